What follows belongs to an exercise in optimizing a design on an open flow for small area and a short achievable clock period; a production flow would make more cautious choices. Function was checked by simulation only, so behaviour that the tests miss may differ from the original. The runs stand in the order in which they began. Some may have run side by side, so a run need not build on the results above it, and the first need not be the original design. The series may have gaps, and a smaller design here may also do less where the tests do not look. Power figures rest on the tool's default switching activity, not on a simulated workload.

[flow/config.mk]
export PLATFORM = sky130hd
export DESIGN_NAME = fmul
export DESIGN_NICKNAME = fmul
export VERILOG_FILES = /design/flow/design.v
export SDC_FILE = /design/flow/constraint.sdc
export NUM_CORES = 4
export LEC_CHECK = 0
export CAP_MARGIN = 20
export CORE_MARGIN = 2
export CORE_UTILIZATION = 40
export SLEW_MARGIN = 20
[flow/constraint.sdc]
create_clock -name core_clock -period 11.0 [get_ports {clk}]
set_input_delay 2.2000 -clock core_clock [delete_from_list [all_inputs] [get_ports {clk}]]
set_output_delay 2.2000 -clock core_clock [all_outputs]
set_load 0.01 [all_outputs]
[flow/design.v]
module fmul
  (
   input             clk,
   input             reset,
   input             req,
   input [31:0]      x,
   input [31:0]      y,
   output reg [31:0] rslt,
   output reg [4:0]  flag
   );
   integer           i;
   reg [31:0]        xh;
   wire [2:0]    br0 = {xh[1:0],1'b0};
   wire [2:0]    br1 = xh[3:1];
   wire [2:0]    br2 = xh[5:3];
   wire [2:0]    br3 = xh[15:13];
   wire [2:0]    br4 = xh[17:15];
   wire [2:0]    br5 = xh[19:17];
   wire [35:0]   by0, by1, by2;
   wire [35:0]   by3, by4, by5;
   wire          ng0 = (br0[2:1]==2'b10)|(br0[2:0]==3'b110);
   wire          ng1 = (br1[2:1]==2'b10)|(br1[2:0]==3'b110);
   reg           ng2;
   wire          ng3 = (br3[2:1]==2'b10)|(br3[2:0]==3'b110);
   wire          ng4 = (br4[2:1]==2'b10)|(br4[2:0]==3'b110);
   reg           ng5;
   wire [23:0]   fracy;
   booth booth0(.i(1'b0), .y_signed(1'b0), .br(br0), .y({fracy,8'h00}), .by(by0));
   booth booth1(.i(1'b1), .y_signed(1'b0), .br(br1), .y({fracy,8'h00}), .by(by1));
   booth booth2(.i(1'b1), .y_signed(1'b0), .br(br2), .y({fracy,8'h00}), .by(by2));
   booth booth3(.i(1'b1), .y_signed(1'b0), .br(br3), .y({fracy,8'h00}), .by(by3));
   booth booth4(.i(1'b1), .y_signed(1'b0), .br(br4), .y({fracy,8'h00}), .by(by4));
   booth booth5(.i(1'b1), .y_signed(1'b0), .br(br5), .y({fracy,8'h00}), .by(by5));
   reg [50:18]   ms;
   reg [64:0]    m;
   wire [7:0]    expx = (x[30:23]==8'h00) ? 8'h01 : x[30:23];
   wire [7:0]    expy = (y[30:23]==8'h00) ? 8'h01 : y[30:23];
   reg [9:0]     expr;
   reg           subn;
   wire          sgnr = x[31]^y[31];
   wire [23:0]   fracx = {(x[30:23]!=8'h00),x[22:0]};
   assign        fracy = {(y[30:23]!=8'h00),y[22:0]};
   wire [25:0]   fracr;
   wire [30:0]   guard;
   wire          rnd;
   wire [5:0]    nrmsft;                                         
   wire [56:0]   nrmi,nrm0,nrm1,nrm2,nrm3,nrm4,nrm5;
   wire [5:0]    snci;
   wire [4:0]    snc5;
   wire [3:0]    snc4;
   wire [2:0]    snc3;
   wire [1:0]    snc2;
   wire          snc1;
   assign nrmsft[5] = snci[5] & (~(|nrmi[56:24])|(&nrmi[56:24]));
   assign nrmsft[4] = snc5[4] & (~(|nrm5[56:40])|(&nrm5[56:40]));
   assign nrmsft[3] = snc4[3] & (~(|nrm4[56:48])|(&nrm4[56:48]));
   assign nrmsft[2] = snc3[2] & (~(|nrm3[56:52])|(&nrm3[56:52]));
   assign nrmsft[1] = snc2[1] & (~(|nrm2[56:54])|(&nrm2[56:54]));
   assign nrmsft[0] = snc1    & (~(|nrm1[56:55])|(&nrm1[56:55]));
   assign snci[5:0] = (expr[8:6]!=3'h0)    ? 6'h3f : expr[5:0];
   assign snc5[4:0] = (snci[5]&~nrmsft[5]) ? 5'h1f : snci[4:0];
   assign snc4[3:0] = (snc5[4]&~nrmsft[4]) ? 4'hf  : snc5[3:0];
   assign snc3[2:0] = (snc4[3]&~nrmsft[3]) ? 3'h7  : snc4[2:0];
   assign snc2[1:0] = (snc3[2]&~nrmsft[2]) ? 2'h3  : snc3[1:0];
   assign snc1      = (snc2[1]&~nrmsft[1]) ? 1'h1  : snc2[0];
   assign {fracr[25:0],guard[30:0]} = (subn) ? {1'b0,{26{1'b0}},m[55:28],(|m[27:0])}
                                             : {1'b0,m[55:2],|m[1:0]};
   assign nrmi = {fracr,guard};
   assign nrm5 = (~nrmsft[5]) ? nrmi : {nrmi[24:0], 32'h0000};
   assign nrm4 = (~nrmsft[4]) ? nrm5 : {nrm5[40:0], 16'h0000};
   assign nrm3 = (~nrmsft[3]) ? nrm4 : {nrm4[48:0], 8'h00};
   assign nrm2 = (~nrmsft[2]) ? nrm3 : {nrm3[52:0], 4'h0};
   assign nrm1 = (~nrmsft[1]) ? nrm2 : {nrm2[54:0], 2'b00};
   assign nrm0 = (~nrmsft[0]) ? nrm1 : {nrm1[55:0], 1'b0};
   wire [1:0] ssn = {nrm0[30],(|nrm0[29:0])};
   wire [2:0] grsn = {nrm0[32:31],(|ssn)};
   assign rnd = (grsn[1:0]==2'b11)|(grsn[2:1]==2'b11);
   wire [9:0]  expn = expr-nrmsft+(nrm0[56]^nrm0[55]);  
   always @ (posedge clk) begin
      if(req) begin
         subn <= 1'b0;
         expr <= expx + expy - 127 + 1;
         i<=5;
         xh<={8'h00,(x[30:23]!=8'h00),x[22:0]};
      end else if(i>=2) begin  
         ng2 <= (br2[2:1]==2'b10)|(br2[2:0]==3'b110);
         ng5 <= (br5[2:1]==2'b10)|(br5[2:0]==3'b110);
         case(i)
           5: begin
              ms[50:26] <= {3'b000,by0[35:14]}+{1'b0,by1[35:12]}+{1'b0,by2[33:10]};
              ms[25:18] <= 8'h00;
              m[64:8] <= {7'h00,by3[35:0],               by0[13:0]}+
                         {5'h00,by4[35:0],1'b0,ng3,      by1[11:0],1'b0,ng0}+
                         {3'h0 ,by5[35:0],1'b0,ng4,2'b00,by2[ 9:0],1'b0,ng1,2'b00};
              m[7:0]  <= 8'h00;
           end
           4,3: begin
              ms[50:26] <= {3'b000,ms[50],~ms[50],ms[49:30]}+{1'b0,by1[35:12]}+{1'b0,by2[33:10]};
              ms[25:18] <= ms[29:22];
              m[64:8] <= {3'b000, m[64], ~m[64], m[63:12]}+
                         {5'h00,by4[35:0],1'b0,ng5,      by1[11:0],1'b0,ng2}+
                         {3'h0 ,by5[33:0],1'b0,ng4,2'b00,by2[ 9:0],1'b0,ng1,2'b00};
              m[7:0]  <= m[11:4];
           end
           2: begin
              m[64:0] <= m[64:0]+
                         {1'b0,by4[35:0],1'b0,ng5,26'h0}+
                         {       ms[50], ~ms[50], ms[49:18],1'b0,ng2,12'h0000};
              if((expr==0)|expr[9])begin
                 expr <= expr+26;
                 subn <= 1'b1;
              end
           end
         endcase
         i<=i-1;
         xh<={4'h0,xh[31:4]};
      end
   end
   always @(*) begin
      rslt[31] = sgnr;
      flag = 0;
      if((x[30:23]==8'hff)&(x[22:0]!=0))begin
         rslt = x|32'h00400000;
         flag[4]=~x[22]|((y[30:23]==8'hff)&~y[22]&(y[21:0]!=0));
      end else if((y[30:23]==8'hff)&(y[22:0]!=0))begin
         rslt = y|32'h00400000;
         flag[4]=~y[22]|((x[30:23]==8'hff)&~x[22]&(x[21:0]!=0));
      end else if(x[30:23]==8'hff)begin
         if(y[30:0]==0)begin
            rslt = 32'hffc00000;
            flag[4] = 1'b1;
         end else begin
            rslt[31:0] = {x[31]^y[31],x[30:0]};
         end
      end else if(y[30:23]==8'hff)begin
         if(x[30:0]==0)begin
            rslt = 32'hffc00000;
            flag[4] = 1'b1;
         end else begin
            rslt[31:0] = {x[31]^y[31],y[30:0]};
         end
      end else if({fracr,guard}==0)begin
         rslt[30:0] = 31'h00000000;
      end else if(expn[9])begin
         rslt[30:0] = 31'h00000000;
         flag[0] = 1'b1;
         flag[1] = 1'b1;
      end else if((expn[8:0]>=9'h0ff)&(~expn[9]))begin
         rslt[30:0] = 31'h7f800000;
         flag[0] = 1'b1;
         flag[2] = 1'b1;
      end else begin
         rslt[30:0] = {expn[7:0],nrm0[54:32]}+rnd;
         flag[0]=|grsn[1:0];
         flag[1]=((rslt[30:23]==8'h00)|((expn[7:0]==8'h00)&~ssn[1]))&(flag[0]);
         flag[2]=(rslt[30:23]==8'hff);
      end
   end
endmodule
module booth
  (
   input             i,
   input             y_signed,
   input [2:0]       br,
   input [31:0]      y,
   output reg [35:0] by
   );
   wire              S = ((br==3'b000)|(br==3'b111)) ? 1'b0 : (y[31]&y_signed)^br[2] ;
   always @(*) begin
      case(br)
        3'b000: by[32:0] =  {33{1'b0}};
        3'b001: by[32:0] =  {y[31]&y_signed,y[31:0]};
        3'b010: by[32:0] =  {y[31]&y_signed,y[31:0]};
        3'b011: by[32:0] =  {y[31:0],1'b0};
        3'b100: by[32:0] = ~{y[31:0],1'b0};
        3'b101: by[32:0] = ~{y[31]&y_signed,y[31:0]};
        3'b110: by[32:0] = ~{y[31]&y_signed,y[31:0]};
        3'b111: by[32:0] =  {33{1'b0}};
      endcase
      if(i) by[35:33] = {2'b01,~S};
      else  by[35:33] = {~S,S,S};
   end
endmodule
[flow/run.sh]
#!/bin/bash
# synth_recipe.tcl (not shown) runs the flow's synth.tcl, then flattens the netlist and writes it again
# the make line also repeats each setting of config.mk as NAME=value (left out here)
make -C /OpenROAD-flow-scripts/flow DESIGN_CONFIG=/design/flow/config.mk WORK_HOME=/design/flow/orfs CLKGATE_MAP_FILE= SYNTH_SCRIPT=/design/flow/synth_recipe.tcl finish
==> impl_results.md, run 1 <==
- Detailed Routing Iterations Pass 1: 6
- Core Region: 75800 um2
- Most area-hungry cell type in the Yosys netlist: sky130_fd_sc_hd__edfxtp_1
- Ranking of synthesized cells by area: sky130_fd_sc_hd__edfxtp_1 (13%), sky130_fd_sc_hd__ha_1 (11%), sky130_fd_sc_hd__fa_1 (9.9%)
- Endpoint class of the critical path: primary output
- Rows: roughly 100
- I/O Pins: 104
- Reg2Reg Setup Slack: around 2.2 ns
- Root cell of the clock tree: sky130_fd_sc_hd__clkbuf_16
- Number of instances in the synthesized netlist: ~3900
- Uppermost routed layer: met5
- Area of the mapped netlist: 30500 um2
- Clock tree skew after final layout: about 0.025 ns
- Met3 wire length: between 7000 and 8000 um
- Count of vias placed by the detailed router: 29500
- Overall routing resource usage: between 20% and 30%
- Pin count of the biggest net entering global routing: 66
- Data required, critical path: 8.80 ns
- Total negative slack for setup checks: 0 ns
- # H-tree levels: 4
- Die Ht: ~280 um
- Clock buffer count from CTS: 17
- Flip-flop cell with the highest count after synthesis: sky130_fd_sc_hd__edfxtp_1
- GP Congestion: 0.978
- Number of synthesized flops with an enable pin: about 130
- Average size of a mapped cell: just under 8 um2
- Maximum capacitance violations: 0
- Share of the yosys chip area belonging to registers: roughly 15%
- Net count after synthesis: between 4000 and 5000
- Data arrival time at the worst-slack endpoint: between 8 and 9 ns
- WL met1: between 40000 and 50000 um
- Layout-stage area growth over the synthesis result: 11.0%
- Initial DRC count: 2946
- Worst flop-to-flop path endpoint: m[61]$_DFFE_PP_
- Post-DRT Antenna Nets: 0
- Worst reg2reg path depth: 23
- Result of the run: timing/DRC/antenna clean
- Effective utilization at floorplan: between 40% and 50%
- Type of the worst setup path: reg2out
- Highest net fanout along the worst path: 28
- Share of synthesized registers carrying an async set or reset: 0%
- PortBufs: ~100
- Period utilisation layout: between 90% and 100%
- Horizontal extent of the die: around 280 um
- WL final: 110000 um
- Number of library cell types mapped by synthesis: 100
- Antenna diode instance count: 0
- Nature of the critical path startpoint: flop
- Detailed-route wire length per cell: about 23 um
- Pin slew with the least headroom to its limit: ~1.2 ns
- Max Clk Rate: between 90 and 100 MHz
- Final nets: between 4000 and 5000
- Slowest stage cell, crit path: sky130_fd_sc_hd__clkdlybuf4s50_1
- Worst-case hold slack: ~0.47 ns
- Cell mode on critical path: sky130_fd_sc_hd__buf_4
- Worst min path class: reg2reg
- Share of the synthesized area in the top cell type: 13.2%
- Most frequent cells in the layout: sky130_fd_sc_hd__inv_1 (349), sky130_fd_sc_hd__nor2_1 (316), sky130_fd_sc_hd__nand2_1 (280)
- Dpl hpwl: between 80000 and 90000 um
- CP Capture Point: rslt[22]
- Number of storage elements in the synthesis netlist: approximately 170
- Fraction of layout cells with a size suffix above 1: a little under 9%
- Number of antenna violations at the first check in global routing: 4
- Count of endpoints failing setup in the final report: 0
- Num Clock Sinks: 167
- Setup repair after global routing missed its margin: true
- Global route overflow: 0
- CTS tree: yes
- Final cell utilization of the core: 44.7%
- Overall die area: around 79000 um2
- Final Critical Period: roughly 11 ns
- Max-slew headroom: roughly a fifth
- Non-filler instance count after layout: 4900
- Global-route wire length before repair: about 170000 um
- Met2 WL: 48800 um
- Yosys warns: 2
- Max-slew violation count: 0
- Most common cell after layout, fill and taps aside: sky130_fd_sc_hd__inv_1
- FF-to-FF Start: xh[1]$_DFFE_PP_
- Avg Vias per Cell: 6.03
- Delay of the slowest cell on the worst path: between 0.6 and 0.7 ns
- Number of global-route vias before repair: between 20000 and 30000
- Launch point of the worst path: m[48]$_DFFE_PP_
- Maximum buffer depth of the clock tree: 2
- DP Cell Count: ~4900
- Clk latency of the worst-skew pair: around 0.50 ns
- DRC viols: 0
- CTS clock-pin slew for the worst setup and hold paths: 0.08 ns
- Final Hold Vio Count: 0
-- critical path, delay by kind of cell (launching register included) --
kind / cells / cell delay, ns
AND/OR/NAND/NOR: 8 / 2.66
flip-flops: 1 / 0.45
adder cells (fa/ha/maj): 2 / 0.42
AO/OA/AOI/OAI: 10 / 2.21
buffers and inverters: 8 / 1.59
multiplexers: 2 / 0.62
-- per-layer routing --
layer / track usage (%) / up-vias
met1: 39.1 / 14200
met2: 43.4 / 1187
li1: - / 14000
met5: 0 / -
met4: 9.58 / 4
met3: 3.91 / 198
-- Yosys cell counts, types with 32 or more instances --
cell and count:
sky130_fd_sc_hd__a211oi_1 50, sky130_fd_sc_hd__a21o_1 90, sky130_fd_sc_hd__a21oi_1 238, sky130_fd_sc_hd__a22oi_1 77, sky130_fd_sc_hd__and2_1 35, sky130_fd_sc_hd__buf_1 40
sky130_fd_sc_hd__clkbuf_1 177, sky130_fd_sc_hd__dfxtp_1 33, sky130_fd_sc_hd__edfxtp_1 134, sky130_fd_sc_hd__fa_1 151, sky130_fd_sc_hd__ha_1 272, sky130_fd_sc_hd__inv_1 349
sky130_fd_sc_hd__mux2_2 48, sky130_fd_sc_hd__mux2i_1 105, sky130_fd_sc_hd__nand2_1 281, sky130_fd_sc_hd__nand2b_1 53, sky130_fd_sc_hd__nand3_1 72, sky130_fd_sc_hd__nor2_1 319
sky130_fd_sc_hd__nor2b_1 32, sky130_fd_sc_hd__nor3_1 77, sky130_fd_sc_hd__nor4_1 47, sky130_fd_sc_hd__o21ai_0 234, sky130_fd_sc_hd__o221ai_1 55, sky130_fd_sc_hd__o22ai_1 51
sky130_fd_sc_hd__o31ai_1 35, sky130_fd_sc_hd__or3_1 45, sky130_fd_sc_hd__xnor2_1 230, sky130_fd_sc_hd__xor2_1 109
-- registers in the layout (all words and copies together) (netlist names) --
register,flops
expr,10
i,32
m,65
ms,33
ng2,1
ng5,1
subn,1
xh,24
-- metrics by stage --
stage / instance area [um2] / worst slack, ns
after global placement: 33000 / 0.275
after CTS: 33700 / 0.0327
final: 33900 / 0.309
after detailed placement: 33000 / 0.276
after global routing: 33900 / -0.0204
after floorplan: 30500 / 0.451
-- worst min path at each step --
stage | to | slack (ns) | start | depth (start not counted)
2_1_floorplan | i[19]$_SDFFE_PP0N_ | 0.44 | i[19]$_SDFFE_PP0N_ | 2
3_3_place_gp | i[19]$_SDFFE_PP0N_ | 0.45 | i[19]$_SDFFE_PP0N_ | 2
3_5_place_dp | i[19]$_SDFFE_PP0N_ | 0.46 | i[19]$_SDFFE_PP0N_ | 2
4_1_cts | i[19]$_SDFFE_PP0N_ | 0.47 | i[19]$_SDFFE_PP0N_ | 2
5_1_grt | i[19]$_SDFFE_PP0N_ | 0.49 | i[19]$_SDFFE_PP0N_ | 2
6_report | i[19]$_SDFFE_PP0N_ | 0.47 | i[19]$_SDFFE_PP0N_ | 2
-- timing repair --
action,in CTS,in global routing
setup buffers,13,5
hold buffers,0,0
resized for setup,9,34
endpoints found under the setup margin,17,26
pin swaps,2,11
-- cells by family after synthesis --
logic type,after synthesis,share of synthesized area [%]
other cells,1,0.0123
buf+inv,586,7.33
xor+xnor,339,9.72
fa+ha+maj,423,21.0
mux,156,5.37
flops,167,15.3
compound gates,1103,24.2
simple gates,1081,17.0
-- final cells by class --
| class | instances | area, um2 |
|---|---|---|
| fill | 7581 | 41900 |
| multi-input combinational | 3103 | 23800 |
| sequential | 167 | 4690 |
| tap | 978 | 1220 |
| inverter | 356 | 1340 |
| clock buffer | 18 | 429 |
| timing repair buffer | 264 | 2260 |
| clock inverter | 14 | 153 |
Power of run 1 is left out: the tool's default activity adds up to more than one toggle a clock period on the data nets, which glitch-free logic cannot reach.
==> run 2: changes to the inputs <==
==> flow/design.v (replaced) <==
module fmul
  (
   input         clk,
   input         reset,
   input         req,
   input [31:0]  x,
   input [31:0]  y,
   output [31:0] rslt,
   output [4:0]  flag
   );
   reg [3:0]     st;             
   always @(posedge clk)
     st <= req ? 4'b0001 : {st[2:0], 1'b0};
   wire          xz = (x[30:23] == 8'h00);
   wire          yz = (y[30:23] == 8'h00);
   wire [23:0]   fx = {~xz, x[22:0]};
   wire [23:0]   fy = {~yz, y[22:0]};
   wire [8:0]    grp = req   ? {fx[7:0], 1'b0} :
                       st[0] ? fx[15:7] : fx[23:15];
   reg [3:0]     bneg, bone, btwo;
   reg           xt;             
   integer       k;
   always @(posedge clk) begin
      for (k = 0; k < 4; k = k + 1) begin
         bneg[k] <= grp[2*k+2] & ~(grp[2*k+1] & grp[2*k]);
         bone[k] <= grp[2*k+1] ^ grp[2*k];
         btwo[k] <= (grp[2*k+2] & ~grp[2*k+1] & ~grp[2*k]) | (~grp[2*k+2] & grp[2*k+1] & grp[2*k]);
      end
      xt <= st[1] & fx[23];
   end
   reg [23:0]    yr;             
   reg [24:0]    hr;             
   reg [2:0]     hc;             
   reg [23:0]    lr;             
   wire [24:0]   y2 = {yr, 1'b0};
   wire [24:0]   y1 = {1'b0, yr};
   wire [24:0]   pp0 = ((y1 & {25{bone[0]}}) | (y2 & {25{btwo[0]}})) ^ {25{bneg[0]}};
   wire [24:0]   pp1 = ((y1 & {25{bone[1]}}) | (y2 & {25{btwo[1]}})) ^ {25{bneg[1]}};
   wire [24:0]   pp2 = ((y1 & {25{bone[2]}}) | (y2 & {25{btwo[2]}})) ^ {25{bneg[2]}};
   wire [24:0]   pp3 = ((y1 & {25{bone[3]}}) | (y2 & {25{btwo[3]}})) ^ {25{bneg[3]}};
   wire [32:0]   r0 = {7'b1010101, ~bneg[0], pp0};
   wire [32:0]   r1 = {5'h00, ~bneg[1], pp1, 1'b0, bneg[0]};
   wire [32:0]   r2 = {3'h0, ~bneg[2], pp2, 1'b0, bneg[1], 2'b00};
   wire [32:0]   r3 = {1'b0, ~bneg[3], pp3, 1'b0, bneg[2], 4'h0};
   wire [32:0]   rh = {7'h00, ~hr[24], hr[24], hr[23:0]};
   wire [32:0]   rx = {1'b0, yr & {24{xt}}, 1'b0, bneg[3], 6'h00};
   function [65:0] csa(input [32:0] a, input [32:0] b, input [32:0] c);
      csa = {a ^ b ^ c, ((a & b) | (a & c) | (b & c)) << 1};
   endfunction
   wire [32:0]   s1, c1, s2, c2, s3, c3, s4, c4;
   assign {s1, c1} = csa(r0, r1, r2);
   assign {s2, c2} = csa(r3, rh, rx);
   assign {s3, c3} = csa(s1, c1, s2);
   assign {s4, c4} = csa(s3, c3, c2);
   wire [8:0]    b0 = {1'b0, s4[7:0]}   + {1'b0, c4[7:0]}   + {8'h00, hc[0] & ~st[0]};
   wire [8:0]    b1 = {1'b0, s4[15:8]}  + {1'b0, c4[15:8]}  + {8'h00, hc[1] & ~st[0]};
   wire [8:0]    b2 = {1'b0, s4[23:16]} + {1'b0, c4[23:16]} + {8'h00, hc[2] & ~st[0]};
   wire [8:0]    b3 = s4[32:24] + c4[32:24];
   always @(posedge clk) begin
      lr <= {b0[7:0], lr[23:8]};
      hr <= req ? 25'h0 : {b3, b2[7:0], b1[7:0]};
      hc <= {b2[8], b1[8], b0[8]};
   end
   function [4:0] lzc24(input [23:0] v);
      integer i;
      begin
         lzc24 = 5'd24;
         for (i = 0; i < 24; i = i + 1)
           if (v[i]) lzc24 = 5'd23 - i;
      end
   endfunction
   reg [9:0]     er;             
   reg [6:0]     qr;             
   reg           cok, nrmok;
   wire [7:0]    ex = xz ? 8'h01 : x[30:23];
   wire [7:0]    ey = yz ? 8'h01 : y[30:23];
   wire [9:0]    e0 = {2'b00, ex} + {2'b00, ey} - 10'd126;
   wire [5:0]    lz = {1'b0, lzc24(fx)} + {1'b0, lzc24(fy)};
   wire [9:0]    l1 = {4'h0, qr[5:0]} + 10'd1;
   wire [9:0]    e_l1 = er - l1;                 
   wire          e_ge = ~e_l1[9];                
   wire [9:0]    t0 = e_ge ? l1 : er;            
   wire [8:0]    h0 = {1'b0, hr[7:0]} + {8'h00, hc[0]};
   wire [8:0]    h1 = {1'b0, hr[15:8]} + {8'h00, hc[1]} + {8'h00, h0[8]};
   wire [7:0]    h2 = hr[23:16] + {7'h00, hc[2]} + {7'h00, h1[8]};
   wire [49:0]   v0 = {h2, h1[7:0], h0[7:0], lr, 2'b00};
   wire [49:0]   v1 = qr[5] ? {32'h0, v0[49:32]} : v0;
   wire          k1 = qr[5] & (|v0[31:0]);
   wire [41:0]   v2 = qr[4] ? {8'h00, v1[49:16]} : v1[41:0];
   wire          k2 = qr[4] & (|v1[15:0]);
   wire [33:0]   v3 = qr[3] ? v2[41:8] : v2[33:0];
   wire          k3 = qr[3] & (|v2[7:0]);
   wire [29:0]   v4 = qr[2] ? v3[33:4] : v3[29:0];
   wire          k4 = qr[2] & (|v3[3:0]);
   wire [27:0]   v5 = qr[1] ? v4[29:2] : v4[27:0];
   wire          k5 = qr[1] & (|v4[1:0]);
   wire [26:0]   w  = qr[0] ? v5[27:1] : v5[26:0];
   wire          k6 = qr[0] & v5[0];
   wire          stk0 = k1 | k2 | k3 | k4 | k5 | k6;
   wire          c = ~w[26];
   wire          sh = c & cok;
   wire [25:0]   nw = sh ? w[25:0] : w[26:1];
   wire          stk = stk0 | (~sh & w[0]);
   wire [22:0]   man = nw[24:2];
   wire          gb = nw[1];
   wire          rb = nw[0];
   wire          rnd = gb & (rb | stk | man[0]);
   wire          inx = gb | rb | stk;
   wire [9:0]    expn = c ? er - 10'd1 : er;     
   wire [7:0]    e8 = nrmok ? expn[7:0] : 8'h00;
   wire          ovf = nrmok & (expn[8:0] >= 9'h0ff);
   wire          xnan = (x[30:23] == 8'hff) & (x[22:0] != 0);
   wire          ynan = (y[30:23] == 8'hff) & (y[22:0] != 0);
   wire          xinf = (x[30:23] == 8'hff) & (x[22:0] == 0);
   wire          yinf = (y[30:23] == 8'hff) & (y[22:0] == 0);
   wire          xsn = xnan & ~x[22];
   wire          ysn = ynan & ~y[22];
   wire          xzero = (x[30:0] == 0);
   wire          yzero = (y[30:0] == 0);
   wire          flush = e0[9] & (e0 <= 10'd997);      
   reg           o_sgn, o_inc, o_f4, o_f2, o_f0, o_ufa, o_ufb, o_nm;
   reg [30:0]    o_v;
   always @(*) begin
      o_sgn = x[31] ^ y[31]; o_v = 31'h0; o_inc = 1'b0; o_f4 = 1'b0; o_f2 = 1'b0; o_f0 = 1'b0;
      o_ufa = 1'b0; o_ufb = 1'b0; o_nm = 1'b0;
      if (xnan) begin
         o_sgn = x[31]; o_v = x[30:0] | 31'h00400000;
         o_f4 = xsn | ysn;
      end else if (ynan) begin
         o_sgn = y[31]; o_v = y[30:0] | 31'h00400000;
         o_f4 = ysn;
      end else if ((xinf & yzero) | (yinf & xzero)) begin
         o_sgn = 1'b1; o_v = 31'h7fc00000; o_f4 = 1'b1;
      end else if (xinf | yinf) begin
         o_v = 31'h7f800000;
      end else if (xzero | yzero) begin
      end else if (flush) begin
         o_f0 = 1'b1; o_ufa = 1'b1; o_ufb = 1'b1;
      end else if (ovf) begin
         o_v = 31'h7f800000; o_f2 = 1'b1; o_f0 = 1'b1;
      end else begin
         o_v = {e8, man}; o_inc = rnd; o_f0 = inx; o_nm = 1'b1;
         o_ufa = inx & (e8 == 8'h00);
         o_ufb = inx & (e8 == 8'h00) & ~rb;
      end
   end
   always @(posedge clk) begin
      if (req)
        yr <= fy;
      else if (st[3])
        yr <= o_v[23:0];
      if (req)
        er <= e0;
      else if (st[1])
        er <= er - {4'h0, qr[5:0]};
      else if (st[3])
        er <= {o_f4, o_inc, o_sgn, o_v[30:24]};
      if (st[0])
        qr <= {1'b0, lz};
      else if (st[1])
        qr <= 7'd24 - t0[6:0];
      else if (st[3])
        qr <= {2'b00, o_nm, o_ufb, o_ufa, o_f2, o_f0};
      if (st[1]) begin
         cok <= e_ge & (e_l1 != 10'd0);
         nrmok <= e_ge;
      end
   end
   wire [30:0]   rv = {er[6:0], yr};
   wire          r_inc = er[8];
   wire          c23 = r_inc & (&rv[22:0]);
   assign rslt = {er[7], rv + {30'h0, r_inc}};
   assign flag = {er[9], 1'b0, qr[1] | (qr[4] & c23 & (rv[30:23] == 8'hfe)),
                  qr[3] | (qr[2] & ~c23), qr[0]};
endmodule
--- a/flow/config.mk
+++ b/flow/config.mk
@@ -7,5 +7,7 @@
 export LEC_CHECK = 0
+export ABC_CLOCK_PERIOD_IN_PS = 4000
 export CAP_MARGIN = 20
 export CORE_MARGIN = 2
-export CORE_UTILIZATION = 40
+export CORE_UTILIZATION = 55
+export SETUP_SLACK_MARGIN = 5
 export SLEW_MARGIN = 20
==> impl_results.md, run 2 <==
- Worst path cell trace: ha_1 > nand3_1 > or2_2 > nor3_2 > nand2_1 > nor2_1 > xor2_1 > clkdlybuf4s50_1
- Share of the yosys chip area belonging to registers: 16.5%
- Crit-path leading delay family: simple AND/OR/NAND/NOR gates
- Detailed Routing Iterations Pass 1: 6
- Horizontal extent of the die: ~170 um
- Post-DRT Antenna Nets: 0
- Area of the mapped netlist: about 16000 um2
- Average size of a mapped cell: around 8.3 um2
- Most used standard cell by instance count after synthesis: sky130_fd_sc_hd__inv_1
- Crit path buffers/inverters: 1
- Die Ht: between 150 and 200 um
- Number of library cell types mapped by synthesis: 86
- Max Clk Rate: around 170 MHz
- # H-tree levels: 3
- Dpl hpwl: 39900 um
- Result of the run: timing/DRC/antenna clean
- Register ranked first by flip-flop count: hr
- Nature of the critical path startpoint: flop
- I/O Pins: 104
- Ranking of synthesized cells by area: sky130_fd_sc_hd__fa_1 (13%), sky130_fd_sc_hd__xnor2_1 (9.3%), sky130_fd_sc_hd__dfxtp_1 (8.6%)
- Clk latency of the worst-skew pair: roughly 0.39 ns
- Highest net fanout along the worst path: 14
- Data required, critical path: 8.80 ns
- Type of the worst setup path: reg2out
- WL final: 51600 um
- Most area-hungry cell type in the Yosys netlist: sky130_fd_sc_hd__fa_1
- Count of endpoints failing setup in the final report: 0
- Count of vias placed by the detailed router: ~15000
- Most frequent cells in the layout: sky130_fd_sc_hd__inv_1 (191), sky130_fd_sc_hd__xnor2_1 (169), sky130_fd_sc_hd__nand2_1 (125)
- Net count after synthesis: between 2000 and 2500
- Max-slew headroom: between 30% and 40%
- Area fraction in compound gates after synthesis: between 20% and 30%
- Area occupied by registers: between 2000 and 3000 um2
- Data arrival time at the worst-slack endpoint: approximately 3.7 ns
- Yosys warns: 1
- Antenna diode instance count: 0
- Number of synthesized flops with an enable pin: 42
- Rows: slightly above 60
- CTS clock-pin slew for the worst setup and hold paths: around 0.08 ns
- Endpoint class of the critical path: primary output
- GP Congestion: ~0.96
- Global-route wire length before repair: slightly above 80000 um
- Multiplexer share of the synthesized area: between 8 and 9%
- Setup repair after global routing missed its margin: true
- Top cells by instance count after synthesis: sky130_fd_sc_hd__inv_1 (191), sky130_fd_sc_hd__xnor2_1 (170), sky130_fd_sc_hd__nand2_1 (127)
- Slowest stage cell, crit path: sky130_fd_sc_hd__edfxtp_1
- Fraction of layout cells with a size suffix above 1: roughly 6.9%
- Post-cts hold buffer count: 0
- Maximum buffer depth of the clock tree: 2
- Overall die area: just over 30000 um2
- Delay of the slowest cell on the worst path: approximately 0.70 ns
- Root cell of the clock tree: sky130_fd_sc_hd__clkbuf_16
- Clock buffer count from CTS: 9
- Number of storage elements in the synthesis netlist: 111
- Final Critical Period: just under 6 ns
- Most common cell after layout, fill and taps aside: sky130_fd_sc_hd__inv_1
- Number of antenna violations at the first check in global routing: 1
- Simple-gate area share of the yosys netlist: between 10% and 20%
- DRC viols: 0
- Flip-flop cell with the highest count after synthesis: sky130_fd_sc_hd__dfxtp_1
- Pin slew with the least headroom to its limit: 0.924 ns
- Fraction of the mapped netlist area in adder cells: 20.5%
- Pin count of the biggest net entering global routing: 69
- Main combinational cell family by area after synthesis: compound AO/OA/AOI/OAI gates
- Initial DRC count: between 1500 and 2000
- Number of instances in the synthesized netlist: roughly 1900
- Share of synthesized registers carrying an async set or reset: 0%
- Total negative slack for setup checks: 0 ns
- Period utilisation layout: a little over half
- Combined area of the multi-input logic cells: about 12000 um2
- Worst min path class: reg2reg
- Core Region: 28700 um2
- Max-slew violation count: 0
- Final Hold Vio Count: 0
- Final nets: ~2200
- Xor-xnor portion of the synthesized cell area: between 10 and 15%
- Global route overflow: 0
- Overall routing resource usage: 34.2%
- Filler instances: 2567
- Effective utilization at floorplan: a little under three fifths
- Share of the synthesized area in the top cell type: roughly 13%
- Clock tree skew after final layout: 0.0143 ns
- Number of global-route vias before repair: about 14000
- Registers with the most flip-flops: hr (25), lr (24), yr (24)
- Avg Vias per Cell: 6.35
- Layout-stage area growth over the synthesis result: 9.32%
- Detailed-route wire length per cell: about 22 um
- PortBufs: ~100
- Maximum capacitance violations: 0
- Num Clock Sinks: around 110
- CTS tree: yes
- Largest register FFs: 25
## run 2: changes by cell type in the layout (fill, tap and decap cells not counted), sizes merged, moves of 47 or more
cell / previous run / this run
ha: 272 / 96
xnor2: 230 / 170
edfxtp: 134 / 42
nand2: 281 / 127
fa: 151 / 104
o221ai: 55 / 6
o21ai: 240 / 87
buf: 164 / 27
nor2: 321 / 117
xor2: 109 / 28
a21o: 91 / 29
a21oi: 240 / 94
inv: 364 / 197
## run 2: cell type report
type,count,share of cell area (%)
clock buffer,10,1.31
clock inverter,6,0.300
inverter,195,4.18
multi-input combinational,1481,69.5
sequential,111,15.1
tap,384,2.74
timing repair buffer,127,6.88
## run 2: cell families after synthesis
logic type                 count (synthesis)
and+or+nand+nor                          486
AOI/OAI and AO/OA                        477
buffers and inverters                    331
adders and majority gates                200
xor gates and xnor gates                 198
muxes                                    119
DFF                                      111
other                                      1
## run 2: what timing repair did
item / 4_1_cts / 5_1_grt
endpoints found under the hold margin: 0 / 0
setup buffers: 4 / 2
pin swaps: 1 / 2
endpoints found under the setup margin: 42 / 37
gates resized for setup: 10 / 13
## run 2: metrics by stage
step / hold slack, ns / area (um2) / utilization (%) / setup slack [ns] / std cells
floorplan: 0.348 / 16000 / - / 5.58 / 1923
global placement: 0.362 / 17100 / 59.5 / 4.14 / 2292
detailed placement: 0.368 / 17100 / 59.5 / 4.04 / 2292
CTS: 0.381 / 17400 / 60.7 / 5.03 / 2312
global route: 0.394 / 17500 / 61.0 / 4.99 / 2314
finish: 0.381 / 17500 / 61.0 / 5.15 / 2314
## run 2: worst paths after layout
check	to	slack (ns)	cells after the start	start
setup reg to reg	yr[1]$_DFFE_PP_	5.42	20	hr[0]$_SDFF_PP0_
hold reg to reg	lr[1]$_DFF_P_	0.38	0	lr[9]$_DFF_P_
setup / recovery	rslt[30]	5.15	8	yr[1]$_DFFE_PP_
hold / removal	lr[1]$_DFF_P_	0.38	0	lr[9]$_DFF_P_
## run 2: routing by layer
layer	global-route usage, %	wire length (um)
met3	6.66	4420
met4	11.9	1730
met5	1.60	75
met1	47.1	22000
met2	53.6	23400
Power of run 2 is not shown: the default activity estimate is doubtful for this run.
==> run 3: changes to the inputs <==
--- a/flow/design.v
+++ b/flow/design.v
@@ -54,5 +54,8 @@
    assign {s4, c4} = csa(s3, c3, c2);
-   wire [8:0]    b0 = {1'b0, s4[7:0]}   + {1'b0, c4[7:0]}   + {8'h00, hc[0] & ~st[0]};
-   wire [8:0]    b1 = {1'b0, s4[15:8]}  + {1'b0, c4[15:8]}  + {8'h00, hc[1] & ~st[0]};
-   wire [8:0]    b2 = {1'b0, s4[23:16]} + {1'b0, c4[23:16]} + {8'h00, hc[2] & ~st[0]};
+   wire [9:0]    a0 = {1'b0, s4[7:0], 1'b1}   + {1'b0, c4[7:0], hc[0] & ~st[0]};
+   wire [9:0]    a1 = {1'b0, s4[15:8], 1'b1}  + {1'b0, c4[15:8], hc[1] & ~st[0]};
+   wire [9:0]    a2 = {1'b0, s4[23:16], 1'b1} + {1'b0, c4[23:16], hc[2] & ~st[0]};
+   wire [8:0]    b0 = a0[9:1];
+   wire [8:0]    b1 = a1[9:1];
+   wire [8:0]    b2 = a2[9:1];
    wire [8:0]    b3 = s4[32:24] + c4[32:24];
@@ -73,15 +76,13 @@
    reg [6:0]     qr;             
-   reg           cok, nrmok;
-   wire [7:0]    ex = xz ? 8'h01 : x[30:23];
-   wire [7:0]    ey = yz ? 8'h01 : y[30:23];
-   wire [9:0]    e0 = {2'b00, ex} + {2'b00, ey} - 10'd126;
-   wire [5:0]    lz = {1'b0, lzc24(fx)} + {1'b0, lzc24(fy)};
-   wire [9:0]    l1 = {4'h0, qr[5:0]} + 10'd1;
-   wire [9:0]    e_l1 = er - l1;                 
-   wire          e_ge = ~e_l1[9];                
-   wire [9:0]    t0 = e_ge ? l1 : er;            
-   wire [8:0]    h0 = {1'b0, hr[7:0]} + {8'h00, hc[0]};
-   wire [8:0]    h1 = {1'b0, hr[15:8]} + {8'h00, hc[1]} + {8'h00, h0[8]};
-   wire [7:0]    h2 = hr[23:16] + {7'h00, hc[2]} + {7'h00, h1[8]};
-   wire [49:0]   v0 = {h2, h1[7:0], h0[7:0], lr, 2'b00};
+   reg           cok, nrmok, flush;
+   wire [7:0]    ex = {x[30:24], x[23] | xz};
+   wire [7:0]    ey = {y[30:24], y[23] | yz};
+   wire [8:0]    sxy = {1'b0, ex} + {1'b0, ey};
+   wire [4:0]    lz = lzc24(xz ? fx : fy);
+   wire [9:0]    sm = {1'b0, er[8:0]} - {5'h00, qr[4:0]};    
+   wire [9:0]    e_l1 = sm - 10'd127;                       
+   wire          e_ge = ~e_l1[9];                           
+   wire [5:0]    shv = e_ge ? 6'd23 - {1'b0, qr[4:0]} : 6'd22 - er[5:0];   
+   wire [23:0]   hf = hr[23:0] + {7'h00, hc[2], 7'h00, hc[1], 7'h00, hc[0]};
+   wire [49:0]   v0 = {hf, lr, 2'b00};
    wire [49:0]   v1 = qr[5] ? {32'h0, v0[49:32]} : v0;
@@ -119,3 +120,2 @@
    wire          yzero = (y[30:0] == 0);
-   wire          flush = e0[9] & (e0 <= 10'd997);      
    reg           o_sgn, o_inc, o_f4, o_f2, o_f0, o_ufa, o_ufb, o_nm;
@@ -152,5 +152,5 @@
       if (req)
-        er <= e0;
+        er <= {1'b0, sxy};
       else if (st[1])
-        er <= er - {4'h0, qr[5:0]};
+        er <= sm - 10'd126;
       else if (st[3])
@@ -158,5 +158,5 @@
       if (st[0])
-        qr <= {1'b0, lz};
+        qr <= {2'b00, lz};
       else if (st[1])
-        qr <= 7'd24 - t0[6:0];
+        qr <= {1'b0, shv};
       else if (st[3])
@@ -166,2 +166,3 @@
          nrmok <= e_ge;
+         flush <= (er[8:0] <= 9'd99);           
       end
==> flow/flow/run.sh (new file) <==
#!/bin/bash
export SETUP_SLACK_MARGIN=${SETUP_SLACK_MARGIN_OVERRIDE:-7}
bash standard.sh > standard_flow.log 2>&1
==> flow/standard.sh (new file) <==
#!/bin/bash
# synth_recipe.tcl (not shown) runs the flow's synth.tcl, then flattens the netlist and writes it again
# the make line also repeats each setting of config.mk as NAME=value (left out here)
make -C /OpenROAD-flow-scripts/flow DESIGN_CONFIG=/design/flow/config.mk WORK_HOME=/design/flow/orfs CLKGATE_MAP_FILE= SYNTH_SCRIPT=/design/flow/synth_recipe.tcl "${@:-finish}"
--- a/flow/config.mk
+++ b/flow/config.mk
@@ -11,3 +11,2 @@
 export CORE_UTILIZATION = 55
-export SETUP_SLACK_MARGIN = 5
 export SLEW_MARGIN = 20
removed: flow/run.sh
==> impl_results.md, run 3 <==
- Result of the run: timing/DRC/antenna clean
- Global route overflow: 0
- Most common cell after layout, fill and taps aside: sky130_fd_sc_hd__inv_1
- DRC viols: 0
- Highest net fanout along the worst path: 3
- Pin count of the biggest net entering global routing: 73
- Register ranked first by flip-flop count: hr
- Max Clk Rate: ~210 MHz
- Post-cts hold buffer count: 0
- Share of the synthesized area in the top cell type: 11.7%
- Worst path cell trace: and2_4 > nand4_1 > nor2_4 > and3_4 > and3_4 > nand3_2 > xnor2_2 > buf_2
- PortBufs: 101
- Ranking of synthesized cells by area: sky130_fd_sc_hd__fa_1 (12%), sky130_fd_sc_hd__xnor2_1 (8.6%), sky130_fd_sc_hd__dfxtp_1 (8.5%)
- Number of instances in the synthesized netlist: ~2100
- Overall routing resource usage: between 30% and 40%
- CTS tree: yes
- Final Hold Vio Count: 0
- Period utilisation layout: a little over two fifths
- Delay of the slowest cell on the worst path: around 0.50 ns
- Average size of a mapped cell: about 8.1 um2
- Number of synthesized flops with an enable pin: between 40 and 50
- Initial DRC count: ~2100
- Dpl hpwl: about 45000 um
- GP Congestion: about 1
- Layout-stage area growth over the synthesis result: 28.6%
- Yosys warns: 1
- Max-slew violation count: 0
- Detailed Routing Iterations Pass 1: 6
- Global-route wire length before repair: 96400 um
- Overall die area: 32000 um2
- Share of synthesized registers carrying an async set or reset: 0%
- Number of antenna violations at the first check in global routing: 0
- Most used standard cell by instance count after synthesis: sky130_fd_sc_hd__inv_1
- Type of the worst setup path: reg2out
- Endpoint class of the critical path: primary output
- Fraction of layout cells with a size suffix above 1: about 28%
- Count of vias placed by the detailed router: approximately 18000
- Slowest stage cell, crit path: sky130_fd_sc_hd__edfxtp_1
- Crit path buffers/inverters: 1
- Root cell of the clock tree: sky130_fd_sc_hd__clkbuf_16
- Number of storage elements in the synthesis netlist: between 100 and 150
- Total negative slack for setup checks: 0 ns
- Top cells by instance count after synthesis: sky130_fd_sc_hd__inv_1 (174), sky130_fd_sc_hd__xnor2_1 (165), sky130_fd_sc_hd__nor2_1 (157)
- Registers with the most flip-flops: hr (25), lr (24), yr (24)
- Net count after synthesis: around 2300
- Die Ht: roughly 180 um
- Most frequent cells in the layout: sky130_fd_sc_hd__inv_1 (164), sky130_fd_sc_hd__xnor2_1 (145), sky130_fd_sc_hd__nor2_1 (140)
- Clock tree skew after final layout: between 0.01 and 0.015 ns
- Final cell utilization of the core: between 70% and 80%
- # H-tree levels: 3
- Area of the mapped netlist: between 15000 and 20000 um2
- Share of the yosys chip area belonging to registers: approximately 16%
- Maximum buffer depth of the clock tree: 2
- Final nets: roughly 2500
- Horizontal extent of the die: 179 um
- Detailed-route wire length per cell: 25.0 um
- Post-DRT Antenna Nets: 0
- Flip-flop cell with the highest count after synthesis: sky130_fd_sc_hd__dfxtp_1
- Antenna diode instance count: 0
- WL final: roughly 66000 um
- Data required, critical path: approximately 9 ns
- Avg Vias per Cell: approximately 6.8
- Cell mode on critical path: sky130_fd_sc_hd__and3_4
- Final Critical Period: around 4.7 ns
- Nature of the critical path startpoint: flop
- Data arrival time at the worst-slack endpoint: between 2 and 2.5 ns
- Pin slew with the least headroom to its limit: ~0.90 ns
- Clock buffer count from CTS: 9
- Effective utilization at floorplan: between 50% and 60%
- Number of library cell types mapped by synthesis: between 100 and 150
- Core Region: 30300 um2
- Worst min path class: reg2reg
- Largest register FFs: 25
- Filler instances: 2249
- Crit-path leading delay family: simple AND/OR/NAND/NOR gates
- Setup repair after global routing missed its margin: true
- Num Clock Sinks: about 110
- I/O Pins: 104
- Number of global-route vias before repair: 16500
- CTS clock-pin slew for the worst setup and hold paths: about 0.09 ns
- Maximum capacitance violations: 0
- Rows: 64
- Most area-hungry cell type in the Yosys netlist: sky130_fd_sc_hd__fa_1
- Count of endpoints failing setup in the final report: 0
- Clk latency of the worst-skew pair: ~0.38 ns
- Max-slew headroom: about 40%
-- run 3: cell types whose count changed in the layout (fill, tap and decap cells not counted), moves of 30 or more --
cell and delta:
sky130_fd_sc_hd__a22oi_2 +45, sky130_fd_sc_hd__buf_6 +69, sky130_fd_sc_hd__a22oi_1 -42, sky130_fd_sc_hd__clkdlybuf4s50_1 -92, sky130_fd_sc_hd__buf_2 +35, sky130_fd_sc_hd__dlygate4sd2_1 +30
sky130_fd_sc_hd__a21oi_1 -35, sky130_fd_sc_hd__buf_4 +114
-- run 3: per-layer routing --
metal  share of wire, %  track usage [%]  wire length [um]
met5                  0                0                 0
met4                6.6             21.1              4380
met3                8.9             5.70              5930
met2                 45             61.7             30100
met1                 39             52.6             26100
-- run 3: path summary, 6_finish.rpt --
path	from	to	slack, ns	cells after the start
setup / recovery	yr[3]$_DFFE_PP_	rslt[28]	6.34	8
hold / removal	lr[11]$_DFF_P_	lr[3]$_DFF_P_	0.37	0
setup reg to reg	yr[2]$_DFFE_PP_	hr[7]$_SDFF_PP0_	6.55	20
hold reg to reg	lr[11]$_DFF_P_	lr[3]$_DFF_P_	0.37	0
-- run 3: kinds of logic after synthesis --
| family | after synthesis | share of synthesized area [%] |
|---|---|---|
| flip-flops | 112 | 15.8 |
| adder cells (fa/ha/maj) | 176 | 17.5 |
| AND/OR/NAND/NOR | 603 | 18.3 |
| multiplexers | 94 | 6.14 |
| XOR/XNOR | 192 | 10.0 |
| buffers and inverters | 337 | 7.99 |
| other | 1 | 0.0223 |
| AO/OA/AOI/OAI | 561 | 24.3 |
-- run 3: metrics by stage --
| stage | hold WS, ns | instances | worst slack, ns | instance area (um2) |
|---|---|---|---|---|
| floorplan | 0.344 | 2076 | 6.28 | 17300 |
| global placement | 0.357 | 2441 | 5.67 | 18000 |
| detailed placement | 0.359 | 2441 | 5.60 | 18000 |
| CTS | 0.366 | 2597 | 6.46 | 20500 |
| global route | 0.374 | 2653 | 6.25 | 21600 |
| finish | 0.366 | 2653 | 6.34 | 21600 |
-- run 3: repair_timing --
item                                   4_1_cts  5_1_grt
setup endpoints to repair                  100       88
pin swaps                                  130      141
resized for setup                          513      177
buffers inserted                           134       56
endpoints found under the hold margin        0        0
gates cloned                                 6        0
-- run 3: cell type report --
class	instances	area, um2	area share (%)
Clock inverter	6	72.6	0.336
Sequential cell	112	2680	12.4
Clock buffer	10	250	1.16
Inverter	180	697	3.22
Tap cell	396	495	2.29
Timing Repair Buffer	321	2870	13.3
Multi-Input combinational cell	1628	14600	67.3
-- run 3: worst reg2reg max path: cells and delay by family (launching register included) --
family,cells,cell delay (ns)
AO/OA/AOI/OAI,6,1.00
buffers and inverters,5,0.47
XOR/XNOR,2,0.25
flip-flops,1,0.51
adder cells (fa/ha/maj),4,1.76
AND/OR/NAND/NOR,3,0.30
Power of run 3 is not shown: the default activity estimate is doubtful for this run.
==> run 4: changes to the inputs <==
==> flow/run.sh (new file) <==
#!/bin/bash
# synth_recipe.tcl (not shown) runs the flow's synth.tcl, then flattens the netlist and writes it again
# the make line also repeats each setting of config.mk as NAME=value (left out here)
make -C /OpenROAD-flow-scripts/flow DESIGN_CONFIG=/design/flow/config.mk WORK_HOME=/design/flow/orfs CLKGATE_MAP_FILE= SYNTH_SCRIPT=/design/flow/synth_recipe.tcl finish
--- a/flow/config.mk
+++ b/flow/config.mk
@@ -11,2 +11,3 @@
 export CORE_UTILIZATION = 55
+export SETUP_SLACK_MARGIN = 5
 export SLEW_MARGIN = 20
removed: flow/flow/run.sh
removed: flow/standard.sh
==> impl_results.md, run 4 <==
- Crit path buffers/inverters: 1
- Most frequent cells in the layout: sky130_fd_sc_hd__inv_1 (174), sky130_fd_sc_hd__xnor2_1 (165), sky130_fd_sc_hd__nor2_1 (156)
- Detailed Routing Iterations Pass 1: 8
- Reg2Reg Setup Slack: ~5.5 ns
- Number of antenna violations at the first check in global routing: 0
- Maximum buffer depth of the clock tree: 2
- Ranking of synthesized cells by area: sky130_fd_sc_hd__fa_1 (12%), sky130_fd_sc_hd__xnor2_1 (8.6%), sky130_fd_sc_hd__dfxtp_1 (8.5%)
- Net count after synthesis: 2319
- CTS clock-pin slew for the worst setup and hold paths: 0.08 ns
- Yosys warns: 1
- Number of instances in the synthesized netlist: slightly above 2000
- Data arrival time at the worst-slack endpoint: about 3.6 ns
- Flip-flop cell with the highest count after synthesis: sky130_fd_sc_hd__dfxtp_1
- Global-route wire length before repair: ~88000 um
- Max-slew headroom: roughly 17%
- Worst setup slack after layout: around 5.2 ns
- Initial DRC count: 1986
- Most common cell after layout, fill and taps aside: sky130_fd_sc_hd__inv_1
- Worst hold path startpoint: lr[11]$_DFF_P_
- Max-slew violation count: 0
- Effective utilization at floorplan: 55.4%
- Share of the synthesized area in the top cell type: a little under an eighth
- Total negative slack for setup checks: 0 ns
- Core Region: 30300 um2
- WP depth: 8
- Number of global-route vias before repair: ~15000
- Worst reg2reg path depth: 12
- Detailed-route wire length per cell: ~24 um
- Average size of a mapped cell: between 8 and 9 um2
- # H-tree levels: 3
- Rows: 64
- Pin slew with the least headroom to its limit: roughly 1.2 ns
- Final nets: 2300
- Most area-hungry cell type in the Yosys netlist: sky130_fd_sc_hd__fa_1
- Crit-path leading delay family: simple AND/OR/NAND/NOR gates
- Final Hold Vio Count: 0
- Die Ht: 179 um
- Registers with the most flip-flops: hr (25), lr (24), yr (24)
- Num Clock Sinks: between 100 and 150
- Slowest stage cell, crit path: sky130_fd_sc_hd__edfxtp_1
- Endpoint class of the critical path: primary output
- Data required, critical path: slightly below 9 ns
- CP Capture Point: rslt[29]
- Nature of the critical path startpoint: flop
- I/O Pins: 104
- Worst-case hold slack: about 0.37 ns
- Root cell of the clock tree: sky130_fd_sc_hd__clkbuf_16
- Number of synthesized flops with an enable pin: 41
- Clock tree skew after final layout: ~0.013 ns
- Final Critical Period: between 5 and 6 ns
- Most used standard cell by instance count after synthesis: sky130_fd_sc_hd__inv_1
- Period utilisation layout: between 50% and 60%
- Worst min path class: reg2reg
- Highest net fanout along the worst path: 13
- Worst path cell trace: and2_1 > nand4_1 > nor2_1 > and3_1 > and3_1 > nand3_1 > xnor2_1 > clkdlybuf4s50_1
- PortBufs: approximately 100
- Type of the worst setup path: reg2out
- Clock buffer count from CTS: 9
- Pin count of the biggest net entering global routing: 73
- Maximum capacitance violations: 0
- Avg Vias per Cell: roughly 6.6
- Count of vias placed by the detailed router: 16300
- Clk latency of the worst-skew pair: roughly 0.39 ns
- Cell mode on critical path: sky130_fd_sc_hd__and3_1
- Result of the run: timing/DRC/antenna clean
- Layout-stage area growth over the synthesis result: 7.92%
- Overall routing resource usage: approximately 36%
- Share of synthesized registers carrying an async set or reset: 0%
- CTS tree: yes
- Post-DRT Antenna Nets: 0
- Setup repair after global routing missed its margin: false
- Number of storage elements in the synthesis netlist: between 100 and 150
- Overall die area: around 32000 um2
- Horizontal extent of the die: between 150 and 200 um
- WL final: about 60000 um
- Area of the mapped netlist: about 17000 um2
- Largest register FFs: 25
- Launch point of the worst path: yr[3]$_DFFE_PP_
- Dpl hpwl: around 45000 um
- Number of library cell types mapped by synthesis: 105
- Share of the yosys chip area belonging to registers: about 16%
- Fraction of layout cells with a size suffix above 1: under 10%
- Top cells by instance count after synthesis: sky130_fd_sc_hd__inv_1 (174), sky130_fd_sc_hd__xnor2_1 (165), sky130_fd_sc_hd__nor2_1 (157)
- GP Congestion: roughly 0.98
- Register ranked first by flip-flop count: hr
- Post-cts hold buffer count: 0
- FF-to-FF Start: hr[0]$_SDFF_PP0_
- Placement-stage worst setup slack: between 5 and 6 ns
- Global route overflow: 0
- Count of endpoints failing setup in the final report: 0
- Number of setup buffers added after CTS: 0
- Final cell utilization of the core: approximately three fifths
- Worst flop-to-flop path endpoint: qr[3]$_DFFE_PP_
- Delay of the slowest cell on the worst path: roughly 0.7 ns
- Antenna diode instance count: 0
- Filler instances: 2715
- Max Clk Rate: ~170 MHz
- DRC viols: 0
-- run 4: layout make-up --
cell class / count / area, um2 / area share, %
multi-input combinational: 1627 / 12800 / 70.7
sequential: 112 / 2650 / 14.6
timing repair buffer: 127 / 1200 / 6.62
inverter: 180 / 676 / 3.72
tap: 396 / 495 / 2.73
clock buffer: 9 / 225 / 1.24
clock inverter: 7 / 73.8 / 0.407
-- run 4: stage by stage --
step | instance area, um2 | instances
CTS | 18100 | 2458
floorplan | 16800 | 2076
detailed placement | 17800 | 2442
global placement | 17800 | 2442
finish | 18200 | 2458
global route | 18200 | 2458
-- run 4: kinds of logic (layout without fill, tap and decap cells) --
group                    after synthesis  count (layout)  synth area share (%)
XOR/XNOR                             192             192                  10.0
buffers and inverters                337             323                  7.99
AND/OR/NAND/NOR                      603             603                  18.3
adder cells (fa/ha/maj)              176             176                  17.5
flip-flops                           112             112                  15.8
other                                  1               1                0.0223
AO/OA/AOI/OAI                        561             561                  24.3
multiplexers                          94              94                  6.14
-- run 4: worst reg2reg max path, stage by stage (launching register included) --
cell and delay, ns:
sky130_fd_sc_hd__dfxtp_1 0.34, sky130_fd_sc_hd__ha_1 0.26, sky130_fd_sc_hd__ha_1 0.27, sky130_fd_sc_hd__nand4_2 0.23
sky130_fd_sc_hd__o21a_1 0.55, sky130_fd_sc_hd__o211ai_1 0.35, sky130_fd_sc_hd__a2111oi_0 0.89, sky130_fd_sc_hd__a221oi_1 0.17
sky130_fd_sc_hd__a2111oi_0 0.67, sky130_fd_sc_hd__o211ai_1 0.24, sky130_fd_sc_hd__a2111oi_0 0.82, sky130_fd_sc_hd__nor3_1 0.18
sky130_fd_sc_hd__a31o_2 0.28
-- run 4: timing repair --
| action | in CTS | in global routing |
|---|---|---|
| endpoints found under the setup margin | 1 | 2 |
| cloned | 0 | 0 |
| gates resized for setup | 1 | 1 |
-- run 4: worst min path at each step --
stage / endpoint / depth (start not counted) / slack, ns
after floorplan: lr[2]$_DFF_P_ / 0 / 0.34
after global placement: lr[2]$_DFF_P_ / 0 / 0.36
after detailed placement: lr[3]$_DFF_P_ / 0 / 0.36
after CTS: lr[3]$_DFF_P_ / 0 / 0.36
after global routing: lr[3]$_DFF_P_ / 0 / 0.37
final: lr[3]$_DFF_P_ / 0 / 0.37
-- run 4: layer usage --
layer	GRT usage [%]	vias to the layer above	part of all wire, %	wire length [um]
met5	0	-	0	0
met4	16.0	0	4.7	2720
met3	4.96	143	8.5	4980
met2	55.8	910	45	26200
met1	50.7	7825	42	24400
li1	-	7466	-	-
Power of run 4 is not shown: the default activity estimate is doubtful for this run.
==> run 5: changes to the inputs <==
--- a/flow/design.v
+++ b/flow/design.v
@@ -19,3 +19,3 @@
                        st[0] ? fx[15:7] : fx[23:15];
-   reg [3:0]     bneg, bone, btwo;
+   reg [3:0]     bneg, bone, btwo, bneh, bonh, btwh;
    reg           xt;             
@@ -27,4 +27,7 @@
          btwo[k] <= (grp[2*k+2] & ~grp[2*k+1] & ~grp[2*k]) | (~grp[2*k+2] & grp[2*k+1] & grp[2*k]);
+         bneh[k] <= grp[2*k+2] & ~(grp[2*k+1] & grp[2*k]);
+         bonh[k] <= grp[2*k+1] ^ grp[2*k];
+         btwh[k] <= (grp[2*k+2] & ~grp[2*k+1] & ~grp[2*k]) | (~grp[2*k+2] & grp[2*k+1] & grp[2*k]);
       end
-      xt <= st[1] & fx[23];
+      xt <= fx[23];
    end
@@ -32,3 +35,2 @@
    reg [24:0]    hr;             
-   reg [2:0]     hc;             
    reg [23:0]    lr;             
@@ -36,6 +38,10 @@
    wire [24:0]   y1 = {1'b0, yr};
-   wire [24:0]   pp0 = ((y1 & {25{bone[0]}}) | (y2 & {25{btwo[0]}})) ^ {25{bneg[0]}};
-   wire [24:0]   pp1 = ((y1 & {25{bone[1]}}) | (y2 & {25{btwo[1]}})) ^ {25{bneg[1]}};
-   wire [24:0]   pp2 = ((y1 & {25{bone[2]}}) | (y2 & {25{btwo[2]}})) ^ {25{bneg[2]}};
-   wire [24:0]   pp3 = ((y1 & {25{bone[3]}}) | (y2 & {25{btwo[3]}})) ^ {25{bneg[3]}};
+   wire [24:0]   pp0 = {((y1[24:12] & {13{bonh[0]}}) | (y2[24:12] & {13{btwh[0]}})) ^ {13{bneh[0]}},
+                         ((y1[11:0] & {12{bone[0]}}) | (y2[11:0] & {12{btwo[0]}})) ^ {12{bneg[0]}}};
+   wire [24:0]   pp1 = {((y1[24:12] & {13{bonh[1]}}) | (y2[24:12] & {13{btwh[1]}})) ^ {13{bneh[1]}},
+                         ((y1[11:0] & {12{bone[1]}}) | (y2[11:0] & {12{btwo[1]}})) ^ {12{bneg[1]}}};
+   wire [24:0]   pp2 = {((y1[24:12] & {13{bonh[2]}}) | (y2[24:12] & {13{btwh[2]}})) ^ {13{bneh[2]}},
+                         ((y1[11:0] & {12{bone[2]}}) | (y2[11:0] & {12{btwo[2]}})) ^ {12{bneg[2]}}};
+   wire [24:0]   pp3 = {((y1[24:12] & {13{bonh[3]}}) | (y2[24:12] & {13{btwh[3]}})) ^ {13{bneh[3]}},
+                         ((y1[11:0] & {12{bone[3]}}) | (y2[11:0] & {12{btwo[3]}})) ^ {12{bneg[3]}}};
    wire [32:0]   r0 = {7'b1010101, ~bneg[0], pp0};
@@ -45,3 +51,3 @@
    wire [32:0]   rh = {7'h00, ~hr[24], hr[24], hr[23:0]};
-   wire [32:0]   rx = {1'b0, yr & {24{xt}}, 1'b0, bneg[3], 6'h00};
+   wire [32:0]   rx = {1'b0, yr & {24{xt & st[2]}}, 1'b0, bneg[3], 6'h00};
    function [65:0] csa(input [32:0] a, input [32:0] b, input [32:0] c);
@@ -54,13 +60,6 @@
    assign {s4, c4} = csa(s3, c3, c2);
-   wire [9:0]    a0 = {1'b0, s4[7:0], 1'b1}   + {1'b0, c4[7:0], hc[0] & ~st[0]};
-   wire [9:0]    a1 = {1'b0, s4[15:8], 1'b1}  + {1'b0, c4[15:8], hc[1] & ~st[0]};
-   wire [9:0]    a2 = {1'b0, s4[23:16], 1'b1} + {1'b0, c4[23:16], hc[2] & ~st[0]};
-   wire [8:0]    b0 = a0[9:1];
-   wire [8:0]    b1 = a1[9:1];
-   wire [8:0]    b2 = a2[9:1];
-   wire [8:0]    b3 = s4[32:24] + c4[32:24];
+   wire [32:0]   tot = s4 + c4;
    always @(posedge clk) begin
-      lr <= {b0[7:0], lr[23:8]};
-      hr <= req ? 25'h0 : {b3, b2[7:0], b1[7:0]};
-      hc <= {b2[8], b1[8], b0[8]};
+      lr <= {tot[7:0], lr[23:8]};
+      hr <= req ? 25'h0 : tot[32:8];
    end
@@ -77,12 +76,10 @@
    reg           cok, nrmok, flush;
-   wire [7:0]    ex = {x[30:24], x[23] | xz};
-   wire [7:0]    ey = {y[30:24], y[23] | yz};
-   wire [8:0]    sxy = {1'b0, ex} + {1'b0, ey};
+   wire [8:0]    sxy = {1'b0, x[30:23]} + {1'b0, y[30:23]};
+   wire [9:0]    sxz = {1'b0, er[8:0]} + {9'h000, ~xt} + {9'h000, ~yr[23]};
    wire [4:0]    lz = lzc24(xz ? fx : fy);
-   wire [9:0]    sm = {1'b0, er[8:0]} - {5'h00, qr[4:0]};    
+   wire [9:0]    sm = sxz - {5'h00, qr[4:0]};                
    wire [9:0]    e_l1 = sm - 10'd127;                       
    wire          e_ge = ~e_l1[9];                           
-   wire [5:0]    shv = e_ge ? 6'd23 - {1'b0, qr[4:0]} : 6'd22 - er[5:0];   
-   wire [23:0]   hf = hr[23:0] + {7'h00, hc[2], 7'h00, hc[1], 7'h00, hc[0]};
-   wire [49:0]   v0 = {hf, lr, 2'b00};
+   wire [5:0]    shv = e_ge ? 6'd23 - {1'b0, qr[4:0]} : 6'd22 - sxz[5:0];   
+   wire [49:0]   v0 = {hr[23:0], lr, 2'b00};
    wire [49:0]   v1 = qr[5] ? {32'h0, v0[49:32]} : v0;
@@ -120,26 +117,30 @@
    wire          yzero = (y[30:0] == 0);
-   reg           o_sgn, o_inc, o_f4, o_f2, o_f0, o_ufa, o_ufb, o_nm;
-   reg [30:0]    o_v;
+   wire [30:0]   nv = {e8, man};
+   wire          all1 = &man;
+   wire [30:0]   nr = nv + {30'h0, rnd};
+   wire          c23 = rnd & all1;                       
+   wire          uf = inx & (e8 == 8'h00) & (~c23 | ~rb);   
+   wire          of = c23 & (e8 == 8'hfe);
+   reg [31:0]    o_r;
+   reg [4:0]     o_f;
    always @(*) begin
-      o_sgn = x[31] ^ y[31]; o_v = 31'h0; o_inc = 1'b0; o_f4 = 1'b0; o_f2 = 1'b0; o_f0 = 1'b0;
-      o_ufa = 1'b0; o_ufb = 1'b0; o_nm = 1'b0;
+      o_r = {x[31] ^ y[31], 31'h0}; o_f = 5'h00;
       if (xnan) begin
-         o_sgn = x[31]; o_v = x[30:0] | 31'h00400000;
-         o_f4 = xsn | ysn;
+         o_r = x | 32'h00400000;
+         o_f[4] = xsn | ysn;
       end else if (ynan) begin
-         o_sgn = y[31]; o_v = y[30:0] | 31'h00400000;
-         o_f4 = ysn;
+         o_r = y | 32'h00400000;
+         o_f[4] = ysn;
       end else if ((xinf & yzero) | (yinf & xzero)) begin
-         o_sgn = 1'b1; o_v = 31'h7fc00000; o_f4 = 1'b1;
+         o_r = 32'hffc00000; o_f[4] = 1'b1;
       end else if (xinf | yinf) begin
-         o_v = 31'h7f800000;
+         o_r[30:0] = 31'h7f800000;
       end else if (xzero | yzero) begin
       end else if (flush) begin
-         o_f0 = 1'b1; o_ufa = 1'b1; o_ufb = 1'b1;
+         o_f[1:0] = 2'b11;
       end else if (ovf) begin
-         o_v = 31'h7f800000; o_f2 = 1'b1; o_f0 = 1'b1;
+         o_r[30:0] = 31'h7f800000; o_f[2] = 1'b1; o_f[0] = 1'b1;
       end else begin
-         o_v = {e8, man}; o_inc = rnd; o_f0 = inx; o_nm = 1'b1;
-         o_ufa = inx & (e8 == 8'h00);
-         o_ufb = inx & (e8 == 8'h00) & ~rb;
+         o_r[30:0] = nr;
+         o_f[2:0] = {of, uf, inx};
       end
@@ -150,3 +151,3 @@
       else if (st[3])
-        yr <= o_v[23:0];
+        yr <= o_r[23:0];
       if (req)
@@ -156,3 +157,3 @@
       else if (st[3])
-        er <= {o_f4, o_inc, o_sgn, o_v[30:24]};
+        er <= {2'b00, o_r[31:24]};
       if (st[0])
@@ -162,3 +163,3 @@
       else if (st[3])
-        qr <= {2'b00, o_nm, o_ufb, o_ufa, o_f2, o_f0};
+        qr <= {2'b00, o_f};
       if (st[1]) begin
@@ -166,11 +167,7 @@
          nrmok <= e_ge;
-         flush <= (er[8:0] <= 9'd99);           
+         flush <= (sxz[8:0] <= 9'd99);          
       end
    end
-   wire [30:0]   rv = {er[6:0], yr};
-   wire          r_inc = er[8];
-   wire          c23 = r_inc & (&rv[22:0]);
-   assign rslt = {er[7], rv + {30'h0, r_inc}};
-   assign flag = {er[9], 1'b0, qr[1] | (qr[4] & c23 & (rv[30:23] == 8'hfe)),
-                  qr[3] | (qr[2] & ~c23), qr[0]};
+   assign rslt = {er[7:0], yr};
+   assign flag = qr[4:0];
 endmodule
--- a/flow/config.mk
+++ b/flow/config.mk
@@ -7,6 +7,6 @@
 export LEC_CHECK = 0
-export ABC_CLOCK_PERIOD_IN_PS = 4000
+export ABC_AREA = 1
 export CAP_MARGIN = 20
 export CORE_MARGIN = 2
-export CORE_UTILIZATION = 55
+export CORE_UTILIZATION = 65
 export SETUP_SLACK_MARGIN = 5
==> impl_results.md, run 5 <==
- Overall routing resource usage: 41.2%
- Most frequent cells in the layout: sky130_fd_sc_hd__nand2_1 (648), sky130_fd_sc_hd__inv_1 (330), sky130_fd_sc_hd__nand3_1 (218)
- Count of endpoints failing setup in the final report: 0
- Net count after synthesis: around 2700
- Most used standard cell by instance count after synthesis: sky130_fd_sc_hd__nand2_1
- Registers with the most flip-flops: hr (25), lr (24), yr (24)
- Die Ht: roughly 160 um
- Register ranked first by flip-flop count: hr
- Ranking of synthesized cells by area: sky130_fd_sc_hd__nand2_1 (15%), sky130_fd_sc_hd__fa_1 (12%), sky130_fd_sc_hd__dfxtp_1 (8.3%)
- Top cells by instance count after synthesis: sky130_fd_sc_hd__nand2_1 (648), sky130_fd_sc_hd__inv_1 (336), sky130_fd_sc_hd__nand3_1 (218)
- Most area-hungry cell type in the Yosys netlist: sky130_fd_sc_hd__nand2_1
- Share of the yosys chip area belonging to registers: about 16%
- Core Region: roughly 24000 um2
- Non-Filler Cell Area, Final: 17700 um2
- Max-slew violation count: 0
- Final Critical Period: between 5 and 6 ns
- Fraction of layout cells with a size suffix above 1: 6.32%
- Worst min path class: reg2reg
- Post-cts hold buffer count: 0
- Layout-stage area growth over the synthesis result: 8.74%
- Maximum capacitance violations: 0
- Max-slew headroom: ~28%
- Worst hold path startpoint: lr[8]$_DFF_P_
- Largest register FFs: 25
- Rows: 57
- Avg Vias per Cell: between 6 and 7
- Number of synthesized flops with an enable pin: 41
- Placement-stage worst setup slack: a little over 5 ns
- Share of synthesized registers carrying an async set or reset: 0%
- Pin count of the biggest net entering global routing: 60
- Root cell of the clock tree: sky130_fd_sc_hd__clkbuf_16
- Count of vias placed by the detailed router: 17700
- Setup repair after global routing missed its margin: false
- PortBufs: roughly 100
- GP Congestion: roughly 1
- Nature of the critical path startpoint: flop
- Data arrival time at the worst-slack endpoint: between 6 and 7 ns
- Endpoint class of the critical path: flop
- Crit path buffers/inverters: 5
- Total negative slack for setup checks: 0 ns
- Global-route wire length before repair: 85600 um
- Worst setup slack after layout: between 5 and 6 ns
- Slowest stage cell, crit path: sky130_fd_sc_hd__dfxtp_1
- Highest net fanout along the worst path: 7
- Share of the synthesized area in the top cell type: ~15%
- Crit-path leading delay family: compound AO/OA/AOI/OAI gates
- Clock buffer count from CTS: 9
- Flip-flop cell with the highest count after synthesis: sky130_fd_sc_hd__dfxtp_1
- Global route overflow: 0
- Detailed Routing Iterations Pass 1: 6
- Horizontal extent of the die: 162 um
- Number of storage elements in the synthesis netlist: approximately 110
- Clock tree skew after final layout: around 0.015 ns
- Dpl hpwl: between 40000 and 50000 um
- Cell depth of the worst hold path: 0
- Cell mode on critical path: sky130_fd_sc_hd__nand2_1
- # H-tree levels: 3
- Data required, critical path: between 10 and 15 ns
- Type of the worst setup path: reg2reg
- Yosys warns: 1
- WP depth: 26
- FF-to-FF Start: btwh[1]$_DFF_P_
- CTS tree: yes
- Post-DRT Antenna Nets: 0
- CTS clock-pin slew for the worst setup and hold paths: approximately 0.070 ns
- Cell area reported after detailed placement: 17100 um2
- Effective utilization at floorplan: roughly 67%
- I/O Pins: 104
- Antenna diode instance count: 0
- Period utilisation layout: 52.7%
- Number of antenna violations at the first check in global routing: 0
- Average size of a mapped cell: between 6 and 7 um2
- Final nets: ~2700
- DRC viols: 0
- Worst reg2reg path depth: 26
- Initial DRC count: approximately 2700
- Delay of the slowest cell on the worst path: around 0.51 ns
- Maximum buffer depth of the clock tree: 2
- Area of the mapped netlist: about 16000 um2
- Number of library cell types mapped by synthesis: 58
- Clk latency of the worst-skew pair: between 0.3 and 0.4 ns
- Most common cell after layout, fill and taps aside: sky130_fd_sc_hd__nand2_1
- Overall die area: about 26000 um2
- Result of the run: timing/DRC/antenna clean
- Pin slew with the least headroom to its limit: 1.08 ns
- Number of instances in the synthesized netlist: around 2500
- Final Hold Vio Count: 0
- Number of global-route vias before repair: 16600
- Detailed-route wire length per cell: 20.0 um
- Num Clock Sinks: between 100 and 150
- Launch point of the worst path: btwh[1]$_DFF_P_
- WL final: 56600 um
- DP Cell Count: 2796
- Non-filler instance count after layout: 2838
- Max Clk Rate: 173 MHz
run 5: cell types whose count changed in the layout (fill, tap and decap cells not counted), moves of 25 or more:
cell and change:
sky130_fd_sc_hd__o22ai_1 +90, sky130_fd_sc_hd__nor2b_1 -25, sky130_fd_sc_hd__xnor2_1 -153, sky130_fd_sc_hd__xor2_1 +102, sky130_fd_sc_hd__nor3_1 -30, sky130_fd_sc_hd__nand2_1 +511
sky130_fd_sc_hd__nor2_1 -29, sky130_fd_sc_hd__mux2i_1 -61, sky130_fd_sc_hd__o21ai_0 +53, sky130_fd_sc_hd__a22oi_1 -119, sky130_fd_sc_hd__inv_1 +156, sky130_fd_sc_hd__a21o_1 -26
sky130_fd_sc_hd__nand3_1 +173
run 5: final timing paths:
check | end | slack [ns]
worst max-delay path | hr[22]$_SDFF_PP0_ | 5.20
worst min-delay path | lr[0]$_DFF_P_ | 0.38
worst max register to register | hr[22]$_SDFF_PP0_ | 5.20
worst min register to register | lr[0]$_DFF_P_ | 0.38
run 5: kinds of logic after synthesis:
family	after synthesis	share of synthesized area (%)
and+or+nand+nor	1138	30.6
adders and majority gates	170	17.6
DFF	108	15.8
xor gates and xnor gates	141	7.60
AOI/OAI and AO/OA	434	15.6
buffers and inverters	474	12.4
muxes	5	0.308
run 5: what timing repair did:
action / in CTS / in global routing
setup endpoints to repair: 0 / 7
setup buffers: 0 / 19
gates resized for setup: 0 / 13
run 5: metal layers:
metal | track usage, % | wire, um | vias to the layer above
met3 | 7.35 | 6140 | 278
met4 | 22.8 | 3950 | 0
met1 | 50.2 | 20700 | 8096
met5 | 0 | 0 | -
li1 | - | - | 8144
met2 | 69.1 | 25800 | 1214
run 5: cell type report:
cell class / count / area (um2)
clock buffers: 10 / 229
well taps: 324 / 405
flip-flops and latches: 108 / 2570
fillers: 1957 / 6730
clock inverters: 6 / 57.6
repair inverters: 6 / 30.0
repair buffers: 139 / 1330
inverters: 357 / 1380
multi-input cells: 1888 / 11700
run 5: per-stage QoR:
step | hold WS, ns | util, %
2_1_floorplan | 0.347 | -
3_3_place_gp | 0.356 | 70.2
3_5_place_dp | 0.361 | 70.2
4_1_cts | 0.371 | 71.4
5_1_grt | 0.378 | 72.4
6_report | 0.377 | 72.4
Power of run 5 is not shown: the default activity estimate is doubtful for this run.
==> run 6: changes to the inputs <==
==> flow/flow/run.sh (new file) <==
#!/bin/bash
export SETUP_SLACK_MARGIN=${SETUP_SLACK_MARGIN_OVERRIDE:-6}
bash standard.sh > standard_flow.log 2>&1
==> flow/standard.sh (new file) <==
#!/bin/bash
# synth_recipe.tcl (not shown) runs the flow's synth.tcl, then flattens the netlist and writes it again
# the make line also repeats each setting of config.mk as NAME=value (left out here)
make -C /OpenROAD-flow-scripts/flow DESIGN_CONFIG=/design/flow/config.mk WORK_HOME=/design/flow/orfs CLKGATE_MAP_FILE= SYNTH_SCRIPT=/design/flow/synth_recipe.tcl "${@:-finish}"
--- a/flow/config.mk
+++ b/flow/config.mk
@@ -10,4 +10,3 @@
 export CORE_MARGIN = 2
-export CORE_UTILIZATION = 65
-export SETUP_SLACK_MARGIN = 5
+export CORE_UTILIZATION = 50
 export SLEW_MARGIN = 20
removed: flow/run.sh
==> impl_results.md, run 6 <==
- Data required, critical path: about 11 ns
- Number of library cell types mapped by synthesis: 58
- I/O Pins: about 100
- Ranking of synthesized cells by area: sky130_fd_sc_hd__nand2_1 (15%), sky130_fd_sc_hd__fa_1 (12%), sky130_fd_sc_hd__dfxtp_1 (8.3%)
- Slowest stage cell, crit path: sky130_fd_sc_hd__fa_1
- Initial DRC count: ~1600
- Maximum buffer depth of the clock tree: 2
- Net count after synthesis: ~2700
- Number of instances in the synthesized netlist: 2470
- WL final: about 58000 um
- Flip-flop cell with the highest count after synthesis: sky130_fd_sc_hd__dfxtp_1
- Root cell of the clock tree: sky130_fd_sc_hd__clkbuf_16
- Detailed-route wire length per cell: between 15 and 20 um
- CTS tree: yes
- Final cell utilization of the core: 57.9%
- Effective utilization at floorplan: between 50% and 60%
- FF-to-FF Start: yr[4]$_DFFE_PP_
- Number of storage elements in the synthesis netlist: 108
- Filler instances: between 3000 and 4000
- Met2 WL: around 27000 um
- Most common cell after layout, fill and taps aside: sky130_fd_sc_hd__nand2_1
- Endpoint class of the critical path: flop
- CP Capture Point: hr[24]$_SDFF_PP0_
- Met3 wire length: between 4000 and 5000 um
- Final nets: between 2000 and 3000
- GP Congestion: 0.988
- Type of the worst setup path: reg2reg
- Avg Vias per Cell: approximately 5.7
- Top cells by instance count after synthesis: sky130_fd_sc_hd__nand2_1 (648), sky130_fd_sc_hd__inv_1 (336), sky130_fd_sc_hd__nand3_1 (218)
- Detailed Routing Iterations Pass 1: 6
- Launch point of the worst path: yr[4]$_DFFE_PP_
- Final Hold Vio Count: 0
- Most used standard cell by instance count after synthesis: sky130_fd_sc_hd__nand2_1
- Uppermost routed layer: met4
- Max-slew violation count: 0
- PortBufs: 102
- Area of the mapped netlist: around 16000 um2
- Most area-hungry cell type in the Yosys netlist: sky130_fd_sc_hd__nand2_1
- Overall routing resource usage: between 30 and 40%
- Register ranked first by flip-flop count: hr
- Total negative slack for setup checks: 0 ns
- Average size of a mapped cell: between 6 and 7 um2
- Share of the yosys chip area belonging to registers: between 15 and 20%
- Number of antenna violations at the first check in global routing: 0
- Global-route wire length before repair: a little under 90000 um
- Share of the synthesized area in the top cell type: about 15%
- Global route overflow: 0
- Count of endpoints failing setup in the final report: 0
- Dpl hpwl: roughly 46000 um
- Result of the run: timing/DRC/antenna clean
- Data arrival time at the worst-slack endpoint: ~5.2 ns
- Registers with the most flip-flops: hr (25), lr (24), yr (24)
- Post-cts hold buffer count: 0
- Worst min path class: reg2reg
- # H-tree levels: 3
- Fraction of layout cells with a size suffix above 1: 9.66%
- DRC viols: 0
- Delay of the slowest cell on the worst path: 0.52 ns
- Pin count of the biggest net entering global routing: 49
- Worst reg2reg path depth: 26
- Reg2Reg Setup Slack: between 6 and 7 ns
- WL met1: 23400 um
- Period utilisation layout: between 40% and 50%
- Clock buffer count from CTS: 9
- Share of synthesized registers carrying an async set or reset: 0%
- Layout-stage area growth over the synthesis result: 13.5%
- Num Clock Sinks: 108
- Maximum capacitance violations: 0
- Count of vias placed by the detailed router: about 17000
- Number of synthesized flops with an enable pin: 41
- Die Ht: about 180 um
- Overall die area: about 34000 um2
- Final Critical Period: ~5.0 ns
- Nature of the critical path startpoint: flop
- Pin slew with the least headroom to its limit: 0.937 ns
- Antenna diode instance count: 0
- Number of global-route vias before repair: approximately 16000
- Max-slew headroom: between 30 and 40%
- Core Region: ~32000 um2
- Worst setup slack after layout: ~6 ns
- Clock tree skew after final layout: about 0.017 ns
- Placement-stage worst setup slack: between 5 and 6 ns
- Yosys warns: 1
- Worst flop-to-flop path endpoint: hr[24]$_SDFF_PP0_
- Most frequent cells in the layout: sky130_fd_sc_hd__nand2_1 (638), sky130_fd_sc_hd__inv_1 (322), sky130_fd_sc_hd__nand3_1 (218)
- Post-DRT Antenna Nets: 0
- Max Clk Rate: between 200 and 250 MHz
- Highest net fanout along the worst path: 5
- Largest register FFs: 25
- Worst-case hold slack: 0.375 ns
- CTS clock-pin slew for the worst setup and hold paths: ~0.090 ns
- Horizontal extent of the die: 184 um
- Clk latency of the worst-skew pair: 0.38 ns
- Rows: 65
- Setup repair after global routing missed its margin: false
-- run 6: cells by family (layout without fill, tap and decap cells) --
kind of cell | after synthesis | in the layout | share of synthesized area [%]
xor+xnor | 141 | 141 | 7.60
buf+inv | 474 | 539 | 12.4
flops | 108 | 108 | 15.8
mux | 5 | 5 | 0.308
compound gates | 434 | 434 | 15.6
simple gates | 1138 | 1138 | 30.6
fa+ha+maj | 170 | 170 | 17.6
-- run 6: how the worst min path moves through the flow --
stage | start | end | cells past startpoint
4_1_cts | lr[18]$_DFF_P_ | lr[10]$_DFF_P_ | 0
3_5_place_dp | lr[18]$_DFF_P_ | lr[10]$_DFF_P_ | 0
2_1_floorplan | lr[8]$_DFF_P_ | lr[0]$_DFF_P_ | 0
3_3_place_gp | lr[12]$_DFF_P_ | lr[4]$_DFF_P_ | 0
6_report | lr[18]$_DFF_P_ | lr[10]$_DFF_P_ | 0
5_1_grt | lr[18]$_DFF_P_ | lr[10]$_DFF_P_ | 0
-- run 6: cell type report --
class / instances / area, um2 / area share (%)
clock buffer: 9 / 225 / 1.22
clock inverter: 7 / 66.3 / 0.360
inverter: 357 / 1390 / 7.54
multi-input combinational: 1888 / 12000 / 65.0
sequential: 108 / 2580 / 14.0
tap: 435 / 544 / 2.95
timing repair buffer: 163 / 1620 / 8.81
timing repair inverter: 3 / 20.0 / 0.109
-- run 6: repair_timing --
item | CTS | global route
endpoints found under the setup margin | 50 | 37
cloned | 4 | 2
buffers inserted | 15 | 22
pin swaps | 4 | 21
resized for setup | 55 | 69
-- run 6: worst max-delay path: cells and delay by family (launching register included) --
family	cells	cell delay, ns
xor+xnor	1	0.19
compound gates	9	1.35
fa+ha+maj	4	1.73
buf+inv	5	0.49
simple gates	7	0.57
flops	1	0.51
-- run 6: through the flow --
stage	instances	area, um2
finish	2970	18400
global route	2970	18400
CTS	2946	17900
detailed placement	2911	17300
global placement	2911	17300
floorplan	2470	16200
-- run 6: per-layer routing --
layer	GRT usage (%)	vias to the layer above
li1	-	8186
met1	41.2	7962
met2	56.3	745
met3	6.05	146
met4	18.5	0
met5	0	-
Power of run 6 is not shown: the default activity estimate is doubtful for this run.
==> run 7: changes to the inputs <==
--- a/flow/design.v
+++ b/flow/design.v
@@ -60,3 +60,17 @@
    assign {s4, c4} = csa(s3, c3, c2);
-   wire [32:0]   tot = s4 + c4;
+   wire [32:0]   ap = s4 ^ c4;
+   wire [32:0]   ag = s4 & c4;
+   reg [32:0]    pg, pp_;
+   integer       l, m, j;
+   always @(*) begin
+      pg = ag; pp_ = ap;
+      for (l = 0; l < 6; l = l + 1)
+        for (m = 0; m < 33; m = m + 1)
+          if ((m >> l) & 1) begin
+             j = ((m >> l) << l) - 1;
+             pg[m] = pg[m] | (pp_[m] & pg[j]);
+             pp_[m] = pp_[m] & pp_[j];
+          end
+   end
+   wire [32:0]   tot = ap ^ {pg[31:0], 1'b0};
    always @(posedge clk) begin
==> impl_results.md, run 7 <==
- Result of the run: timing/DRC/antenna clean
- Clock tree skew after final layout: ~0.014 ns
- Most frequent cells in the layout: sky130_fd_sc_hd__nand2_1 (563), sky130_fd_sc_hd__inv_1 (328), sky130_fd_sc_hd__nand3_1 (220)
- Setup repair after global routing missed its margin: true
- Fraction of layout cells with a size suffix above 1: 10.9%
- Die Ht: ~180 um
- GP Congestion: between 0.9 and 1
- Detailed Routing Iterations Pass 1: 7
- CTS tree: yes
- Slowest stage cell, crit path: sky130_fd_sc_hd__fa_1
- Share of the synthesized area in the top cell type: a little over an eighth
- Delay of the slowest cell on the worst path: approximately 0.56 ns
- Type of the worst setup path: reg2reg
- Number of instances in the synthesized netlist: approximately 2400
- Rows: 65
- DRC viols: 0
- WL final: approximately 59000 um
- Nature of the critical path startpoint: flop
- Registers with the most flip-flops: hr (25), lr (24), yr (24)
- Clk latency of the worst-skew pair: 0.39 ns
- Cell mode on critical path: sky130_fd_sc_hd__nand2_1
- Register ranked first by flip-flop count: hr
- Period utilisation layout: a little under half
- Maximum capacitance violations: 0
- Clock buffer count from CTS: 9
- Worst min path class: reg2reg
- Flip-flop cell with the highest count after synthesis: sky130_fd_sc_hd__dfxtp_1
- Horizontal extent of the die: 182 um
- Number of antenna violations at the first check in global routing: 0
- Most used standard cell by instance count after synthesis: sky130_fd_sc_hd__nand2_1
- Most area-hungry cell type in the Yosys netlist: sky130_fd_sc_hd__nand2_1
- Yosys warns: 1
- Final nets: approximately 2800
- Max-slew headroom: roughly 52%
- Count of endpoints failing setup in the final report: 0
- Final Critical Period: about 5 ns
- Endpoint class of the critical path: flop
- Largest register FFs: 25
- Dpl hpwl: between 40000 and 50000 um
- Number of synthesized flops with an enable pin: 41
- PortBufs: roughly 100
- Highest net fanout along the worst path: 6
- Crit path buffers/inverters: 4
- Antenna diode instance count: 0
- Share of the yosys chip area belonging to registers: 16.2%
- Top cells by instance count after synthesis: sky130_fd_sc_hd__nand2_1 (573), sky130_fd_sc_hd__inv_1 (351), sky130_fd_sc_hd__nand3_1 (222)
- Max-slew violation count: 0
- Most common cell after layout, fill and taps aside: sky130_fd_sc_hd__nand2_1
- Net count after synthesis: 2655
- Overall routing resource usage: a little over a third
- Crit-path leading delay family: adder cells
- Root cell of the clock tree: sky130_fd_sc_hd__clkbuf_16
- Layout-stage area growth over the synthesis result: 16.1%
- Maximum buffer depth of the clock tree: 2
- Initial DRC count: 1475
- Total negative slack for setup checks: 0 ns
- Share of synthesized registers carrying an async set or reset: 0%
- Overall die area: roughly 33000 um2
- Number of global-route vias before repair: approximately 16000
- Num Clock Sinks: approximately 110
- Number of library cell types mapped by synthesis: 60
- Number of storage elements in the synthesis netlist: 108
- Pin slew with the least headroom to its limit: 0.712 ns
- Ranking of synthesized cells by area: sky130_fd_sc_hd__nand2_1 (14%), sky130_fd_sc_hd__fa_1 (13%), sky130_fd_sc_hd__dfxtp_1 (8.4%)
- Global route overflow: 0
- Data arrival time at the worst-slack endpoint: 5.28 ns
- Avg Vias per Cell: just under 6
- Area of the mapped netlist: ~16000 um2
- Detailed-route wire length per cell: just over 20 um
- CTS clock-pin slew for the worst setup and hold paths: ~0.08 ns
- Global-route wire length before repair: roughly 91000 um
- Data required, critical path: 11.28 ns
- # H-tree levels: 3
- Final Hold Vio Count: 0
- Core Region: 31500 um2
- Post-DRT Antenna Nets: 0
- Max Clk Rate: ~200 MHz
- Pin count of the biggest net entering global routing: 62
- Post-cts hold buffer count: 0
- Average size of a mapped cell: about 6.6 um2
- Count of vias placed by the detailed router: approximately 17000
- Effective utilization at floorplan: a little over 50%
- I/O Pins: 104
## run 7: final timing paths
path                                       from                end  slack [ns]  depth (start not counted)
worst max-delay path            yr[0]$_DFFE_PP_  hr[24]$_SDFF_PP0_        6.00                         27
worst min-delay path              lr[8]$_DFF_P_      lr[0]$_DFF_P_        0.37                          0
worst max register to register  yr[0]$_DFFE_PP_  hr[24]$_SDFF_PP0_        6.00                         27
worst min register to register    lr[8]$_DFF_P_      lr[0]$_DFF_P_        0.37                          0
## run 7: routing by layer
metal  global-route usage (%)  share of wire (%)  up-vias
met3                     5.11                7.4      133
met1                     47.9                 43     8061
met2                     58.1                 46      796
li1                         -                  -     8064
met4                     13.1                3.7        0
met5                        0                  0        -
## run 7: final cells by class
| type | count | area, um2 |
|---|---|---|
| well taps | 402 | 503 |
| multi-input cells | 1827 | 11700 |
| repair buffers | 196 | 1920 |
| repair inverters | 5 | 37.5 |
| fillers | 3121 | 13000 |
| clock buffers | 10 | 229 |
| clock inverters | 6 | 57.6 |
| inverters | 367 | 1450 |
| flip-flops and latches | 108 | 2610 |
## run 7: cells by family (layout without fill, tap and decap cells)
logic type | Yosys count | in the layout | share of synthesized area (%)
and+or+nand+nor | 1121 | 1121 | 30.6
muxes | 3 | 3 | 0.189
AOI/OAI and AO/OA | 389 | 389 | 14.5
DFF | 108 | 108 | 16.2
xor gates and xnor gates | 142 | 142 | 7.81
buffers and inverters | 481 | 584 | 12.5
adders and majority gates | 172 | 172 | 18.2
## run 7: metrics by stage
step | setup slack, ns | cells | util (%) | hold WS (ns) | cell area (um2)
final | 6.00 | 2921 | 58.7 | 0.372 | 18500
after detailed placement | 4.89 | 2828 | 54.0 | 0.360 | 17000
after global routing | 5.79 | 2921 | 58.7 | 0.381 | 18500
after floorplan | 6.04 | 2416 | - | 0.346 | 15900
after CTS | 5.95 | 2883 | 56.8 | 0.371 | 17900
after global placement | 4.88 | 2828 | 54.0 | 0.362 | 17000
## run 7: repair_timing
action,4_1_cts,5_1_grt
resized for setup,68,87
pin swaps,7,36
cloned,8,2
endpoints found under the setup margin,35,36
buffers inserted,31,36
Power of run 7 is not shown: the default activity estimate is doubtful for this run.
==> run 8: changes to the inputs <==
==> flow/flow/run.sh (replaced) <==
#!/bin/bash
export SETUP_SLACK_MARGIN=${SETUP_SLACK_MARGIN_OVERRIDE:-6.5}
bash standard.sh > standard_flow.log 2>&1
==> impl_results.md, run 8 <==
- Clk latency of the worst-skew pair: 0.40 ns
- Max-slew headroom: between 50% and 60%
- Dpl hpwl: 45300 um
- WL final: 61200 um
- Overall die area: roughly 33000 um2
- GP Congestion: roughly 1
- CTS clock-pin slew for the worst setup and hold paths: 0.09 ns
- Share of the synthesized area in the top cell type: 13.5%
- Most common cell after layout, fill and taps aside: sky130_fd_sc_hd__nand2_1
- FF-to-FF Start: bone[1]$_DFF_P_
- Count of vias placed by the detailed router: between 15000 and 20000
- Average size of a mapped cell: ~6.6 um2
- Die Ht: 182 um
- Result of the run: timing/DRC/antenna clean
- Number of antenna violations at the first check in global routing: 0
- Simple-gate area share of the yosys netlist: 30.6%
- DRC viols: 0
- Global-route wire length before repair: between 90000 and 100000 um
- Most area-hungry cell type in the Yosys netlist: sky130_fd_sc_hd__nand2_1
- Horizontal extent of the die: 182 um
- Final nets: approximately 2800
- Initial DRC count: between 1500 and 2000
- Cell area reported after detailed placement: 17100 um2
- Multiplexer share of the synthesized area: less than 1%
- Worst hold path startpoint: lr[8]$_DFF_P_
- Detailed Routing Iterations Pass 1: 6
- Maximum buffer depth of the clock tree: 2
- Yosys warns: 1
- Cell depth of the worst hold path: 0
- Endpoint class of the critical path: flop
- Rows: 65
- Pin count of the biggest net entering global routing: 62
- Xor-xnor portion of the synthesized cell area: 7.81%
- Final Critical Period: around 5 ns
- Avg Vias per Cell: about 6
- Slowest stage cell, crit path: sky130_fd_sc_hd__fa_1
- Count of endpoints failing setup in the final report: 0
- Area fraction in compound gates after synthesis: 14.5%
- Largest register FFs: 25
- Delay of the slowest cell on the worst path: 0.65 ns
- Overall routing resource usage: roughly 36%
- Max Clk Rate: between 150 and 200 MHz
- Data arrival time at the worst-slack endpoint: about 5.3 ns
- Most used standard cell by instance count after synthesis: sky130_fd_sc_hd__nand2_1
- Net count after synthesis: roughly 2700
- # H-tree levels: 3
- Register ranked first by flip-flop count: hr
- PortBufs: roughly 100
- Final Hold Vio Count: 0
- Share of synthesized registers carrying an async set or reset: 0%
- Clock buffer count from CTS: 9
- Top cells by instance count after synthesis: sky130_fd_sc_hd__nand2_1 (573), sky130_fd_sc_hd__inv_1 (351), sky130_fd_sc_hd__nand3_1 (222)
- Total negative slack for setup checks: 0 ns
- Max-slew violation count: 0
- Non-Filler Cell Area, Final: 19500 um2
- Worst setup slack after layout: around 6 ns
- Worst reg2reg path depth: 25
- Main combinational cell family by area after synthesis: simple AND/OR/NAND/NOR gates
- Fraction of the mapped netlist area in adder cells: a little under a fifth
- Post-DRT Antenna Nets: 0
- Global route overflow: 0
- Type of the worst setup path: reg2reg
- Maximum capacitance violations: 0
- Number of library cell types mapped by synthesis: 60
- Ranking of synthesized cells by area: sky130_fd_sc_hd__nand2_1 (14%), sky130_fd_sc_hd__fa_1 (13%), sky130_fd_sc_hd__dfxtp_1 (8.4%)
- Registers with the most flip-flops: hr (25), lr (24), yr (24)
- I/O Pins: 104
- Flip-flop cell with the highest count after synthesis: sky130_fd_sc_hd__dfxtp_1
- Pin slew with the least headroom to its limit: 0.742 ns
- Root cell of the clock tree: sky130_fd_sc_hd__clkbuf_16
- Worst min path class: reg2reg
- CTS tree: yes
- Placement-stage worst setup slack: between 5 and 6 ns
- Core Region: approximately 31000 um2
- Layout-stage area growth over the synthesis result: 22.5%
- Detailed-route wire length per cell: roughly 21 um
- Effective utilization at floorplan: between 50% and 60%
- Share of the yosys chip area belonging to registers: approximately 16%
- Data required, critical path: 11.28 ns
- Antenna diode instance count: 0
- Fraction of layout cells with a size suffix above 1: between 15 and 20%
- Area of the mapped netlist: between 15000 and 20000 um2
- Period utilisation layout: between 40% and 50%
- Worst flop-to-flop path endpoint: hr[23]$_SDFF_PP0_
- Nature of the critical path startpoint: flop
- Number of storage elements in the synthesis netlist: approximately 110
- Reg2Reg Setup Slack: about 6.0 ns
- Setup repair after global routing missed its margin: true
- End point of the most critical hold path: lr[0]$_DFF_P_
- Number of global-route vias before repair: about 17000
- Highest net fanout along the worst path: 7
- Number of synthesized flops with an enable pin: 41
- Clock tree skew after final layout: about 0.019 ns
- Num Clock Sinks: about 110
- Most frequent cells in the layout: sky130_fd_sc_hd__nand2_1 (560), sky130_fd_sc_hd__inv_1 (312), sky130_fd_sc_hd__nand3_1 (211)
- Number of instances in the synthesized netlist: ~2400
## run 8: worst max-delay path by stage
stage / start / to / slack, ns / cells past startpoint
after floorplan: yr[5]$_DFFE_PP_ / hr[8]$_SDFF_PP0_ / 6.49 / 23
after global placement: y[7] / flag[0]$_DFFE_PP_ / 5.26 / 11
after detailed placement: bone[0]$_DFF_P_ / hr[24]$_SDFF_PP0_ / 5.27 / 26
after CTS: yr[4]$_DFFE_PP_ / hr[24]$_SDFF_PP0_ / 6.06 / 26
after global routing: bone[1]$_DFF_P_ / hr[24]$_SDFF_PP0_ / 5.80 / 26
final: bone[1]$_DFF_P_ / hr[23]$_SDFF_PP0_ / 5.99 / 25
## run 8: cell families after synthesis
family	after synthesis
fa+ha+maj	172
simple gates	1121
compound gates	389
buf+inv	481
xor+xnor	142
flops	108
mux	3
## run 8: timing repair
action	CTS	global route
gates cloned	12	2
endpoints found under the setup margin	63	59
hold buffers	0	0
pin swaps	35	73
buffers inserted	79	43
gates resized for setup	132	150
## run 8: layout make-up
cell class	count	area (um2)
multi-input cells	1829	12100
fillers	2949	12000
flip-flops and latches	108	2610
repair buffers	253	2480
inverters	367	1440
well taps	402	503
clock buffers	9	225
clock inverters	7	91.3
repair inverters	5	37.5
## run 8: critical path, delay by kind of cell, from the launching register on
family / cells / cell delay (ns)
adders and majority gates: 4 / 1.90
AOI/OAI and AO/OA: 10 / 1.38
and+or+nand+nor: 7 / 0.59
buffers and inverters: 3 / 0.49
DFF: 1 / 0.41
xor gates and xnor gates: 1 / 0.11
## run 8: metal layers
layer  global-route usage [%]  share of wire [%]
met5                        0              0.075
met4                     16.2                5.4
met3                     7.16                8.6
met2                     58.3                 45
met1                     46.7                 41
## run 8: stage by stage
step                      util (%)  cells  hold slack [ns]
after detailed placement      54.2   2828            0.365
after CTS                     59.2   2935            0.377
after global routing          61.9   2980            0.385
after global placement        54.2   2828            0.361
final                         61.9   2980            0.377
after floorplan                  -   2416            0.346
Power of run 8 is not shown: the default activity estimate is doubtful for this run.
==> run 9: changes to the inputs <==
--- a/flow/design.v
+++ b/flow/design.v
@@ -17,5 +17,6 @@
    wire [23:0]   fy = {~yz, y[22:0]};
-   wire [8:0]    grp = req   ? {fx[7:0], 1'b0} :
-                       st[0] ? fx[15:7] : fx[23:15];
-   reg [3:0]     bneg, bone, btwo, bneh, bonh, btwh;
+   wire          g1 = st[0] & ~req;
+   wire          g2 = st[1] & ~req;
+   wire [8:0]    grp = g1 ? fx[15:7] : g2 ? fx[23:15] : {fx[7:0], 1'b0};
+   reg [3:0]     bneg, bone, btwo;
    reg           xt;             
@@ -27,5 +28,2 @@
          btwo[k] <= (grp[2*k+2] & ~grp[2*k+1] & ~grp[2*k]) | (~grp[2*k+2] & grp[2*k+1] & grp[2*k]);
-         bneh[k] <= grp[2*k+2] & ~(grp[2*k+1] & grp[2*k]);
-         bonh[k] <= grp[2*k+1] ^ grp[2*k];
-         btwh[k] <= (grp[2*k+2] & ~grp[2*k+1] & ~grp[2*k]) | (~grp[2*k+2] & grp[2*k+1] & grp[2*k]);
       end
@@ -38,10 +36,6 @@
    wire [24:0]   y1 = {1'b0, yr};
-   wire [24:0]   pp0 = {((y1[24:12] & {13{bonh[0]}}) | (y2[24:12] & {13{btwh[0]}})) ^ {13{bneh[0]}},
-                         ((y1[11:0] & {12{bone[0]}}) | (y2[11:0] & {12{btwo[0]}})) ^ {12{bneg[0]}}};
-   wire [24:0]   pp1 = {((y1[24:12] & {13{bonh[1]}}) | (y2[24:12] & {13{btwh[1]}})) ^ {13{bneh[1]}},
-                         ((y1[11:0] & {12{bone[1]}}) | (y2[11:0] & {12{btwo[1]}})) ^ {12{bneg[1]}}};
-   wire [24:0]   pp2 = {((y1[24:12] & {13{bonh[2]}}) | (y2[24:12] & {13{btwh[2]}})) ^ {13{bneh[2]}},
-                         ((y1[11:0] & {12{bone[2]}}) | (y2[11:0] & {12{btwo[2]}})) ^ {12{bneg[2]}}};
-   wire [24:0]   pp3 = {((y1[24:12] & {13{bonh[3]}}) | (y2[24:12] & {13{btwh[3]}})) ^ {13{bneh[3]}},
-                         ((y1[11:0] & {12{bone[3]}}) | (y2[11:0] & {12{btwo[3]}})) ^ {12{bneg[3]}}};
+   wire [24:0]   pp0 = ((y1 & {25{bone[0]}}) | (y2 & {25{btwo[0]}})) ^ {25{bneg[0]}};
+   wire [24:0]   pp1 = ((y1 & {25{bone[1]}}) | (y2 & {25{btwo[1]}})) ^ {25{bneg[1]}};
+   wire [24:0]   pp2 = ((y1 & {25{bone[2]}}) | (y2 & {25{btwo[2]}})) ^ {25{bneg[2]}};
+   wire [24:0]   pp3 = ((y1 & {25{bone[3]}}) | (y2 & {25{btwo[3]}})) ^ {25{bneg[3]}};
    wire [32:0]   r0 = {7'b1010101, ~bneg[0], pp0};
@@ -50,3 +44,4 @@
    wire [32:0]   r3 = {1'b0, ~bneg[3], pp3, 1'b0, bneg[2], 4'h0};
-   wire [32:0]   rh = {7'h00, ~hr[24], hr[24], hr[23:0]};
+   wire [24:0]   hg = hr & {25{~st[0]}};      
+   wire [32:0]   rh = {7'h00, ~hg[24], hg[24], hg[23:0]};
    wire [32:0]   rx = {1'b0, yr & {24{xt & st[2]}}, 1'b0, bneg[3], 6'h00};
@@ -77,3 +72,3 @@
       lr <= {tot[7:0], lr[23:8]};
-      hr <= req ? 25'h0 : tot[32:8];
+      hr <= tot[32:8];
    end
@@ -92,3 +87,5 @@
    wire [9:0]    sxz = {1'b0, er[8:0]} + {9'h000, ~xt} + {9'h000, ~yr[23]};
-   wire [4:0]    lz = lzc24(xz ? fx : fy);
+   wire [4:0]    lzx = lzc24({1'b0, x[22:0]});
+   wire [4:0]    lzy = lzc24({1'b0, y[22:0]});
+   wire [4:0]    lz = xz ? lzx : yz ? lzy : 5'd0;
    wire [9:0]    sm = sxz - {5'h00, qr[4:0]};                
==> flow/flow/run.sh (replaced) <==
#!/bin/bash
export SETUP_SLACK_MARGIN=${SETUP_SLACK_MARGIN_OVERRIDE:-6}
bash standard.sh > standard_flow.log 2>&1
==> impl_results.md, run 9 <==
- Flip-flop cell with the highest count after synthesis: sky130_fd_sc_hd__dfxtp_1
- Type of the worst setup path: reg2reg
- Number of instances in the synthesized netlist: ~2500
- Max-slew violation count: 0
- CTS tree: yes
- Ranking of synthesized cells by area: sky130_fd_sc_hd__nand2_1 (15%), sky130_fd_sc_hd__fa_1 (12%), sky130_fd_sc_hd__nand3_1 (11%)
- Final nets: roughly 2800
- Number of global-route vias before repair: 16300
- Most frequent cells in the layout: sky130_fd_sc_hd__nand2_1 (649), sky130_fd_sc_hd__nand3_1 (345), sky130_fd_sc_hd__inv_1 (319)
- Final Hold Vio Count: 0
- Nature of the critical path startpoint: flop
- Endpoint class of the critical path: flop
- DP Cell Count: 2887
- Count of vias placed by the detailed router: between 15000 and 20000
- Fraction of layout cells with a size suffix above 1: approximately 7.6%
- # H-tree levels: 3
- Register ranked first by flip-flop count: hr
- Clock buffer count from CTS: 9
- Detailed Routing Iterations Pass 1: 6
- PortBufs: about 100
- Avg Vias per Cell: about 5.8
- I/O Pins: ~100
- Data arrival time at the worst-slack endpoint: between 5 and 6 ns
- Final Critical Period: ~5 ns
- Initial DRC count: between 1500 and 2000
- Net count after synthesis: ~2700
- Pin slew with the least headroom to its limit: approximately 1.1 ns
- DRC viols: 0
- Detailed-route wire length per cell: roughly 20 um
- Number of antenna violations at the first check in global routing: 5
- Worst min path class: reg2reg
- Non-filler instance count after layout: 2937
- Top cells by instance count after synthesis: sky130_fd_sc_hd__nand2_1 (652), sky130_fd_sc_hd__nand3_1 (345), sky130_fd_sc_hd__inv_1 (330)
- Post-DRT Antenna Nets: 0
- Share of the synthesized area in the top cell type: ~15%
- Most area-hungry cell type in the Yosys netlist: sky130_fd_sc_hd__nand2_1
- Maximum capacitance violations: 0
- Share of the yosys chip area belonging to registers: 15.9%
- Max-slew headroom: 28.9%
- Data required, critical path: around 11 ns
- Horizontal extent of the die: around 180 um
- Overall die area: 33800 um2
- Result of the run: timing/DRC/antenna clean
- Number of synthesized flops with an enable pin: 41
- Count of endpoints failing setup in the final report: 0
- Overall routing resource usage: between 30% and 40%
- Root cell of the clock tree: sky130_fd_sc_hd__clkbuf_16
- Number of library cell types mapped by synthesis: between 50 and 60
- WL final: 57600 um
- Clock tree skew after final layout: 0.0202 ns
- Global route overflow: 0
- Core Region: about 32000 um2
- Setup repair after global routing missed its margin: true
- Die Ht: 184 um
- Most common cell after layout, fill and taps aside: sky130_fd_sc_hd__nand2_1
- Registers with the most flip-flops: hr (25), lr (24), yr (24)
- Total negative slack for setup checks: 0 ns
- Delay of the slowest cell on the worst path: 0.55 ns
- Clk latency of the worst-skew pair: roughly 0.38 ns
- Yosys warns: 1
- Largest register FFs: 25
- Num Clock Sinks: around 110
- Rows: 65
- Dpl hpwl: between 40000 and 50000 um
- Worst path cell trace: clkinvlp_2 > o22ai_1 > xor2_1 > fa_1 > inv_1 > fa_1 > inv_1 > fa_1 > inv_1 > ha_1 > a21oi_1 > inv_1 > a21oi_1 > o21ai_2 > nand2_2 > nand2_4 > fa_1 > xor2_1
- Effective utilization at floorplan: between 50% and 60%
- Global-route wire length before repair: between 80000 and 90000 um
- Slowest stage cell, crit path: sky130_fd_sc_hd__clkinvlp_2
- Number of storage elements in the synthesis netlist: around 110
- Layout-stage area growth over the synthesis result: 11.9%
- Most used standard cell by instance count after synthesis: sky130_fd_sc_hd__nand2_1
- GP Congestion: between 0.9 and 1
- Highest net fanout along the worst path: 11
- Period utilisation layout: between 40% and 50%
- Max Clk Rate: 204 MHz
- Average size of a mapped cell: roughly 6.5 um2
- Area of the mapped netlist: about 16000 um2
- Maximum buffer depth of the clock tree: 2
- CTS clock-pin slew for the worst setup and hold paths: around 0.08 ns
- Pin count of the biggest net entering global routing: 70
- Share of synthesized registers carrying an async set or reset: 0%
run 9: critical path, delay by kind of cell, from the launching register on:
family | cells | cell delay [ns]
AOI/OAI and AO/OA | 4 | 0.84
xor gates and xnor gates | 2 | 0.26
adders and majority gates | 5 | 2.29
buffers and inverters | 5 | 0.77
DFF | 1 | 0.42
and+or+nand+nor | 2 | 0.20
run 9: kinds of logic after synthesis:
logic type / count (synthesis) / share of synthesized area [%]
buffers and inverters: 463 / 12.1
and+or+nand+nor: 1296 / 35.5
DFF: 108 / 15.9
AOI/OAI and AO/OA: 279 / 10.2
xor gates and xnor gates: 155 / 8.38
muxes: 1 / 0.0618
adders and majority gates: 172 / 17.9
run 9: worst paths after layout:
kind | to | from | cells past startpoint | slack [ns]
setup / recovery | hr[9]$_DFF_P_ | btwo[3]$_DFF_P_ | 18 | 6.11
hold / removal | lr[2]$_DFF_P_ | lr[10]$_DFF_P_ | 0 | 0.37
setup reg to reg | hr[9]$_DFF_P_ | btwo[3]$_DFF_P_ | 18 | 6.11
hold reg to reg | lr[2]$_DFF_P_ | lr[10]$_DFF_P_ | 0 | 0.37
run 9: metrics by stage:
step | util [%] | instance area, um2 | hold slack [ns] | worst slack (ns)
floorplan | - | 16200 | 0.351 | 6.01
global placement | 54.4 | 17300 | 0.363 | 5.13
detailed placement | 54.4 | 17300 | 0.358 | 5.04
CTS | 55.9 | 17700 | 0.369 | 6.01
global route | 57.1 | 18100 | 0.383 | 5.94
finish | 57.1 | 18100 | 0.369 | 6.11
run 9: metal layers:
layer | track usage (%) | share of wire, % | routed length [um]
met1 | 45.4 | 43 | 24700
met2 | 55.0 | 45 | 26000
met3 | 7.03 | 7.9 | 4550
met4 | 13.2 | 3.9 | 2260
met5 | 0 | 0.099 | 57
run 9: cell type report:
type | instances | area, um2
Fill cell | 3210 | 13600
Tap cell | 402 | 503
Multi-Input combinational cell | 1903 | 11900
Inverter | 350 | 1350
Sequential cell | 108 | 2590
Clock inverter | 5 | 42.5
Timing Repair Buffer | 153 | 1480
Antenna cell | 1 | 2.50
Timing Repair inverter | 4 | 22.5
Clock buffer | 11 | 254
run 9: what timing repair did:
| item | CTS | global route |
|---|---|---|
| pin swaps | 2 | 18 |
| resized for setup | 28 | 51 |
| setup endpoints to repair | 20 | 35 |
| hold buffers | 0 | 0 |
| gates cloned | 4 | 0 |
| setup buffers | 12 | 17 |
Power of run 9 is not shown: the default activity estimate is doubtful for this run.
==> run 10: changes to the inputs <==
--- a/flow/design.v
+++ b/flow/design.v
@@ -33,2 +33,3 @@
    reg [24:0]    hr;             
+   reg [2:0]     hc;             
    reg [23:0]    lr;             
@@ -55,17 +56,8 @@
    assign {s4, c4} = csa(s3, c3, c2);
-   wire [32:0]   ap = s4 ^ c4;
-   wire [32:0]   ag = s4 & c4;
-   reg [32:0]    pg, pp_;
-   integer       l, m, j;
-   always @(*) begin
-      pg = ag; pp_ = ap;
-      for (l = 0; l < 6; l = l + 1)
-        for (m = 0; m < 33; m = m + 1)
-          if ((m >> l) & 1) begin
-             j = ((m >> l) << l) - 1;
-             pg[m] = pg[m] | (pp_[m] & pg[j]);
-             pp_[m] = pp_[m] & pp_[j];
-          end
-   end
-   wire [32:0]   tot = ap ^ {pg[31:0], 1'b0};
+   wire [2:0]    hci = hc & {3{~st[0]}};
+   wire [9:0]    a0 = {1'b0, s4[7:0], 1'b1}   + {1'b0, c4[7:0], hci[0]};
+   wire [9:0]    a1 = {1'b0, s4[15:8], 1'b1}  + {1'b0, c4[15:8], hci[1]};
+   wire [9:0]    a2 = {1'b0, s4[23:16], 1'b1} + {1'b0, c4[23:16], hci[2]};
+   wire [8:0]    a3 = s4[32:24] + c4[32:24];
+   wire [32:0]   tot = {a3, a2[8:1], a1[8:1], a0[8:1]};
    always @(posedge clk) begin
@@ -73,2 +65,3 @@
       hr <= tot[32:8];
+      hc <= {a2[9], a1[9], a0[9]};
    end
@@ -94,3 +87,4 @@
    wire [5:0]    shv = e_ge ? 6'd23 - {1'b0, qr[4:0]} : 6'd22 - sxz[5:0];   
-   wire [49:0]   v0 = {hr[23:0], lr, 2'b00};
+   wire [23:0]   hf = hr[23:0] + {7'h00, hc[2], 7'h00, hc[1], 7'h00, hc[0]};
+   wire [49:0]   v0 = {hf, lr, 2'b00};
    wire [49:0]   v1 = qr[5] ? {32'h0, v0[49:32]} : v0;
==> flow/flow/run.sh (replaced) <==
#!/bin/bash
export SETUP_SLACK_MARGIN=${SETUP_SLACK_MARGIN_OVERRIDE:-6.5}
bash standard.sh > standard_flow.log 2>&1
==> impl_results.md, run 10 <==
- Result of the run: timing/DRC/antenna clean
- Maximum capacitance violations: 0
- Overall routing resource usage: 35.4%
- Data required, critical path: approximately 11 ns
- Detailed Routing Iterations Pass 1: 6
- Clk pwr share: 5.5%
- Placement-stage worst setup slack: about 5.3 ns
- Pin count of the biggest net entering global routing: 46
- Endpoint class of the critical path: flop
- Number of storage elements in the synthesis netlist: between 100 and 150
- DRC viols: 0
- Max-slew headroom: between 40% and 50%
- GP Congestion: ~0.98
- Dpl hpwl: about 50000 um
- Type of the worst setup path: in2reg
- Final nets: a little over 3000
- WL final: ~66000 um
- Yosys warns: 1
- Root cell of the clock tree: sky130_fd_sc_hd__clkbuf_16
- PortBufs: 102
- # H-tree levels: 3
- Flip-flop cell with the highest count after synthesis: sky130_fd_sc_hd__dfxtp_1
- Area occupied by registers: about 2700 um2
- Clock tree skew after final layout: between 0.015 and 0.02 ns
- Avg Vias per Cell: about 5.8
- Overall die area: around 36000 um2
- Share of the yosys chip area belonging to registers: 15.2%
- Largest register FFs: 25
- Nature of the critical path startpoint: primary input
- Count of vias placed by the detailed router: 19300
- Max Clk Rate: 225 MHz
- Number of library cell types mapped by synthesis: 56
- Number of global-route vias before repair: roughly 18000
- Highest ir drop seen on vdd: about 350 uV
- Layout-stage area growth over the synthesis result: 17.7%
- Leakage Power: approximately 0.01 uW
- Period utilisation layout: 40.5%
- Core Region: 34400 um2
- Filler instances: around 3300
- Num Clock Sinks: about 110
- Total negative slack for setup checks: 0 ns
- Number of antenna violations at the first check in global routing: 1
- Die Ht: 190 um
- Sw frac: ~56%
- Most frequent cells in the layout: sky130_fd_sc_hd__nand2_1 (655), sky130_fd_sc_hd__nand3_1 (409), sky130_fd_sc_hd__inv_1 (340)
- Comb power frac: slightly above 80%
- Effective utilization at floorplan: between 50% and 60%
- Count of endpoints failing setup in the final report: 0
- Clk latency of the worst-skew pair: ~0.4 ns
- Ranking of synthesized cells by area: sky130_fd_sc_hd__nand2_1 (15%), sky130_fd_sc_hd__nand3_1 (12%), sky130_fd_sc_hd__fa_1 (11%)
- CTS clock-pin slew for the worst setup and hold paths: 0.09 ns
- Rows: 68
- Share of synthesized registers carrying an async set or reset: 0%
- Data arrival time at the worst-slack endpoint: ~4.6 ns
- Detailed-route wire length per cell: approximately 20 um
- Power Density: between 300 and 400 nW/um2
- Registers with the most flip-flops: hr (25), lr (24), yr (24)
- Number of synthesized flops with an enable pin: 41
- Register share of total power: around 14%
- Most area-hungry cell type in the Yosys netlist: sky130_fd_sc_hd__nand2_1
- Most common cell after layout, fill and taps aside: sky130_fd_sc_hd__nand2_1
- Clock buffer count from CTS: 9
- Fraction of layout cells with a size suffix above 1: 13.6%
- Number of instances in the synthesized netlist: approximately 2700
- Highest net fanout along the worst path: 10
- Net count after synthesis: just under 3000
- Area of the mapped netlist: 17400 um2
- Final Hold Vio Count: 0
- Share of the synthesized area in the top cell type: roughly 15%
- Combined area of the multi-input logic cells: roughly 13000 um2
- Post-DRT Antenna Nets: 0
- Maximum buffer depth of the clock tree: 2
- Horizontal extent of the die: 190 um
- Global route overflow: 0
- Average size of a mapped cell: between 6 and 7 um2
- Max-slew violation count: 0
- Setup repair after global routing missed its margin: true
- CTS tree: yes
- Worst setup slack after layout: around 6.5 ns
- Worst min path class: reg2reg
- I/O Pins: 104
- Cell-internal power: 2840 uW
- Switching pwr: between 3000 and 4000 uW
- Pin slew with the least headroom to its limit: 0.850 ns
- Most used standard cell by instance count after synthesis: sky130_fd_sc_hd__nand2_1
- Global-route wire length before repair: slightly below 100000 um
- Initial DRC count: around 2300
- Top cells by instance count after synthesis: sky130_fd_sc_hd__nand2_1 (677), sky130_fd_sc_hd__nand3_1 (430), sky130_fd_sc_hd__inv_1 (358)
- Post-cts hold buffer count: 0
- Final Critical Period: 4.45 ns
- Register ranked first by flip-flop count: hr
==> run 10: cell count changes after synthesis, moves of 9 or more <==
cell                      change
sky130_fd_sc_hd__inv_1       +28
sky130_fd_sc_hd__nand2_1     +25
sky130_fd_sc_hd__buf_1       +20
sky130_fd_sc_hd__nand3_1     +85
sky130_fd_sc_hd__nand4_1      -9
sky130_fd_sc_hd__a21oi_1     +21
sky130_fd_sc_hd__nor2_1      +46
sky130_fd_sc_hd__or2_2       +13
sky130_fd_sc_hd__xor2_1      +18
==> run 10: metal layers <==
metal	vias to the layer above	track usage, %	part of all wire, %
met2	976	58.7	47
met5	-	0	0
met1	9066	46.2	41
met4	0	13.8	3.6
met3	147	5.82	8.7
li1	9100	-	-
==> run 10: worst paths after layout <==
check              startpoint                end  slack, ns  cells past startpoint
max                     y[11]  flag[4]$_DFFE_PP_       6.55                     14
min             lr[8]$_DFF_P_      lr[0]$_DFF_P_       0.38                      0
max reg2reg  yr[11]$_DFFE_PP_      hc[2]$_DFF_P_       6.67                     20
min reg2reg     lr[8]$_DFF_P_      lr[0]$_DFF_P_       0.38                      0
==> run 10: timing repair <==
action	CTS	global route
setup endpoints to repair	49	50
setup buffers	15	63
gates resized for setup	71	169
gates cloned	9	7
pin swaps	6	41
==> run 10: kinds of logic after synthesis <==
family,count (synthesis),synth area share (%)
buf+inv,501,11.4
compound gates,313,10.7
xor+xnor,165,8.32
fa+ha+maj,177,17.0
simple gates,1463,37.4
mux,1,0.0577
flops,111,15.2
==> run 10: critical path: stages <==
cell	delay, ns
sky130_fd_sc_hd__clkdlybuf4s50_1	0.48
sky130_fd_sc_hd__nor2_2	0.18
sky130_fd_sc_hd__nand2_1	0.11
sky130_fd_sc_hd__nor2_2	0.16
sky130_fd_sc_hd__nand2_1	0.11
sky130_fd_sc_hd__nor2_4	0.14
sky130_fd_sc_hd__inv_1	0.10
sky130_fd_sc_hd__nand2_4	0.11
sky130_fd_sc_hd__clkinvlp_4	0.11
sky130_fd_sc_hd__buf_4	0.19
sky130_fd_sc_hd__a221oi_2	0.24
sky130_fd_sc_hd__nor2_1	0.08
sky130_fd_sc_hd__nor2_2	0.25
sky130_fd_sc_hd__o211ai_1	0.13
==> run 10: power groups by stage <==
stage	combinational, uW	clock, uW	sequential (uW)
after floorplan	3750	0	757
after global placement	4770	0	868
after detailed placement	4870	0	868
after CTS	4950	359	866
after global routing	5880	374	890
final	5200	355	884
==> run 10: layout make-up <==
class | count | share of cell area, %
Timing Repair inverter | 12 | 0.435
Inverter | 384 | 7.44
Timing Repair Buffer | 201 | 9.22
Antenna cell | 1 | 0.0122
Clock buffer | 9 | 1.10
Sequential cell | 111 | 13.0
Tap cell | 455 | 2.79
Multi-Input combinational cell | 2123 | 65.6
Clock inverter | 7 | 0.380
==> run 10: metrics by stage <==
step	hold WS, ns	utilization [%]	cell area, um2	total power [uW]	std cells
floorplan	0.345	-	17400	4510	2731
global placement	0.357	54.0	18600	5640	3191
detailed placement	0.364	54.0	18600	5740	3191
CTS	0.371	56.1	19300	6180	3231
global route	0.387	59.4	20400	7150	3302
finish	0.375	59.4	20400	6440	3303
==> run 11: changes to the inputs <==
--- a/flow/design.v
+++ b/flow/design.v
@@ -33,3 +33,2 @@
    reg [24:0]    hr;             
-   reg [2:0]     hc;             
    reg [23:0]    lr;             
@@ -56,8 +55,17 @@
    assign {s4, c4} = csa(s3, c3, c2);
-   wire [2:0]    hci = hc & {3{~st[0]}};
-   wire [9:0]    a0 = {1'b0, s4[7:0], 1'b1}   + {1'b0, c4[7:0], hci[0]};
-   wire [9:0]    a1 = {1'b0, s4[15:8], 1'b1}  + {1'b0, c4[15:8], hci[1]};
-   wire [9:0]    a2 = {1'b0, s4[23:16], 1'b1} + {1'b0, c4[23:16], hci[2]};
-   wire [8:0]    a3 = s4[32:24] + c4[32:24];
-   wire [32:0]   tot = {a3, a2[8:1], a1[8:1], a0[8:1]};
+   wire [32:0]   ap = s4 ^ c4;
+   wire [32:0]   ag = s4 & c4;
+   reg [32:0]    pg, pp_;
+   integer       l, m, j;
+   always @(*) begin
+      pg = ag; pp_ = ap;
+      for (l = 0; l < 6; l = l + 1)
+        for (m = 0; m < 33; m = m + 1)
+          if ((m >> l) & 1) begin
+             j = ((m >> l) << l) - 1;
+             pg[m] = pg[m] | (pp_[m] & pg[j]);
+             pp_[m] = pp_[m] & pp_[j];
+          end
+   end
+   wire [32:0]   tot = ap ^ {pg[31:0], 1'b0};
    always @(posedge clk) begin
@@ -65,3 +73,2 @@
       hr <= tot[32:8];
-      hc <= {a2[9], a1[9], a0[9]};
    end
@@ -87,4 +94,3 @@
    wire [5:0]    shv = e_ge ? 6'd23 - {1'b0, qr[4:0]} : 6'd22 - sxz[5:0];   
-   wire [23:0]   hf = hr[23:0] + {7'h00, hc[2], 7'h00, hc[1], 7'h00, hc[0]};
-   wire [49:0]   v0 = {hf, lr, 2'b00};
+   wire [49:0]   v0 = {hr[23:0], lr, 2'b00};
    wire [49:0]   v1 = qr[5] ? {32'h0, v0[49:32]} : v0;
@@ -99,9 +105,7 @@
    wire          k5 = qr[1] & (|v4[1:0]);
-   wire [26:0]   w  = qr[0] ? v5[27:1] : v5[26:0];
-   wire          k6 = qr[0] & v5[0];
-   wire          stk0 = k1 | k2 | k3 | k4 | k5 | k6;
-   wire          c = ~w[26];
+   wire          c = ~(qr[0] ? v5[27] : v5[26]);
    wire          sh = c & cok;
-   wire [25:0]   nw = sh ? w[25:0] : w[26:1];
-   wire          stk = stk0 | (~sh & w[0]);
+   wire [2:0]    t = {qr[0] & ~sh, qr[0] ^ ~sh, ~qr[0] & sh};    
+   wire [25:0]   nw = ({26{t[0]}} & v5[25:0]) | ({26{t[1]}} & v5[26:1]) | ({26{t[2]}} & v5[27:2]);
+   wire          stk = k1 | k2 | k3 | k4 | k5 | (~t[0] & v5[0]) | (t[2] & v5[1]);
    wire [22:0]   man = nw[24:2];
==> impl_results.md, run 11 <==
- Result of the run: timing/DRC/antenna clean
- Delay of the slowest cell on the worst path: approximately 0.5 ns
- PortBufs: 102
- Share of the yosys chip area belonging to registers: ~17%
- Data required, critical path: ~11 ns
- Layout-stage area growth over the synthesis result: 22.6%
- Endpoint class of the critical path: flop
- Overall die area: roughly 32000 um2
- Count of endpoints failing setup in the final report: 0
- Antenna diode instance count: 0
- Number of instances in the synthesized netlist: about 2300
- Pin slew with the least headroom to its limit: 1.03 ns
- Overall routing resource usage: a little over a third
- Max-slew violation count: 0
- Worst path cell trace: clkinvlp_4 > buf_6 > buf_4 > o22ai_2 > xor2_1 > fa_1 > fa_1 > inv_1 > fa_1 > inv_1 > ha_4 > nand4_1 > nor4_4 > buf_4 > a21oi_4 > nor2_4 > nor2_4 > buf_4 > o21ai_2 > xor2_1
- Slowest stage cell, crit path: sky130_fd_sc_hd__fa_1
- Root cell of the clock tree: sky130_fd_sc_hd__clkbuf_16
- Number of storage elements in the synthesis netlist: between 100 and 150
- Highest net fanout along the worst path: 4
- Detailed Routing Iterations Pass 1: 7
- Initial DRC count: between 1500 and 2000
- Num Clock Sinks: about 110
- Registers with the most flip-flops: hr (25), lr (24), yr (24)
- Most common cell after layout, fill and taps aside: sky130_fd_sc_hd__nand2_1
- Detailed-route wire length per cell: 21.1 um
- Yosys warns: 1
- Global route overflow: 0
- Top cells by instance count after synthesis: sky130_fd_sc_hd__nand2_1 (426), sky130_fd_sc_hd__nand3_1 (375), sky130_fd_sc_hd__inv_1 (331)
- # H-tree levels: 3
- Number of global-route vias before repair: around 16000
- Post-DRT Antenna Nets: 0
- Global-route wire length before repair: roughly 88000 um
- GP Congestion: 0.976
- Number of library cell types mapped by synthesis: 60
- Maximum capacitance violations: 0
- Average size of a mapped cell: roughly 7 um2
- Largest register FFs: 25
- Max-slew headroom: 31.2%
- CTS tree: yes
- Worst min path class: reg2reg
- Type of the worst setup path: reg2reg
- Final nets: around 2600
- Max Clk Rate: 219 MHz
- Number of antenna violations at the first check in global routing: 1
- Share of synthesized registers carrying an async set or reset: 0%
- Share of the synthesized area in the top cell type: about an eighth
- Clock tree skew after final layout: 0.0226 ns
- Filler instances: about 2800
- CTS clock-pin slew for the worst setup and hold paths: roughly 0.09 ns
- Setup repair after global routing missed its margin: true
- Dpl hpwl: between 40000 and 50000 um
- Horizontal extent of the die: ~180 um
- Maximum buffer depth of the clock tree: 2
- Net count after synthesis: roughly 2500
- Final Hold Vio Count: 0
- Data arrival time at the worst-slack endpoint: ~4.9 ns
- Pin count of the biggest net entering global routing: 72
- Period utilisation layout: roughly two fifths
- Avg Vias per Cell: 5.94
- Most used standard cell by instance count after synthesis: sky130_fd_sc_hd__nand2_1
- Clk latency of the worst-skew pair: 0.39 ns
- Flip-flop cell with the highest count after synthesis: sky130_fd_sc_hd__dfxtp_1
- Total negative slack for setup checks: 0 ns
- Clock buffer count from CTS: 9
- DRC viols: 0
- Register ranked first by flip-flop count: hr
- Ranking of synthesized cells by area: sky130_fd_sc_hd__fa_1 (13%), sky130_fd_sc_hd__nand3_1 (12%), sky130_fd_sc_hd__nand2_1 (10%)
- Effective utilization at floorplan: about half
- Area of the mapped netlist: approximately 15000 um2
- Number of synthesized flops with an enable pin: between 40 and 50
- Nature of the critical path startpoint: flop
- Die Ht: 180 um
- Rows: 64
- Most area-hungry cell type in the Yosys netlist: sky130_fd_sc_hd__fa_1
- Core Region: around 31000 um2
- Most frequent cells in the layout: sky130_fd_sc_hd__nand2_1 (420), sky130_fd_sc_hd__nand3_1 (374), sky130_fd_sc_hd__inv_1 (307)
- I/O Pins: approximately 100
- Final Critical Period: about 4.6 ns
- Fraction of layout cells with a size suffix above 1: around 14%
- WL final: between 50000 and 60000 um
- Count of vias placed by the detailed router: between 15000 and 20000
## run 11: cell families (layout without fill, tap and decap cells)
group | Yosys count | count (layout) | share of synthesized area, %
adder cells (fa/ha/maj) | 174 | 174 | 18.9
XOR/XNOR | 169 | 169 | 9.66
flip-flops | 108 | 108 | 16.6
AND/OR/NAND/NOR | 1068 | 1069 | 31.3
buffers and inverters | 452 | 579 | 12.0
AO/OA/AOI/OAI | 304 | 304 | 11.4
multiplexers | 1 | 1 | 0.0646
## run 11: cell type report
class	count	area, um2	area share (%)
clock inverter	7	88.8	0.468
sequential	108	2590	13.7
tap	396	495	2.61
clock buffer	9	225	1.19
timing repair inverter	6	46.3	0.244
multi-input combinational	1717	12000	62.9
timing repair buffer	209	2160	11.4
inverter	348	1430	7.53
## run 11: repair_timing
| item | 4_1_cts | 5_1_grt |
|---|---|---|
| pin swaps | 52 | 55 |
| hold buffers | 0 | 0 |
| cloned | 9 | 2 |
| gates resized for setup | 144 | 120 |
| setup endpoints to repair | 63 | 58 |
| setup buffers | 53 | 31 |
## run 11: metrics by stage
stage	hold slack [ns]	instances	setup slack [ns]	instance area [um2]	utilization, %
finish	0.372	2800	6.43	19000	62.2
global route	0.388	2800	6.29	19000	62.2
CTS	0.372	2767	6.48	18100	59.5
detailed placement	0.360	2689	4.92	16600	54.4
global placement	0.357	2689	4.92	16600	54.4
floorplan	0.344	2276	6.52	15500	-
## run 11: final timing paths
check	cells after the start	slack, ns	start	end
setup / recovery	20	6.43	btwo[2]$_DFF_P_	hr[24]$_DFF_P_
hold / removal	0	0.37	lr[10]$_DFF_P_	lr[2]$_DFF_P_
setup reg to reg	20	6.43	btwo[2]$_DFF_P_	hr[24]$_DFF_P_
hold reg to reg	0	0.37	lr[10]$_DFF_P_	lr[2]$_DFF_P_
## run 11: metal layers
| metal | vias to the layer above | track usage [%] | share of wire [%] |
|---|---|---|---|
| met5 | - | 0 | 0.029 |
| met4 | 2 | 10.7 | 3.2 |
| met3 | 148 | 6.04 | 9.3 |
| met2 | 845 | 55.8 | 46 |
| met1 | 7896 | 48.3 | 42 |
| li1 | 7736 | - | - |
## run 11: critical path: cells and delay by family, from the launching register on
kind                     cells  cell delay (ns)
buffers and inverters        7             0.99
XOR/XNOR                     2             0.38
flip-flops                   1             0.39
AND/OR/NAND/NOR              4             0.63
AO/OA/AOI/OAI                3             0.35
adder cells (fa/ha/maj)      4             1.75
Power of run 11 is not shown: the default activity estimate is doubtful for this run.
==> run 12: changes to the inputs <==
==> flow/flow/run.sh (replaced) <==
#!/bin/bash
export SETUP_SLACK_MARGIN=${SETUP_SLACK_MARGIN_OVERRIDE:-6}
bash standard.sh > standard_flow.log 2>&1
==> impl_results.md, run 12 <==
- Result of the run: timing/DRC/antenna clean
- Overall routing resource usage: 33.6%
- Global-route wire length before repair: roughly 85000 um
- Period utilisation layout: approximately 45%
- Max Clk Rate: between 200 and 250 MHz
- Maximum buffer depth of the clock tree: 2
- Most frequent cells in the layout: sky130_fd_sc_hd__nand2_1 (424), sky130_fd_sc_hd__nand3_1 (374), sky130_fd_sc_hd__inv_1 (316)
- Delay of the slowest cell on the worst path: approximately 0.58 ns
- Endpoint class of the critical path: flop
- Slowest stage cell, crit path: sky130_fd_sc_hd__nor4_2
- Largest register FFs: 25
- Total negative slack for setup checks: 0 ns
- WL final: between 50000 and 60000 um
- Setup repair after global routing missed its margin: true
- Post-cts hold buffer count: 0
- FF-to-FF Start: btwo[3]$_DFF_P_
- Final Critical Period: between 4 and 5 ns
- End point of the most critical hold path: lr[0]$_DFF_P_
- GP Congestion: around 0.94
- Maximum capacitance violations: 0
- Average size of a mapped cell: approximately 7 um2
- Reg2Reg Setup Slack: approximately 6.1 ns
- DP Cell Count: between 2000 and 3000
- Core Region: roughly 31000 um2
- Nature of the critical path startpoint: flop
- Worst reg2reg path depth: 18
- Area of the mapped netlist: roughly 15000 um2
- Data arrival time at the worst-slack endpoint: around 5.2 ns
- Clock tree skew after final layout: ~0.013 ns
- Worst flop-to-flop path endpoint: hr[21]$_DFF_P_
- Dpl hpwl: ~43000 um
- Most used standard cell by instance count after synthesis: sky130_fd_sc_hd__nand2_1
- Highest net fanout along the worst path: 11
- Fraction of layout cells with a size suffix above 1: 7.10%
- Rows: between 60 and 70
- Fraction of the mapped netlist area in adder cells: between 10% and 20%
- Pin count of the biggest net entering global routing: between 70 and 80
- Most area-hungry cell type in the Yosys netlist: sky130_fd_sc_hd__fa_1
- Data required, critical path: around 11 ns
- Worst min path class: reg2reg
- PortBufs: ~100
- I/O Pins: between 100 and 150
- CTS tree: yes
- Final Hold Vio Count: 0
- Share of the yosys chip area belonging to registers: ~17%
- CTS clock-pin slew for the worst setup and hold paths: 0.09 ns
- Register ranked first by flip-flop count: hr
- Number of storage elements in the synthesis netlist: between 100 and 150
- Cell depth of the worst hold path: 0
- Number of global-route vias before repair: around 15000
- Layout-stage area growth over the synthesis result: 12.3%
- Registers with the most flip-flops: hr (25), lr (24), yr (24)
- Avg Vias per Cell: 5.87
- Number of instances in the synthesized netlist: 2276
- Worst hold path startpoint: lr[8]$_DFF_P_
- Type of the worst setup path: reg2reg
- Filler instances: 3114
- Global route overflow: 0
- Ranking of synthesized cells by area: sky130_fd_sc_hd__fa_1 (13%), sky130_fd_sc_hd__nand3_1 (12%), sky130_fd_sc_hd__nand2_1 (10%)
- Clk latency of the worst-skew pair: 0.38 ns
- Net count after synthesis: approximately 2500
- Share of the synthesized area in the top cell type: approximately 13%
- Yosys warns: 1
- Count of endpoints failing setup in the final report: 0
- Max-slew violation count: 0
- Non-filler instance count after layout: 2735
- Detailed Routing Iterations Pass 1: 6
- Area fraction in compound gates after synthesis: a little under an eighth
- Xor-xnor portion of the synthesized cell area: under 10%
- Initial DRC count: 1894
- Multiplexer share of the synthesized area: less than 1%
- Main combinational cell family by area after synthesis: simple AND/OR/NAND/NOR gates
- Overall die area: 32400 um2
- Number of library cell types mapped by synthesis: 60
- Most common cell after layout, fill and taps aside: sky130_fd_sc_hd__nand2_1
- Worst path cell trace: clkinvlp_4 > o22ai_1 > xor2_1 > fa_1 > inv_1 > fa_1 > inv_1 > fa_1 > inv_1 > ha_1 > nand4_1 > nor4_2 > a21oi_4 > nor2_2 > nor2_1 > nor2_1 > nor2_1 > xnor2_1
- Die Ht: ~180 um
- Simple-gate area share of the yosys netlist: between 30% and 40%
- Num Clock Sinks: between 100 and 150
- Crit-path leading delay family: adder cells
- Post-DRT Antenna Nets: 0
- Final nets: 2574
- Count of vias placed by the detailed router: around 16000
- # H-tree levels: 3
- Clock buffer count from CTS: 9
- Number of antenna violations at the first check in global routing: 3
- Flip-flop cell with the highest count after synthesis: sky130_fd_sc_hd__dfxtp_1
- Share of synthesized registers carrying an async set or reset: 0%
- DRC viols: 0
- Max-slew headroom: ~33%
- Effective utilization at floorplan: 50.8%
- Number of synthesized flops with an enable pin: 41
- Crit path buffers/inverters: 4
- Horizontal extent of the die: ~180 um
- Root cell of the clock tree: sky130_fd_sc_hd__clkbuf_16
- Top cells by instance count after synthesis: sky130_fd_sc_hd__nand2_1 (426), sky130_fd_sc_hd__nand3_1 (375), sky130_fd_sc_hd__inv_1 (331)
- Detailed-route wire length per cell: about 20 um
- Pin slew with the least headroom to its limit: between 1 and 1.5 ns
-- run 12: cell counts after synthesis --
Identical to the previous run, type by type.
-- run 12: final cells by class --
cell class	count	area (um2)	share of cell area, %
clock buffers	10	250	1.44
clock inverters	6	58.8	0.338
inverters	348	1380	7.91
repair inverters	8	57.6	0.331
flip-flops and latches	108	2590	14.9
diodes	1	2.50	0.0144
well taps	396	495	2.85
repair buffers	142	1410	8.10
multi-input cells	1716	11100	64.1
-- run 12: cell families (layout without fill, tap and decap cells) --
group | count (synthesis) | count (layout)
muxes | 1 | 1
and+or+nand+nor | 1068 | 1068
DFF | 108 | 108
adders and majority gates | 174 | 174
AOI/OAI and AO/OA | 304 | 304
xor gates and xnor gates | 169 | 169
buffers and inverters | 452 | 514
other | 0 | 1
-- run 12: worst max path at each step --
stage / cells after the start / start / endpoint / slack (ns)
after CTS: 22 / xt$_DFF_P_ / hr[21]$_DFF_P_ / 6.00
after global placement: 9 / x[4] / er[7]$_DFFE_PP_ / 4.94
after floorplan: 22 / bneg[3]$_DFF_P_ / hr[24]$_DFF_P_ / 6.39
after detailed placement: 9 / x[4] / er[7]$_DFFE_PP_ / 4.91
after global routing: 18 / btwo[3]$_DFF_P_ / hr[21]$_DFF_P_ / 5.87
final: 18 / btwo[3]$_DFF_P_ / hr[21]$_DFF_P_ / 6.07
-- run 12: routing by layer --
layer  share of wire (%)  global-route usage, %  vias up
met5               0.057                      0        -
met4                 3.3                   11.5        4
met3                 8.9                   7.05      110
met2                  45                   53.7      730
met1                  43                   45.0     7593
li1                    -                      -     7610
-- run 12: timing repair --
item,4_1_cts,5_1_grt
resized for setup,31,48
setup endpoints to repair,44,44
cloned,6,3
buffers inserted,11,12
pin swaps,0,3
-- run 12: metrics by stage --
step	hold slack [ns]	instance area (um2)	utilization, %	setup WS, ns
after floorplan	0.344	15500	-	6.39
after global placement	0.357	16600	54.3	4.94
after detailed placement	0.360	16600	54.3	4.91
after CTS	0.372	17100	56.0	6.00
after global routing	0.376	17400	57.0	5.87
final	0.373	17400	57.0	6.07
Power of run 12 is not shown: the default activity estimate is doubtful for this run.
==> run 13: changes to the inputs <==
==> flow/flow/run.sh (replaced) <==
#!/bin/bash
export SETUP_SLACK_MARGIN=${SETUP_SLACK_MARGIN_OVERRIDE:-6}
export BUFFER_PORTS_ARGS="-buffer_cell sky130_fd_sc_hd__buf_1"
bash standard.sh > standard_flow.log 2>&1
==> impl_results.md, run 13 <==
- End point of the most critical hold path: lr[6]$_DFF_P_
- Result of the run: timing/DRC/antenna clean
- Maximum capacitance violations: 0
- Num Clock Sinks: around 110
- Max-slew headroom: 33.8%
- Reg2Reg Setup Slack: ~6.3 ns
- PortBufs: ~100
- Die Ht: about 180 um
- Share of the synthesized area in the top cell type: about 13%
- GP Congestion: roughly 1
- Maximum buffer depth of the clock tree: 2
- Endpoint class of the critical path: flop
- Detailed Routing Iterations Pass 1: 6
- I/O Pins: roughly 100
- Number of storage elements in the synthesis netlist: approximately 110
- Initial DRC count: ~1800
- Final Hold Vio Count: 0
- Area of the mapped netlist: approximately 15000 um2
- Worst flop-to-flop path endpoint: hr[21]$_DFF_P_
- Slowest stage cell, crit path: sky130_fd_sc_hd__fa_1
- Area occupied by registers: approximately 2600 um2
- Count of vias placed by the detailed router: ~16000
- Final Critical Period: ~4.7 ns
- Clock buffer count from CTS: 9
- Uppermost routed layer: met5
- Max-slew violation count: 0
- Number of global-route vias before repair: around 15000
- Most used standard cell by instance count after synthesis: sky130_fd_sc_hd__nand2_1
- Root cell of the clock tree: sky130_fd_sc_hd__clkbuf_16
- CTS clock-pin slew for the worst setup and hold paths: roughly 0.090 ns
- Overall routing resource usage: between 30% and 40%
- Core Region: about 31000 um2
- Pin slew with the least headroom to its limit: between 0.9 and 1 ns
- Delay of the slowest cell on the worst path: 0.54 ns
- Filler instances: ~3100
- Number of antenna violations at the first check in global routing: 3
- Count of endpoints failing setup in the final report: 0
- Data required, critical path: roughly 11 ns
- Met3 wire length: 4470 um
- Registers with the most flip-flops: hr (25), lr (24), yr (24)
- Post-cts hold buffer count: 0
- Most area-hungry cell type in the Yosys netlist: sky130_fd_sc_hd__fa_1
- Global-route wire length before repair: 84900 um
- Number of instances in the synthesized netlist: approximately 2300
- Max Clk Rate: 212 MHz
- Share of synthesized registers carrying an async set or reset: 0%
- Layout-stage area growth over the synthesis result: 7.80%
- Most frequent cells in the layout: sky130_fd_sc_hd__nand2_1 (425), sky130_fd_sc_hd__nand3_1 (375), sky130_fd_sc_hd__inv_1 (319)
- Share of the yosys chip area belonging to registers: 16.6%
- FF-to-FF Start: btwo[3]$_DFF_P_
- Effective utilization at floorplan: about half
- Combined area of the multi-input logic cells: 11100 um2
- Final nets: about 2600
- WL met1: approximately 24000 um
- Clock tree skew after final layout: 0.0109 ns
- Ranking of synthesized cells by area: sky130_fd_sc_hd__fa_1 (13%), sky130_fd_sc_hd__nand3_1 (12%), sky130_fd_sc_hd__nand2_1 (10%)
- Worst hold path startpoint: lr[14]$_DFF_P_
- WL final: about 55000 um
- Crit path buffers/inverters: 4
- Rows: 64
- Cell area reported after detailed placement: between 15000 and 20000 um2
- Global route overflow: 0
- Most common cell after layout, fill and taps aside: sky130_fd_sc_hd__nand2_1
- Overall die area: roughly 32000 um2
- Top cells by instance count after synthesis: sky130_fd_sc_hd__nand2_1 (426), sky130_fd_sc_hd__nand3_1 (375), sky130_fd_sc_hd__inv_1 (331)
- Data arrival time at the worst-slack endpoint: approximately 5.0 ns
- Number of synthesized flops with an enable pin: 41
- CTS tree: yes
- Worst reg2reg path depth: 18
- Type of the worst setup path: reg2reg
- Average size of a mapped cell: ~7 um2
- Nature of the critical path startpoint: flop
- Flip-flop cell with the highest count after synthesis: sky130_fd_sc_hd__dfxtp_1
- Post-DRT Antenna Nets: 0
- Horizontal extent of the die: between 150 and 200 um
- Register ranked first by flip-flop count: hr
- Met2 WL: about 24000 um
- Period utilisation layout: a little over two fifths
- Avg Vias per Cell: slightly below 6
- Dpl hpwl: approximately 43000 um
- Crit-path leading delay family: adder cells
- Worst path cell trace: clkinvlp_4 > o22ai_1 > xor2_1 > fa_1 > inv_1 > fa_1 > inv_1 > fa_1 > inv_1 > ha_1 > nand4_1 > nor4_4 > a21oi_4 > nor2_2 > nor2_1 > nor2_1 > nor2_1 > xnor2_1
- Non-Filler Cell Area, Final: approximately 17000 um2
- DRC viols: 0
- Clk latency of the worst-skew pair: between 0.3 and 0.4 ns
- Total negative slack for setup checks: 0 ns
- # H-tree levels: 3
- Setup repair after global routing missed its margin: true
- Highest net fanout along the worst path: 11
- Net count after synthesis: approximately 2500
- Yosys warns: 1
- Pin count of the biggest net entering global routing: 72
- Detailed-route wire length per cell: slightly above 20 um
- Fraction of layout cells with a size suffix above 1: 6.39%
- Worst min path class: reg2reg
- Number of library cell types mapped by synthesis: 60
- Cell depth of the worst hold path: 0
- Largest register FFs: 25
-- run 13: what timing repair did --
action	in CTS	in global routing
endpoints found under the setup margin	35	35
resized for setup	22	45
cloned	5	2
pin swaps	0	1
buffers inserted	8	9
-- run 13: logic make-up after synthesis --
group,Yosys count,share of synthesized area (%)
compound gates,304,11.4
xor+xnor,169,9.66
fa+ha+maj,174,18.9
buf+inv,452,12.0
flops,108,16.6
mux,1,0.0646
simple gates,1068,31.3
-- run 13: area by class of cell --
cell class	count	area share, %
Clock inverter	7	0.585
Timing Repair inverter	6	0.270
Inverter	348	8.22
Tap cell	396	2.97
Timing Repair Buffer	138	4.48
Multi-Input combinational cell	1716	66.6
Antenna cell	2	0.0300
Clock buffer	9	1.35
Sequential cell	108	15.5
-- run 13: worst max-delay path by stage --
| stage | from | endpoint | slack (ns) | cells after the start |
|---|---|---|---|---|
| 4_1_cts | bneg[2]$_DFF_P_ | hr[21]$_DFF_P_ | 6.00 | 20 |
| 5_1_grt | flag[4]$_DFFE_PP_ | er[2]$_DFFE_PP_ | 5.98 | 27 |
| 2_1_floorplan | bneg[3]$_DFF_P_ | hr[24]$_DFF_P_ | 6.39 | 22 |
| 3_3_place_gp | x[6] | er[7]$_DFFE_PP_ | 5.31 | 9 |
| 3_5_place_dp | x[0] | er[7]$_DFFE_PP_ | 5.32 | 11 |
| 6_report | btwo[3]$_DFF_P_ | hr[21]$_DFF_P_ | 6.29 | 18 |
-- run 13: metal layers --
layer / global-route usage, % / up-vias
li1: - / 7606
met5: 0 / -
met4: 12.1 / 4
met1: 47.2 / 7601
met2: 52.2 / 702
met3: 5.04 / 121
-- run 13: metrics by stage --
stage / cells / hold slack, ns / utilization (%) / worst slack, ns
2_1_floorplan: 2276 / 0.344 / - / 6.39
3_3_place_gp: 2688 / 0.359 / 52.3 / 5.31
3_5_place_dp: 2688 / 0.357 / 52.3 / 5.32
4_1_cts: 2717 / 0.369 / 53.8 / 6.00
5_1_grt: 2728 / 0.374 / 54.7 / 5.98
6_report: 2730 / 0.370 / 54.7 / 6.29
Power of run 13 is not shown: the default activity estimate is doubtful for this run.
==> run 14: changes to the inputs <==
==> flow/flow/run.sh (replaced) <==
#!/bin/bash
export SETUP_SLACK_MARGIN=${SETUP_SLACK_MARGIN_OVERRIDE:-6}
export BUFFER_PORTS_ARGS="-buffer_cell sky130_fd_sc_hd__buf_2"
bash standard.sh > standard_flow.log 2>&1
==> impl_results.md, run 14 <==
- Period utilisation layout: between 40% and 50%
- # H-tree levels: 3
- Final Critical Period: a little under 5 ns
- Slowest stage cell, crit path: sky130_fd_sc_hd__fa_1
- Worst path cell trace: clkinvlp_4 > o22ai_1 > xor2_1 > fa_1 > inv_1 > fa_1 > fa_1 > ha_1 > a21o_1 > a31oi_2 > o21bai_2 > a21oi_2 > o31ai_1 > buf_4 > a21oi_2 > nor2_1 > nor2_1 > nor2_1 > nor2_1 > xnor2_1
- Total negative slack for setup checks: 0 ns
- Worst reg2reg path depth: 20
- Final nets: around 2600
- CTS clock-pin slew for the worst setup and hold paths: 0.09 ns
- Data required, critical path: about 11 ns
- Endpoint class of the critical path: flop
- Antenna diode instance count: 0
- Share of the synthesized area in the top cell type: approximately 13%
- Worst min path class: reg2reg
- Number of instances in the synthesized netlist: ~2300
- Flip-flop cell with the highest count after synthesis: sky130_fd_sc_hd__dfxtp_1
- Horizontal extent of the die: 180 um
- Largest register FFs: 25
- Nature of the critical path startpoint: flop
- Rows: 64
- Result of the run: timing/DRC/antenna clean
- Reg2Reg Setup Slack: 6.16 ns
- Ranking of synthesized cells by area: sky130_fd_sc_hd__fa_1 (13%), sky130_fd_sc_hd__nand3_1 (12%), sky130_fd_sc_hd__nand2_1 (10%)
- Global route overflow: 0
- Number of library cell types mapped by synthesis: 60
- PortBufs: just over 100
- Max Clk Rate: 207 MHz
- Placement-stage worst setup slack: 5.30 ns
- CTS tree: yes
- Clock buffer count from CTS: 9
- Maximum buffer depth of the clock tree: 2
- Count of vias placed by the detailed router: 16000
- Overall routing resource usage: between 30% and 40%
- Register ranked first by flip-flop count: hr
- Number of synthesized flops with an enable pin: roughly 40
- Dpl hpwl: between 40000 and 50000 um
- Die Ht: ~180 um
- GP Congestion: just under 1
- Detailed-route wire length per cell: approximately 20 um
- Overall die area: approximately 32000 um2
- Layout-stage area growth over the synthesis result: 8.70%
- Clk latency of the worst-skew pair: between 0.3 and 0.4 ns
- Top cells by instance count after synthesis: sky130_fd_sc_hd__nand2_1 (426), sky130_fd_sc_hd__nand3_1 (375), sky130_fd_sc_hd__inv_1 (331)
- Filler instances: 3087
- Max-slew headroom: roughly 30%
- Initial DRC count: 1719
- I/O Pins: around 100
- Launch point of the worst path: bone[0]$_DFF_P_
- Num Clock Sinks: 108
- Maximum capacitance violations: 0
- Number of storage elements in the synthesis netlist: 108
- CP Capture Point: hr[21]$_DFF_P_
- Delay of the slowest cell on the worst path: 0.55 ns
- Detailed Routing Iterations Pass 1: 8
- Final Hold Vio Count: 0
- Registers with the most flip-flops: hr (25), lr (24), yr (24)
- Avg Vias per Cell: slightly below 6
- Clock tree skew after final layout: approximately 0.018 ns
- Worst flop-to-flop path endpoint: hr[21]$_DFF_P_
- Net count after synthesis: 2517
- Max-slew violation count: 0
- Most used standard cell by instance count after synthesis: sky130_fd_sc_hd__nand2_1
- Average size of a mapped cell: slightly below 7 um2
- Cell mode on critical path: sky130_fd_sc_hd__nor2_1
- Pin slew with the least headroom to its limit: 1.03 ns
- Number of global-route vias before repair: between 10000 and 15000
- Data arrival time at the worst-slack endpoint: about 5 ns
- Setup repair after global routing missed its margin: true
- Count of endpoints failing setup in the final report: 0
- Non-Filler Cell Area, Final: between 15000 and 20000 um2
- Root cell of the clock tree: sky130_fd_sc_hd__clkbuf_16
- Yosys warns: 1
- Worst setup slack after layout: roughly 6.2 ns
- Effective utilization at floorplan: between 50% and 60%
- Pin count of the biggest net entering global routing: roughly 70
- Most frequent cells in the layout: sky130_fd_sc_hd__nand2_1 (425), sky130_fd_sc_hd__nand3_1 (375), sky130_fd_sc_hd__inv_1 (318)
- Most area-hungry cell type in the Yosys netlist: sky130_fd_sc_hd__fa_1
- Post-cts hold buffer count: 0
- Global-route wire length before repair: about 84000 um
- DRC viols: 0
- Most common cell after layout, fill and taps aside: sky130_fd_sc_hd__nand2_1
- Share of the yosys chip area belonging to registers: roughly 17%
- Cell area reported after detailed placement: approximately 16000 um2
- Share of synthesized registers carrying an async set or reset: 0%
- Area of the mapped netlist: around 15000 um2
- Core Region: ~31000 um2
- Number of antenna violations at the first check in global routing: 4
- Type of the worst setup path: reg2reg
- FF-to-FF Start: bone[0]$_DFF_P_
- Fraction of layout cells with a size suffix above 1: 11.0%
- WL final: 55600 um
- Post-DRT Antenna Nets: 0
- Highest net fanout along the worst path: 5
[run 14: worst max-delay path, delay by kind of cell, from the launching register on]
| kind | cells | cell delay (ns) |
|---|---|---|
| AOI/OAI and AO/OA | 7 | 1.28 |
| buffers and inverters | 3 | 0.43 |
| and+or+nand+nor | 4 | 0.39 |
| adders and majority gates | 4 | 1.90 |
| DFF | 1 | 0.45 |
| xor gates and xnor gates | 2 | 0.26 |
[run 14: logic make-up (layout without fill, tap and decap cells)]
| group | after synthesis | in the layout | share of synthesized area [%] |
|---|---|---|---|
| and+or+nand+nor | 1068 | 1068 | 31.3 |
| buffers and inverters | 452 | 512 | 12.0 |
| AOI/OAI and AO/OA | 304 | 304 | 11.4 |
| adders and majority gates | 174 | 174 | 18.9 |
| xor gates and xnor gates | 169 | 169 | 9.66 |
| DFF | 108 | 108 | 16.6 |
| muxes | 1 | 1 | 0.0646 |
[run 14: worst min path at each step]
stage          slack (ns)            end  cells after the start      startpoint
5_1_grt              0.37  lr[6]$_DFF_P_                      0  lr[14]$_DFF_P_
3_5_place_dp         0.36  lr[6]$_DFF_P_                      0  lr[14]$_DFF_P_
3_3_place_gp         0.36  lr[2]$_DFF_P_                      0  lr[10]$_DFF_P_
2_1_floorplan        0.34  lr[0]$_DFF_P_                      0   lr[8]$_DFF_P_
4_1_cts              0.37  lr[6]$_DFF_P_                      0  lr[14]$_DFF_P_
6_report             0.37  lr[2]$_DFF_P_                      0  lr[10]$_DFF_P_
[run 14: what timing repair did]
action	4_1_cts	5_1_grt
gates resized for setup	22	42
setup buffers	9	12
cloned	5	2
pin swaps	0	1
endpoints found under the setup margin	37	34
[run 14: area by class of cell]
class                   instances  area [um2]  area share, %
flip-flops and latches        108        2580           15.4
repair inverters                6        45.0          0.268
repair buffers                142         907           5.39
clock buffers                   9         225           1.34
multi-input cells            1716       11100           66.0
well taps                     396         495           2.94
clock inverters                 7        95.1          0.565
inverters                     348        1370           8.12
[run 14: layer usage]
metal | share of wire (%) | vias to the layer above | global-route usage (%) | routed length, um
met3 | 9.1 | 102 | 5.90 | 5070
met5 | 0.095 | - | 0 | 53
met2 | 45 | 765 | 53.1 | 25100
li1 | - | 7613 | - | -
met4 | 2.9 | 8 | 10.4 | 1600
met1 | 43 | 7527 | 46.2 | 23800
[run 14: metrics by stage]
step / util (%) / instances / hold WS [ns]
after floorplan: - / 2276 / 0.344
after global placement: 52.7 / 2688 / 0.357
after detailed placement: 52.7 / 2688 / 0.359
after CTS: 54.3 / 2718 / 0.371
after global routing: 55.2 / 2732 / 0.375
final: 55.2 / 2732 / 0.372
Power of run 14 is not shown: the default activity estimate is doubtful for this run.
==> run 15: changes to the inputs <==
==> flow/flow/run.sh (replaced) <==
#!/bin/bash
export SETUP_SLACK_MARGIN=${SETUP_SLACK_MARGIN_OVERRIDE:-6.5}
export BUFFER_PORTS_ARGS="-buffer_cell sky130_fd_sc_hd__buf_1"
bash standard.sh > standard_flow.log 2>&1
==> impl_results.md, run 15 <==
- Share of synthesized registers carrying an async set or reset: 0%
- Post-DRT Antenna Nets: 0
- Number of antenna violations at the first check in global routing: 3
- Period utilisation layout: roughly 41%
- Number of global-route vias before repair: around 15000
- Data required, critical path: around 11 ns
- Most common cell after layout, fill and taps aside: sky130_fd_sc_hd__nand2_1
- Final nets: approximately 2600
- Result of the run: timing/DRC/antenna clean
- Pin slew with the least headroom to its limit: between 0.9 and 1 ns
- Net count after synthesis: about 2500
- Dpl hpwl: 42800 um
- Most area-hungry cell type in the Yosys netlist: sky130_fd_sc_hd__fa_1
- Most used standard cell by instance count after synthesis: sky130_fd_sc_hd__nand2_1
- # H-tree levels: 3
- Max-slew violation count: 0
- Final cell utilization of the core: roughly three fifths
- Largest register FFs: 25
- Area of the mapped netlist: ~15000 um2
- GP Congestion: around 1
- Effective utilization at floorplan: 50.8%
- Core Region: between 30000 and 40000 um2
- Highest net fanout along the worst path: 7
- Rows: 64
- Share of the synthesized area in the top cell type: between 10% and 20%
- Worst min path class: reg2reg
- Data arrival time at the worst-slack endpoint: ~4.8 ns
- Maximum capacitance violations: 0
- Share of the yosys chip area belonging to registers: between 15 and 20%
- Overall die area: 32400 um2
- Final Hold Vio Count: 0
- Count of vias placed by the detailed router: between 15000 and 20000
- Detailed-route wire length per cell: ~21 um
- Fraction of layout cells with a size suffix above 1: between 10% and 20%
- Detailed Routing Iterations Pass 1: 7
- Clock buffer count from CTS: 9
- Total negative slack for setup checks: 0 ns
- Number of instances in the synthesized netlist: approximately 2300
- Initial DRC count: between 1500 and 2000
- Placement-stage worst setup slack: around 5.2 ns
- Horizontal extent of the die: approximately 180 um
- Post-cts hold buffer count: 0
- Top cells by instance count after synthesis: sky130_fd_sc_hd__nand2_1 (426), sky130_fd_sc_hd__nand3_1 (375), sky130_fd_sc_hd__inv_1 (331)
- Global route overflow: 0
- Register ranked first by flip-flop count: hr
- Max Clk Rate: ~220 MHz
- Number of synthesized flops with an enable pin: a little over 40
- Ranking of synthesized cells by area: sky130_fd_sc_hd__fa_1 (13%), sky130_fd_sc_hd__nand3_1 (12%), sky130_fd_sc_hd__nand2_1 (10%)
- Endpoint class of the critical path: flop
- Final Critical Period: 4.52 ns
- Crit-path leading delay family: adder cells
- Layout-stage area growth over the synthesis result: 18.9%
- Filler instances: between 2000 and 3000
- Global-route wire length before repair: about 90000 um
- WL final: 59000 um
- Flip-flop cell with the highest count after synthesis: sky130_fd_sc_hd__dfxtp_1
- Clock tree skew after final layout: 0.0155 ns
- PortBufs: about 100
- I/O Pins: between 100 and 150
- Most frequent cells in the layout: sky130_fd_sc_hd__nand2_1 (418), sky130_fd_sc_hd__nand3_1 (370), sky130_fd_sc_hd__inv_1 (301)
- Pin count of the biggest net entering global routing: around 70
- Registers with the most flip-flops: hr (25), lr (24), yr (24)
- Avg Vias per Cell: a little under 6
- Type of the worst setup path: reg2reg
- Clk latency of the worst-skew pair: between 0.3 and 0.4 ns
- Average size of a mapped cell: ~7 um2
- Number of storage elements in the synthesis netlist: around 110
- DP Cell Count: 2686
- CTS tree: yes
- Slowest stage cell, crit path: sky130_fd_sc_hd__fa_1
- Worst path cell trace: clkinvlp_4 > buf_6 > o22ai_2 > xor2_1 > fa_1 > inv_2 > fa_1 > inv_2 > fa_1 > inv_2 > ha_4 > a21oi_2 > inv_1 > a21oi_2 > nor2_1 > nor2_2 > o221ai_4 > a21oi_4 > buf_6 > nor2_4 > a21oi_2 > xor2_1
- Yosys warns: 1
- Nature of the critical path startpoint: flop
- Non-filler instance count after layout: ~2800
- Count of endpoints failing setup in the final report: 0
- Overall routing resource usage: 35.1%
- CTS clock-pin slew for the worst setup and hold paths: ~0.080 ns
- Crit path buffers/inverters: 7
- Delay of the slowest cell on the worst path: 0.54 ns
- Die Ht: ~180 um
- Num Clock Sinks: around 110
- Maximum buffer depth of the clock tree: 2
- Number of library cell types mapped by synthesis: 60
- Worst setup slack after layout: around 6.5 ns
- Max-slew headroom: 33.2%
- Root cell of the clock tree: sky130_fd_sc_hd__clkbuf_16
- Setup repair after global routing missed its margin: true
- DRC viols: 0
[run 15: cell counts after synthesis]
Identical to the previous run, type by type.
[run 15: cell families (layout without fill, tap and decap cells)]
family	after synthesis	after routing	synth area share, %
adder cells (fa/ha/maj)	174	174	18.9
multiplexers	1	1	0.0646
AO/OA/AOI/OAI	304	304	11.4
buffers and inverters	452	588	12.0
AND/OR/NAND/NOR	1068	1068	31.3
other	0	1	0
XOR/XNOR	169	169	9.66
flip-flops	108	108	16.6
[run 15: final timing paths]
kind,start,to,slack (ns),cells past startpoint
worst max-delay path,yr[11]$_DFFE_PP_,hr[18]$_DFF_P_,6.48,22
worst max register to register,yr[11]$_DFFE_PP_,hr[18]$_DFF_P_,6.48,22
worst min-delay path,lr[14]$_DFF_P_,lr[6]$_DFF_P_,0.38,0
worst min register to register,lr[14]$_DFF_P_,lr[6]$_DFF_P_,0.38,0
[run 15: through the flow]
| step | cell area [um2] | hold WS, ns |
|---|---|---|
| final | 18400 | 0.378 |
| after detailed placement | 15900 | 0.362 |
| after floorplan | 15500 | 0.344 |
| after global placement | 15900 | 0.357 |
| after CTS | 17300 | 0.374 |
| after global routing | 18400 | 0.385 |
[run 15: repair_timing]
item / CTS / global route
setup buffers: 47 / 47
hold endpoints to repair: 0 / 0
cloned: 10 / 2
endpoints found under the setup margin: 63 / 55
pin swaps: 33 / 63
resized for setup: 117 / 144
[run 15: layout make-up]
class	count	area (um2)	area share (%)
inverters	348	1410	7.67
diodes	1	2.50	0.0136
clock buffers	9	225	1.22
repair inverters	7	52.6	0.285
multi-input cells	1716	11900	64.8
well taps	396	495	2.69
clock inverters	7	68.8	0.374
flip-flops and latches	108	2610	14.2
repair buffers	217	1610	8.73
[run 15: per-layer routing]
| metal | track usage, % | up-vias | wire (um) |
|---|---|---|---|
| met5 | 0 | - | 11 |
| met4 | 10.8 | 2 | 2080 |
| met3 | 6.42 | 135 | 5330 |
| met2 | 55.4 | 805 | 26500 |
| met1 | 48.7 | 7990 | 25200 |
| li1 | - | 7761 | - |
[run 15: worst reg2reg max path, cell delays in order, from the launching register on]
cell and delay [ns]:
sky130_fd_sc_hd__edfxtp_1 0.47, sky130_fd_sc_hd__clkinvlp_4 0.27, sky130_fd_sc_hd__buf_6 0.19, sky130_fd_sc_hd__o22ai_2 0.09, sky130_fd_sc_hd__xor2_1 0.10, sky130_fd_sc_hd__fa_1 0.51
sky130_fd_sc_hd__inv_2 0.04, sky130_fd_sc_hd__fa_1 0.54, sky130_fd_sc_hd__inv_2 0.04, sky130_fd_sc_hd__fa_1 0.50, sky130_fd_sc_hd__inv_2 0.05, sky130_fd_sc_hd__ha_4 0.22
sky130_fd_sc_hd__a21oi_2 0.11, sky130_fd_sc_hd__inv_1 0.08, sky130_fd_sc_hd__a21oi_2 0.12, sky130_fd_sc_hd__nor2_1 0.05, sky130_fd_sc_hd__nor2_2 0.18, sky130_fd_sc_hd__o221ai_4 0.18
sky130_fd_sc_hd__a21oi_4 0.20, sky130_fd_sc_hd__buf_6 0.13, sky130_fd_sc_hd__nor2_4 0.04, sky130_fd_sc_hd__a21oi_2 0.16, sky130_fd_sc_hd__xor2_1 0.17
Power of run 15 is not shown: the default activity estimate is doubtful for this run.
==> run 16: changes to the inputs <==
==> flow/flow/run.sh (replaced) <==
#!/bin/bash
export SETUP_SLACK_MARGIN=${SETUP_SLACK_MARGIN_OVERRIDE:-6}
export BUFFER_PORTS_ARGS="-buffer_cell sky130_fd_sc_hd__buf_1"
bash standard.sh > standard_flow.log 2>&1
--- a/flow/config.mk
+++ b/flow/config.mk
@@ -10,3 +10,3 @@
 export CORE_MARGIN = 2
-export CORE_UTILIZATION = 50
+export CORE_UTILIZATION = 60
 export SLEW_MARGIN = 20
==> impl_results.md, run 16 <==
- Result of the run: timing/DRC/antenna clean
- Post-cts hold buffer count: 0
- Num Clock Sinks: between 100 and 150
- CTS tree: yes
- Cell area reported after detailed placement: approximately 16000 um2
- Type of the worst setup path: in2reg
- Pin count of the biggest net entering global routing: 72
- Net count after synthesis: between 2000 and 3000
- Flip-flop cell with the highest count after synthesis: sky130_fd_sc_hd__dfxtp_1
- Worst reg2reg path depth: 26
- Nature of the critical path startpoint: primary input
- Endpoint class of the critical path: flop
- Most used standard cell by instance count after synthesis: sky130_fd_sc_hd__nand2_1
- Cell depth of the worst hold path: 0
- Global route overflow: 0
- Area of the mapped netlist: approximately 15000 um2
- Overall routing resource usage: 39.3%
- Setup repair after global routing missed its margin: true
- Root cell of the clock tree: sky130_fd_sc_hd__clkbuf_16
- Ranking of synthesized cells by area: sky130_fd_sc_hd__fa_1 (13%), sky130_fd_sc_hd__nand3_1 (12%), sky130_fd_sc_hd__nand2_1 (10%)
- Die Ht: between 150 and 200 um
- Pin slew with the least headroom to its limit: roughly 1 ns
- Most area-hungry cell type in the Yosys netlist: sky130_fd_sc_hd__fa_1
- Post-DRT Antenna Nets: 0
- Most frequent cells in the layout: sky130_fd_sc_hd__nand2_1 (425), sky130_fd_sc_hd__nand3_1 (375), sky130_fd_sc_hd__inv_1 (316)
- Dpl hpwl: 40800 um
- Number of antenna violations at the first check in global routing: 3
- PortBufs: slightly above 100
- Avg Vias per Cell: between 6 and 7
- Effective utilization at floorplan: around three fifths
- Layout-stage area growth over the synthesis result: 7.60%
- Registers with the most flip-flops: hr (25), lr (24), yr (24)
- I/O Pins: approximately 100
- Register ranked first by flip-flop count: hr
- Fraction of layout cells with a size suffix above 1: slightly above 7%
- Top cells by instance count after synthesis: sky130_fd_sc_hd__nand2_1 (426), sky130_fd_sc_hd__nand3_1 (375), sky130_fd_sc_hd__inv_1 (331)
- Non-Filler Cell Area, Final: approximately 17000 um2
- Clock buffer count from CTS: 9
- Share of the synthesized area in the top cell type: 12.9%
- DRC viols: 0
- Data arrival time at the worst-slack endpoint: ~5 ns
- Period utilisation layout: 43.4%
- Detailed-route wire length per cell: a little over 20 um
- Number of storage elements in the synthesis netlist: 108
- Max Clk Rate: about 210 MHz
- Yosys warns: 1
- Number of library cell types mapped by synthesis: 60
- Clock tree skew after final layout: 0.0217 ns
- Overall die area: 27100 um2
- Max-slew headroom: between 30% and 40%
- Maximum buffer depth of the clock tree: 2
- Horizontal extent of the die: about 160 um
- Rows: 58
- WL final: 54200 um
- Final nets: around 2600
- Count of vias placed by the detailed router: 16400
- Initial DRC count: approximately 2100
- Number of synthesized flops with an enable pin: 41
- GP Congestion: just over 1
- Worst min path class: reg2reg
- Most common cell after layout, fill and taps aside: sky130_fd_sc_hd__nand2_1
- Total negative slack for setup checks: 0 ns
- Number of instances in the synthesized netlist: ~2300
- Average size of a mapped cell: between 6 and 7 um2
- CTS clock-pin slew for the worst setup and hold paths: 0.10 ns
- Count of endpoints failing setup in the final report: 0
- Share of the yosys chip area belonging to registers: 16.6%
- Clk latency of the worst-skew pair: between 0.3 and 0.4 ns
- Core Region: approximately 25000 um2
- Number of global-route vias before repair: between 15000 and 20000
- Highest net fanout along the worst path: 19
- Max-slew violation count: 0
- Final Hold Vio Count: 0
- Largest register FFs: 25
- Global-route wire length before repair: ~80000 um
- Data required, critical path: ~11 ns
- Maximum capacitance violations: 0
- Detailed Routing Iterations Pass 1: 7
- Final Critical Period: ~4.8 ns
- # H-tree levels: 3
- Share of synthesized registers carrying an async set or reset: 0%
==> run 16: cell counts after synthesis <==
No cell type changed its count.
==> run 16: cell type report <==
cell class,instances,area [um2]
Multi-Input combinational cell,1716,11100
Fill cell,2387,8590
Sequential cell,108,2590
Inverter,348,1380
Timing Repair Buffer,142,749
Tap cell,330,413
Clock buffer,9,225
Clock inverter,7,91.3
Timing Repair inverter,9,67.6
Antenna cell,3,7.51
==> run 16: worst paths after layout <==
| path | startpoint | endpoint | slack, ns |
|---|---|---|---|
| setup / recovery | y[7] | flag[4]$_DFFE_PP_ | 6.23 |
| hold / removal | lr[8]$_DFF_P_ | lr[0]$_DFF_P_ | 0.36 |
| setup reg to reg | flag[3]$_DFFE_PP_ | er[0]$_DFFE_PP_ | 6.25 |
| hold reg to reg | lr[8]$_DFF_P_ | lr[0]$_DFF_P_ | 0.36 |
==> run 16: per-stage QoR <==
stage,util (%),std cells,hold WS [ns],setup WS [ns]
6_report,66.0,2672,0.363,6.23
5_1_grt,66.0,2672,0.369,5.98
4_1_cts,64.7,2655,0.365,6.01
3_5_place_dp,62.7,2620,0.362,5.60
3_3_place_gp,62.7,2620,0.356,5.68
2_1_floorplan,-,2276,0.344,6.39
==> run 16: cells by family after synthesis <==
logic type / Yosys count / share of synthesized area (%)
AND/OR/NAND/NOR: 1068 / 31.3
buffers and inverters: 452 / 12.0
AO/OA/AOI/OAI: 304 / 11.4
adder cells (fa/ha/maj): 174 / 18.9
XOR/XNOR: 169 / 9.66
flip-flops: 108 / 16.6
multiplexers: 1 / 0.0646
==> run 16: repair_timing <==
item | CTS | global route
pin swaps | 0 | 1
setup endpoints to repair | 28 | 45
cloned | 8 | 2
gates resized for setup | 20 | 54
buffers inserted | 11 | 12
==> run 16: routing by layer <==
layer / vias up / track usage (%) / wire length, um
met5: - / 0 / 0
met4: 0 / 17.1 / 2420
met3: 167 / 8.69 / 6110
met2: 1003 / 60.6 / 23700
met1: 7632 / 53.1 / 22000
li1: 7606 / - / -
==> run 16: worst max-delay path: stages <==
cell	delay, ns
sky130_fd_sc_hd__buf_1	0.12
sky130_fd_sc_hd__nor4_1	0.65
sky130_fd_sc_hd__nand3_1	0.29
sky130_fd_sc_hd__nand2_1	0.35
sky130_fd_sc_hd__clkinvlp_4	0.43
sky130_fd_sc_hd__a221oi_1	0.42
sky130_fd_sc_hd__nor2_1	0.07
sky130_fd_sc_hd__nor2_1	0.23
sky130_fd_sc_hd__o211ai_1	0.14
Power of run 16 is not shown: the default activity estimate is doubtful for this run.
==> run 17: changes to the inputs <==
==> flow/flow/run.sh (replaced) <==
#!/bin/bash
export SETUP_SLACK_MARGIN=${SETUP_SLACK_MARGIN_OVERRIDE:-5.75}
export BUFFER_PORTS_ARGS="-buffer_cell sky130_fd_sc_hd__buf_1"
bash standard.sh > standard_flow.log 2>&1
--- a/flow/config.mk
+++ b/flow/config.mk
@@ -10,3 +10,3 @@
 export CORE_MARGIN = 2
-export CORE_UTILIZATION = 60
+export CORE_UTILIZATION = 50
 export SLEW_MARGIN = 20
==> impl_results.md, run 17 <==
- Result of the run: timing/DRC/antenna clean
- Horizontal extent of the die: 180 um
- GP Congestion: slightly below 1
- Max Clk Rate: approximately 200 MHz
- Global route overflow: 0
- Delay of the slowest cell on the worst path: 0.55 ns
- Type of the worst setup path: reg2reg
- Data arrival time at the worst-slack endpoint: 5.22 ns
- Share of synthesized registers carrying an async set or reset: 0%
- Overall routing resource usage: between 30% and 40%
- Avg Vias per Cell: between 5 and 6
- Registers with the most flip-flops: hr (25), lr (24), yr (24)
- PortBufs: approximately 100
- Setup repair after global routing missed its margin: false
- Area of the mapped netlist: 15500 um2
- Detailed-route wire length per cell: ~20 um
- Layout-stage area growth over the synthesis result: 6.66%
- Number of instances in the synthesized netlist: roughly 2300
- Cell mode on critical path: sky130_fd_sc_hd__nor2_1
- Crit path buffers/inverters: 5
- I/O Pins: 104
- Number of antenna violations at the first check in global routing: 3
- Worst setup slack after layout: approximately 6 ns
- Dpl hpwl: around 43000 um
- Clk latency of the worst-skew pair: approximately 0.37 ns
- Core Region: a little over 30000 um2
- Max-slew headroom: between 30% and 40%
- Nature of the critical path startpoint: flop
- Fraction of layout cells with a size suffix above 1: just under 6%
- Most common cell after layout, fill and taps aside: sky130_fd_sc_hd__nand2_1
- Clock tree skew after final layout: roughly 0.014 ns
- Post-DRT Antenna Nets: 0
- Number of storage elements in the synthesis netlist: 108
- CTS clock-pin slew for the worst setup and hold paths: ~0.090 ns
- Share of the synthesized area in the top cell type: roughly an eighth
- Top cells by instance count after synthesis: sky130_fd_sc_hd__nand2_1 (426), sky130_fd_sc_hd__nand3_1 (375), sky130_fd_sc_hd__inv_1 (331)
- Cell area reported after detailed placement: 15900 um2
- Post-cts hold buffer count: 0
- Clock buffer count from CTS: 9
- Average size of a mapped cell: between 6 and 7 um2
- Count of vias placed by the detailed router: between 15000 and 20000
- End point of the most critical hold path: lr[6]$_DFF_P_
- Most used standard cell by instance count after synthesis: sky130_fd_sc_hd__nand2_1
- Rows: 64
- Num Clock Sinks: between 100 and 150
- Final Hold Vio Count: 0
- Effective utilization at floorplan: about half
- Slowest stage cell, crit path: sky130_fd_sc_hd__fa_1
- Initial DRC count: ~1800
- Yosys warns: 1
- Largest register FFs: 25
- Worst reg2reg path depth: 22
- # H-tree levels: 3
- Worst hold path startpoint: lr[14]$_DFF_P_
- Pin count of the biggest net entering global routing: 72
- Period utilisation layout: between 40 and 50%
- Worst path cell trace: nand2_1 > clkinvlp_4 > nand2_1 > fa_1 > inv_1 > fa_1 > inv_1 > fa_1 > inv_1 > ha_1 > a21oi_1 > inv_1 > a21oi_1 > nor2_1 > nor2_1 > o221ai_1 > a21oi_2 > nor2_1 > nor2_1 > nor2_1 > nor2_1 > xnor2_1
- Final nets: about 2600
- Cell depth of the worst hold path: 0
- Number of library cell types mapped by synthesis: 60
- Die Ht: 180 um
- Count of endpoints failing setup in the final report: 0
- DRC viols: 0
- Non-Filler Cell Area, Final: 16500 um2
- Number of global-route vias before repair: approximately 15000
- Ranking of synthesized cells by area: sky130_fd_sc_hd__fa_1 (13%), sky130_fd_sc_hd__nand3_1 (12%), sky130_fd_sc_hd__nand2_1 (10%)
- Worst flop-to-flop path endpoint: hr[21]$_DFF_P_
- Maximum buffer depth of the clock tree: 2
- Flip-flop cell with the highest count after synthesis: sky130_fd_sc_hd__dfxtp_1
- Final Critical Period: just under 5 ns
- Filler instances: between 3000 and 4000
- WL final: approximately 55000 um
- Overall die area: roughly 32000 um2
- CTS tree: yes
- Number of synthesized flops with an enable pin: 41
- Net count after synthesis: about 2500
- Share of the yosys chip area belonging to registers: approximately 17%
- Global-route wire length before repair: between 80000 and 90000 um
- Endpoint class of the critical path: flop
- Worst-case hold slack: 0.370 ns
- Root cell of the clock tree: sky130_fd_sc_hd__clkbuf_16
- Pin slew with the least headroom to its limit: around 1 ns
- Most area-hungry cell type in the Yosys netlist: sky130_fd_sc_hd__fa_1
- Highest net fanout along the worst path: 17
- Maximum capacitance violations: 0
- Placement-stage worst setup slack: 5.32 ns
- Total negative slack for setup checks: 0 ns
- FF-to-FF Start: xt$_DFF_P_
- Detailed Routing Iterations Pass 1: 6
- Reg2Reg Setup Slack: about 6.1 ns
- Max-slew violation count: 0
- Worst min path class: reg2reg
- Most frequent cells in the layout: sky130_fd_sc_hd__nand2_1 (426), sky130_fd_sc_hd__nand3_1 (375), sky130_fd_sc_hd__inv_1 (322)
- Data required, critical path: roughly 11 ns
- Crit-path leading delay family: adder cells
- Register ranked first by flip-flop count: hr
## run 17: cell count changes in the layout (fill, tap and decap cells not counted), sizes merged
cell,change
diode,-1
clkinvlp,-9
clkbuf,-1
bufinv,+1
buf,-8
clkinv,+5
## run 17: what timing repair did
item | 4_1_cts | 5_1_grt
endpoints found under the setup margin | 13 | 32
gates cloned | 2 | 4
setup buffers | 4 | 9
hold endpoints to repair | 0 | 0
resized for setup | 6 | 32
## run 17: final cells by class
type | count | area, um2 | area share [%]
Timing Repair Buffer | 133 | 647 | 3.92
Clock buffer | 9 | 225 | 1.36
Antenna cell | 2 | 5.00 | 0.0303
Sequential cell | 108 | 2580 | 15.6
Clock inverter | 7 | 97.6 | 0.591
Tap cell | 396 | 495 | 3.00
Inverter | 348 | 1350 | 8.15
Multi-Input combinational cell | 1716 | 11100 | 67.1
Timing Repair inverter | 6 | 45.0 | 0.273
## run 17: cell families (layout without fill, tap and decap cells)
| kind of cell | Yosys count | after routing | synth area share [%] |
|---|---|---|---|
| AOI/OAI and AO/OA | 304 | 304 | 11.4 |
| DFF | 108 | 108 | 16.6 |
| buffers and inverters | 452 | 503 | 12.0 |
| other | 0 | 2 | 0 |
| and+or+nand+nor | 1068 | 1068 | 31.3 |
| xor gates and xnor gates | 169 | 169 | 9.66 |
| adders and majority gates | 174 | 174 | 18.9 |
| muxes | 1 | 1 | 0.0646 |
## run 17: per-stage QoR
stage                     utilization, %  std cells
after floorplan                        -       2276
after global placement              52.3       2688
after detailed placement            52.3       2688
after CTS                           53.5       2710
after global routing                54.1       2723
final                               54.1       2725
## run 17: metal layers
metal / up-vias / global-route usage [%] / share of wire (%)
li1: 7583 / - / -
met1: 7500 / 46.8 / 44
met2: 729 / 52.1 / 44
met3: 108 / 4.34 / 7.8
met4: 4 / 11.0 / 3.5
met5: - / 0 / 0.047
## run 17: worst max path at each step
stage | from | end | slack, ns | depth (start not counted)
4_1_cts | bneg[2]$_DFF_P_ | hr[21]$_DFF_P_ | 5.76 | 20
2_1_floorplan | bneg[3]$_DFF_P_ | hr[24]$_DFF_P_ | 6.39 | 22
6_report | xt$_DFF_P_ | hr[21]$_DFF_P_ | 6.08 | 22
3_3_place_gp | x[6] | er[7]$_DFFE_PP_ | 5.31 | 9
5_1_grt | bneg[0]$_DFF_P_ | hr[24]$_DFF_P_ | 5.78 | 19
3_5_place_dp | x[0] | er[7]$_DFFE_PP_ | 5.32 | 11
Power of run 17 is not shown: the default activity estimate is doubtful for this run.
==> run 18: changes to the inputs <==
==> flow/flow/run.sh (replaced) <==
#!/bin/bash
export SETUP_SLACK_MARGIN=${SETUP_SLACK_MARGIN_OVERRIDE:-6.25}
export BUFFER_PORTS_ARGS="-buffer_cell sky130_fd_sc_hd__buf_1"
bash standard.sh > standard_flow.log 2>&1
==> impl_results.md, run 18 <==
- Average size of a mapped cell: roughly 7 um2
- Register ranked first by flip-flop count: hr
- Post-cts hold buffer count: 0
- Clk latency of the worst-skew pair: around 0.38 ns
- Worst flop-to-flop path endpoint: hr[9]$_DFF_P_
- Net count after synthesis: around 2500
- Area of the mapped netlist: 15500 um2
- Overall routing resource usage: ~34%
- Detailed-route wire length per cell: approximately 20 um
- Worst min path class: reg2reg
- Pin slew with the least headroom to its limit: 1.02 ns
- DRC viols: 0
- Max-slew headroom: about a third
- Core Region: approximately 31000 um2
- Share of the synthesized area in the top cell type: approximately 13%
- Reg2Reg Setup Slack: about 6.4 ns
- Number of antenna violations at the first check in global routing: 3
- Number of library cell types mapped by synthesis: 60
- Die Ht: about 180 um
- Count of vias placed by the detailed router: 16200
- Registers with the most flip-flops: hr (25), lr (24), yr (24)
- CP Capture Point: hr[9]$_DFF_P_
- Num Clock Sinks: ~110
- Initial DRC count: 1936
- Flip-flop cell with the highest count after synthesis: sky130_fd_sc_hd__dfxtp_1
- Yosys warns: 1
- Global-route wire length before repair: between 80000 and 90000 um
- Most used standard cell by instance count after synthesis: sky130_fd_sc_hd__nand2_1
- Count of endpoints failing setup in the final report: 0
- Rows: 64
- # H-tree levels: 3
- WL final: 56700 um
- Effective utilization at floorplan: between 50% and 60%
- Share of the yosys chip area belonging to registers: 16.6%
- Max Clk Rate: about 220 MHz
- Highest net fanout along the worst path: 12
- Number of global-route vias before repair: ~15000
- Global route overflow: 0
- Largest register FFs: 25
- Overall die area: 32400 um2
- I/O Pins: 104
- Share of synthesized registers carrying an async set or reset: 0%
- Most common cell after layout, fill and taps aside: sky130_fd_sc_hd__nand2_1
- Final Hold Vio Count: 0
- Result of the run: timing/DRC/antenna clean
- Number of storage elements in the synthesis netlist: 108
- Nature of the critical path startpoint: flop
- Setup repair after global routing missed its margin: false
- Post-DRT Antenna Nets: 0
- Final Critical Period: around 4.6 ns
- Final nets: ~2600
- Maximum buffer depth of the clock tree: 2
- Pin count of the biggest net entering global routing: 72
- Number of instances in the synthesized netlist: between 2000 and 2500
- Maximum capacitance violations: 0
- Ranking of synthesized cells by area: sky130_fd_sc_hd__fa_1 (13%), sky130_fd_sc_hd__nand3_1 (12%), sky130_fd_sc_hd__nand2_1 (10%)
- FF-to-FF Start: bneg[0]$_DFF_P_
- Total negative slack for setup checks: 0 ns
- PortBufs: between 100 and 150
- Worst reg2reg path depth: 17
- CTS clock-pin slew for the worst setup and hold paths: ~0.09 ns
- Detailed Routing Iterations Pass 1: 6
- Layout-stage area growth over the synthesis result: 10.9%
- Clock tree skew after final layout: approximately 0.013 ns
- Endpoint class of the critical path: flop
- Top cells by instance count after synthesis: sky130_fd_sc_hd__nand2_1 (426), sky130_fd_sc_hd__nand3_1 (375), sky130_fd_sc_hd__inv_1 (331)
- Type of the worst setup path: reg2reg
- Most area-hungry cell type in the Yosys netlist: sky130_fd_sc_hd__fa_1
- Max-slew violation count: 0
- Cell depth of the worst hold path: 0
- CTS tree: yes
- Fraction of layout cells with a size suffix above 1: roughly 8.7%
- Data arrival time at the worst-slack endpoint: 4.86 ns
- Period utilisation layout: a little over two fifths
- Launch point of the worst path: bneg[0]$_DFF_P_
- Root cell of the clock tree: sky130_fd_sc_hd__clkbuf_16
- Dpl hpwl: ~43000 um
- Most frequent cells in the layout: sky130_fd_sc_hd__nand2_1 (424), sky130_fd_sc_hd__nand3_1 (374), sky130_fd_sc_hd__inv_1 (313)
- Data required, critical path: ~11 ns
- Avg Vias per Cell: 5.89
- Clock buffer count from CTS: 9
- Horizontal extent of the die: between 150 and 200 um
- Number of synthesized flops with an enable pin: between 40 and 50
- GP Congestion: about 0.99
run 18: cell counts after synthesis:
No cell type changed its count.
run 18: what timing repair did:
| item | 4_1_cts | 5_1_grt |
|---|---|---|
| pin swaps | 1 | 23 |
| setup buffers | 14 | 25 |
| cloned | 8 | 1 |
| resized for setup | 52 | 67 |
| endpoints found under the hold margin | 0 | 0 |
| endpoints found under the setup margin | 59 | 48 |
run 18: layout make-up:
cell class	instances	area (um2)
inverters	348	1400
multi-input cells	1716	11300
diodes	2	5.00
well taps	396	495
fillers	3106	13300
repair buffers	162	1000
repair inverters	6	45.0
clock inverters	7	97.6
clock buffers	9	225
flip-flops and latches	108	2600
run 18: routing by layer:
| layer | global-route usage [%] | part of all wire [%] | wire length, um |
|---|---|---|---|
| met2 | 53.0 | 44 | 25200 |
| met5 | 0 | 0.046 | 26 |
| met1 | 48.4 | 44 | 24800 |
| met4 | 11.4 | 3.3 | 1860 |
| met3 | 5.00 | 8.5 | 4800 |
run 18: critical path, stage by stage, from the launching register on:
cell                         delay (ns)
sky130_fd_sc_hd__dfxtp_2           0.39
sky130_fd_sc_hd__buf_12            0.18
sky130_fd_sc_hd__clkinvlp_4        0.17
sky130_fd_sc_hd__xor2_1            0.21
sky130_fd_sc_hd__fa_1              0.56
sky130_fd_sc_hd__inv_1             0.06
sky130_fd_sc_hd__fa_1              0.56
sky130_fd_sc_hd__fa_1              0.46
sky130_fd_sc_hd__ha_4              0.32
sky130_fd_sc_hd__a21o_1            0.16
sky130_fd_sc_hd__a31oi_4           0.05
sky130_fd_sc_hd__o21bai_2          0.17
sky130_fd_sc_hd__a21oi_2           0.10
sky130_fd_sc_hd__o31ai_1           0.21
sky130_fd_sc_hd__buf_4             0.23
sky130_fd_sc_hd__inv_1             0.08
sky130_fd_sc_hd__fa_1              0.44
sky130_fd_sc_hd__xnor2_1           0.14
run 18: metrics by stage:
step / hold WS [ns] / instance area [um2] / std cells / setup slack (ns) / util [%]
2_1_floorplan: 0.344 / 15500 / 2276 / 6.39 / -
3_3_place_gp: 0.359 / 15900 / 2688 / 5.31 / 52.3
3_5_place_dp: 0.357 / 15900 / 2688 / 5.32 / 52.3
4_1_cts: 0.369 / 16600 / 2726 / 6.23 / 54.5
5_1_grt: 0.374 / 17200 / 2752 / 6.19 / 56.3
6_report: 0.370 / 17200 / 2754 / 6.40 / 56.3
run 18: worst min path at each step:
stage / end / slack [ns] / from
2_1_floorplan: lr[0]$_DFF_P_ / 0.34 / lr[8]$_DFF_P_
3_3_place_gp: lr[6]$_DFF_P_ / 0.36 / lr[14]$_DFF_P_
3_5_place_dp: lr[6]$_DFF_P_ / 0.36 / lr[14]$_DFF_P_
4_1_cts: lr[6]$_DFF_P_ / 0.37 / lr[14]$_DFF_P_
5_1_grt: lr[6]$_DFF_P_ / 0.37 / lr[14]$_DFF_P_
6_report: lr[6]$_DFF_P_ / 0.37 / lr[14]$_DFF_P_
run 18: logic make-up (layout without fill, tap and decap cells):
| family | Yosys count | count (layout) | synth area share [%] |
|---|---|---|---|
| mux | 1 | 1 | 0.0646 |
| xor+xnor | 169 | 169 | 9.66 |
| simple gates | 1068 | 1068 | 31.3 |
| fa+ha+maj | 174 | 174 | 18.9 |
| compound gates | 304 | 304 | 11.4 |
| flops | 108 | 108 | 16.6 |
| buf+inv | 452 | 532 | 12.0 |
| other cells | 0 | 2 | 0 |
Power of run 18 is not shown: the default activity estimate is doubtful for this run.
==> run 19: changes to the inputs <==
--- a/flow/design.v
+++ b/flow/design.v
@@ -126,30 +126,26 @@
    wire          yzero = (y[30:0] == 0);
-   wire [30:0]   nv = {e8, man};
-   wire          all1 = &man;
-   wire [30:0]   nr = nv + {30'h0, rnd};
-   wire          c23 = rnd & all1;                       
-   wire          uf = inx & (e8 == 8'h00) & (~c23 | ~rb);   
-   wire          of = c23 & (e8 == 8'hfe);
-   reg [31:0]    o_r;
-   reg [4:0]     o_f;
+   reg           o_sgn, o_inc, o_f4, o_f2, o_f0, o_ufa, o_ufb, o_nm;
+   reg [30:0]    o_v;
    always @(*) begin
-      o_r = {x[31] ^ y[31], 31'h0}; o_f = 5'h00;
+      o_sgn = x[31] ^ y[31]; o_v = 31'h0; o_inc = 1'b0; o_f4 = 1'b0; o_f2 = 1'b0; o_f0 = 1'b0;
+      o_ufa = 1'b0; o_ufb = 1'b0; o_nm = 1'b0;
       if (xnan) begin
-         o_r = x | 32'h00400000;
-         o_f[4] = xsn | ysn;
+         o_sgn = x[31]; o_v = x[30:0] | 31'h00400000;
+         o_f4 = xsn | ysn;
       end else if (ynan) begin
-         o_r = y | 32'h00400000;
-         o_f[4] = ysn;
+         o_sgn = y[31]; o_v = y[30:0] | 31'h00400000;
+         o_f4 = ysn;
       end else if ((xinf & yzero) | (yinf & xzero)) begin
-         o_r = 32'hffc00000; o_f[4] = 1'b1;
+         o_sgn = 1'b1; o_v = 31'h7fc00000; o_f4 = 1'b1;
       end else if (xinf | yinf) begin
-         o_r[30:0] = 31'h7f800000;
+         o_v = 31'h7f800000;
       end else if (xzero | yzero) begin
       end else if (flush) begin
-         o_f[1:0] = 2'b11;
+         o_f0 = 1'b1; o_ufa = 1'b1; o_ufb = 1'b1;
       end else if (ovf) begin
-         o_r[30:0] = 31'h7f800000; o_f[2] = 1'b1; o_f[0] = 1'b1;
+         o_v = 31'h7f800000; o_f2 = 1'b1; o_f0 = 1'b1;
       end else begin
-         o_r[30:0] = nr;
-         o_f[2:0] = {of, uf, inx};
+         o_v = {e8, man}; o_inc = rnd; o_f0 = inx; o_nm = 1'b1;
+         o_ufa = inx & (e8 == 8'h00);
+         o_ufb = inx & (e8 == 8'h00) & ~rb;
       end
@@ -160,3 +156,3 @@
       else if (st[3])
-        yr <= o_r[23:0];
+        yr <= o_v[23:0];
       if (req)
@@ -166,3 +162,3 @@
       else if (st[3])
-        er <= {2'b00, o_r[31:24]};
+        er <= {o_f4, o_inc, o_sgn, o_v[30:24]};
       if (st[0])
@@ -172,3 +168,3 @@
       else if (st[3])
-        qr <= {2'b00, o_f};
+        qr <= {2'b00, o_nm, o_ufb, o_ufa, o_f2, o_f0};
       if (st[1]) begin
@@ -179,4 +175,7 @@
    end
-   assign rslt = {er[7:0], yr};
-   assign flag = qr[4:0];
+   wire [30:0]   rv = {er[6:0], yr};
+   wire          c23 = er[8] & (&rv[22:0]);            
+   assign rslt = {er[7], rv + {30'h0, er[8]}};
+   assign flag = {er[9], 1'b0, qr[1] | (qr[4] & c23 & (rv[30:23] == 8'hfe)),
+                  qr[3] | (qr[2] & ~c23), qr[0]};
 endmodule
==> flow/flow/run.sh (replaced) <==
#!/bin/bash
export SETUP_SLACK_MARGIN=${SETUP_SLACK_MARGIN_OVERRIDE:-6}
export BUFFER_PORTS_ARGS="-buffer_cell sky130_fd_sc_hd__buf_1"
bash standard.sh > standard_flow.log 2>&1
==> impl_results.md, run 19 <==
- Final Hold Vio Count: 0
- # H-tree levels: 3
- Data arrival time at the worst-slack endpoint: between 3 and 4 ns
- Count of vias placed by the detailed router: 15600
- Core Region: 29700 um2
- Yosys warns: 1
- Pin slew with the least headroom to its limit: about 0.93 ns
- Result of the run: timing/DRC/antenna clean
- Placement-stage worst setup slack: approximately 5.2 ns
- Pin count of the biggest net entering global routing: 50
- Maximum capacitance violations: 0
- Number of synthesized flops with an enable pin: a little over 40
- Worst min path class: reg2reg
- Initial DRC count: approximately 1500
- Worst setup slack after layout: between 5 and 6 ns
- Number of storage elements in the synthesis netlist: between 100 and 150
- Period utilisation layout: 49.4%
- GP Congestion: 0.935
- Overall routing resource usage: between 30% and 40%
- Most common cell after layout, fill and taps aside: sky130_fd_sc_hd__nand2_1
- Final nets: 2579
- Number of library cell types mapped by synthesis: 59
- Max-slew headroom: between 30% and 40%
- Ranking of synthesized cells by area: sky130_fd_sc_hd__fa_1 (13%), sky130_fd_sc_hd__nand2_1 (12%), sky130_fd_sc_hd__xor2_1 (9.3%)
- WL final: approximately 54000 um
- Horizontal extent of the die: between 150 and 200 um
- Fraction of layout cells with a size suffix above 1: 10.3%
- Most used standard cell by instance count after synthesis: sky130_fd_sc_hd__nand2_1
- Setup repair after global routing missed its margin: true
- Clock buffer count from CTS: 9
- CTS tree: yes
- Average size of a mapped cell: between 6 and 7 um2
- Share of the yosys chip area belonging to registers: between 10% and 20%
- Nature of the critical path startpoint: flop
- Largest register FFs: 25
- Maximum buffer depth of the clock tree: 2
- Effective utilization at floorplan: 50.9%
- I/O Pins: 104
- Antenna diode instance count: 0
- Net count after synthesis: around 2500
- Total negative slack for setup checks: 0 ns
- Most area-hungry cell type in the Yosys netlist: sky130_fd_sc_hd__fa_1
- Count of endpoints failing setup in the final report: 0
- PortBufs: ~100
- Endpoint class of the critical path: primary output
- Register ranked first by flip-flop count: hr
- Type of the worst setup path: reg2out
- Highest net fanout along the worst path: 3
- Post-DRT Antenna Nets: 0
- Root cell of the clock tree: sky130_fd_sc_hd__clkbuf_16
- Share of synthesized registers carrying an async set or reset: 0%
- Layout-stage area growth over the synthesis result: 13.4%
- Overall die area: between 30000 and 40000 um2
- Worst-case hold slack: 0.368 ns
- Max-slew violation count: 0
- DRC viols: 0
- Non-filler instance count after layout: approximately 2700
- Num Clock Sinks: 109
- Final Critical Period: approximately 5.4 ns
- CTS clock-pin slew for the worst setup and hold paths: ~0.080 ns
- Number of antenna violations at the first check in global routing: 0
- Detailed-route wire length per cell: between 15 and 20 um
- Data required, critical path: 8.80 ns
- Number of instances in the synthesized netlist: roughly 2200
- Avg Vias per Cell: around 5.7
- Most frequent cells in the layout: sky130_fd_sc_hd__nand2_1 (482), sky130_fd_sc_hd__inv_1 (303), sky130_fd_sc_hd__nor2_1 (226)
- Max Clk Rate: about 180 MHz
- Global-route wire length before repair: 81800 um
- Die Ht: ~180 um
- Rows: 63
- Flip-flop cell with the highest count after synthesis: sky130_fd_sc_hd__dfxtp_1
- Number of global-route vias before repair: approximately 14000
- DP Cell Count: roughly 2600
- Clk latency of the worst-skew pair: 0.39 ns
- Top cells by instance count after synthesis: sky130_fd_sc_hd__nand2_1 (489), sky130_fd_sc_hd__inv_1 (309), sky130_fd_sc_hd__nor2_1 (233)
- Area of the mapped netlist: about 15000 um2
- Post-cts hold buffer count: 0
- Detailed Routing Iterations Pass 1: 5
- Registers with the most flip-flops: hr (25), lr (24), yr (24)
- Dpl hpwl: 42000 um
- Clock tree skew after final layout: 0.0131 ns
- Global route overflow: 0
- Share of the synthesized area in the top cell type: a little over an eighth
[run 19: area by class of cell]
cell class	instances	area (um2)
Tap cell	390	488
Clock inverter	6	50.0
Timing Repair inverter	2	12.5
Multi-Input combinational cell	1663	11100
Clock buffer	10	239
Timing Repair Buffer	206	1290
Sequential cell	109	2590
Fill cell	2970	12600
Inverter	343	1370
[run 19: final timing paths]
check                         to       startpoint  cells past startpoint  slack [ns]
setup / recovery        rslt[27]  yr[0]$_DFFE_PP_                     15        5.56
hold / removal     lr[5]$_DFF_P_   lr[13]$_DFF_P_                      0        0.37
setup reg to reg  hr[12]$_DFF_P_  yr[0]$_DFFE_PP_                     25        6.01
hold reg to reg    lr[5]$_DFF_P_   lr[13]$_DFF_P_                      0        0.37
[run 19: critical path, stage by stage (launching register included)]
cell and delay (ns):
sky130_fd_sc_hd__edfxtp_1 0.53, sky130_fd_sc_hd__ha_4 0.20, sky130_fd_sc_hd__nand3_4 0.07, sky130_fd_sc_hd__nor2_4 0.12, sky130_fd_sc_hd__nand2_2 0.09, sky130_fd_sc_hd__nor3_4 0.22
sky130_fd_sc_hd__nand3_2 0.16, sky130_fd_sc_hd__nor2_4 0.14, sky130_fd_sc_hd__nand4_1 0.21, sky130_fd_sc_hd__nor3_4 0.26, sky130_fd_sc_hd__nand3_2 0.18, sky130_fd_sc_hd__nor2_4 0.14
sky130_fd_sc_hd__nand3_2 0.10, sky130_fd_sc_hd__buf_4 0.16, sky130_fd_sc_hd__xor2_1 0.13, sky130_fd_sc_hd__buf_2 0.14
[run 19: timing repair]
action,CTS,global route
pin swaps,23,34
cloned,0,3
setup endpoints to repair,37,63
gates resized for setup,58,56
hold endpoints to repair,0,0
buffers inserted,39,46
[run 19: metal layers]
layer  share of wire [%]  GRT usage [%]  routed length [um]
met3                 8.0           6.67                4350
met5                0.11           1.60                  57
met4                 4.1           14.1                2190
met2                  46           54.0               24700
met1                  42           44.9               22800
[run 19: cells by family (layout without fill, tap and decap cells)]
logic type / Yosys count / after routing / synth area share, %
AND/OR/NAND/NOR: 908 / 908 / 25.2
buffers and inverters: 435 / 567 / 11.3
AO/OA/AOI/OAI: 378 / 378 / 14.9
adder cells (fa/ha/maj): 178 / 178 / 19.7
XOR/XNOR: 175 / 175 / 10.2
flip-flops: 109 / 109 / 17.1
multiplexers: 23 / 23 / 1.52
other: 1 / 1 / 0.0248
[run 19: metrics by stage]
stage	util (%)	cell area, um2
after floorplan	-	15200
after global placement	52.9	15700
after detailed placement	52.9	15700
after CTS	55.8	16600
after global routing	57.8	17200
final	57.8	17200
Power of run 19 is not shown: the default activity estimate is doubtful for this run.
==> run 20: changes to the inputs <==
--- a/flow/design.v
+++ b/flow/design.v
@@ -20,3 +20,3 @@
    wire [8:0]    grp = g1 ? fx[15:7] : g2 ? fx[23:15] : {fx[7:0], 1'b0};
-   reg [3:0]     bneg, bone, btwo;
+   reg [3:0]     bneg, bone, btwo, nneg, none, ntwo;
    reg           xt;             
@@ -28,2 +28,5 @@
          btwo[k] <= (grp[2*k+2] & ~grp[2*k+1] & ~grp[2*k]) | (~grp[2*k+2] & grp[2*k+1] & grp[2*k]);
+         nneg[k] <= ~(grp[2*k+2] & ~(grp[2*k+1] & grp[2*k]));
+         none[k] <= ~(grp[2*k+1] ^ grp[2*k]);
+         ntwo[k] <= ~((grp[2*k+2] & ~grp[2*k+1] & ~grp[2*k]) | (~grp[2*k+2] & grp[2*k+1] & grp[2*k]));
       end
@@ -36,6 +39,10 @@
    wire [24:0]   y1 = {1'b0, yr};
-   wire [24:0]   pp0 = ((y1 & {25{bone[0]}}) | (y2 & {25{btwo[0]}})) ^ {25{bneg[0]}};
-   wire [24:0]   pp1 = ((y1 & {25{bone[1]}}) | (y2 & {25{btwo[1]}})) ^ {25{bneg[1]}};
-   wire [24:0]   pp2 = ((y1 & {25{bone[2]}}) | (y2 & {25{btwo[2]}})) ^ {25{bneg[2]}};
-   wire [24:0]   pp3 = ((y1 & {25{bone[3]}}) | (y2 & {25{btwo[3]}})) ^ {25{bneg[3]}};
+   wire [24:0]   pp0 = {~((~y1[24:12] | {13{none[0]}}) & (~y2[24:12] | {13{ntwo[0]}})) ^ ~{13{nneg[0]}},
+                         ((y1[11:0] & {12{bone[0]}}) | (y2[11:0] & {12{btwo[0]}})) ^ {12{bneg[0]}}};
+   wire [24:0]   pp1 = {~((~y1[24:12] | {13{none[1]}}) & (~y2[24:12] | {13{ntwo[1]}})) ^ ~{13{nneg[1]}},
+                         ((y1[11:0] & {12{bone[1]}}) | (y2[11:0] & {12{btwo[1]}})) ^ {12{bneg[1]}}};
+   wire [24:0]   pp2 = {~((~y1[24:12] | {13{none[2]}}) & (~y2[24:12] | {13{ntwo[2]}})) ^ ~{13{nneg[2]}},
+                         ((y1[11:0] & {12{bone[2]}}) | (y2[11:0] & {12{btwo[2]}})) ^ {12{bneg[2]}}};
+   wire [24:0]   pp3 = {~((~y1[24:12] | {13{none[3]}}) & (~y2[24:12] | {13{ntwo[3]}})) ^ ~{13{nneg[3]}},
+                         ((y1[11:0] & {12{bone[3]}}) | (y2[11:0] & {12{btwo[3]}})) ^ {12{bneg[3]}}};
    wire [32:0]   r0 = {7'b1010101, ~bneg[0], pp0};
@@ -126,26 +133,30 @@
    wire          yzero = (y[30:0] == 0);
-   reg           o_sgn, o_inc, o_f4, o_f2, o_f0, o_ufa, o_ufb, o_nm;
-   reg [30:0]    o_v;
+   wire [30:0]   nv = {e8, man};
+   wire          all1 = &man;
+   wire [30:0]   nr = nv + {30'h0, rnd};
+   wire          c23 = rnd & all1;                       
+   wire          uf = inx & (e8 == 8'h00) & (~c23 | ~rb);   
+   wire          of = c23 & (e8 == 8'hfe);
+   reg [31:0]    o_r;
+   reg [4:0]     o_f;
    always @(*) begin
-      o_sgn = x[31] ^ y[31]; o_v = 31'h0; o_inc = 1'b0; o_f4 = 1'b0; o_f2 = 1'b0; o_f0 = 1'b0;
-      o_ufa = 1'b0; o_ufb = 1'b0; o_nm = 1'b0;
+      o_r = {x[31] ^ y[31], 31'h0}; o_f = 5'h00;
       if (xnan) begin
-         o_sgn = x[31]; o_v = x[30:0] | 31'h00400000;
-         o_f4 = xsn | ysn;
+         o_r = x | 32'h00400000;
+         o_f[4] = xsn | ysn;
       end else if (ynan) begin
-         o_sgn = y[31]; o_v = y[30:0] | 31'h00400000;
-         o_f4 = ysn;
+         o_r = y | 32'h00400000;
+         o_f[4] = ysn;
       end else if ((xinf & yzero) | (yinf & xzero)) begin
-         o_sgn = 1'b1; o_v = 31'h7fc00000; o_f4 = 1'b1;
+         o_r = 32'hffc00000; o_f[4] = 1'b1;
       end else if (xinf | yinf) begin
-         o_v = 31'h7f800000;
+         o_r[30:0] = 31'h7f800000;
       end else if (xzero | yzero) begin
       end else if (flush) begin
-         o_f0 = 1'b1; o_ufa = 1'b1; o_ufb = 1'b1;
+         o_f[1:0] = 2'b11;
       end else if (ovf) begin
-         o_v = 31'h7f800000; o_f2 = 1'b1; o_f0 = 1'b1;
+         o_r[30:0] = 31'h7f800000; o_f[2] = 1'b1; o_f[0] = 1'b1;
       end else begin
-         o_v = {e8, man}; o_inc = rnd; o_f0 = inx; o_nm = 1'b1;
-         o_ufa = inx & (e8 == 8'h00);
-         o_ufb = inx & (e8 == 8'h00) & ~rb;
+         o_r[30:0] = nr;
+         o_f[2:0] = {of, uf, inx};
       end
@@ -156,3 +167,3 @@
       else if (st[3])
-        yr <= o_v[23:0];
+        yr <= o_r[23:0];
       if (req)
@@ -162,3 +173,3 @@
       else if (st[3])
-        er <= {o_f4, o_inc, o_sgn, o_v[30:24]};
+        er <= {2'b00, o_r[31:24]};
       if (st[0])
@@ -168,3 +179,3 @@
       else if (st[3])
-        qr <= {2'b00, o_nm, o_ufb, o_ufa, o_f2, o_f0};
+        qr <= {2'b00, o_f};
       if (st[1]) begin
@@ -175,7 +186,4 @@
    end
-   wire [30:0]   rv = {er[6:0], yr};
-   wire          c23 = er[8] & (&rv[22:0]);            
-   assign rslt = {er[7], rv + {30'h0, er[8]}};
-   assign flag = {er[9], 1'b0, qr[1] | (qr[4] & c23 & (rv[30:23] == 8'hfe)),
-                  qr[3] | (qr[2] & ~c23), qr[0]};
+   assign rslt = {er[7:0], yr};
+   assign flag = qr[4:0];
 endmodule
==> flow/flow/run.sh (replaced) <==
#!/bin/bash
export SETUP_SLACK_MARGIN=${SETUP_SLACK_MARGIN_OVERRIDE:-6.25}
export BUFFER_PORTS_ARGS="-buffer_cell sky130_fd_sc_hd__buf_1"
bash standard.sh > standard_flow.log 2>&1
==> impl_results.md, run 20 <==
- Result of the run: timing/DRC/antenna clean
- Horizontal extent of the die: 184 um
- WL final: ~57000 um
- PortBufs: slightly above 100
- Share of synthesized registers carrying an async set or reset: 0%
- Global-route wire length before repair: between 80000 and 90000 um
- Worst reg2reg path depth: 20
- Global route overflow: 0
- Worst path cell trace: clkinvlp_4 > buf_6 > o22ai_4 > xor2_2 > fa_1 > fa_1 > inv_1 > fa_1 > inv_1 > ha_4 > a21oi_1 > a21boi_2 > o21bai_2 > a21oi_2 > o21ai_2 > nand2_2 > nand2_4 > inv_6 > fa_2 > inv_1
- GP Congestion: about 0.96
- FF-to-FF Start: bone[1]$_DFF_P_
- Final cell utilization of the core: between 50% and 60%
- Registers with the most flip-flops: hr (25), lr (24), yr (24)
- Met2 GRT Util: between 50% and 60%
- Data required, critical path: approximately 11 ns
- Max-slew violation count: 0
- Register ranked first by flip-flop count: hr
- Highest net fanout along the worst path: 4
- Maximum capacitance violations: 0
- Detailed-route wire length per cell: around 20 um
- Max-slew headroom: a little under half
- Overall die area: ~34000 um2
- Root cell of the clock tree: sky130_fd_sc_hd__clkbuf_16
- Clock buffer count from CTS: 17
- Largest register FFs: 25
- DRC viols: 0
- Effective utilization at floorplan: roughly half
- Count of endpoints failing setup in the final report: 0
- Dpl hpwl: roughly 45000 um
- I/O Pins: roughly 100
- Initial DRC count: approximately 1700
- Final Critical Period: between 4 and 5 ns
- Number of global-route vias before repair: around 16000
- # H-tree levels: 4
- Total negative slack for setup checks: 0 ns
- Met1 usage in global routing: 45.0%
- Worst flop-to-flop path endpoint: hr[8]$_DFF_P_
- Share of the synthesized area in the top cell type: between 10 and 15%
- M3 GR Usage: just over 7%
- Busiest layer in global routing: met2
- Antenna diode instance count: 0
- Most used standard cell by instance count after synthesis: sky130_fd_sc_hd__nand2_1
- Count of vias placed by the detailed router: around 17000
- Data arrival time at the worst-slack endpoint: 5.05 ns
- Number of antenna violations at the first check in global routing: 2
- Fraction of layout cells with a size suffix above 1: between 10% and 20%
- Layout-stage area growth over the synthesis result: 13.1%
- Nature of the critical path startpoint: flop
- Number of storage elements in the synthesis netlist: 120
- Launch point of the worst path: bone[1]$_DFF_P_
- Number of instances in the synthesized netlist: 2371
- CTS tree: yes
- Final nets: 2715
- Endpoint class of the critical path: flop
- Average size of a mapped cell: 6.80 um2
- Max Clk Rate: roughly 210 MHz
- Net count after synthesis: approximately 2600
- Area of the mapped netlist: approximately 16000 um2
- Yosys warns: 1
- Die Ht: between 150 and 200 um
- Detailed Routing Iterations Pass 1: 7
- Pin count of the biggest net entering global routing: between 70 and 80
- Worst min path class: reg2reg
- Most area-hungry cell type in the Yosys netlist: sky130_fd_sc_hd__fa_1
- Ranking of synthesized cells by area: sky130_fd_sc_hd__fa_1 (13%), sky130_fd_sc_hd__nand3_1 (11%), sky130_fd_sc_hd__nand2_1 (11%)
- Final Hold Vio Count: 0
- Clock tree skew after final layout: 0.0110 ns
- Delay of the slowest cell on the worst path: approximately 0.56 ns
- Number of library cell types mapped by synthesis: 53
- Reg2Reg Setup Slack: 6.29 ns
- Type of the worst setup path: reg2reg
- Most common cell after layout, fill and taps aside: sky130_fd_sc_hd__nand2_1
- Pin slew with the least headroom to its limit: approximately 0.8 ns
- Num Clock Sinks: between 100 and 150
- Maximum buffer depth of the clock tree: 2
- Number of synthesized flops with an enable pin: 41
- Slowest stage cell, crit path: sky130_fd_sc_hd__fa_2
- Rows: 65
- Clk latency of the worst-skew pair: ~0.44 ns
- Most frequent cells in the layout: sky130_fd_sc_hd__nand2_1 (438), sky130_fd_sc_hd__nand3_1 (360), sky130_fd_sc_hd__inv_1 (338)
- CTS clock-pin slew for the worst setup and hold paths: around 0.060 ns
- Post-DRT Antenna Nets: 0
- Setup repair after global routing missed its margin: true
- Period utilisation layout: around 43%
- Avg Vias per Cell: 5.79
- Overall routing resource usage: between 30% and 40%
- Core Region: 31600 um2
- Flip-flop cell with the highest count after synthesis: sky130_fd_sc_hd__dfxtp_1
- Share of the yosys chip area belonging to registers: between 10% and 20%
- CP Capture Point: hr[8]$_DFF_P_
- Top cells by instance count after synthesis: sky130_fd_sc_hd__nand2_1 (451), sky130_fd_sc_hd__inv_1 (369), sky130_fd_sc_hd__nand3_1 (361)
[run 20: changes by cell type after synthesis, moves of 16 or more]
cell and change:
sky130_fd_sc_hd__o21ai_0 -57, sky130_fd_sc_hd__mux2i_1 -23, sky130_fd_sc_hd__nor2_1 -64, sky130_fd_sc_hd__nand3_1 +270, sky130_fd_sc_hd__inv_1 +60, sky130_fd_sc_hd__nand3_2 +35
sky130_fd_sc_hd__xor2_1 -17, sky130_fd_sc_hd__o21ai_1 +29, sky130_fd_sc_hd__o221ai_1 -16, sky130_fd_sc_hd__nand2_1 -38, sky130_fd_sc_hd__o22ai_1 -24
[run 20: cell type report]
class / count / area, um2
fill: 3127 / 13400
multi-input combinational: 1756 / 11600
sequential: 120 / 2840
inverter: 390 / 1580
timing repair buffer: 187 / 1100
clock buffer: 21 / 514
tap: 402 / 503
clock inverter: 11 / 121
timing repair inverter: 1 / 5.00
[run 20: worst max-delay path, delay by kind of cell (launching register included)]
kind	cells	cell delay, ns
DFF	1	0.35
and+or+nand+nor	2	0.23
AOI/OAI and AO/OA	6	0.89
adders and majority gates	5	2.35
buffers and inverters	6	0.61
xor gates and xnor gates	1	0.18
[run 20: stage by stage]
step	setup slack, ns	instances	hold slack, ns	area [um2]
final	6.29	2888	0.365	18200
after global routing	6.19	2888	0.371	18200
after CTS	6.18	2852	0.365	17600
after detailed placement	5.05	2782	0.358	16500
after global placement	5.08	2782	0.357	16500
after floorplan	6.26	2371	0.351	16100
[run 20: worst min-delay path by stage]
stage	cells past startpoint	startpoint	to	slack (ns)
after floorplan	0	lr[8]$_DFF_P_	lr[0]$_DFF_P_	0.35
after global placement	0	lr[14]$_DFF_P_	lr[6]$_DFF_P_	0.36
after detailed placement	0	lr[14]$_DFF_P_	lr[6]$_DFF_P_	0.36
after CTS	0	lr[8]$_DFF_P_	lr[0]$_DFF_P_	0.36
after global routing	0	lr[14]$_DFF_P_	lr[6]$_DFF_P_	0.37
final	0	lr[8]$_DFF_P_	lr[0]$_DFF_P_	0.36
[run 20: kinds of logic (layout without fill, tap and decap cells)]
kind of cell | count (synthesis) | in the layout | synth area share (%)
simple gates | 1115 | 1115 | 31.8
compound gates | 303 | 303 | 10.9
flops | 120 | 120 | 17.4
xor+xnor | 163 | 163 | 8.86
fa+ha+maj | 175 | 175 | 18.3
buf+inv | 495 | 610 | 12.7
[run 20: per-layer routing]
metal	routed length, um	up-vias
met4	2080	2
met3	5020	137
met5	13	-
met2	26000	744
met1	24100	7881
li1	-	7957
[run 20: timing repair]
item,in CTS,in global routing
pin swaps,14,23
setup endpoints to repair,55,52
hold buffers,0,0
cloned,1,0
gates resized for setup,55,87
buffers inserted,37,36
hold endpoints to repair,0,0
Power of run 20 is not shown: the default activity estimate is doubtful for this run.
==> run 21: changes to the inputs <==
--- a/flow/design.v
+++ b/flow/design.v
@@ -20,3 +20,3 @@
    wire [8:0]    grp = g1 ? fx[15:7] : g2 ? fx[23:15] : {fx[7:0], 1'b0};
-   reg [3:0]     bneg, bone, btwo, nneg, none, ntwo;
+   reg [3:0]     bneg, bone, btwo;
    reg           xt;             
@@ -28,5 +28,2 @@
          btwo[k] <= (grp[2*k+2] & ~grp[2*k+1] & ~grp[2*k]) | (~grp[2*k+2] & grp[2*k+1] & grp[2*k]);
-         nneg[k] <= ~(grp[2*k+2] & ~(grp[2*k+1] & grp[2*k]));
-         none[k] <= ~(grp[2*k+1] ^ grp[2*k]);
-         ntwo[k] <= ~((grp[2*k+2] & ~grp[2*k+1] & ~grp[2*k]) | (~grp[2*k+2] & grp[2*k+1] & grp[2*k]));
       end
@@ -39,10 +36,6 @@
    wire [24:0]   y1 = {1'b0, yr};
-   wire [24:0]   pp0 = {~((~y1[24:12] | {13{none[0]}}) & (~y2[24:12] | {13{ntwo[0]}})) ^ ~{13{nneg[0]}},
-                         ((y1[11:0] & {12{bone[0]}}) | (y2[11:0] & {12{btwo[0]}})) ^ {12{bneg[0]}}};
-   wire [24:0]   pp1 = {~((~y1[24:12] | {13{none[1]}}) & (~y2[24:12] | {13{ntwo[1]}})) ^ ~{13{nneg[1]}},
-                         ((y1[11:0] & {12{bone[1]}}) | (y2[11:0] & {12{btwo[1]}})) ^ {12{bneg[1]}}};
-   wire [24:0]   pp2 = {~((~y1[24:12] | {13{none[2]}}) & (~y2[24:12] | {13{ntwo[2]}})) ^ ~{13{nneg[2]}},
-                         ((y1[11:0] & {12{bone[2]}}) | (y2[11:0] & {12{btwo[2]}})) ^ {12{bneg[2]}}};
-   wire [24:0]   pp3 = {~((~y1[24:12] | {13{none[3]}}) & (~y2[24:12] | {13{ntwo[3]}})) ^ ~{13{nneg[3]}},
-                         ((y1[11:0] & {12{bone[3]}}) | (y2[11:0] & {12{btwo[3]}})) ^ {12{bneg[3]}}};
+   wire [24:0]   pp0 = ((y1 & {25{bone[0]}}) | (y2 & {25{btwo[0]}})) ^ {25{bneg[0]}};
+   wire [24:0]   pp1 = ((y1 & {25{bone[1]}}) | (y2 & {25{btwo[1]}})) ^ {25{bneg[1]}};
+   wire [24:0]   pp2 = ((y1 & {25{bone[2]}}) | (y2 & {25{btwo[2]}})) ^ {25{bneg[2]}};
+   wire [24:0]   pp3 = ((y1 & {25{bone[3]}}) | (y2 & {25{btwo[3]}})) ^ {25{bneg[3]}};
    wire [32:0]   r0 = {7'b1010101, ~bneg[0], pp0};
--- a/flow/config.mk
+++ b/flow/config.mk
@@ -10,3 +10,3 @@
 export CORE_MARGIN = 2
-export CORE_UTILIZATION = 50
+export CORE_UTILIZATION = 45
 export SLEW_MARGIN = 20
==> impl_results.md, run 21 <==
- Result of the run: timing/DRC/antenna clean
- Number of global-route vias before repair: ~15000
- Clock buffer count from CTS: 9
- Most frequent cells in the layout: sky130_fd_sc_hd__nand2_1 (424), sky130_fd_sc_hd__nand3_1 (375), sky130_fd_sc_hd__inv_1 (313)
- Number of instances in the synthesized netlist: between 2000 and 2500
- Effective utilization at floorplan: between 40 and 50%
- Placement-stage worst setup slack: 5.09 ns
- Detailed-route wire length per cell: 20.1 um
- Most common cell after layout, fill and taps aside: sky130_fd_sc_hd__nand2_1
- Most area-hungry cell type in the Yosys netlist: sky130_fd_sc_hd__fa_1
- Largest register FFs: 25
- Root cell of the clock tree: sky130_fd_sc_hd__clkbuf_16
- Initial DRC count: between 2000 and 2500
- Highest net fanout along the worst path: 27
- Total negative slack for setup checks: 0 ns
- Number of storage elements in the synthesis netlist: 108
- DP Cell Count: between 2000 and 3000
- Max Clk Rate: 216 MHz
- Number of synthesized flops with an enable pin: 41
- Global-route wire length before repair: 86600 um
- Uppermost routed layer: met5
- Max-slew headroom: between 30% and 40%
- Most used standard cell by instance count after synthesis: sky130_fd_sc_hd__nand2_1
- Core Region: 33700 um2
- Registers with the most flip-flops: hr (25), lr (24), yr (24)
- Count of endpoints failing setup in the final report: 0
- Reg2Reg Setup Slack: approximately 6.5 ns
- Global route overflow: 0
- Area of the mapped netlist: 15500 um2
- Worst setup slack after layout: about 6.4 ns
- CTS tree: yes
- Met3 wire length: a little under 5000 um
- Pin count of the biggest net entering global routing: slightly above 70
- Type of the worst setup path: in2reg
- Number of library cell types mapped by synthesis: 60
- Layout-stage area growth over the synthesis result: 11.1%
- Cell mode on critical path: sky130_fd_sc_hd__nor2_1
- Overall die area: 35900 um2
- Final nets: between 2000 and 3000
- Yosys warns: 1
- Share of the synthesized area in the top cell type: between 10% and 20%
- Max-slew violation count: 0
- Flip-flop cell with the highest count after synthesis: sky130_fd_sc_hd__dfxtp_1
- Detailed Routing Iterations Pass 1: 9
- Net count after synthesis: approximately 2500
- Num Clock Sinks: 108
- DRC viols: 0
- Final Critical Period: about 4.6 ns
- Data required, critical path: 11.12 ns
- Clk latency of the worst-skew pair: roughly 0.39 ns
- Average size of a mapped cell: around 6.8 um2
- Ranking of synthesized cells by area: sky130_fd_sc_hd__fa_1 (13%), sky130_fd_sc_hd__nand3_1 (12%), sky130_fd_sc_hd__nand2_1 (10%)
- Count of vias placed by the detailed router: between 15000 and 20000
- Data arrival time at the worst-slack endpoint: between 4 and 5 ns
- Maximum capacitance violations: 0
- Clock tree skew after final layout: 0.0222 ns
- Horizontal extent of the die: 190 um
- Post-cts hold buffer count: 0
- Register ranked first by flip-flop count: hr
- Die Ht: ~190 um
- Top cells by instance count after synthesis: sky130_fd_sc_hd__nand2_1 (426), sky130_fd_sc_hd__nand3_1 (375), sky130_fd_sc_hd__inv_1 (331)
- Delay of the slowest cell on the worst path: slightly above 0.6 ns
- Final Hold Vio Count: 0
- GP Congestion: 0.954
- Endpoint class of the critical path: flop
- WL final: 56300 um
- Nature of the critical path startpoint: primary input
- I/O Pins: ~100
- Share of synthesized registers carrying an async set or reset: 0%
- Share of the yosys chip area belonging to registers: ~17%
- Number of antenna violations at the first check in global routing: 5
- Worst min path class: reg2reg
- Period utilisation layout: approximately 42%
- Non-filler instance count after layout: approximately 2800
- Pin slew with the least headroom to its limit: between 0.9 and 1 ns
- Post-DRT Antenna Nets: 0
- Fraction of layout cells with a size suffix above 1: between 8 and 9%
- Avg Vias per Cell: around 5.8
- CTS clock-pin slew for the worst setup and hold paths: approximately 0.090 ns
- Worst-case hold slack: 0.367 ns
- # H-tree levels: 3
- WL met1: 25100 um
- Rows: between 60 and 70
- Met2 WL: roughly 25000 um
- PortBufs: approximately 100
- Overall routing resource usage: between 30 and 40%
- Maximum buffer depth of the clock tree: 2
- Worst path cell trace: buf_1 > nor4_1 > nand4_1 > nand2_2 > inv_4 > a221oi_1 > nor2_1 > nor2_1 > o211ai_1
- Setup repair after global routing missed its margin: false
- Slowest stage cell, crit path: sky130_fd_sc_hd__nor4_1
- Dpl hpwl: roughly 43000 um
run 21: cell count changes after synthesis, sizes merged, moves of 6 or more:
cell   previous run  this run
a21oi            69        82
dfxtp            79        67
inv             380       338
nand2           458       443
nand3           399       387
nor2            185       154
nor3             20        29
o21ai            93        78
o22ai            94       100
xnor2            20        28
run 21: what timing repair did:
item / in CTS / in global routing
resized for setup: 46 / 73
cloned: 5 / 2
buffers inserted: 11 / 25
pin swaps: 1 / 10
setup endpoints to repair: 59 / 45
run 21: cell type report:
type	instances	area (um2)
clock inverter	6	72.6
inverter	348	1410
antenna	3	7.51
fill	3446	16500
timing repair buffer	162	1030
sequential	108	2590
multi-input combinational	1716	11200
clock buffer	10	250
timing repair inverter	3	22.5
tap	448	561
run 21: path summary, 6_finish.rpt:
check,startpoint,cells after the start,to
setup / recovery,x[6],9,flag[4]$_DFFE_PP_
hold / removal,lr[12]$_DFF_P_,0,lr[4]$_DFF_P_
setup reg to reg,bneg[0]$_DFF_P_,20,hr[21]$_DFF_P_
hold reg to reg,lr[12]$_DFF_P_,0,lr[4]$_DFF_P_
run 21: layer usage:
layer,global-route usage (%),up-vias
li1,-,7646
met1,43.9,7685
met2,48.5,787
met3,5.52,109
met4,9.33,4
met5,0,-
run 21: through the flow:
stage / util (%) / area [um2]
2_1_floorplan: - / 15500
3_3_place_gp: 47.5 / 16000
3_5_place_dp: 47.5 / 16000
4_1_cts: 49.4 / 16700
5_1_grt: 51.0 / 17200
6_report: 51.0 / 17200
run 21: cell families after synthesis:
kind of cell               count (synthesis)  share of synthesized area [%]
AOI/OAI and AO/OA                        304                           11.4
xor gates and xnor gates                 169                           9.66
adders and majority gates                174                           18.9
buffers and inverters                    452                           12.0
DFF                                      108                           16.6
muxes                                      1                         0.0646
and+or+nand+nor                         1068                           31.3
run 21: critical path: cells and delay by family:
kind,cells,cell delay (ns)
and+or+nand+nor,5,1.69
AOI/OAI and AO/OA,2,0.50
buffers and inverters,2,0.34
Power of run 21 is not shown: the default activity estimate is doubtful for this run.
==> run 22: changes to the inputs <==
--- a/flow/config.mk
+++ b/flow/config.mk
@@ -7,6 +7,5 @@
 export LEC_CHECK = 0
-export ABC_AREA = 1
 export CAP_MARGIN = 20
 export CORE_MARGIN = 2
-export CORE_UTILIZATION = 45
+export CORE_UTILIZATION = 50
 export SLEW_MARGIN = 20
==> impl_results.md, run 22 <==
- Final Hold Vio Count: 0
- I/O Pins: around 100
- Die Ht: roughly 180 um
- Average size of a mapped cell: between 8 and 9 um2
- WL final: 58800 um
- Number of library cell types mapped by synthesis: between 100 and 150
- Count of endpoints failing setup in the final report: 0
- Pin count of the biggest net entering global routing: 51
- Nature of the critical path startpoint: flop
- Most area-hungry cell type in the Yosys netlist: sky130_fd_sc_hd__fa_1
- CTS clock-pin slew for the worst setup and hold paths: 0.08 ns
- Count of vias placed by the detailed router: around 16000
- Avg Vias per Cell: about 6.6
- Registers with the most flip-flops: hr (25), lr (24), yr (24)
- Root cell of the clock tree: sky130_fd_sc_hd__clkbuf_16
- Data arrival time at the worst-slack endpoint: about 5.0 ns
- Horizontal extent of the die: ~180 um
- Overall routing resource usage: about 34%
- Max-slew violation count: 0
- Endpoint class of the critical path: flop
- Maximum capacitance violations: 0
- Most frequent cells in the layout: sky130_fd_sc_hd__inv_1 (156), sky130_fd_sc_hd__xnor2_1 (138), sky130_fd_sc_hd__nand2_1 (122)
- Most common cell after layout, fill and taps aside: sky130_fd_sc_hd__inv_1
- Worst min path class: reg2reg
- Global route overflow: 0
- Most used standard cell by instance count after synthesis: sky130_fd_sc_hd__inv_1
- Highest net fanout along the worst path: 12
- Worst reg2reg path depth: 18
- Share of the synthesized area in the top cell type: about 12%
- Number of synthesized flops with an enable pin: between 40 and 50
- Non-Filler Cell Area, Final: 18800 um2
- Data required, critical path: between 10 and 15 ns
- Flip-flop cell with the highest count after synthesis: sky130_fd_sc_hd__dfxtp_1
- Clock tree skew after final layout: about 0.015 ns
- Clk latency of the worst-skew pair: ~0.38 ns
- Area of the mapped netlist: ~16000 um2
- DRC viols: 0
- # H-tree levels: 3
- Fraction of layout cells with a size suffix above 1: about 18%
- Largest register FFs: 25
- Net count after synthesis: approximately 2100
- Ranking of synthesized cells by area: sky130_fd_sc_hd__fa_1 (12%), sky130_fd_sc_hd__dfxtp_1 (8.3%), sky130_fd_sc_hd__xnor2_1 (7.8%)
- Share of synthesized registers carrying an async set or reset: 0%
- Antenna diode instance count: 0
- Number of storage elements in the synthesis netlist: 108
- Number of instances in the synthesized netlist: roughly 1900
- Initial DRC count: between 1500 and 2000
- Period utilisation layout: between 40% and 50%
- Layout-stage area growth over the synthesis result: 16.3%
- Global-route wire length before repair: 88300 um
- Top cells by instance count after synthesis: sky130_fd_sc_hd__inv_1 (162), sky130_fd_sc_hd__xnor2_1 (144), sky130_fd_sc_hd__a22oi_1 (127)
- Number of global-route vias before repair: around 15000
- Effective utilization at floorplan: between 50% and 60%
- Maximum buffer depth of the clock tree: 2
- Type of the worst setup path: reg2reg
- Yosys warns: 1
- Final nets: roughly 2200
- Number of antenna violations at the first check in global routing: 0
- Share of the yosys chip area belonging to registers: between 10% and 20%
- Result of the run: timing/DRC/antenna clean
- Detailed-route wire length per cell: 24.4 um
- Cell depth of the worst hold path: 0
- Num Clock Sinks: roughly 110
- Rows: between 60 and 70
- GP Congestion: 0.957
- PortBufs: 102
- Detailed Routing Iterations Pass 1: 6
- Pin slew with the least headroom to its limit: just under 0.9 ns
- Cell area reported after detailed placement: ~17000 um2
- Max-slew headroom: 42.4%
- Setup repair after global routing missed its margin: true
- Post-DRT Antenna Nets: 0
- Core Region: around 32000 um2
- Max Clk Rate: between 200 and 250 MHz
- CTS tree: yes
- Overall die area: around 34000 um2
- Final Critical Period: around 4.7 ns
- Register ranked first by flip-flop count: hr
- Total negative slack for setup checks: 0 ns
- Clock buffer count from CTS: 9
- Dpl hpwl: roughly 41000 um
## run 22: cell types whose count changed after synthesis, moves of 30 or more
cell                       delta
sky130_fd_sc_hd__xor2_1     -114
sky130_fd_sc_hd__mux2_2      +30
sky130_fd_sc_hd__nand3_1    -339
sky130_fd_sc_hd__nand2b_1    +44
sky130_fd_sc_hd__nor2b_1     +42
sky130_fd_sc_hd__o22ai_1     -81
sky130_fd_sc_hd__a22oi_1    +125
sky130_fd_sc_hd__nand2_1    -303
sky130_fd_sc_hd__xnor2_1    +117
sky130_fd_sc_hd__inv_1      -169
sky130_fd_sc_hd__mux2i_1     +56
## run 22: cell type report
class | instances | area [um2]
Multi-Input combinational cell | 1490 | 13000
Clock inverter | 5 | 52.6
Fill cell | 2854 | 12900
Tap cell | 402 | 503
Inverter | 167 | 643
Timing Repair Buffer | 228 | 1800
Clock buffer | 11 | 254
Sequential cell | 108 | 2590
## run 22: critical path, stage by stage, from the launching register on
cell and delay, ns:
sky130_fd_sc_hd__dfxtp_2 0.42, sky130_fd_sc_hd__buf_12 0.20, sky130_fd_sc_hd__clkinvlp_4 0.13, sky130_fd_sc_hd__xnor2_1 0.16
sky130_fd_sc_hd__fa_1 0.52, sky130_fd_sc_hd__inv_1 0.08, sky130_fd_sc_hd__fa_1 0.53, sky130_fd_sc_hd__fa_1 0.51
sky130_fd_sc_hd__ha_1 0.34, sky130_fd_sc_hd__nand4_1 0.14, sky130_fd_sc_hd__a21boi_2 0.21, sky130_fd_sc_hd__o31ai_2 0.08
sky130_fd_sc_hd__buf_4 0.16, sky130_fd_sc_hd__a211oi_4 0.25, sky130_fd_sc_hd__nor2_4 0.10, sky130_fd_sc_hd__a311oi_4 0.38
sky130_fd_sc_hd__o21a_1 0.20, sky130_fd_sc_hd__nor2_1 0.05, sky130_fd_sc_hd__xnor2_1 0.12
## run 22: per-stage QoR
step | utilization, % | hold WS, ns | cells | worst slack, ns
final | 59.4 | 0.372 | 2411 | 6.30
after global routing | 59.4 | 0.380 | 2411 | 6.06
after CTS | 56.4 | 0.374 | 2369 | 6.22
after detailed placement | 52.2 | 0.363 | 2294 | 4.60
after global placement | 52.2 | 0.358 | 2294 | 4.56
after floorplan | - | 0.345 | 1903 | 6.24
## run 22: cell families (layout without fill, tap and decap cells)
kind of cell / after synthesis / count (layout) / synth area share, %
simple gates: 558 / 558 / 18.2
compound gates: 477 / 477 / 21.5
buf+inv: 305 / 411 / 8.35
fa+ha+maj: 175 / 175 / 18.1
xor+xnor: 171 / 171 / 9.30
mux: 109 / 109 / 8.60
flops: 108 / 108 / 15.9
## run 22: worst paths after layout
path | startpoint | slack (ns) | endpoint
min reg2reg | lr[10]$_DFF_P_ | 0.37 | lr[2]$_DFF_P_
max | bneg[1]$_DFF_P_ | 6.30 | hr[23]$_DFF_P_
max reg2reg | bneg[1]$_DFF_P_ | 6.30 | hr[23]$_DFF_P_
min | lr[10]$_DFF_P_ | 0.37 | lr[2]$_DFF_P_
## run 22: timing repair
action,4_1_cts,5_1_grt
pin swaps,14,43
buffers inserted,54,38
gates cloned,5,3
gates resized for setup,89,113
hold buffers,0,0
endpoints found under the setup margin,62,44
## run 22: metal layers
metal  vias up  part of all wire, %  GRT usage [%]
met5         -                    0              0
met4         0                  3.4           11.4
met3       145                  9.5           5.33
met2       920                   45           53.4
met1      7762                   42           47.5
li1       7073                    -              -
Power of run 22 is not shown: the default activity estimate is doubtful for this run.
==> run 23: changes to the inputs <==
==> flow/flow/run.sh (replaced) <==
#!/bin/bash
set -e
export BUFFER_PORTS_ARGS="-buffer_cell sky130_fd_sc_hd__buf_1"
SETUP_SLACK_MARGIN=5.5 bash standard.sh cts > standard_flow_cts.log 2>&1
SETUP_SLACK_MARGIN=6.25 bash standard.sh finish > standard_flow.log 2>&1
--- a/flow/config.mk
+++ b/flow/config.mk
@@ -7,2 +7,3 @@
 export LEC_CHECK = 0
+export ABC_AREA = 1
 export CAP_MARGIN = 20
==> impl_results.md, run 23 <==
- Non-filler instance count after layout: 2770
- Overall die area: between 30000 and 40000 um2
- Post-cts hold buffer count: 0
- Clock tree skew after final layout: ~0.013 ns
- Global route overflow: 0
- PortBufs: ~100
- Reg2Reg Setup Slack: around 6.4 ns
- Area occupied by registers: 2600 um2
- DRC viols: 0
- Root cell of the clock tree: sky130_fd_sc_hd__clkbuf_16
- Combined area of the multi-input logic cells: approximately 11000 um2
- Core Region: 30500 um2
- Filler instances: approximately 3100
- Dpl hpwl: 42900 um
- Initial DRC count: between 1500 and 2000
- Rows: 64
- Period utilisation layout: between 40% and 50%
- Register ranked first by flip-flop count: hr
- Area of the mapped netlist: 15500 um2
- Nature of the critical path startpoint: flop
- Post-DRT Antenna Nets: 0
- DP Cell Count: around 2700
- # H-tree levels: 3
- Net count after synthesis: around 2500
- Count of endpoints failing setup in the final report: 0
- Global-route wire length before repair: between 80000 and 90000 um
- Count of vias placed by the detailed router: approximately 16000
- Most frequent cells in the layout: sky130_fd_sc_hd__nand2_1 (424), sky130_fd_sc_hd__nand3_1 (373), sky130_fd_sc_hd__inv_1 (315)
- Maximum capacitance violations: 0
- Data arrival time at the worst-slack endpoint: between 4 and 5 ns
- Effective utilization at floorplan: roughly half
- Cell area reported after detailed placement: approximately 16000 um2
- Final nets: roughly 2600
- Die Ht: approximately 180 um
- Max-slew headroom: 32.1%
- Number of storage elements in the synthesis netlist: roughly 110
- Highest net fanout along the worst path: 5
- Max Clk Rate: 217 MHz
- Flip-flop cell with the highest count after synthesis: sky130_fd_sc_hd__dfxtp_1
- Type of the worst setup path: reg2reg
- Final Critical Period: 4.62 ns
- Detailed Routing Iterations Pass 1: 6
- Detailed-route wire length per cell: around 21 um
- Top cells by instance count after synthesis: sky130_fd_sc_hd__nand2_1 (426), sky130_fd_sc_hd__nand3_1 (375), sky130_fd_sc_hd__inv_1 (331)
- Average size of a mapped cell: roughly 7 um2
- Horizontal extent of the die: roughly 180 um
- Most area-hungry cell type in the Yosys netlist: sky130_fd_sc_hd__fa_1
- Fraction of layout cells with a size suffix above 1: a little under a tenth
- Share of the yosys chip area belonging to registers: 16.6%
- Most common cell after layout, fill and taps aside: sky130_fd_sc_hd__nand2_1
- Data required, critical path: about 11 ns
- Pin count of the biggest net entering global routing: between 70 and 80
- Pin slew with the least headroom to its limit: 1.02 ns
- Number of library cell types mapped by synthesis: 60
- Most used standard cell by instance count after synthesis: sky130_fd_sc_hd__nand2_1
- Non-Filler Cell Area, Final: approximately 17000 um2
- Final Hold Vio Count: 0
- Max-slew violation count: 0
- I/O Pins: 104
- CTS tree: yes
- Share of synthesized registers carrying an async set or reset: 0%
- Number of antenna violations at the first check in global routing: 3
- Layout-stage area growth over the synthesis result: 12.2%
- CTS clock-pin slew for the worst setup and hold paths: about 0.09 ns
- Number of instances in the synthesized netlist: 2276
- Final cell utilization of the core: roughly 57%
- Num Clock Sinks: 108
- Setup repair after global routing missed its margin: true
- Ranking of synthesized cells by area: sky130_fd_sc_hd__fa_1 (13%), sky130_fd_sc_hd__nand3_1 (12%), sky130_fd_sc_hd__nand2_1 (10%)
- Clk latency of the worst-skew pair: roughly 0.37 ns
- WL final: about 57000 um
- Result of the run: timing/DRC/antenna clean
- Total negative slack for setup checks: 0 ns
- Largest register FFs: 25
- Share of the synthesized area in the top cell type: between 10% and 20%
- Number of synthesized flops with an enable pin: between 40 and 50
- Avg Vias per Cell: 5.90
- Registers with the most flip-flops: hr (25), lr (24), yr (24)
- Maximum buffer depth of the clock tree: 2
- Yosys warns: 1
- Number of global-route vias before repair: 14800
- Worst min path class: reg2reg
- Endpoint class of the critical path: flop
- Clock buffer count from CTS: 9
- GP Congestion: between 0.9 and 1
- Overall routing resource usage: 32.8%
-- run 23: cell types whose count changed after synthesis, moves of 56 or more --
cell                      delta
sky130_fd_sc_hd__nand3_1   +339
sky130_fd_sc_hd__xnor2_1   -117
sky130_fd_sc_hd__o22ai_1    +81
sky130_fd_sc_hd__nand2_1   +303
sky130_fd_sc_hd__mux2i_1    -56
sky130_fd_sc_hd__xor2_1    +114
sky130_fd_sc_hd__inv_1     +169
sky130_fd_sc_hd__a22oi_1   -125
-- run 23: worst paths after layout --
check	end	startpoint	cells past startpoint
setup / recovery	hr[18]$_DFF_P_	yr[5]$_DFFE_PP_	18
hold / removal	lr[6]$_DFF_P_	lr[14]$_DFF_P_	0
setup reg to reg	hr[18]$_DFF_P_	yr[5]$_DFFE_PP_	18
hold reg to reg	lr[6]$_DFF_P_	lr[14]$_DFF_P_	0
-- run 23: metrics by stage --
stage / worst slack [ns] / hold slack, ns
floorplan: 6.39 / 0.344
global placement: 5.31 / 0.359
detailed placement: 5.32 / 0.357
CTS: 5.56 / 0.369
global route: 6.18 / 0.374
finish: 6.38 / 0.374
-- run 23: what timing repair did --
item,in CTS,in global routing
setup buffers,0,52
gates resized for setup,0,129
endpoints found under the setup margin,0,62
-- run 23: cell type report --
class | instances | share of cell area (%)
tap | 396 | 2.85
antenna | 2 | 0.0288
timing repair inverter | 8 | 0.353
inverter | 348 | 8.08
timing repair buffer | 176 | 6.73
multi-input combinational | 1716 | 65.1
clock inverter | 7 | 0.562
sequential | 108 | 15.0
clock buffer | 9 | 1.30
-- run 23: metal layers --
metal / wire length [um] / vias to the layer above / GRT usage [%]
met5: 26 / - / 0
met2: 25300 / 773 / 51.9
met1: 24700 / 7747 / 46.6
li1: - / 7685 / -
met3: 4880 / 142 / 4.13
met4: 2210 / 4 / 10.8
-- run 23: cells by family (layout without fill, tap and decap cells) --
group           after synthesis  count (layout)  synth area share [%]
other cells                   0               2                     0
mux                           1               1                0.0646
flops                       108             108                  16.6
fa+ha+maj                   174             174                  18.9
xor+xnor                    169             169                  9.66
buf+inv                     452             548                  12.0
simple gates               1068            1068                  31.3
compound gates              304             304                  11.4
-- run 23: critical path: stages, from the launching register on --
cell and delay, ns:
sky130_fd_sc_hd__edfxtp_1 0.49, sky130_fd_sc_hd__inv_2 0.16, sky130_fd_sc_hd__o22ai_2 0.12, sky130_fd_sc_hd__xor2_1 0.17
sky130_fd_sc_hd__fa_1 0.56, sky130_fd_sc_hd__inv_1 0.06, sky130_fd_sc_hd__fa_1 0.56, sky130_fd_sc_hd__fa_1 0.46
sky130_fd_sc_hd__ha_4 0.28, sky130_fd_sc_hd__a21o_1 0.19, sky130_fd_sc_hd__a31oi_4 0.18, sky130_fd_sc_hd__o21bai_2 0.10
sky130_fd_sc_hd__a21oi_2 0.26, sky130_fd_sc_hd__o31ai_1 0.10, sky130_fd_sc_hd__buf_4 0.18, sky130_fd_sc_hd__a21oi_4 0.20
sky130_fd_sc_hd__nor2_1 0.11, sky130_fd_sc_hd__a21oi_2 0.17, sky130_fd_sc_hd__xor2_1 0.19
Power of run 23 is not shown: the default activity estimate is doubtful for this run.
==> run 24: changes to the inputs <==
==> flow/flow/run.sh (replaced) <==
#!/bin/bash
export SETUP_SLACK_MARGIN=${SETUP_SLACK_MARGIN_OVERRIDE:-6.25}
export BUFFER_PORTS_ARGS="-buffer_cell sky130_fd_sc_hd__buf_1"
bash standard.sh > standard_flow.log 2>&1
--- a/flow/config.mk
+++ b/flow/config.mk
@@ -11,2 +11,3 @@
 export CORE_UTILIZATION = 50
+export GPL_ROUTABILITY_DRIVEN = 0
 export SLEW_MARGIN = 20
==> impl_results.md, run 24 <==
- Result of the run: timing/DRC/antenna clean
- Clock tree skew after final layout: around 0.017 ns
- Yosys warns: 1
- # H-tree levels: 3
- PortBufs: ~100
- Avg Vias per Cell: ~5.9
- CTS clock-pin slew for the worst setup and hold paths: approximately 0.09 ns
- Net count after synthesis: approximately 2500
- Area of the mapped netlist: 15500 um2
- Maximum capacitance violations: 0
- Fraction of layout cells with a size suffix above 1: 9.17%
- Registers with the most flip-flops: hr (25), lr (24), yr (24)
- Area occupied by registers: between 2000 and 3000 um2
- Worst path cell trace: clkinvlp_4 > buf_6 > o22ai_2 > xor2_1 > fa_1 > fa_1 > inv_1 > fa_1 > inv_1 > ha_4 > nand4_1 > o31ai_2 > buf_4 > a21oi_4 > nor2_2 > nor2_2 > nor2_2 > nor2_2 > xnor2_1
- Register ranked first by flip-flop count: hr
- Overall die area: approximately 32000 um2
- Count of vias placed by the detailed router: ~16000
- Number of storage elements in the synthesis netlist: between 100 and 150
- I/O Pins: approximately 100
- Worst flop-to-flop path endpoint: hr[21]$_DFF_P_
- Global route overflow: 0
- Number of global-route vias before repair: between 15000 and 20000
- Average size of a mapped cell: around 6.8 um2
- Overall routing resource usage: between 30% and 40%
- Final Critical Period: between 4 and 5 ns
- Share of the synthesized area in the top cell type: between 10% and 20%
- Global-route wire length before repair: between 80000 and 90000 um
- Worst hold path startpoint: lr[14]$_DFF_P_
- Num Clock Sinks: approximately 110
- Number of instances in the synthesized netlist: approximately 2300
- Cell depth of the worst hold path: 0
- Final Hold Vio Count: 0
- Setup repair after global routing missed its margin: false
- Type of the worst setup path: reg2reg
- Die Ht: around 180 um
- WL final: between 50000 and 60000 um
- Rows: 64
- Max-slew headroom: about a third
- Placement-stage worst setup slack: 5.30 ns
- Worst reg2reg path depth: 19
- Delay of the slowest cell on the worst path: approximately 0.55 ns
- Cell mode on critical path: sky130_fd_sc_hd__nor2_2
- Slowest stage cell, crit path: sky130_fd_sc_hd__fa_1
- Antenna diode instance count: 0
- Detailed-route wire length per cell: between 20 and 25 um
- CTS tree: yes
- Combined area of the multi-input logic cells: about 11000 um2
- Flip-flop cell with the highest count after synthesis: sky130_fd_sc_hd__dfxtp_1
- Post-DRT Antenna Nets: 0
- Filler instances: 3085
- Core Region: around 30000 um2
- Total negative slack for setup checks: 0 ns
- Number of library cell types mapped by synthesis: 60
- Detailed Routing Iterations Pass 1: 8
- Ranking of synthesized cells by area: sky130_fd_sc_hd__fa_1 (13%), sky130_fd_sc_hd__nand3_1 (12%), sky130_fd_sc_hd__nand2_1 (10%)
- Pin slew with the least headroom to its limit: around 0.97 ns
- Worst min path class: reg2reg
- Horizontal extent of the die: 180 um
- Post-cts hold buffer count: 0
- Root cell of the clock tree: sky130_fd_sc_hd__clkbuf_16
- Pin count of the biggest net entering global routing: 72
- Period utilisation layout: a little over two fifths
- Largest register FFs: 25
- Maximum buffer depth of the clock tree: 2
- Number of synthesized flops with an enable pin: 41
- Data arrival time at the worst-slack endpoint: ~5 ns
- Top cells by instance count after synthesis: sky130_fd_sc_hd__nand2_1 (426), sky130_fd_sc_hd__nand3_1 (375), sky130_fd_sc_hd__inv_1 (331)
- Reg2Reg Setup Slack: ~6.4 ns
- Max-slew violation count: 0
- Clock buffer count from CTS: 9
- Most frequent cells in the layout: sky130_fd_sc_hd__nand2_1 (423), sky130_fd_sc_hd__nand3_1 (375), sky130_fd_sc_hd__inv_1 (313)
- Share of the yosys chip area belonging to registers: around 17%
- Worst-case hold slack: 0.370 ns
- Layout-stage area growth over the synthesis result: 11.5%
- End point of the most critical hold path: lr[6]$_DFF_P_
- Clk latency of the worst-skew pair: 0.38 ns
- Most used standard cell by instance count after synthesis: sky130_fd_sc_hd__nand2_1
- Data required, critical path: roughly 11 ns
- Share of synthesized registers carrying an async set or reset: 0%
- DRC viols: 0
- Endpoint class of the critical path: flop
- Dpl hpwl: ~42000 um
- Max Clk Rate: about 220 MHz
- Nature of the critical path startpoint: flop
- Highest net fanout along the worst path: 6
- Most common cell after layout, fill and taps aside: sky130_fd_sc_hd__nand2_1
- Final nets: ~2600
- Most area-hungry cell type in the Yosys netlist: sky130_fd_sc_hd__fa_1
- Number of antenna violations at the first check in global routing: 3
- Count of endpoints failing setup in the final report: 0
- Initial DRC count: about 1500
- Final cell utilization of the core: 56.6%
- FF-to-FF Start: bone[0]$_DFF_P_
- Effective utilization at floorplan: around 51%
- Worst setup slack after layout: 6.36 ns
## run 24: cell count changes in the layout (fill, tap and decap cells not counted), moves of 3 or more
cell | before | now
sky130_fd_sc_hd__buf_12 | 11 | 8
sky130_fd_sc_hd__bufbuf_16 | 0 | 3
sky130_fd_sc_hd__clkbuf_16 | 13 | 9
sky130_fd_sc_hd__clkinvlp_4 | 21 | 15
sky130_fd_sc_hd__inv_2 | 8 | 12
sky130_fd_sc_hd__inv_6 | 4 | 1
sky130_fd_sc_hd__nor2_1 | 137 | 134
sky130_fd_sc_hd__nor2_2 | 13 | 17
## run 24: cells by family (layout without fill, tap and decap cells)
group	Yosys count	after routing	share of synthesized area [%]
flip-flops	108	108	16.6
multiplexers	1	1	0.0646
buffers and inverters	452	542	12.0
XOR/XNOR	169	169	9.66
AO/OA/AOI/OAI	304	304	11.4
AND/OR/NAND/NOR	1068	1068	31.3
adder cells (fa/ha/maj)	174	174	18.9
## run 24: critical path: cells and delay by family (launching register included)
kind | cells | cell delay [ns]
xor gates and xnor gates | 2 | 0.40
AOI/OAI and AO/OA | 3 | 0.59
and+or+nand+nor | 5 | 0.58
DFF | 1 | 0.41
buffers and inverters | 5 | 0.70
adders and majority gates | 4 | 1.86
## run 24: worst max-delay path by stage
stage / from / endpoint / slack [ns]
after floorplan: bneg[3]$_DFF_P_ / hr[24]$_DFF_P_ / 6.39
after global placement: x[6] / flag[4]$_DFFE_PP_ / 5.32
after detailed placement: x[6] / flag[4]$_DFFE_PP_ / 5.30
after CTS: btwo[3]$_DFF_P_ / hr[21]$_DFF_P_ / 6.21
after global routing: bone[1]$_DFF_P_ / hr[21]$_DFF_P_ / 6.21
final: bone[0]$_DFF_P_ / hr[21]$_DFF_P_ / 6.36
## run 24: repair_timing
action | CTS | global route
setup buffers | 21 | 29
cloned | 8 | 0
resized for setup | 56 | 66
pin swaps | 1 | 18
setup endpoints to repair | 57 | 47
## run 24: area by class of cell
| class | instances | share of cell area, % |
|---|---|---|
| Tap cell | 396 | 2.87 |
| Timing Repair inverter | 5 | 0.217 |
| Sequential cell | 108 | 15.0 |
| Inverter | 348 | 8.05 |
| Clock buffer | 10 | 1.33 |
| Multi-Input combinational cell | 1716 | 65.5 |
| Clock inverter | 6 | 0.478 |
| Timing Repair Buffer | 173 | 6.47 |
## run 24: through the flow
stage          cell area [um2]  std cells
3_3_place_gp             15900       2688
2_1_floorplan            15500       2276
4_1_cts                  16700       2733
5_1_grt                  17300       2762
3_5_place_dp             15900       2688
6_report                 17300       2762
## run 24: metal layers
metal  share of wire [%]  wire (um)  track usage [%]
met3                 9.0       4990             6.34
met5               0.061         34                0
met2                  44      24500             52.4
met1                  43      24100             47.9
met4                 3.9       2150             11.5
Power of run 24 is not shown: the default activity estimate is doubtful for this run.
==> run 25: changes to the inputs <==
--- a/flow/config.mk
+++ b/flow/config.mk
@@ -11,3 +11,3 @@
 export CORE_UTILIZATION = 50
-export GPL_ROUTABILITY_DRIVEN = 0
+export PLACE_DENSITY = 0.75
 export SLEW_MARGIN = 20
==> impl_results.md, run 25 <==
- Final Hold Vio Count: 0
- Max Clk Rate: about 220 MHz
- CTS clock-pin slew for the worst setup and hold paths: ~0.080 ns
- Share of synthesized registers carrying an async set or reset: 0%
- Largest register FFs: 25
- Number of antenna violations at the first check in global routing: 2
- Dpl hpwl: 40300 um
- Result of the run: timing/DRC/antenna clean
- Global route overflow: 0
- Effective utilization at floorplan: between 50% and 60%
- Core Region: about 31000 um2
- Final Critical Period: between 4 and 5 ns
- Pin count of the biggest net entering global routing: between 70 and 80
- Count of vias placed by the detailed router: between 15000 and 20000
- Multiplexer share of the synthesized area: less than 1%
- Post-DRT Antenna Nets: 0
- Average size of a mapped cell: 6.80 um2
- Ranking of synthesized cells by area: sky130_fd_sc_hd__fa_1 (13%), sky130_fd_sc_hd__nand3_1 (12%), sky130_fd_sc_hd__nand2_1 (10%)
- Top cells by instance count after synthesis: sky130_fd_sc_hd__nand2_1 (426), sky130_fd_sc_hd__nand3_1 (375), sky130_fd_sc_hd__inv_1 (331)
- I/O Pins: between 100 and 150
- Main combinational cell family by area after synthesis: simple AND/OR/NAND/NOR gates
- Number of storage elements in the synthesis netlist: between 100 and 150
- Initial DRC count: 1986
- Global-route wire length before repair: approximately 82000 um
- CTS tree: yes
- Maximum capacitance violations: 0
- Type of the worst setup path: reg2reg
- Area fraction in compound gates after synthesis: a little under an eighth
- Flip-flop cell with the highest count after synthesis: sky130_fd_sc_hd__dfxtp_1
- Count of endpoints failing setup in the final report: 0
- Num Clock Sinks: 108
- Total negative slack for setup checks: 0 ns
- Most frequent cells in the layout: sky130_fd_sc_hd__nand2_1 (424), sky130_fd_sc_hd__nand3_1 (375), sky130_fd_sc_hd__inv_1 (319)
- Xor-xnor portion of the synthesized cell area: about a tenth
- Maximum buffer depth of the clock tree: 2
- Clock buffer count from CTS: 9
- Data arrival time at the worst-slack endpoint: ~4.9 ns
- Delay of the slowest cell on the worst path: slightly above 0.6 ns
- Rows: between 60 and 70
- Die Ht: about 180 um
- Share of the synthesized area in the top cell type: about an eighth
- Area of the mapped netlist: 15500 um2
- FF-to-FF Start: bneg[3]$_DFF_P_
- PortBufs: 102
- # H-tree levels: 3
- Fraction of layout cells with a size suffix above 1: roughly 7.4%
- Endpoint class of the critical path: flop
- Clock tree skew after final layout: 0.0189 ns
- Most used standard cell by instance count after synthesis: sky130_fd_sc_hd__nand2_1
- Highest net fanout along the worst path: 18
- Detailed-route wire length per cell: 19.4 um
- Max-slew headroom: between 30% and 40%
- Horizontal extent of the die: about 180 um
- Period utilisation layout: around two fifths
- Data required, critical path: around 11 ns
- Simple-gate area share of the yosys netlist: 31.3%
- Number of global-route vias before repair: 15300
- Pin slew with the least headroom to its limit: 0.954 ns
- Most common cell after layout, fill and taps aside: sky130_fd_sc_hd__nand2_1
- Filler instances: slightly below 3000
- Max-slew violation count: 0
- Registers with the most flip-flops: hr (25), lr (24), yr (24)
- Share of the yosys chip area belonging to registers: about 17%
- Slowest stage cell, crit path: sky130_fd_sc_hd__dfxtp_2
- DRC viols: 0
- Root cell of the clock tree: sky130_fd_sc_hd__clkbuf_16
- Detailed Routing Iterations Pass 1: 5
- Avg Vias per Cell: 6.00
- Setup repair after global routing missed its margin: true
- Clk latency of the worst-skew pair: about 0.38 ns
- Layout-stage area growth over the synthesis result: 9.04%
- Worst hold path startpoint: lr[15]$_DFF_P_
- Number of instances in the synthesized netlist: around 2300
- Final nets: 2574
- Register ranked first by flip-flop count: hr
- Fraction of the mapped netlist area in adder cells: a little under a fifth
- Nature of the critical path startpoint: flop
- Worst path cell trace: inv_4 > xor2_1 > fa_1 > inv_1 > fa_1 > inv_1 > fa_1 > inv_1 > ha_1 > a21oi_1 > inv_1 > a21oi_1 > nor2_1 > nor2_1 > o221ai_2 > a21oi_4 > nor2_4 > nor2_2 > nor2_1 > nor2_1 > xnor2_1
- WL final: roughly 53000 um
- Number of library cell types mapped by synthesis: 60
- GP Congestion: a little under 1
- Launch point of the worst path: bneg[3]$_DFF_P_
- Post-cts hold buffer count: 0
- Net count after synthesis: 2517
- Yosys warns: 1
- Most area-hungry cell type in the Yosys netlist: sky130_fd_sc_hd__fa_1
- Overall routing resource usage: a little under a third
- Overall die area: 32400 um2
- Number of synthesized flops with an enable pin: 41
- Worst min path class: reg2reg
## run 25: cell count changes in the layout (fill, tap and decap cells not counted), moves of 3 or more
| cell | previous run | this run |
|---|---|---|
| sky130_fd_sc_hd__nor2_1 | 134 | 138 |
| sky130_fd_sc_hd__inv_1 | 313 | 319 |
| sky130_fd_sc_hd__clkinvlp_4 | 15 | 12 |
| sky130_fd_sc_hd__buf_4 | 54 | 32 |
| sky130_fd_sc_hd__nor2_2 | 17 | 11 |
| sky130_fd_sc_hd__dfxtp_1 | 57 | 60 |
| sky130_fd_sc_hd__dfxtp_4 | 5 | 2 |
| sky130_fd_sc_hd__inv_2 | 12 | 8 |
## run 25: cell type report
class | instances | area (um2) | share of cell area, %
flip-flops and latches | 108 | 2590 | 15.3
clock inverters | 7 | 66.3 | 0.393
diodes | 2 | 5.00 | 0.0296
multi-input cells | 1716 | 11300 | 66.8
well taps | 396 | 495 | 2.93
repair inverters | 4 | 30.0 | 0.178
inverters | 348 | 1370 | 8.14
repair buffers | 146 | 832 | 4.93
clock buffers | 9 | 225 | 1.33
## run 25: kinds of logic (layout without fill, tap and decap cells)
group	count (synthesis)	after routing
XOR/XNOR	169	169
AND/OR/NAND/NOR	1068	1068
buffers and inverters	452	514
adder cells (fa/ha/maj)	174	174
multiplexers	1	1
other	0	2
AO/OA/AOI/OAI	304	304
flip-flops	108	108
## run 25: path summary, 6_finish.rpt
path / depth (start not counted) / endpoint / slack [ns]
hold / removal: 0 / lr[7]$_DFF_P_ / 0.38
setup / recovery: 21 / hr[21]$_DFF_P_ / 6.39
setup reg to reg: 21 / hr[21]$_DFF_P_ / 6.39
hold reg to reg: 0 / lr[7]$_DFF_P_ / 0.38
## run 25: timing repair
action,4_1_cts,5_1_grt
pin swaps,1,9
gates cloned,5,0
endpoints found under the setup margin,56,39
gates resized for setup,44,57
hold endpoints to repair,0,0
setup buffers,10,14
## run 25: layer usage
layer  share of wire [%]  wire [um]  global-route usage, %  vias to the layer above
li1                    -          -                      -                     7613
met1                  41      21800                   43.6                     7707
met2                  45      24100                   50.9                      952
met3                 9.4       4990                   5.00                      157
met4                 4.2       2240                   12.7                        0
met5                   0          0                      0                        -
## run 25: through the flow
step / worst slack (ns) / cell area [um2] / hold slack [ns] / util, % / cells
4_1_cts: 6.27 / 16500 / 0.374 / 54.1 / 2720
2_1_floorplan: 6.39 / 15500 / 0.344 / - / 2276
3_5_place_dp: 5.26 / 15900 / 0.358 / 52.3 / 2689
5_1_grt: 6.19 / 16900 / 0.383 / 55.3 / 2736
6_report: 6.39 / 16900 / 0.376 / 55.3 / 2736
3_3_place_gp: 5.25 / 15900 / 0.356 / 52.3 / 2689
## run 25: critical path, delay by kind of cell, from the launching register on
family                   cells  cell delay (ns)
adder cells (fa/ha/maj)      4             1.83
AO/OA/AOI/OAI                4             0.67
flip-flops                   1             0.61
AND/OR/NAND/NOR              6             0.59
buffers and inverters        5             0.47
XOR/XNOR                     2             0.37
Power of run 25 is not shown: the default activity estimate is doubtful for this run.
==> run 26: changes to the inputs <==
--- a/flow/config.mk
+++ b/flow/config.mk
@@ -11,3 +11,3 @@
 export CORE_UTILIZATION = 50
-export PLACE_DENSITY = 0.75
+export PLACE_DENSITY = 0.85
 export SLEW_MARGIN = 20
==> impl_results.md, run 26 <==
- Maximum capacitance violations: 0
- Dpl hpwl: between 40000 and 50000 um
- Delay of the slowest cell on the worst path: around 0.49 ns
- Clock buffer count from CTS: 9
- Overall die area: approximately 32000 um2
- Flip-flop cell with the highest count after synthesis: sky130_fd_sc_hd__dfxtp_1
- Number of storage elements in the synthesis netlist: about 110
- Worst reg2reg path depth: 16
- Cell mode on critical path: sky130_fd_sc_hd__fa_1
- Die Ht: about 180 um
- Max Clk Rate: ~210 MHz
- Root cell of the clock tree: sky130_fd_sc_hd__clkbuf_16
- Detailed Routing Iterations Pass 1: 6
- FF-to-FF Start: yr[19]$_DFFE_PP_
- Pin count of the biggest net entering global routing: between 70 and 80
- CTS clock-pin slew for the worst setup and hold paths: 0.09 ns
- Horizontal extent of the die: 180 um
- Total negative slack for setup checks: 0 ns
- Number of antenna violations at the first check in global routing: 6
- Final Hold Vio Count: 0
- Period utilisation layout: between 40% and 50%
- Number of instances in the synthesized netlist: between 2000 and 2500
- Avg Vias per Cell: slightly above 6
- Most used standard cell by instance count after synthesis: sky130_fd_sc_hd__nand2_1
- PortBufs: roughly 100
- Share of synthesized registers carrying an async set or reset: 0%
- Type of the worst setup path: reg2reg
- Area of the mapped netlist: 15500 um2
- Area occupied by registers: around 2600 um2
- Num Clock Sinks: 108
- Data arrival time at the worst-slack endpoint: about 5.1 ns
- Endpoint class of the critical path: flop
- Result of the run: timing/DRC/antenna clean
- Nature of the critical path startpoint: flop
- # H-tree levels: 3
- Fraction of layout cells with a size suffix above 1: under 10%
- Worst hold path startpoint: lr[15]$_DFF_P_
- Average size of a mapped cell: 6.80 um2
- Layout-stage area growth over the synthesis result: 11.4%
- CTS tree: yes
- Rows: 64
- Net count after synthesis: 2517
- DRC viols: 0
- Post-DRT Antenna Nets: 0
- Core Region: between 30000 and 40000 um2
- Number of global-route vias before repair: 15900
- Effective utilization at floorplan: 50.8%
- Count of endpoints failing setup in the final report: 0
- Count of vias placed by the detailed router: ~17000
- Most area-hungry cell type in the Yosys netlist: sky130_fd_sc_hd__fa_1
- Data required, critical path: ~11 ns
- Filler instances: 2794
- Global route overflow: 0
- WL final: 55800 um
- Cell area reported after detailed placement: approximately 16000 um2
- GP Congestion: 1.00
- Worst min path class: reg2reg
- Non-Filler Cell Area, Final: 17300 um2
- Largest register FFs: 25
- Global-route wire length before repair: about 85000 um
- Setup repair after global routing missed its margin: true
- Worst flop-to-flop path endpoint: hr[22]$_DFF_P_
- Number of synthesized flops with an enable pin: 41
- Worst-case hold slack: approximately 0.37 ns
- Launch point of the worst path: yr[19]$_DFFE_PP_
- Ranking of synthesized cells by area: sky130_fd_sc_hd__fa_1 (13%), sky130_fd_sc_hd__nand3_1 (12%), sky130_fd_sc_hd__nand2_1 (10%)
- Overall routing resource usage: between 30% and 40%
- Final Critical Period: about 4.8 ns
- Yosys warns: 1
- Post-cts hold buffer count: 0
- Highest net fanout along the worst path: 9
- Detailed-route wire length per cell: between 20 and 25 um
- Most frequent cells in the layout: sky130_fd_sc_hd__nand2_1 (423), sky130_fd_sc_hd__nand3_1 (375), sky130_fd_sc_hd__inv_1 (310)
- Crit-path leading delay family: adder cells
- Initial DRC count: 2200
- Top cells by instance count after synthesis: sky130_fd_sc_hd__nand2_1 (426), sky130_fd_sc_hd__nand3_1 (375), sky130_fd_sc_hd__inv_1 (331)
- Register ranked first by flip-flop count: hr
- Clk latency of the worst-skew pair: roughly 0.38 ns
- Max-slew headroom: between 30% and 40%
- Worst path cell trace: clkinv_1 > o22ai_1 > xor2_1 > fa_1 > fa_1 > inv_1 > fa_1 > inv_1 > ha_1 > nand4_1 > nor4_4 > a21oi_4 > nor2_4 > nor2_1 > a21oi_1 > xor2_1
- Number of library cell types mapped by synthesis: 60
- Max-slew violation count: 0
- Most common cell after layout, fill and taps aside: sky130_fd_sc_hd__nand2_1
- Reg2Reg Setup Slack: 6.21 ns
- Clock tree skew after final layout: around 0.03 ns
- Share of the synthesized area in the top cell type: between 10% and 20%
- Combined area of the multi-input logic cells: 11400 um2
- Crit path buffers/inverters: 3
- Slowest stage cell, crit path: sky130_fd_sc_hd__fa_1
- WP depth: 16
- Pin slew with the least headroom to its limit: between 0.9 and 1 ns
- I/O Pins: 104
- Share of the yosys chip area belonging to registers: between 10% and 20%
- CP Capture Point: hr[22]$_DFF_P_
- Registers with the most flip-flops: hr (25), lr (24), yr (24)
- Final nets: 2595
- Maximum buffer depth of the clock tree: 2
## run 26: cell counts after synthesis
No cell type changed its count.
## run 26: logic make-up after synthesis
family / Yosys count / synth area share (%)
adders and majority gates: 174 / 18.9
and+or+nand+nor: 1068 / 31.3
DFF: 108 / 16.6
AOI/OAI and AO/OA: 304 / 11.4
buffers and inverters: 452 / 12.0
xor gates and xnor gates: 169 / 9.66
muxes: 1 / 0.0646
## run 26: what timing repair did
item / CTS / global route
gates resized for setup: 57 / 80
cloned: 8 / 1
setup buffers: 13 / 31
pin swaps: 0 / 24
endpoints found under the setup margin: 56 / 43
## run 26: worst min path at each step
stage                          to  slack (ns)  cells past startpoint
global placement    lr[6]$_DFF_P_        0.36                      0
CTS                 lr[7]$_DFF_P_        0.37                      0
floorplan           lr[0]$_DFF_P_        0.34                      0
global route        lr[7]$_DFF_P_        0.38                      0
finish              lr[7]$_DFF_P_        0.37                      0
detailed placement  lr[7]$_DFF_P_        0.36                      0
## run 26: final cells by class
type / count / share of cell area (%)
Timing Repair Buffer: 164 / 5.83
Clock inverter: 6 / 0.377
Clock buffer: 10 / 1.39
Multi-Input combinational cell: 1716 / 66.0
Sequential cell: 108 / 15.1
Inverter: 348 / 8.10
Tap cell: 396 / 2.87
Timing Repair inverter: 7 / 0.305
Antenna cell: 5 / 0.0725
## run 26: through the flow
stage	utilization [%]	instances	setup slack, ns
after floorplan	-	2276	6.39
after global placement	52.2	2686	5.37
after detailed placement	52.2	2686	5.31
after CTS	54.3	2723	6.22
after global routing	56.5	2757	6.11
final	56.5	2760	6.21
## run 26: metal layers
layer	vias to the layer above	wire length, um	global-route usage [%]
met1	7862	21400	42.5
li1	7655	-	-
met5	-	16	0
met3	243	6400	7.17
met4	2	3100	14.5
met2	1127	24800	52.2
Power of run 26 is not shown: the default activity estimate is doubtful for this run.
==> run 27: changes to the inputs <==
--- a/flow/config.mk
+++ b/flow/config.mk
@@ -11,3 +11,3 @@
 export CORE_UTILIZATION = 50
-export PLACE_DENSITY = 0.85
+export PLACE_DENSITY = 0.92
 export SLEW_MARGIN = 20
==> impl_results.md, run 27 <==
- Registers with the most flip-flops: hr (25), lr (24), yr (24)
- Worst-case hold slack: ~0.37 ns
- Max-slew headroom: a little under a third
- I/O Pins: between 100 and 150
- Worst reg2reg path depth: 22
- Die Ht: around 180 um
- Fraction of the mapped netlist area in adder cells: a little under a fifth
- Pin count of the biggest net entering global routing: 72
- Maximum capacitance violations: 0
- Area fraction in compound gates after synthesis: between 10% and 20%
- CTS tree: yes
- Cell depth of the worst hold path: 0
- Maximum buffer depth of the clock tree: 2
- Most frequent cells in the layout: sky130_fd_sc_hd__nand2_1 (423), sky130_fd_sc_hd__nand3_1 (375), sky130_fd_sc_hd__inv_1 (313)
- Number of antenna violations at the first check in global routing: 2
- PortBufs: around 100
- Most common cell after layout, fill and taps aside: sky130_fd_sc_hd__nand2_1
- Clock tree skew after final layout: ~0.032 ns
- Overall die area: 32400 um2
- Detailed Routing Iterations Pass 1: 10
- Nature of the critical path startpoint: flop
- WP depth: 22
- Rows: 64
- Final Critical Period: approximately 5 ns
- Slowest stage cell, crit path: sky130_fd_sc_hd__fa_1
- Max-slew violation count: 0
- Clk latency of the worst-skew pair: roughly 0.39 ns
- Final Hold Vio Count: 0
- Data arrival time at the worst-slack endpoint: 5.22 ns
- Dpl hpwl: approximately 40000 um
- Most used standard cell by instance count after synthesis: sky130_fd_sc_hd__nand2_1
- Horizontal extent of the die: 180 um
- Data required, critical path: between 10 and 15 ns
- Highest net fanout along the worst path: 19
- Main combinational cell family by area after synthesis: simple AND/OR/NAND/NOR gates
- Clock buffer count from CTS: 9
- Register ranked first by flip-flop count: hr
- Initial DRC count: about 2600
- CTS clock-pin slew for the worst setup and hold paths: 0.09 ns
- Type of the worst setup path: reg2reg
- Overall routing resource usage: between 30% and 40%
- Number of synthesized flops with an enable pin: 41
- Yosys warns: 1
- Most area-hungry cell type in the Yosys netlist: sky130_fd_sc_hd__fa_1
- Pin slew with the least headroom to its limit: 1.02 ns
- Core Region: ~31000 um2
- Simple-gate area share of the yosys netlist: 31.3%
- Total negative slack for setup checks: 0 ns
- Worst path cell trace: inv_2 > buf_6 > nand2_1 > fa_1 > inv_1 > fa_1 > inv_1 > fa_1 > inv_1 > ha_1 > a21oi_1 > inv_1 > a21oi_1 > nor2_1 > nor2_2 > o221ai_2 > a21oi_4 > nor2_4 > nor2_2 > nor2_1 > nor2_1 > xnor2_1
- Final cell utilization of the core: 55.8%
- DRC viols: 0
- WL final: about 57000 um
- Number of library cell types mapped by synthesis: 60
- Effective utilization at floorplan: between 50% and 60%
- Share of the synthesized area in the top cell type: 12.9%
- Final nets: approximately 2600
- Count of endpoints failing setup in the final report: 0
- Crit path buffers/inverters: 6
- Average size of a mapped cell: 6.80 um2
- Share of the yosys chip area belonging to registers: 16.6%
- Crit-path leading delay family: adder cells
- Multiplexer share of the synthesized area: less than 1%
- Fraction of layout cells with a size suffix above 1: around 8.4%
- DP Cell Count: between 2000 and 3000
- Max Clk Rate: between 200 and 250 MHz
- Delay of the slowest cell on the worst path: between 0.5 and 0.6 ns
- # H-tree levels: 3
- Root cell of the clock tree: sky130_fd_sc_hd__clkbuf_16
- Largest register FFs: 25
- Net count after synthesis: 2517
- Post-DRT Antenna Nets: 0
- Xor-xnor portion of the synthesized cell area: between 9 and 10%
- Area of the mapped netlist: 15500 um2
- Avg Vias per Cell: about 6.3
- Ranking of synthesized cells by area: sky130_fd_sc_hd__fa_1 (13%), sky130_fd_sc_hd__nand3_1 (12%), sky130_fd_sc_hd__nand2_1 (10%)
- Result of the run: timing/DRC/antenna clean
- Endpoint class of the critical path: flop
- Count of vias placed by the detailed router: 17200
- Cell mode on critical path: sky130_fd_sc_hd__inv_1
- Layout-stage area growth over the synthesis result: 9.91%
- Number of global-route vias before repair: 15900
- Setup repair after global routing missed its margin: true
- Global-route wire length before repair: between 80000 and 90000 um
- GP Congestion: roughly 1.0
- Num Clock Sinks: roughly 110
- Number of instances in the synthesized netlist: 2276
- Number of storage elements in the synthesis netlist: ~110
- Flip-flop cell with the highest count after synthesis: sky130_fd_sc_hd__dfxtp_1
- Global route overflow: 0
- Detailed-route wire length per cell: about 21 um
- Post-cts hold buffer count: 0
- Non-filler instance count after layout: around 2800
- Share of synthesized registers carrying an async set or reset: 0%
- Worst min path class: reg2reg
- Period utilisation layout: between 40% and 50%
- Top cells by instance count after synthesis: sky130_fd_sc_hd__nand2_1 (426), sky130_fd_sc_hd__nand3_1 (375), sky130_fd_sc_hd__inv_1 (331)
-- run 27: routing by layer --
metal  part of all wire, %  track usage (%)
met3                    13             5.85
met4                   7.3             17.2
met1                    36             41.5
met2                    44             51.7
met5                  0.11                0
-- run 27: final timing paths --
check / endpoint / start / slack [ns]
max: hr[21]$_DFF_P_ / st[0]$_DFF_P_ / 6.07
min: lr[2]$_DFF_P_ / lr[10]$_DFF_P_ / 0.37
max reg2reg: hr[21]$_DFF_P_ / st[0]$_DFF_P_ / 6.07
min reg2reg: lr[2]$_DFF_P_ / lr[10]$_DFF_P_ / 0.37
-- run 27: cell type report --
cell class                 instances  area (um2)
fill                            2736       13500
multi-input combinational       1716       11200
sequential                       108        2610
inverter                         348        1380
timing repair buffer             160         958
tap                              396         495
clock buffer                       9         225
clock inverter                     7        67.6
timing repair inverter             5        37.5
antenna                            1        2.50
-- run 27: kinds of logic after synthesis --
family / count (synthesis)
AOI/OAI and AO/OA: 304
xor gates and xnor gates: 169
adders and majority gates: 174
buffers and inverters: 452
DFF: 108
muxes: 1
and+or+nand+nor: 1068
-- run 27: through the flow --
stage               setup slack [ns]  instance area (um2)
detailed placement              5.21                15900
global route                    6.03                17000
global placement                5.27                15900
floorplan                       6.39                15500
CTS                             6.25                16500
finish                          6.07                17000
-- run 27: timing repair --
item	CTS	global route
buffers inserted	11	27
gates resized for setup	50	70
gates cloned	5	3
pin swaps	1	14
endpoints found under the setup margin	60	45
Power of run 27 is not shown: the default activity estimate is doubtful for this run.

## afterwards: timing with drivers on the ports
The results above use ideal ports. As a check the final layouts listed here were re-extracted and re-timed, cells and wires unchanged. Step 1, drivers: a clkbuf_16 drives clk and a buf_2 each remaining input, both assumed. Step 2 times the ports against the registers' clock, not the clock port: input delays grow and output delays shrink by t, the midpoint of the rising clock arrivals with the driver on. Slacks: ideal / step 1 / step 2; pairs: ideal / step 1.
| run | t (ns) | slack for setup (ns) | worst setup path after step 2 | latest minus earliest clock arrival (ns) | pins driven straight from the clock port |
|---|---|---|---|---|---|
| run 1 | 0.554 | 0.309 / 0.245 / 0.800 | register to output | 0.025 / 0.025 | 1 |
| run 2 | 0.438 | 5.147 / 5.094 / 4.834 | input to register | 0.015 / 0.014 | 1 |
| run 3 | 0.427 | 6.338 / 6.284 / 6.210 | input to register | 0.014 / 0.014 | 1 |
| run 4 | 0.438 | 5.182 / 5.127 / 4.971 | input to register | 0.013 / 0.013 | 1 |
| run 5 | 0.402 | 5.203 / 5.203 / 5.122 | input to register | 0.014 / 0.014 | 1 |
| run 6 | 0.424 | 6.049 / 6.049 / 5.731 | input to register | 0.017 / 0.016 | 1 |
| run 7 | 0.438 | 6.003 / 6.003 / 5.657 | input to register | 0.014 / 0.014 | 1 |
| run 8 | 0.446 | 5.990 / 5.990 / 5.990 | register to register | 0.019 / 0.019 | 1 |
| run 9 | 0.424 | 6.108 / 6.108 / 5.834 | input to register | 0.021 / 0.020 | 1 |
| run 10 | 0.455 | 6.549 / 6.578 / 6.123 | input to register | 0.015 / 0.015 | 1 |
| run 11 | 0.426 | 6.430 / 6.430 / 6.123 | input to register | 0.022 / 0.022 | 1 |
| run 12 | 0.425 | 6.072 / 6.072 / 5.874 | input to register | 0.013 / 0.013 | 1 |
| run 13 | 0.418 | 6.289 / 6.289 / 5.881 | input to register | 0.012 / 0.011 | 1 |
| run 14 | 0.423 | 6.162 / 6.162 / 5.939 | input to register | 0.018 / 0.017 | 1 |
| run 15 | 0.421 | 6.482 / 6.482 / 6.288 | input to register | 0.015 / 0.016 | 1 |
| run 16 | 0.419 | 6.229 / 6.219 / 5.800 | input to register | 0.021 / 0.022 | 1 |
| run 17 | 0.417 | 6.083 / 6.083 / 5.689 | input to register | 0.016 / 0.016 | 1 |
| run 18 | 0.420 | 6.399 / 6.399 / 6.181 | input to register | 0.013 / 0.013 | 1 |
| run 19 | 0.435 | 5.564 / 5.510 / 5.830 | input to register | 0.013 / 0.013 | 1 |
| run 20 | 0.490 | 6.292 / 6.292 / 6.075 | input to register | 0.011 / 0.011 | 1 |
| run 21 | 0.433 | 6.379 / 6.412 / 5.979 | input to register | 0.022 / 0.022 | 1 |
| run 22 | 0.425 | 6.299 / 6.299 / 6.132 | input to register | 0.015 / 0.015 | 1 |
| run 23 | 0.420 | 6.381 / 6.381 / 6.021 | input to register | 0.013 / 0.013 | 1 |
| run 24 | 0.421 | 6.364 / 6.364 / 6.101 | input to register | 0.017 / 0.017 | 1 |
| run 25 | 0.420 | 6.386 / 6.386 / 6.099 | input to register | 0.018 / 0.019 | 1 |
| run 26 | 0.416 | 6.215 / 6.215 / 6.050 | input to register | 0.030 / 0.029 | 1 |
| run 27 | 0.423 | 6.070 / 6.070 / 6.070 | register to register | 0.032 / 0.032 | 1 |
After both steps every run listed still meets setup and hold. The setup slack of run 16, which loses most, moves by -0.010 ns with the drivers and by -0.429 ns with both steps.
